Source: an optimization exercise on an open RTL-to-GDS flow (aim: small area). Production flows keep margins and buffers that such runs may drop.
Where RTL was checked, it was by simulation tests only, not by an equivalence proof against the original.
The runs stand in the order in which they began. Some may have run side by side, so a run need not build on the results above it, and the first need not be the original design.
The series may have gaps, and a smaller design here may also do less where the tests do not look.
No functional check of the RTL was part of runs 2 to 5.
Power and IR drop assume default switching activity.

`design.v`:
```
`timescale 1ns / 1ps
module axis_extremum_finder #
(
    parameter integer                       AXIS_TDATA_WIDTH    = 32
)
(
    input  wire                             aclk,
    input  wire                             aresetn,
    input  wire [4:0]                       log_count,
    input  wire [2:0]                       shift,
    output wire [AXIS_TDATA_WIDTH/2-1:0]    lower_threshold,
    output wire [AXIS_TDATA_WIDTH/2-1:0]    upper_threshold,
    input  wire                             S_AXIS_tvalid,
    input  wire [AXIS_TDATA_WIDTH-1:0]      S_AXIS_tdata,
    output wire                             S_AXIS_tready
);
    localparam                              idle            = 1'b0, 
                                            measure         = 1'b1;
    logic  [AXIS_TDATA_WIDTH/2-1:0]         min,            min_next;
    logic  [AXIS_TDATA_WIDTH/2-1:0]         max,            max_next;
    logic  [AXIS_TDATA_WIDTH/2-1:0]         tmp_min,        tmp_min_next;
    logic  [AXIS_TDATA_WIDTH/2-1:0]         tmp_max,        tmp_max_next;
    logic  [31:0]                           count,          count_next;
    logic                                   state,          state_next;
    logic  [AXIS_TDATA_WIDTH/2-1:0]         tmp_center;
    logic  [AXIS_TDATA_WIDTH/2-1:0]         testreg;
    wire   [AXIS_TDATA_WIDTH/2-1:0]         signal_a;
    wire   [AXIS_TDATA_WIDTH/2-1:0]         signal_b; 
    wire   [31:0]                           max_count;
    assign S_AXIS_tready                    = aresetn;
    assign lower_threshold                  = min;
    assign upper_threshold                  = max;
    assign signal_a                         = S_AXIS_tdata[AXIS_TDATA_WIDTH/2-1:0];
    assign signal_b                         = S_AXIS_tdata[AXIS_TDATA_WIDTH-1:AXIS_TDATA_WIDTH/2];
    assign max_count                        = 1 << log_count;
    always_ff @(posedge aclk) begin
        if (~aresetn) begin
            min             <= {1'b0, {(AXIS_TDATA_WIDTH/2-1){1'b1}}};  
            max             <= {1'b1, {(AXIS_TDATA_WIDTH/2-1){1'b0}}};  
            tmp_min         <= {1'b0, {(AXIS_TDATA_WIDTH/2-1){1'b1}}};  
            tmp_max         <= {1'b1, {(AXIS_TDATA_WIDTH/2-1){1'b0}}};  
            count           <= 0;
            state           <= idle;
        end else begin
            min             <= min_next;
            max             <= max_next;
            tmp_min         <= tmp_min_next;
            tmp_max         <= tmp_max_next;
            count           <= count_next;
            state           <= state_next; 
        end
    end
    always_comb begin 
        min_next            = min;
        max_next            = max;
        tmp_min_next        = tmp_min;
        tmp_max_next        = tmp_max;
        count_next          = count;
        state_next          = state;
        tmp_center          = ($signed(tmp_max) + $signed(tmp_min)) >>> 1;
        case(state)
            idle: begin
                tmp_min_next        = {1'b0, {(AXIS_TDATA_WIDTH/2-1){1'b1}}};  
                tmp_max_next        = {1'b1, {(AXIS_TDATA_WIDTH/2-1){1'b0}}};  
                count_next          = 0;
                state_next          = measure;
            end
            measure: begin
                if ($signed(signal_a) < $signed(tmp_min))
                    tmp_min_next    = $signed(signal_a);
                if ($signed(signal_a) > $signed(tmp_max))
                    tmp_max_next    = $signed(signal_a);
                if (count >= max_count - 1) begin
                    min_next        = (($signed(tmp_min) - $signed(tmp_center)) >>> shift) + $signed(tmp_center);
                    max_next        = (($signed(tmp_max) - $signed(tmp_center)) >>> shift) + $signed(tmp_center);
                    state_next      = idle;
                end
                count_next = count + 1;
            end
        endcase
    end
endmodule
`timescale 1ns / 1ps
module axis_position_tracker #
(
    parameter integer                           S_AXIS_TDATA_WIDTH  = 32,
    parameter integer                           M_AXIS_TDATA_WIDTH  = 32
)
(
    input  wire                                 aclk,
    input  wire                                 aresetn,
    input  wire [(S_AXIS_TDATA_WIDTH/2)-1:0]    lower_threshold,
    input  wire [(S_AXIS_TDATA_WIDTH/2)-1:0]    upper_threshold,
    input  wire [4:0]                           log_scale,
    input  wire                                 S_AXIS_tvalid,
    input  wire [S_AXIS_TDATA_WIDTH-1:0]        S_AXIS_tdata,
    output wire                                 S_AXIS_tready,
    input  wire                                 M_AXIS_tready,
    output wire                                 M_AXIS_tvalid,
    output wire [M_AXIS_TDATA_WIDTH-1:0]        M_AXIS_tdata
);
    localparam                                  idle            = 2'b00, 
                                                low             = 2'b01, 
                                                high            = 2'b10;              
    logic  [M_AXIS_TDATA_WIDTH-1:0]             position,       position_next;
    logic  [1:0]                                state,          state_next;                
    logic  [S_AXIS_TDATA_WIDTH/2-1:0]           center;
    wire   [S_AXIS_TDATA_WIDTH/2-1:0]           signal_a;
    wire   [S_AXIS_TDATA_WIDTH/2-1:0]           signal_b;
    assign S_AXIS_tready                        = aresetn;
    assign M_AXIS_tvalid                        = aresetn;
    assign M_AXIS_tdata                         = position;
    assign signal_a                             = S_AXIS_tdata[(S_AXIS_TDATA_WIDTH/2)-1:0];
    assign signal_b                             = S_AXIS_tdata[S_AXIS_TDATA_WIDTH-1:S_AXIS_TDATA_WIDTH/2];
    always_ff @(posedge aclk) begin
        if (~aresetn) begin
            position        <= 0;
            state           <= idle;
        end else begin
            position        <= position_next;
            state           <= state_next;
        end
    end
    always_comb begin 
        position_next       = position;
        state_next          = state;
        center              = (($signed(upper_threshold) + $signed(lower_threshold)) >>> 1);
        case(state)
            idle: begin
                if ($signed(signal_a) < $signed(lower_threshold))
                    state_next = low;
            end
            low: begin
                if ($signed(signal_a) > $signed(upper_threshold))
                    state_next = high;
            end
            high: begin
                if ($signed(signal_a) < $signed(lower_threshold)) begin
                    if ($signed(signal_b) > $signed(center))
                        position_next = $signed(position) + $signed((1 << log_scale));
                    else
                        position_next = $signed(position) - $signed((1 << log_scale));
                    state_next = low;             
                end
            end
        endcase       
    end
endmodule
`timescale 1ns / 1ps
module axis_throttler #
(
    parameter integer                       AXIS_TDATA_WIDTH    = 32
)
(
    input  wire                             aclk,
    input  wire                             aresetn,
    input  wire [4:0]                       log_throttle,
    input  wire                             M_AXIS_tready,
    output wire                             M_AXIS_tvalid,
    output wire [AXIS_TDATA_WIDTH-1:0]      M_AXIS_tdata,
    output wire                             S_AXIS_tready,
    input  wire                             S_AXIS_tvalid,
    input  wire [AXIS_TDATA_WIDTH-1:0]      S_AXIS_tdata
);     
    logic [31:0]                            count,          count_next;
    logic                                   deny,           deny_next;
    wire  [31:0]                            max;
    assign      S_AXIS_tready               = M_AXIS_tready && ~deny;
    assign      M_AXIS_tvalid               = S_AXIS_tvalid && ~deny;
    assign      M_AXIS_tdata                = S_AXIS_tdata;
    assign      max                         = 1 << log_throttle;
    always_ff @(posedge aclk) begin
        if (~aresetn) begin
            count           <= 0;
            deny            <= 1'b0;
        end else begin
            count           <= count_next;
            deny            <= deny_next;
        end
    end
    always_comb begin 
        deny_next           = deny;
        count_next          = count;
        if (S_AXIS_tvalid) begin
            if (count >= max - 1) begin
                count_next      = 0;
                deny_next       = 1'b0;
            end else begin
                count_next      = count + 1;
                deny_next       = 1'b1;
            end
        end
    end
endmodule
`timescale 1ns / 1ps
module axis_differentiator #
(
    parameter integer                       AXIS_TDATA_WIDTH    = 32
)
(
    input  wire                             aclk,
    input  wire                             aresetn,
    input  wire                             enable,
    input  wire                             S_AXIS_tvalid,
    input  wire [AXIS_TDATA_WIDTH-1:0]      S_AXIS_tdata,
    output wire                             S_AXIS_tready,
    input  wire                             M_AXIS_tready,
    output wire                             M_AXIS_tvalid,
    output wire [AXIS_TDATA_WIDTH-1:0]      M_AXIS_tdata
);
    genvar                                  i;
    logic  signed [AXIS_TDATA_WIDTH-1:0]    shift1,                 shift1_next;
    logic  signed [AXIS_TDATA_WIDTH-1:0]    shift2,                 shift2_next;
    logic  signed [AXIS_TDATA_WIDTH-1:0]    shift3,                 shift3_next;
    logic  signed [AXIS_TDATA_WIDTH-1:0]    result,                 result_next;
    logic  signed [AXIS_TDATA_WIDTH-1:0]    shift_register[4:0],    shift_register_next[4:0];
    wire   signed [AXIS_TDATA_WIDTH:0]      sum1;                    
    wire   signed [AXIS_TDATA_WIDTH:0]      sum2;                    
    assign sum1             = shift_register[4] - shift_register[0];
    assign sum2             = shift_register[1] - shift_register[3];    
    assign M_AXIS_tdata     = enable ? result : S_AXIS_tdata;
    assign M_AXIS_tvalid    = S_AXIS_tvalid;
    assign S_AXIS_tready    = aresetn;
    for (i = 0; i < 5 ; i = i + 1) begin
        always_ff @(posedge aclk) begin
            if (~aresetn)
                shift_register[i] <= 0;
            else
                shift_register[i] <= shift_register_next[i];
        end       
    end
    always_ff @(posedge aclk) begin
        if (~aresetn) begin
            shift1    <= 0;
            shift2    <= 0;
            shift3    <= 0;
            result    <= 0;
        end else begin
            shift1 <= shift1_next;
            shift2 <= shift2_next;
            shift3 <= shift3_next;
            result <= result_next;
        end
    end     
    for (i = 1; i < 5 ; i = i + 1) begin
        always_comb begin  
            if (S_AXIS_tvalid)
                shift_register_next[i] = shift_register[i - 1];
            else
                shift_register_next[i] = shift_register[i];
        end
    end
    always_comb begin 
        shift1_next                 = shift1;
        shift2_next                 = shift2;
        shift3_next                 = shift3;
        result_next                 = result;
        shift_register_next[0]      = shift_register[0];
        if (S_AXIS_tvalid) begin
            shift_register_next[0]  = S_AXIS_tdata;
            shift1_next             = sum1 >>> 3;
            shift2_next             = sum1 >>> 4;
            shift3_next             = sum2 >>> 5;
            result_next             = shift1 + shift2 + sum2 - shift3;
        end
    end
endmodule
`timescale 1ns / 1ps
module vibrometer_tracker
(
    input  wire                             clk,
    input  wire                             aresetn,
    input  wire [4:0]                       log_count_extremum,
    input  wire [2:0]                       shift_extremum,
    input  wire [4:0]                       log_scale,
    input  wire                             filter_enable,
    input  wire [4:0]                       log_throttle,
    input  wire [31:0]                      raw_tdata,
    output wire [15:0]                      lower_threshold,
    output wire [15:0]                      upper_threshold,
    output wire [31:0]                      position_tdata,
    output wire                             filter_tvalid,
    output wire [31:0]                      filter_tdata
);
    wire                                    position_tvalid;
    wire                                    position_tready;
    wire                                    throttled_tvalid;
    wire   [31:0]                           throttled_tdata;
    wire                                    throttled_tready;
    wire                                    raw_tready_pt;
    wire                                    raw_tready_ef;
    axis_extremum_finder #(
        .AXIS_TDATA_WIDTH   (32)
    ) axis_extremum_finder (
        .aclk               (clk),
        .aresetn            (aresetn),
        .log_count          (log_count_extremum),
        .shift              (shift_extremum),
        .lower_threshold    (lower_threshold),
        .upper_threshold    (upper_threshold),
        .S_AXIS_tvalid      (1'b1),
        .S_AXIS_tdata       (raw_tdata),
        .S_AXIS_tready      (raw_tready_ef)
    );
    axis_position_tracker #(
        .S_AXIS_TDATA_WIDTH (32),
        .M_AXIS_TDATA_WIDTH (32)
    ) axis_position_tracker (
        .aclk               (clk),
        .aresetn            (aresetn),
        .lower_threshold    (lower_threshold),
        .upper_threshold    (upper_threshold),
        .log_scale          (log_scale),
        .S_AXIS_tvalid      (1'b1),
        .S_AXIS_tdata       (raw_tdata),
        .S_AXIS_tready      (raw_tready_pt),
        .M_AXIS_tready      (position_tready),
        .M_AXIS_tvalid      (position_tvalid),
        .M_AXIS_tdata       (position_tdata)
    );
    axis_throttler #(
        .AXIS_TDATA_WIDTH   (32)
    ) axis_throttler (
        .aclk               (clk),
        .aresetn            (aresetn),
        .log_throttle       (log_throttle),
        .M_AXIS_tready      (throttled_tready),
        .M_AXIS_tvalid      (throttled_tvalid),
        .M_AXIS_tdata       (throttled_tdata),
        .S_AXIS_tready      (position_tready),
        .S_AXIS_tvalid      (position_tvalid),
        .S_AXIS_tdata       (position_tdata)
    );
    axis_differentiator #(
        .AXIS_TDATA_WIDTH   (32)
    ) axis_differentiator (
        .aclk               (clk),
        .aresetn            (aresetn),
        .enable             (filter_enable),
        .S_AXIS_tvalid      (throttled_tvalid),
        .S_AXIS_tdata       (throttled_tdata),
        .S_AXIS_tready      (throttled_tready),
        .M_AXIS_tready      (1'b1),
        .M_AXIS_tvalid      (filter_tvalid),
        .M_AXIS_tdata       (filter_tdata)
    );
endmodule
```
`run.sh`:
```
#!/bin/bash
# synth_recipe.tcl (not shown) runs the flow's synth.tcl, then flattens the netlist and writes it again
# the make line also repeats each setting of config.mk as NAME=value (left out here)
make -C /OpenROAD-flow-scripts/flow DESIGN_CONFIG=/design/flow/config.mk WORK_HOME=/design/flow/orfs CLKGATE_MAP_FILE= SYNTH_SCRIPT=/design/flow/synth_recipe.tcl finish
```
`config.mk`:
```
export PLATFORM = sky130hd
export DESIGN_NAME = vibrometer_tracker
export DESIGN_NICKNAME = vibrometer_tracker
export VERILOG_FILES = /design/flow/design.v
export SDC_FILE = /design/flow/constraint.sdc
export NUM_CORES = 4
export LEC_CHECK = 0
export CAP_MARGIN = 20
export CORE_MARGIN = 2
export CORE_UTILIZATION = 40
export SLEW_MARGIN = 20
```
`constraint.sdc`:
```
create_clock -name core_clock -period 8.0 [get_ports {clk}]
set_input_delay 1.6000 -clock core_clock [delete_from_list [all_inputs] [get_ports {clk}]]
set_output_delay 1.6000 -clock core_clock [all_outputs]
set_load 0.01 [all_outputs]
```
==> results.cfg, run 1 <==
[logic_synthesis]
async_reset_ff_frac = 0
synth.cell_area_mm2 = 0.0328
synthFlopType = dfxtp_1
ys_warnings = 6
number_of_standard_cells_after_synthesis = 3946
synth_seq_cells = 414
synth_cell_type_count = 105
yosysSeqAreaShare = 0.253
synth_edf_count = 0
postSynthAreaPerCell_um2 = 8.31

[power]
comb_power_share = 0.428
internal_power_mw = 5.02
switchingPower_mw = 3.00
p_leak_nw = 16.5
ir_worst_vdd_mv = 0.180
power.density_cell_area_mw_per_mm2 = 216
p_sw_frac = 0.374
power_frac_seq = 0.275
design_power_total_mw = 8.02
share_clk_of_total_power = 0.297

[clock_network]
clock_tree.buffer_depth = 3
cts.sinks = 414
worst_setup_hold_path_clk_slew_ns = 0.07
clk_latency_ns = 0.63
cts_made_buffers = 50
clock-root-buffer = clkbuf_16
clock_tree_from_tritoncts = yes
htree_levels = 2

[timing]
post_route_fraction_of_the_period_consumed_by_the_critical_path = 0.935
setup_total_negative_slack_ns = 0
period_minus_slack_ns = 7.48
worst_slack_ns = 0.522
maxSlewHeadroom = 0.287
finalClockSkew_ns = 0.0289
worst_pin_slew_ns = 1.07
setup_violations = 0
fmax_mhz = 134
slew_violations = 0
report.final.hold_viol_count = 0

[global_routing]
grt_pass1_wl_mm = 148
first_global_vias = 26600
grt_antenna_before_repair = 4
grt.total_usage = 0.214
grt-ovfl-total = 0
largest_net_degree_at_the_start_of_global_routing = 179

[detailed_routing]
detail_route.first_pass.iterations = 5
number_of_vias_per_cell_after_detailed_routing = 5.45
drt_drc_violations_left = 0
dr.first_iter.drc_count = 1822
antenna_left = 0
route.detailed.wl_per_inst_um = 17.9
dr_total_vias = 28000
drt-total-wl_mm = 91.7

[place]
port-buffer-count = 149
finalWeightedCongestion = 0.898
placement.setup.worst_slack_ns = 0.282
place.detailed.instances = 5030
dp.final_hpwl_mm = 69.1

[flow_run]
max_cap_violations = 0

[floorplan]
chipHeight_um = 290
die-area_mm2 = 0.0843
die_w_um = 290
std_cell_rows = 104
initial_core_util = 0.406
core_area_mm2 = 0.0808
io_pins = 150

[setup_path]
timing.critical_path.slowest_stage_cell = fa_1
worst-path-max-fanout = 22
timing.critical_path.from_type = register
worst_ep_required_time_ns = 8.53
endpoint_class_of_the_critical_path = register
critical_path_class = register to register
worst-endpoint-arrival_ns = 8.01
crit_path_max_incr_delay_ns = 0.41

[cells_and_area]
layout.core_utilization = 0.459
syn_to_final_growth_pct = 13.2
ff_latch_area_mm2 = 0.00829
fillers = 7974
diodes = 0
final_net_count = 4507
multi_input_area_mm2 = 0.0229
layoutNonFillerInstCount = 5124
drive_gt1_frac = 0.0600

[run_status]
run_status = finished clean

[hold_path]
holdCritPathClass = register to register
[final timing paths]
path | start | end | slack (ns) | depth (start not counted)
worst max register to register | axis_extremum_finder.min[0]$_SDFFE_PN1P_ | axis_position_tracker.position[31]$_SDFFE_PN0P_ | 0.52 | 35
worst min-delay path | axis_differentiator.shift3[5]$_SDFFE_PN0P_ | axis_differentiator.shift3[5]$_SDFFE_PN0P_ | 0.45 | 2
worst max-delay path | axis_extremum_finder.min[0]$_SDFFE_PN1P_ | axis_position_tracker.position[31]$_SDFFE_PN0P_ | 0.52 | 35
worst min register to register | axis_differentiator.shift3[5]$_SDFFE_PN0P_ | axis_differentiator.shift3[5]$_SDFFE_PN0P_ | 0.45 | 2
[cells in the final DEF (no fill, tap or decap), drive strengths merged, types with 93 or more instances in the layout]
master         netlist  final
xnor2              148    148
nor2               475    475
dfxtp              414    414
o21ai              201    201
a21oi              301    301
inv                268    268
clkdlybuf4s50        0    147
nand3              102    102
a21o                98     98
xor2                93     93
nand2              237    237
ha                 362    362
mux2i              245    245
[sequential cells by signal, summed over array words and instances, names as in the netlist]
signal                              count
axis_differentiator.result             32
axis_differentiator.shift1             30
axis_differentiator.shift3             28
axis_differentiator.shift_register    160
axis_extremum_finder.count             32
axis_extremum_finder.max               16
axis_extremum_finder.min               16
axis_extremum_finder.state              1
axis_extremum_finder.tmp_max           16
axis_extremum_finder.tmp_min           16
axis_position_tracker.position         32
axis_position_tracker.state             2
axis_throttler.count                   32
axis_throttler.deny                     1
[through the flow]
step,cell area [µm²],hold WS [ns]
6_report,37100,0.452
3_3_place_gp,35300,0.439
4_1_cts,37100,0.454
5_1_grt,37100,0.470
3_5_place_dp,35300,0.445
2_1_floorplan,32800,0.426
[cells in the mapped netlist (all sizes together), types with 21 or more instances]
cell	count	area, µm²
mux2	48	541
dfxtp	414	8290
ha	362	4530
fa	68	1360
o21a	57	428
xnor2	148	1340
nor2b	50	320
o211ai	33	248
nor3	65	325
mux2i	245	2450
buf	37	156
and2	30	188
and3	34	213
nand4	32	200
o21ai	201	1020
nand2b	42	263
inv	268	1010
o311ai	26	235
xor2	93	815
a31oi	26	163
nand3	102	510
nor2	475	1790
or3	26	163
a211oi	41	330
o31ai	21	163
nand2	237	890
a21oi	301	1530
a21o	98	737
clkbuf	133	499
[layout make-up]
type | count | share of cell area
clock buffers | 74 | 0.0394
multi-input cells | 3094 | 0.617
clock inverters | 18 | 0.00684
inverters | 269 | 0.0274
well taps | 1060 | 0.0357
flip-flops and latches | 414 | 0.223
repair buffers | 195 | 0.0499
[cell families (layout without fill, tap and decap cells)]
family,Yosys count,count (layout),share of synthesized area
other cells,1,2,0.000114
mux,294,294,0.0920
simple gates,1157,1157,0.163
compound gates,969,969,0.195
flops,414,414,0.253
fa+ha+maj,430,430,0.180
buf+inv,439,556,0.0508
xor+xnor,242,242,0.0663
[power by group through the flow]
stage	Clock [mW]	Combinational, mW	Sequential (mW)
2_1_floorplan	0	2.59	2.21
3_3_place_gp	0	3.36	2.25
3_5_place_dp	0	3.36	2.25
4_1_cts	2.44	3.39	2.21
5_1_grt	2.51	3.80	2.21
6_report	2.38	3.44	2.20
[repair_timing]
| item | 4_1_cts | 5_1_grt |
|---|---|---|
| setup endpoints to repair | 0 | 7 |
| gates resized for setup | 0 | 6 |
| hold buffers | 0 | 0 |
| buffers inserted | 0 | 2 |
[metal layers]
layer,up-vias,GRT usage,wire [µm]
li1,14200,-,-
met1,13100,0.305,45100
met2,546,0.340,39900
met3,120,0.0243,4120
met4,2,0.0606,2630
met5,-,0,15
[worst max-delay path: cells and delay by family (launching register included)]
kind                       cells  cell delay, ns
muxes                          1            0.29
and+or+nand+nor                6            0.94
AOI/OAI and AO/OA             20            3.90
adders and majority gates      3            1.01
buffers and inverters          3            0.58
DFF                            1            0.36
xor gates and xnor gates       2            0.30
==> inputs of run 2 (changes only) <==
==> design.v (replaced) <==
`timescale 1ns / 1ps
module axis_extremum_finder
(
    input  wire                             aclk,
    input  wire                             aresetn,
    input  wire [4:0]                       log_count,
    input  wire [2:0]                       shift,
    output logic [15:0]                     lower_threshold,
    output logic [15:0]                     upper_threshold,
    input  wire [15:0]                      signal_a
);
    logic                                   measure;
    logic  [15:0]                           tmp_min, tmp_max;
    logic  [30:0]                           count;
    wire   [31:0]                           inc;
    wire                                    last;
    wire   [15:0]                           sum, center, d_min, d_max, new_min, new_max;
    wire   [15:0]                           sh_min, sh_max;
    vt_add #(.W(32)) u_inc (.a({1'b0, count}), .b(32'd0), .cin(1'b1), .s(inc));
    assign last = |(inc & (32'hFFFFFFFF << log_count));
    vt_add #(.W(16)) u_sum  (.a(tmp_max), .b(tmp_min),  .cin(1'b0), .s(sum));
    assign center = {sum[15], sum[15:1]};
    vt_add #(.W(16)) u_dmin (.a(tmp_min), .b(~center), .cin(1'b1), .s(d_min));
    vt_add #(.W(16)) u_dmax (.a(tmp_max), .b(~center), .cin(1'b1), .s(d_max));
    assign sh_min = $signed(d_min) >>> shift;
    assign sh_max = $signed(d_max) >>> shift;
    vt_add #(.W(16)) u_nmin (.a(sh_min),  .b(center),  .cin(1'b0), .s(new_min));
    vt_add #(.W(16)) u_nmax (.a(sh_max),  .b(center),  .cin(1'b0), .s(new_max));
    always_ff @(posedge aclk) begin
        if (~aresetn) begin
            lower_threshold <= 16'h7FFF;
            upper_threshold <= 16'h8000;
            measure         <= 1'b0;
        end else begin
            if (measure && last) begin
                lower_threshold <= new_min;
                upper_threshold <= new_max;
            end
            measure         <= ~(measure & last);
        end
    end
    always_ff @(posedge aclk) begin
        if (~measure) begin
            tmp_min         <= 16'h7FFF;
            tmp_max         <= 16'h8000;
            count           <= 31'd0;
        end else begin
            if ($signed(signal_a) < $signed(tmp_min))
                tmp_min     <= signal_a;
            if ($signed(signal_a) > $signed(tmp_max))
                tmp_max     <= signal_a;
            count           <= inc[30:0];
        end
    end
endmodule
`timescale 1ns / 1ps
module axis_position_tracker
(
    input  wire                             aclk,
    input  wire                             aresetn,
    input  wire [15:0]                      lower_threshold,
    input  wire [15:0]                      upper_threshold,
    input  wire [4:0]                       log_scale,
    input  wire [15:0]                      signal_a,
    input  wire [15:0]                      signal_b,
    output logic [31:0]                     position
);
    localparam                              idle            = 2'b00,
                                            low             = 2'b01,
                                            high            = 2'b10;
    logic  [1:0]                            state;
    wire   [15:0]                           sum, center;
    wire                                    below, above, forward, step;
    wire   [31:0]                           y, run, flip, from_l;
    vt_add #(.W(16)) u_sum (.a(upper_threshold), .b(lower_threshold), .cin(1'b0), .s(sum));
    assign center  = {sum[15], sum[15:1]};
    assign below   = $signed(signal_a) < $signed(lower_threshold);
    assign above   = $signed(signal_a) > $signed(upper_threshold);
    assign forward = $signed(signal_b) > $signed(center);
    assign step    = (state == high) & below;
    assign from_l  = 32'hFFFFFFFF << log_scale;
    assign y       = (position ^ {32{~forward}}) | ~from_l;
    vt_prefix_and #(.W(32)) u_run (.x(y), .y(run));
    assign flip    = {32{step}} & from_l & run;
    always_ff @(posedge aclk) begin
        if (~aresetn) begin
            position        <= 32'd0;
            state           <= idle;
        end else begin
            position        <= position ^ flip;
            case (state)
                idle:    if (below) state <= low;
                low:     if (above) state <= high;
                high:    if (below) state <= low;
                default: ;
            endcase
        end
    end
endmodule
`timescale 1ns / 1ps
module axis_throttler
(
    input  wire                             aclk,
    input  wire                             aresetn,
    input  wire [4:0]                       log_throttle,
    output logic                            deny
);
    logic [30:0]                            count;
    wire  [31:0]                            inc;
    wire                                    last;
    vt_add #(.W(32)) u_inc (.a({1'b0, count}), .b(32'd0), .cin(1'b1), .s(inc));
    assign last = |(inc & (32'hFFFFFFFF << log_throttle));
    always_ff @(posedge aclk) begin
        count <= (aresetn & ~last) ? inc[30:0] : 31'd0;
        deny  <= aresetn & ~last;
    end
endmodule
`timescale 1ns / 1ps
module axis_differentiator
(
    input  wire                             aclk,
    input  wire                             aresetn,
    input  wire                             enable,
    input  wire                             load,        
    input  wire                             hold,        
    input  wire [31:0]                      din,
    output wire [31:0]                      dout
);
    logic  [31:0]                           x0, x1, x2, x3, x4, part, result;
    wire   [32:0]                           sum1, sum2;
    wire   [31:0]                           a, b, c, cs_s, cs_c, part_next, result_next;
    vt_add #(.W(33)) u_sum1 (.a({x4[31], x4}), .b(~{x0[31], x0}), .cin(1'b1), .s(sum1));
    vt_add #(.W(33)) u_sum2 (.a({x1[31], x1}), .b(~{x3[31], x3}), .cin(1'b1), .s(sum2));
    assign a      = {{2{sum1[32]}}, sum1[32:3]};
    assign b      = {{3{sum1[32]}}, sum1[32:4]};
    assign c      = ~{{4{sum2[32]}}, sum2[32:5]};
    assign cs_s   = a ^ b ^ c;
    assign cs_c   = (a & b) | (a & c) | (b & c);
    vt_add #(.W(32)) u_part (.a(cs_s), .b({cs_c[30:0], 1'b1}), .cin(1'b0), .s(part_next));
    vt_add #(.W(32)) u_res  (.a(part), .b(sum2[31:0]), .cin(1'b0), .s(result_next));
    assign dout = enable ? result : din;
    always_ff @(posedge aclk) begin
        x0     <= ({32{load}} & din)         | ({32{hold}} & x0);
        x1     <= ({32{load}} & x0)          | ({32{hold}} & x1);
        x2     <= ({32{load}} & x1)          | ({32{hold}} & x2);
        x3     <= ({32{load}} & x2)          | ({32{hold}} & x3);
        x4     <= ({32{load}} & x3)          | ({32{hold}} & x4);
        part   <= ({32{load}} & part_next)   | ({32{hold}} & part);
        result <= ({32{load}} & result_next) | ({32{hold}} & result);
    end
endmodule
`timescale 1ns / 1ps
module vibrometer_tracker
(
    input  wire                             clk,
    input  wire                             aresetn,
    input  wire [4:0]                       log_count_extremum,
    input  wire [2:0]                       shift_extremum,
    input  wire [4:0]                       log_scale,
    input  wire                             filter_enable,
    input  wire [4:0]                       log_throttle,
    input  wire [31:0]                      raw_tdata,
    output wire [15:0]                      lower_threshold,
    output wire [15:0]                      upper_threshold,
    output wire [31:0]                      position_tdata,
    output wire                             filter_tvalid,
    output wire [31:0]                      filter_tdata
);
    wire                                    deny;
    axis_extremum_finder axis_extremum_finder (
        .aclk               (clk),
        .aresetn            (aresetn),
        .log_count          (log_count_extremum),
        .shift              (shift_extremum),
        .lower_threshold    (lower_threshold),
        .upper_threshold    (upper_threshold),
        .signal_a           (raw_tdata[15:0])
    );
    axis_position_tracker axis_position_tracker (
        .aclk               (clk),
        .aresetn            (aresetn),
        .lower_threshold    (lower_threshold),
        .upper_threshold    (upper_threshold),
        .log_scale          (log_scale),
        .signal_a           (raw_tdata[15:0]),
        .signal_b           (raw_tdata[31:16]),
        .position           (position_tdata)
    );
    axis_throttler axis_throttler (
        .aclk               (clk),
        .aresetn            (aresetn),
        .log_throttle       (log_throttle),
        .deny               (deny)
    );
    assign filter_tvalid = aresetn & ~deny;
    axis_differentiator axis_differentiator (
        .aclk               (clk),
        .aresetn            (aresetn),
        .enable             (filter_enable),
        .load               (filter_tvalid),
        .hold               (aresetn & deny),
        .din                (position_tdata),
        .dout               (filter_tdata)
    );
endmodule
module vt_add #
(
    parameter integer                       W = 32
)
(
    input  wire [W-1:0]                     a,
    input  wire [W-1:0]                     b,
    input  wire                             cin,
    output wire [W-1:0]                     s
);
    localparam integer                      LG = $clog2(W);
    wire   [W-1:0]                          p, g, gin;
    assign p   = a ^ b;
    assign g   = a & b;
    assign gin = {g[W-1:1], g[0] | (p[0] & cin)};
    genvar k, i;
    for (k = 0; k < 2 * LG; k = k + 1) begin : level
        localparam integer D = (k < LG) ? (1 << k) : (1 << (2 * LG - 1 - k));
        wire [W-1:0] gi, pi, go, po;
        if (k == 0) begin : first
            assign gi = gin;
            assign pi = p;
        end else begin : next
            assign gi = level[k-1].go;
            assign pi = level[k-1].po;
        end
        for (i = 0; i < W; i = i + 1) begin : bit_
            if ((k <  LG && i >= 2 * D - 1 && (i - (2 * D - 1)) % (2 * D) == 0) ||
                (k >= LG && i >= 3 * D - 1 && (i - (3 * D - 1)) % (2 * D) == 0)) begin : op
                assign go[i] = gi[i] | (pi[i] & gi[i - D]);
                assign po[i] = pi[i] & pi[i - D];
            end else begin : pass
                assign go[i] = gi[i];
                assign po[i] = pi[i];
            end
        end
    end
    assign s = p ^ {level[2*LG-1].go[W-2:0], cin};
endmodule
module vt_prefix_and #
(
    parameter integer                       W = 32
)
(
    input  wire [W-1:0]                     x,
    output wire [W-1:0]                     y
);
    localparam integer                      LG = $clog2(W);
    genvar k, i;
    for (k = 0; k < 2 * LG; k = k + 1) begin : level
        localparam integer D = (k < LG) ? (1 << k) : (1 << (2 * LG - 1 - k));
        wire [W-1:0] qi, qo;
        if (k == 0) begin : first
            assign qi = x;
        end else begin : next
            assign qi = level[k-1].qo;
        end
        for (i = 0; i < W; i = i + 1) begin : bit_
            if ((k <  LG && i >= 2 * D - 1 && (i - (2 * D - 1)) % (2 * D) == 0) ||
                (k >= LG && i >= 3 * D - 1 && (i - (3 * D - 1)) % (2 * D) == 0)) begin : op
                assign qo[i] = qi[i] & qi[i - D];
            end else begin : pass
                assign qo[i] = qi[i];
            end
        end
    end
    assign y = {level[2*LG-1].qo[W-2:0], 1'b1};
endmodule
==> run 2 against run 1 <==
Net effect:
- register-to-register slack got worse by 0.08 ns
- clock skew increased by 0.0010 ns
- setup slack got worse by 0.077 ns
==> results.cfg, run 2 <==
[detailed_routing]
drt_drc_violations_left = 0
antenna_left = 0
dr_total_vias = 22300
route.detailed.wl_per_inst_um = 16.6
detail_route.first_pass.iterations = 5
dr.first_iter.drc_count = 1138
drt-total-wl_mm = 71.8
number_of_vias_per_cell_after_detailed_routing = 5.16

[setup_path]
worst-path-max-fanout = 3
critical_path_class = register to register
timing.critical_path.slowest_stage_cell = fa_1
timing.critical_path.from_type = register
path_common_cell = a21o_1
critical_path.reg2reg.endpoint = axis_extremum_finder.upper_threshold[15]$_SDFFE_PN1P_
setup.worst_path.end = axis_extremum_finder.upper_threshold[15]$_SDFFE_PN1P_
worst-endpoint-arrival_ns = 7.99
regToRegStartpoint = axis_extremum_finder.tmp_max[1]$_SDFFE_PN0N_
worstSetupStartpoint = axis_extremum_finder.tmp_max[1]$_SDFFE_PN0N_
crit_path_max_incr_delay_ns = 0.49
worst-r2r-setup-slack_ns = 0.45
r2r.worst_path.cells = 34
endpoint_class_of_the_critical_path = register
worst_ep_required_time_ns = 8.43

[logic_synthesis]
synthMuxAreaShare = 0.109
synthTopCellsByArea = dfxtp_1, ha_1, fa_1, mux2i_1, nor2_1
synthFlopType = dfxtp_1
number_of_standard_cells_after_synthesis = 3251
yosysSeqAreaShare = 0.271
synth_edf_count = 0
post-synth-top-area-cell = dfxtp_1
async_reset_ff_frac = 0
synth_top_family_by_area = adder cells
post-synth-top-count-cell = nor2_1
synth-compound-area-share = 0.129
ys_warnings = 4
top_area_cell_type_share_of_the_netlist_area = 0.271
area_share_of_fa_ha_maj_cells_after_synthesis = 0.229
synth.cell_area_mm2 = 0.0285
postSynthAreaPerCell_um2 = 8.78
netlist_top_cells_count = nor2_1, dfxtp_1, ha_1, inv_1, mux2i_1
synth-xor-area-share = 0.0528
synth_seq_cells = 386
synth_cell_type_count = 72
synth_simple_gate_area_frac = 0.152

[floorplan]
die-area_mm2 = 0.0735
chipHeight_um = 271
initial_core_util = 0.406
die_w_um = 271
core_area_mm2 = 0.0703
std_cell_rows = 97
io_pins = 150

[place]
dp.final_hpwl_mm = 54.8
place.detailed.instances = 4238
finalWeightedCongestion = 0.849
port-buffer-count = 149

[cells_and_area]
syn_to_final_growth_pct = 14.7
multi_input_area_mm2 = 0.0193
top_library_cells_by_usage_in_the_layout_fill_and_taps_aside = nor2_1, dfxtp_1, inv_1, ha_1, mux2i_1
ff_latch_area_mm2 = 0.00773
final_net_count = 3839
layout_commonest_cell = nor2_1
fillers = 6823
layoutNonFillerInstCount = 4327
drive_gt1_frac = 0.0614

[power]
design_power_total_mw = 10.2
share_clk_of_total_power = 0.221
power_frac_seq = 0.210
p_leak_nw = 14.7
switchingPower_mw = 4.29
internal_power_mw = 5.95
comb_power_share = 0.570
p_sw_frac = 0.419
power.density_cell_area_mw_per_mm2 = 313
ir_worst_vdd_mv = 0.207

[clock_network]
htree_levels = 2
worst_setup_hold_path_clk_slew_ns = 0.06
cts.sinks = 386
clock-root-buffer = clkbuf_16
clk_latency_ns = 0.61
clock_tree_from_tritoncts = yes
cts_made_buffers = 47
clock_tree.buffer_depth = 3
holdBufCountCts = 0

[timing]
report.final.hold_viol_count = 0
setup_violations = 0
maxSlewHeadroom = 0.290
period_minus_slack_ns = 7.55
worst_pin_slew_ns = 1.06
finalClockSkew_ns = 0.0299
slew_violations = 0
fmax_mhz = 132
post_route_fraction_of_the_period_consumed_by_the_critical_path = 0.944

[flow_run]
max_cap_violations = 0

[run_status]
run_status = finished clean

[global_routing]
first_global_vias = 21700
grt.total_usage = 0.193
grt_pass1_wl_mm = 115
grt_antenna_before_repair = 2
largest_net_degree_at_the_start_of_global_routing = 169
grt-ovfl-total = 0

[hold_path]
holdCritPathClass = register to register
hold_start = axis_throttler.count[0]$_SDFF_PN0_
## run 2: repair_timing
action,in CTS,in global routing
gates resized for setup,0,27
setup endpoints to repair,0,7
setup buffers,0,1
## run 2: per-stage QoR
stage	util	instance area [µm²]	hold WS, ns	setup slack [ns]	setup TNS [ns]
floorplan	-	28500	0.421	0.514	0
finish	0.466	32700	0.450	0.445	0
global placement	0.440	30900	0.443	0.232	0
detailed placement	0.440	30900	0.445	0.168	0
global route	0.466	32700	0.473	-0.0213	-0.0213
CTS	0.464	32600	0.453	0.134	0
## run 2: logic make-up after synthesis
| logic type | Yosys count |
|---|---|
| compound gates | 578 |
| xor+xnor | 172 |
| fa+ha+maj | 444 |
| buf+inv | 441 |
| flops | 386 |
| mux | 302 |
| simple gates | 928 |
## run 2: cell type report
| cell class | count | area share |
|---|---|---|
| Clock inverter | 27 | 0.0104 |
| Timing Repair Buffer | 181 | 0.0528 |
| Inverter | 308 | 0.0356 |
| Antenna cell | 2 | 0.000153 |
| Tap cell | 940 | 0.0359 |
| Multi-Input combinational cell | 2424 | 0.589 |
| Clock buffer | 59 | 0.0401 |
| Sequential cell | 386 | 0.236 |
## run 2: worst min path at each step
stage                                               endpoint  cells past startpoint  slack (ns)
after floorplan           axis_throttler.count[0]$_SDFF_PN0_                      1        0.42
after global placement    axis_throttler.count[0]$_SDFF_PN0_                      1        0.44
after detailed placement  axis_throttler.count[0]$_SDFF_PN0_                      1        0.44
after CTS                 axis_throttler.count[0]$_SDFF_PN0_                      1        0.45
after global routing      axis_throttler.count[0]$_SDFF_PN0_                      1        0.47
final                     axis_throttler.count[0]$_SDFF_PN0_                      1        0.45
## run 2: power by group through the flow
stage | Sequential, mW | Clock (mW) | Combinational, mW
floorplan | 2.15 | 0 | 4.15
global placement | 2.19 | 0 | 5.62
detailed placement | 2.19 | 0 | 5.65
CTS | 2.15 | 2.32 | 5.70
global route | 2.16 | 2.40 | 6.51
finish | 2.15 | 2.26 | 5.84
## run 2: worst max-delay path, delay by kind of cell, from the launching register on
kind,cells,cell delay [ns]
buffers and inverters,1,0.08
DFF,1,0.35
AOI/OAI and AO/OA,17,2.74
xor gates and xnor gates,3,0.50
and+or+nand+nor,5,0.48
adders and majority gates,8,3.23
## run 2: routing by layer
layer | global-route usage | share of wire
met2 | 0.314 | 0.45
met5 | 0 | 0.000098
met1 | 0.263 | 0.48
met4 | 0.0486 | 0.022
met3 | 0.0347 | 0.047
==> inputs of run 3 (changes only) <==
--- a/design.v
+++ b/design.v
@@ -16,8 +16,10 @@
     wire                                    last;
     wire   [15:0]                           sum, center, d_min, d_max, new_min, new_max;
     wire   [15:0]                           sh_min, sh_max;
-    vt_add #(.W(32)) u_inc (.a({1'b0, count}), .b(32'd0), .cin(1'b1), .s(inc));
-    assign last = |(inc & (32'hFFFFFFFF << log_count));
+    wire   [30:0]                           upper;
+    assign upper = 31'h7FFFFFFF << log_count;
+    assign last  = (|(count & upper)) | (&(count | upper));
+    assign inc   = count + 32'd1;
     vt_add #(.W(16)) u_sum  (.a(tmp_max), .b(tmp_min),  .cin(1'b0), .s(sum));
     assign center = {sum[15], sum[15:1]};
     vt_add #(.W(16)) u_dmin (.a(tmp_min), .b(~center), .cin(1'b1), .s(d_min));
@@ -103,16 +105,20 @@
     input  wire                             aclk,
     input  wire                             aresetn,
     input  wire [4:0]                       log_throttle,
-    output logic                            deny
+    output logic                            deny,
+    output logic                            pass_        
 );
     logic [30:0]                            count;
     wire  [31:0]                            inc;
     wire                                    last;
-    vt_add #(.W(32)) u_inc (.a({1'b0, count}), .b(32'd0), .cin(1'b1), .s(inc));
-    assign last = |(inc & (32'hFFFFFFFF << log_throttle));
+    wire  [30:0]                            upper;
+    assign upper = 31'h7FFFFFFF << log_throttle;
+    assign last  = (|(count & upper)) | (&(count | upper));
+    assign inc   = count + 32'd1;
     always_ff @(posedge aclk) begin
         count <= (aresetn & ~last) ? inc[30:0] : 31'd0;
         deny  <= aresetn & ~last;
+        pass_ <= ~aresetn | last;
     end
 endmodule
 `timescale 1ns / 1ps
@@ -166,7 +172,7 @@
     output wire                             filter_tvalid,
     output wire [31:0]                      filter_tdata
 );
-    wire                                    deny;
+    wire                                    deny, pass_;
     axis_extremum_finder axis_extremum_finder (
         .aclk               (clk),
         .aresetn            (aresetn),
@@ -190,14 +196,15 @@
         .aclk               (clk),
         .aresetn            (aresetn),
         .log_throttle       (log_throttle),
-        .deny               (deny)
+        .deny               (deny),
+        .pass_              (pass_)
     );
     assign filter_tvalid = aresetn & ~deny;
     axis_differentiator axis_differentiator (
         .aclk               (clk),
         .aresetn            (aresetn),
         .enable             (filter_enable),
-        .load               (filter_tvalid),
+        .load               (aresetn & pass_),
         .hold               (aresetn & deny),
         .din                (position_tdata),
         .dout               (filter_tdata)
--- a/config.mk
+++ b/config.mk
@@ -8,4 +8,6 @@
 export CAP_MARGIN = 20
 export CORE_MARGIN = 2
 export CORE_UTILIZATION = 40
+export CTS_BUF_LIST = sky130_fd_sc_hd__clkbuf_4 sky130_fd_sc_hd__clkbuf_8
+export CTS_CLUSTER_SIZE = 24
 export SLEW_MARGIN = 20
==> run 3 against run 2 <==
Net effect:
- area after synthesis fell by 2.7%
- clock-buffer cell count rose by 59
- wire length up 5.9%
- sequential share of layout area up 0.74 points
- still clean
- clock skew grew 0.011 ns
==> results.cfg, run 3 <==
[clock_network]
cts.sinks = 387
htree_levels = 3
clock_tree.buffer_depth = 3
worst_setup_hold_path_clk_slew_ns = 0.06
cts_made_buffers = 77
clock-root-buffer = clkbuf_8
clk_latency_ns = 0.69
clock_tree_from_tritoncts = yes

[global_routing]
first_global_vias = 21900
grt.total_usage = 0.212
grt_antenna_before_repair = 7
grt_pass1_wl_mm = 120
grt-ovfl-total = 0
largest_net_degree_at_the_start_of_global_routing = 203

[logic_synthesis]
async_reset_ff_frac = 0
synth-compound-area-share = 0.196
synth_cell_type_count = 76
synth_edf_count = 0
synthFlopType = dfxtp_1
synthMuxAreaShare = 0.0378
synth_simple_gate_area_frac = 0.138
synth_seq_cells = 387
synth.cell_area_mm2 = 0.0278
post-synth-top-area-cell = dfxtp_1
top_area_cell_type_share_of_the_netlist_area = 0.279
synthTopCellsByArea = dfxtp_1, ha_1, fa_1, o21ai_0, nand2_1
netlist_top_cells_count = dfxtp_1, nand2_1, inv_1, o21ai_0, ha_1
synth_top_family_by_area = adder cells
number_of_standard_cells_after_synthesis = 3222
yosysSeqAreaShare = 0.279
postSynthAreaPerCell_um2 = 8.62
ys_warnings = 4
area_share_of_fa_ha_maj_cells_after_synthesis = 0.221
post-synth-top-count-cell = dfxtp_1
synth-xor-area-share = 0.0644

[floorplan]
core_area_mm2 = 0.0687
die_w_um = 267
die-area_mm2 = 0.0715
initial_core_util = 0.404
io_pins = 150
chipHeight_um = 267
std_cell_rows = 96

[cells_and_area]
top_library_cells_by_usage_in_the_layout_fill_and_taps_aside = dfxtp_1, nand2_1, inv_1, o21ai_0, ha_1
syn_to_final_growth_pct = 14.6
final_net_count = 3789
drive_gt1_frac = 0.0761
layout_commonest_cell = dfxtp_1
post-route-cell-area_mm2 = 0.0318
fillers = 6905
layoutNonFillerInstCount = 4323

[detailed_routing]
drt_drc_violations_left = 0
drt-total-wl_mm = 76.0
dr_total_vias = 22900
detail_route.first_pass.iterations = 7
met2_wirelength_mm = 33.2
highest-signal-layer = met5
detail_route.wirelength.met1_mm = 35.8
number_of_vias_per_cell_after_detailed_routing = 5.31
route.detailed.wl_per_inst_um = 17.6
dr.first_iter.drc_count = 1408
antenna_left = 0
route.met3.wl_mm = 4.96

[hold_path]
hold-path-endpoint = axis_differentiator.x3[22]$_DFF_P_
holdCritPathClass = register to register
hold_start = axis_differentiator.x2[22]$_DFF_P_
worstHoldPathCells = 1

[setup_path]
worst-path-max-fanout = 3
worst_ep_required_time_ns = 8.51
critical_path.reg2reg.endpoint = axis_extremum_finder.lower_threshold[15]$_SDFFE_PN0P_
timing.critical_path.slowest_stage_cell = fa_1
timing.critical_path.from_type = register
worst-endpoint-arrival_ns = 8.09
crit_path_max_incr_delay_ns = 0.59
r2r.worst_path.cells = 35
critical_path_class = register to register
regToRegStartpoint = axis_extremum_finder.tmp_max[1]$_SDFFE_PN0N_
worst-r2r-setup-slack_ns = 0.42
endpoint_class_of_the_critical_path = register

[place]
finalWeightedCongestion = 0.915
dpl-instance-area_mm2 = 0.0300
dp.final_hpwl_mm = 56.9
placement.setup.worst_slack_ns = 0.191
port-buffer-count = 149
place.detailed.instances = 4178

[timing]
report.final.hold_viol_count = 0
maxSlewHeadroom = 0.323
post_route_fraction_of_the_period_consumed_by_the_critical_path = 0.948
worst_pin_slew_ns = 1.01
worst_slack_ns = 0.419
fmax_mhz = 132
period_minus_slack_ns = 7.58
slew_violations = 0
finalClockSkew_ns = 0.0406
rsz0062_at_grt = yes
setup_total_negative_slack_ns = 0
setup_violations = 0

[power]
p_leak_nw = 13.5
ir_worst_vdd_mv = 0.303
power.density_cell_area_mw_per_mm2 = 422

[flow_run]
max_cap_violations = 0

[run_status]
run_status = finished clean
==> run 3: cell count changes after synthesis, sizes merged, moves of 30 or more <==
cell	previous run	this run
a22o	0	100
ha	307	277
mux2i	260	65
nand2	175	325
nand3	31	74
nor2	407	157
nor2b	67	28
o21ai	117	282
==> run 3: cell type report <==
class	count	area (µm²)	share of cell area
Tap cell	931	1160	0.0366
Sequential cell	387	7750	0.244
Clock inverter	22	215	0.00677
Antenna cell	3	7.51	0.000236
Inverter	305	1140	0.0360
Multi-Input combinational cell	2381	18400	0.577
Clock buffer	118	1470	0.0462
Timing Repair Buffer	176	1690	0.0532
==> run 3: worst max-delay path by stage <==
stage	from	endpoint	slack, ns	cells past startpoint
floorplan	axis_extremum_finder.tmp_max[1]$_SDFFE_PN0N_	axis_extremum_finder.lower_threshold[15]$_SDFFE_PN0P_	0.88	35
global placement	axis_extremum_finder.tmp_max[1]$_SDFFE_PN0N_	axis_extremum_finder.lower_threshold[15]$_SDFFE_PN0P_	0.29	35
detailed placement	axis_extremum_finder.tmp_max[2]$_SDFFE_PN0N_	axis_extremum_finder.lower_threshold[15]$_SDFFE_PN0P_	0.19	36
CTS	axis_extremum_finder.tmp_max[2]$_SDFFE_PN0N_	axis_extremum_finder.lower_threshold[15]$_SDFFE_PN0P_	0.15	36
global route	axis_extremum_finder.tmp_max[1]$_SDFFE_PN0N_	axis_extremum_finder.lower_threshold[15]$_SDFFE_PN0P_	-0.03	35
finish	axis_extremum_finder.tmp_max[1]$_SDFFE_PN0N_	axis_extremum_finder.lower_threshold[15]$_SDFFE_PN0P_	0.42	35
==> run 3: kinds of logic (layout without fill, tap and decap cells) <==
family          after synthesis  count (layout)
compound gates              848             848
xor+xnor                    204             204
fa+ha+maj                   413             413
buf+inv                     454             621
flops                       387             387
mux                         100             100
other cells                   0               3
simple gates                816             816
==> run 3: report_power, final <==
group	leakage [nW]	switching, mW	internal (mW)	total, mW
Combinational	9.43	5.05	3.92	8.97
Sequential	3.14	0.150	2.09	2.24
Clock	0.896	0.941	1.28	2.22
Total	13.5	6.15	7.28	13.4
==> run 3: worst max-delay path: cells and delay by family (launching register included) <==
| kind | cells | cell delay (ns) |
|---|---|---|
| and+or+nand+nor | 8 | 0.82 |
| xor gates and xnor gates | 3 | 0.47 |
| adders and majority gates | 8 | 3.18 |
| muxes | 2 | 0.37 |
| buffers and inverters | 1 | 0.09 |
| DFF | 1 | 0.37 |
| AOI/OAI and AO/OA | 13 | 2.10 |
==> run 3: what timing repair did <==
action | 4_1_cts | 5_1_grt
hold buffers | 0 | 0
resized for setup | 0 | 17
endpoints found under the setup margin | 0 | 9
buffers inserted | 0 | 2
==> run 3: metrics by stage <==
| step | util | hold WS, ns | power, mW |
|---|---|---|---|
| after floorplan | - | 0.420 | 8.94 |
| after global placement | 0.437 | 0.431 | 11.0 |
| after detailed placement | 0.437 | 0.439 | 11.1 |
| after CTS | 0.462 | 0.430 | 13.4 |
| after global routing | 0.463 | 0.448 | 14.8 |
| final | 0.463 | 0.446 | 13.4 |
==> run 3: per-layer routing <==
| layer | global-route usage | up-vias |
|---|---|---|
| met3 | 0.0534 | 133 |
| met2 | 0.327 | 526 |
| met1 | 0.290 | 10800 |
| met5 | 0 | - |
| li1 | - | 11400 |
| met4 | 0.0642 | 8 |
==> inputs of run 4 (changes only) <==
--- a/config.mk
+++ b/config.mk
@@ -8,6 +8,4 @@
 export CAP_MARGIN = 20
 export CORE_MARGIN = 2
 export CORE_UTILIZATION = 40
-export CTS_BUF_LIST = sky130_fd_sc_hd__clkbuf_4 sky130_fd_sc_hd__clkbuf_8
-export CTS_CLUSTER_SIZE = 24
 export SLEW_MARGIN = 20
==> run 4 against run 3 <==
Net effect:
- still clean
- sequential share of layout area hardly changed
- register-to-register slack better by 0.04 ns
- clock skew shrank 0.011 ns
- setup slack better by 0.037 ns
- combinational power barely moved
- area after synthesis is the same
- global-route usage shrank 0.24 points
- die area unchanged
- design area fell by 0.12%
- utilization is 0.055 points lower
- critical endpoint unchanged
- largest cell class unchanged
==> results.cfg, run 4 <==
[detailed_routing]
detail_route.first_pass.iterations = 6
number_of_vias_per_cell_after_detailed_routing = 5.33
dr_total_vias = 22700
route.detailed.wl_per_inst_um = 17.7
antenna_left = 0
drt_drc_violations_left = 0
dr.first_iter.drc_count = 1460
drt-total-wl_mm = 75.5

[timing]
worst_slack_ns = 0.457
period_minus_slack_ns = 7.54
rsz0062_at_grt = yes
post_route_fraction_of_the_period_consumed_by_the_critical_path = 0.943
finalClockSkew_ns = 0.0296
worst_pin_slew_ns = 1.02
fmax_mhz = 133
maxSlewHeadroom = 0.320
setup_violations = 0
slew_violations = 0
report.final.hold_viol_count = 0

[floorplan]
initial_core_util = 0.404
die-area_mm2 = 0.0715
chipHeight_um = 267
std_cell_rows = 96
core_area_mm2 = 0.0687
die_w_um = 267
io_pins = 150

[global_routing]
grt.total_usage = 0.209
grt_antenna_before_repair = 6
first_global_vias = 21700
grt_pass1_wl_mm = 119
largest_net_degree_at_the_start_of_global_routing = 203
grt-ovfl-total = 0

[logic_synthesis]
synth_seq_cells = 387
async_reset_ff_frac = 0
netlist_top_cells_count = dfxtp_1, nand2_1, inv_1, o21ai_0, ha_1
top_area_cell_type_share_of_the_netlist_area = 0.279
yosysSeqAreaShare = 0.279
synth.cell_area_mm2 = 0.0278
post-synth-top-area-cell = dfxtp_1
number_of_standard_cells_after_synthesis = 3222
ys_warnings = 4
postSynthAreaPerCell_um2 = 8.62
synth_edf_count = 0
synth_cell_type_count = 76
synthFlopType = dfxtp_1
synthTopCellsByArea = dfxtp_1, ha_1, fa_1, o21ai_0, nand2_1
post-synth-top-count-cell = dfxtp_1

[clock_network]
htree_levels = 2
worst_setup_hold_path_clk_slew_ns = 0.06
clock_tree_from_tritoncts = yes
cts.sinks = 387
holdBufCountCts = 0
cts_made_buffers = 48
clock-root-buffer = clkbuf_16
clock_tree.buffer_depth = 3
clk_latency_ns = 0.61

[cells_and_area]
final_net_count = 3760
layoutNonFillerInstCount = 4268
layout.core_utilization = 0.462
fillers = 6886
drive_gt1_frac = 0.0588
layout_commonest_cell = dfxtp_1
top_library_cells_by_usage_in_the_layout_fill_and_taps_aside = dfxtp_1, nand2_1, inv_1, o21ai_0, ha_1
syn_to_final_growth_pct = 14.4

[place]
placement.setup.worst_slack_ns = 0.191
finalWeightedCongestion = 0.915
port-buffer-count = 149
place.detailed.instances = 4178
dp.final_hpwl_mm = 56.9

[power]
power.density_cell_area_mw_per_mm2 = 425
ir_worst_vdd_mv = 0.303
p_leak_nw = 13.4

[setup_path]
endpoint_class_of_the_critical_path = register
worst-endpoint-arrival_ns = 8.00
worst-path-max-fanout = 3
critical_path_class = register to register
worst_ep_required_time_ns = 8.45
timing.critical_path.slowest_stage_cell = fa_1
crit_path_max_incr_delay_ns = 0.59
timing.critical_path.from_type = register

[flow_run]
max_cap_violations = 0

[hold_path]
holdCritPathClass = register to register

[run_status]
run_status = finished clean
## run 4: cell counts after synthesis
Identical to the previous run, type by type.
## run 4: cell families after synthesis
group / Yosys count / share of synthesized area
and+or+nand+nor: 816 / 0.138
DFF: 387 / 0.279
muxes: 100 / 0.0378
adders and majority gates: 413 / 0.221
buffers and inverters: 454 / 0.0629
xor gates and xnor gates: 204 / 0.0644
AOI/OAI and AO/OA: 848 / 0.196
## run 4: path summary, 6_finish.rpt
kind / to / depth (start not counted) / slack (ns) / from
worst max-delay path: axis_extremum_finder.lower_threshold[15]$_SDFFE_PN0P_ / 35 / 0.46 / axis_extremum_finder.tmp_max[1]$_SDFFE_PN0N_
worst min-delay path: axis_differentiator.x3[26]$_DFF_P_ / 1 / 0.44 / axis_differentiator.x2[26]$_DFF_P_
worst max register to register: axis_extremum_finder.lower_threshold[15]$_SDFFE_PN0P_ / 35 / 0.46 / axis_extremum_finder.tmp_max[1]$_SDFFE_PN0N_
worst min register to register: axis_differentiator.x3[26]$_DFF_P_ / 1 / 0.44 / axis_differentiator.x2[26]$_DFF_P_
## run 4: metal layers
metal | GRT usage | vias up | part of all wire
met2 | 0.326 | 495 | 0.44
li1 | - | 11400 | -
met3 | 0.0483 | 120 | 0.063
met4 | 0.0565 | 8 | 0.024
met5 | 0 | - | 0.00061
met1 | 0.290 | 10800 | 0.48
## run 4: report_power, final
part / switching, mW / total [mW] / internal, mW
registers: 0.150 / 2.24 / 2.09
clock network: 0.913 / 2.30 / 1.39
logic: 5.04 / 8.96 / 3.92
## run 4: final cells by class
type	instances	area (µm²)	area share
Sequential cell	387	7750	0.244
Antenna cell	2	5.00	0.000158
Timing Repair Buffer	176	1690	0.0533
Tap cell	931	1160	0.0367
Clock inverter	24	334	0.0105
Clock buffer	62	1310	0.0414
Inverter	305	1140	0.0360
Multi-Input combinational cell	2381	18400	0.578
## run 4: what timing repair did
action / CTS / global route
setup endpoints to repair: 0 / 9
buffers inserted: 0 / 2
gates resized for setup: 0 / 17
## run 4: through the flow
step	TNS, ns	hold WS, ns	power (mW)	area [µm²]
3_3_place_gp	0	0.431	11.0	30000
4_1_cts	0	0.446	13.4	31700
5_1_grt	-0.0117	0.471	14.8	31800
2_1_floorplan	0	0.420	8.94	27800
6_report	0	0.440	13.5	31800
3_5_place_dp	0	0.439	11.1	30000
## run 4: critical path, delay by kind of cell (launching register included)
| kind | cells | cell delay (ns) |
|---|---|---|
| muxes | 2 | 0.37 |
| xor gates and xnor gates | 3 | 0.47 |
| AOI/OAI and AO/OA | 13 | 2.08 |
| buffers and inverters | 1 | 0.10 |
| DFF | 1 | 0.37 |
| adders and majority gates | 8 | 3.18 |
| and+or+nand+nor | 8 | 0.82 |
==> inputs of run 5 (changes only) <==
==> flow/run.sh (new file) <==
#!/bin/bash
# Standard layout (standard.sh: standard synthesis, floorplan, power grid, placement,
# CTS, routing) with two knobs changed:
#  - port buffers use the smallest plain buffer instead of the default pick
#  - clock tree synthesis inserts no dummy loads
set -euo pipefail
export BUFFER_PORTS_ARGS="-buffer_cell sky130_fd_sc_hd__buf_1"
export CTS_ARGS="-sink_clustering_enable -repair_clock_nets -dont_use_dummy_load"
bash standard.sh finish > standard_flow.log 2>&1
==> standard.sh (new file) <==
#!/bin/bash
# synth_recipe.tcl (not shown) runs the flow's synth.tcl, then flattens the netlist and writes it again
# the make line also repeats each setting of config.mk as NAME=value (left out here)
make -C /OpenROAD-flow-scripts/flow DESIGN_CONFIG=/design/flow/config.mk WORK_HOME=/design/flow/orfs CLKGATE_MAP_FILE= SYNTH_SCRIPT=/design/flow/synth_recipe.tcl "${@:-finish}"
removed: run.sh
==> run 5 against run 4 <==
Net effect:
- design area is 3.9% lower
- utilization fell by 1.8 points
- global-route usage fell by 0.16 points
- worst hold slack lost 0.024 ns
- flip-flop and latch count stayed put
- first-iteration DRC count is 16% higher
- setup slack better by 0.082 ns
- final cell count decreased by 0.59%
- area after synthesis unchanged
- wire length fell by 1.2%
- fmax up 1.1%
- highest routed layer unchanged
==> results.cfg, run 5 <==
[run_status]
run_status = finished clean

[power]
power_frac_seq = 0.171
p_leak_nw = 12.9
ir_worst_vdd_mv = 0.345
comb_power_share = 0.690
switchingPower_mw = 6.03
p_sw_frac = 0.459
share_clk_of_total_power = 0.140
power.density_cell_area_mw_per_mm2 = 430
design_power_total_mw = 13.1
internal_power_mw = 7.10

[global_routing]
grt.total_usage = 0.208
largest_net_degree_at_the_start_of_global_routing = 199
grt-ovfl-total = 0
grt_antenna_before_repair = 8
first_global_vias = 21200
grt_pass1_wl_mm = 118

[logic_synthesis]
synthTopCellsByArea = dfxtp_1, ha_1, fa_1, o21ai_0, nand2_1
synth.cell_area_mm2 = 0.0278
post-synth-top-count-cell = dfxtp_1
synthFlopType = dfxtp_1
synth_cell_type_count = 76
synth_edf_count = 0
ys_warnings = 4
post-synth-top-area-cell = dfxtp_1
postSynthAreaPerCell_um2 = 8.62
top_area_cell_type_share_of_the_netlist_area = 0.279
yosysSeqAreaShare = 0.279
netlist_top_cells_count = dfxtp_1, nand2_1, inv_1, o21ai_0, ha_1
number_of_standard_cells_after_synthesis = 3222
async_reset_ff_frac = 0
synth_seq_cells = 387

[cells_and_area]
layout.core_utilization = 0.444
final_net_count = 3775
drive_gt1_frac = 0.0568
layout_commonest_cell = dfxtp_1
syn_to_final_growth_pct = 9.97
post-route-cell-area_mm2 = 0.0305
top_library_cells_by_usage_in_the_layout_fill_and_taps_aside = dfxtp_1, nand2_1, inv_1, o21ai_0, ha_1
fillers = 6904
diodes = 0

[flow_run]
max_cap_violations = 0

[clock_network]
htree_levels = 2
clock_tree_from_tritoncts = yes
cts_made_buffers = 48
holdBufCountCts = 0
clk_latency_ns = 0.62
worst_setup_hold_path_clk_slew_ns = 0.05
clock_tree.buffer_depth = 3
clock-root-buffer = clkbuf_16
cts.sinks = 387

[timing]
maxSlewHeadroom = 0.322
worst_pin_slew_ns = 1.02
finalClockSkew_ns = 0.0808
setup_violations = 0
post_route_fraction_of_the_period_consumed_by_the_critical_path = 0.933
rsz0062_at_grt = no
report.final.hold_viol_count = 0
setup_total_negative_slack_ns = 0
slew_violations = 0
period_minus_slack_ns = 7.46
fmax_mhz = 134

[detailed_routing]
drt_drc_violations_left = 0
route.detailed.wl_per_inst_um = 17.6
highest-signal-layer = met5
drt-total-wl_mm = 74.6
detail_route.first_pass.iterations = 8
met2_wirelength_mm = 32.3
detail_route.wirelength.met1_mm = 36.3
dr.first_iter.drc_count = 1688
number_of_vias_per_cell_after_detailed_routing = 5.31
route.met3.wl_mm = 4.15
dr_total_vias = 22600
antenna_left = 0

[floorplan]
io_pins = 150
std_cell_rows = 96
die_w_um = 267
die-area_mm2 = 0.0715
initial_core_util = 0.404
chipHeight_um = 267
core_area_mm2 = 0.0687

[setup_path]
worstSetupStartpoint = axis_extremum_finder.tmp_max[1]$_SDFFE_PN0N_
worst-endpoint-arrival_ns = 7.89
r2r.worst_path.cells = 34
worst-r2r-setup-slack_ns = 0.54
worst_ep_required_time_ns = 8.43
critical_path_class = register to register
crit_path_max_incr_delay_ns = 0.50
worst-path-max-fanout = 3
critical_path.reg2reg.endpoint = axis_extremum_finder.lower_threshold[15]$_SDFFE_PN0P_
regToRegStartpoint = axis_extremum_finder.tmp_max[1]$_SDFFE_PN0N_
endpoint_class_of_the_critical_path = register
timing.critical_path.from_type = register
timing.critical_path.slowest_stage_cell = fa_1

[place]
finalWeightedCongestion = 0.920
dpl-instance-area_mm2 = 0.0292
dp.final_hpwl_mm = 56.8
port-buffer-count = 149

[hold_path]
hold-path-endpoint = axis_differentiator.x3[29]$_DFF_P_
worstHoldPathCells = 1
holdCritPathClass = register to register
hold_start = axis_differentiator.x2[29]$_DFF_P_
[run 5: cell counts after synthesis]
Identical to the previous run, type by type.
[run 5: routing by layer]
metal,vias to the layer above,GRT usage
li1,11300,-
met1,10600,0.298
met2,502,0.319
met3,107,0.0357
met4,6,0.0566
met5,-,0
[run 5: worst max-delay path by stage]
stage	endpoint	slack [ns]
global route	axis_extremum_finder.upper_threshold[15]$_SDFFE_PN1P_	0.03
global placement	axis_extremum_finder.lower_threshold[15]$_SDFFE_PN0P_	0.30
detailed placement	axis_extremum_finder.lower_threshold[15]$_SDFFE_PN0P_	0.24
floorplan	axis_extremum_finder.lower_threshold[15]$_SDFFE_PN0P_	0.88
CTS	axis_extremum_finder.lower_threshold[15]$_SDFFE_PN0P_	0.18
finish	axis_extremum_finder.lower_threshold[15]$_SDFFE_PN0P_	0.54
[run 5: final cells by class]
type,count,area [µm²],area share
clock buffers,48,1200,0.0393
inverters,305,1140,0.0375
multi-input cells,2381,18400,0.602
flip-flops and latches,387,7750,0.254
well taps,931,1160,0.0382
repair buffers,191,893,0.0293
[run 5: what timing repair did]
action / 4_1_cts / 5_1_grt
endpoints found under the setup margin: 0 / 9
setup buffers: 0 / 2
gates resized for setup: 0 / 21
[run 5: per-stage QoR]
step                instances  hold slack (ns)  setup slack (ns)
finish                   4243            0.416             0.539
global route             4243            0.445            0.0287
CTS                      4241            0.421             0.183
detailed placement       4193            0.436             0.240
global placement         4192            0.432             0.305
floorplan                3222            0.420             0.881
[run 5: cells by family after synthesis]
family / Yosys count / share of synthesized area
multiplexers: 100 / 0.0378
adder cells (fa/ha/maj): 413 / 0.221
AO/OA/AOI/OAI: 848 / 0.196
AND/OR/NAND/NOR: 816 / 0.138
XOR/XNOR: 204 / 0.0644
flip-flops: 387 / 0.279
buffers and inverters: 454 / 0.0629
[run 5: power groups by stage]
stage | logic [mW] | clock network, mW | registers [mW]
2_1_floorplan | 6.71 | 0 | 2.23
3_3_place_gp | 8.81 | 0 | 2.28
3_5_place_dp | 8.84 | 0 | 2.28
4_1_cts | 8.91 | 1.89 | 2.24
5_1_grt | 10.3 | 1.96 | 2.26
6_report | 9.06 | 1.83 | 2.24
[run 5: worst max-delay path, delay by kind of cell (launching register included)]
family,cells,cell delay [ns]
muxes,2,0.31
AOI/OAI and AO/OA,13,2.12
and+or+nand+nor,8,0.85
buffers and inverters,1,0.08
DFF,1,0.36
xor gates and xnor gates,2,0.28
adders and majority gates,8,3.35
==> inputs of run 6 (changes only) <==
--- a/design.v
+++ b/design.v
@@ -220,7 +220,7 @@
     input  wire                             cin,
     output wire [W-1:0]                     s
 );
-    localparam integer                      LG = $clog2(W);
+    localparam integer                      LG = (W > 32) ? 6 : (W > 16) ? 5 : (W > 8) ? 4 : (W > 4) ? 3 : (W > 2) ? 2 : 1;
     wire   [W-1:0]                          p, g, gin;
     assign p   = a ^ b;
     assign g   = a & b;
@@ -257,7 +257,7 @@
     input  wire [W-1:0]                     x,
     output wire [W-1:0]                     y
 );
-    localparam integer                      LG = $clog2(W);
+    localparam integer                      LG = (W > 32) ? 6 : (W > 16) ? 5 : (W > 8) ? 4 : (W > 4) ? 3 : (W > 2) ? 2 : 1;
     genvar k, i;
     for (k = 0; k < 2 * LG; k = k + 1) begin : level
         localparam integer D = (k < LG) ? (1 << k) : (1 << (2 * LG - 1 - k));
==> run.sh (new file) <==
#!/bin/bash
# synth_recipe.tcl (not shown) runs the flow's synth.tcl, then flattens the netlist and writes it again
# the make line also repeats each setting of config.mk as NAME=value (left out here)
make -C /OpenROAD-flow-scripts/flow DESIGN_CONFIG=/design/flow/config.mk WORK_HOME=/design/flow/orfs CLKGATE_MAP_FILE= SYNTH_SCRIPT=/design/flow/synth_recipe.tcl finish
removed: flow/run.sh
removed: standard.sh
==> run 6 against run 5 <==
Net effect:
- still clean
- global-route usage rose by 0.16 points
- final cell count grew 0.59%
- die area stayed put
- non-clock buffer count fell by 15
- critical path depth is 1 higher
- design area is 4.1% higher
- clock-buffer cell count rose by 14
- first-iteration DRC count shrank 14%
- synthesized cell count unchanged
- power up 2.8%
- register-to-register slack got worse by 0.08 ns
- flip-flop and latch count is the same
- largest cell class unchanged
- largest power group unchanged
==> results.cfg, run 6 <==
[run_status]
run_status = finished clean

[cells_and_area]
final_net_count = 3760
fillers = 6886
top_library_cells_by_usage_in_the_layout_fill_and_taps_aside = dfxtp_1, nand2_1, inv_1, o21ai_0, ha_1
ff_latch_area_mm2 = 0.00775
post-route-cell-area_mm2 = 0.0318
multi_input_area_mm2 = 0.0184
syn_to_final_growth_pct = 14.4
layout_commonest_cell = dfxtp_1
drive_gt1_frac = 0.0588

[logic_synthesis]
netlist_top_cells_count = dfxtp_1, nand2_1, inv_1, o21ai_0, ha_1
postSynthAreaPerCell_um2 = 8.62
synthFlopType = dfxtp_1
yosysSeqAreaShare = 0.279
synth_edf_count = 0
synthTopCellsByArea = dfxtp_1, ha_1, fa_1, o21ai_0, nand2_1
post-synth-top-count-cell = dfxtp_1
ys_warnings = 4
synth_cell_type_count = 76
synth_seq_cells = 387
post-synth-top-area-cell = dfxtp_1
number_of_standard_cells_after_synthesis = 3222
top_area_cell_type_share_of_the_netlist_area = 0.279
synth.cell_area_mm2 = 0.0278
async_reset_ff_frac = 0

[setup_path]
timing.critical_path.slowest_stage_cell = fa_1
critical_path_class = register to register
setup.worst_path.end = axis_extremum_finder.lower_threshold[15]$_SDFFE_PN0P_
worstSetupStartpoint = axis_extremum_finder.tmp_max[1]$_SDFFE_PN0N_
critical_path.reg2reg.endpoint = axis_extremum_finder.lower_threshold[15]$_SDFFE_PN0P_
endpoint_class_of_the_critical_path = register
worst-path-max-fanout = 3
cp_top_family = adder cells
worst-path-buf-inv = 1
worst_ep_required_time_ns = 8.45
worst-endpoint-arrival_ns = 8.00
regToRegStartpoint = axis_extremum_finder.tmp_max[1]$_SDFFE_PN0N_
worst-r2r-setup-slack_ns = 0.46
timing.critical_path.from_type = register
crit_path_max_incr_delay_ns = 0.59
r2r.worst_path.cells = 35
timing.critical_path.depth = 35

[power]
design_power_total_mw = 13.5
p_leak_nw = 13.4
ir_worst_vdd_mv = 0.303
power.density_cell_area_mw_per_mm2 = 425

[timing]
setup_violations = 0
fmax_mhz = 133
slew_violations = 0
maxSlewHeadroom = 0.320
rsz0062_at_grt = yes
finalClockSkew_ns = 0.0296
worst_pin_slew_ns = 1.02
report.final.hold_viol_count = 0
post_route_fraction_of_the_period_consumed_by_the_critical_path = 0.943
period_minus_slack_ns = 7.54

[detailed_routing]
route.detailed.wl_per_inst_um = 17.7
dr_total_vias = 22700
drt-total-wl_mm = 75.5
antenna_left = 0
dr.first_iter.drc_count = 1460
detail_route.first_pass.iterations = 6
drt_drc_violations_left = 0
number_of_vias_per_cell_after_detailed_routing = 5.33

[place]
finalWeightedCongestion = 0.915
dpl-instance-area_mm2 = 0.0300
port-buffer-count = 149
dp.final_hpwl_mm = 56.9

[clock_network]
clk_latency_ns = 0.61
worst_setup_hold_path_clk_slew_ns = 0.06
clock_tree.buffer_depth = 3
holdBufCountCts = 0
clock_tree_from_tritoncts = yes
cts_made_buffers = 48
htree_levels = 2
clock-root-buffer = clkbuf_16
cts.sinks = 387

[hold_path]
holdCritPathClass = register to register
worstHoldPathCells = 1

[global_routing]
largest_net_degree_at_the_start_of_global_routing = 203
gr-usage-met2 = 0.326
met1_usage = 0.290
grt_antenna_before_repair = 6
first_global_vias = 21700
grt_most_used_layer = met2
grt-ovfl-total = 0
grt_pass1_wl_mm = 119
grt.met3_usage = 0.0483
grt.total_usage = 0.209

[floorplan]
core_area_mm2 = 0.0687
io_pins = 150
die_w_um = 267
chipHeight_um = 267
initial_core_util = 0.404
die-area_mm2 = 0.0715
std_cell_rows = 96

[flow_run]
max_cap_violations = 0
==> run 6: where the power goes <==
part           switching [mW]  total [mW]  internal (mW)
logic                    5.04        8.96           3.92
registers               0.150        2.24           2.09
clock network           0.913        2.30           1.39
total                    6.10        13.5           7.40
==> run 6: layer usage <==
| layer | routed length [µm] | share of wire |
|---|---|---|
| met3 | 4720 | 0.063 |
| met5 | 46 | 0.00061 |
| met1 | 36000 | 0.48 |
| met2 | 32900 | 0.44 |
| met4 | 1820 | 0.024 |
==> run 6: cells by family after synthesis <==
kind of cell	Yosys count	synth area share
fa+ha+maj	413	0.221
compound gates	848	0.196
flops	387	0.279
mux	100	0.0378
xor+xnor	204	0.0644
buf+inv	454	0.0629
simple gates	816	0.138
==> run 6: how the worst min path moves through the flow <==
stage	to	slack, ns	startpoint
finish	axis_differentiator.x3[26]$_DFF_P_	0.44	axis_differentiator.x2[26]$_DFF_P_
detailed placement	axis_differentiator.result[31]$_DFF_P_	0.44	axis_differentiator.result[31]$_DFF_P_
global placement	axis_differentiator.result[3]$_DFF_P_	0.43	axis_differentiator.result[3]$_DFF_P_
CTS	axis_differentiator.x3[26]$_DFF_P_	0.45	axis_differentiator.x2[26]$_DFF_P_
floorplan	axis_differentiator.result[13]$_DFF_P_	0.42	axis_differentiator.result[13]$_DFF_P_
global route	axis_differentiator.x3[26]$_DFF_P_	0.47	axis_differentiator.x2[26]$_DFF_P_
==> run 6: cell type report <==
class,count,share of cell area
Antenna cell,2,0.000158
Clock buffer,62,0.0414
Clock inverter,24,0.0105
Inverter,305,0.0360
Multi-Input combinational cell,2381,0.578
Sequential cell,387,0.244
Tap cell,931,0.0367
Timing Repair Buffer,176,0.0533
==> run 6: metrics by stage <==
step                hold WS, ns  TNS (ns)  utilization  setup WS (ns)  instances
detailed placement        0.439         0        0.437          0.191       4178
global route              0.471   -0.0117        0.462        -0.0117       4266
CTS                       0.446         0        0.461          0.168       4264
finish                    0.440         0        0.462          0.457       4268
floorplan                 0.420         0            -          0.881       3222
global placement          0.431         0        0.437          0.294       4178
==> run 6: what timing repair did <==
action / 4_1_cts / 5_1_grt
buffers inserted: 0 / 2
setup endpoints to repair: 0 / 9
resized for setup: 0 / 17
==> inputs of run 7 (changes only) <==
--- a/design.v
+++ b/design.v
@@ -11,23 +11,26 @@
 );
     logic                                   measure;
     logic  [15:0]                           tmp_min, tmp_max;
-    logic  [30:0]                           count;
-    wire   [31:0]                           inc;
+    logic  [31:0]                           count1;      
     wire                                    last;
     wire   [15:0]                           sum, center, d_min, d_max, new_min, new_max;
     wire   [15:0]                           sh_min, sh_max;
-    wire   [30:0]                           upper;
-    assign upper = 31'h7FFFFFFF << log_count;
-    assign last  = (|(count & upper)) | (&(count | upper));
-    assign inc   = count + 32'd1;
+    assign last = |(count1 & (32'hFFFFFFFF << log_count));
     vt_add #(.W(16)) u_sum  (.a(tmp_max), .b(tmp_min),  .cin(1'b0), .s(sum));
     assign center = {sum[15], sum[15:1]};
-    vt_add #(.W(16)) u_dmin (.a(tmp_min), .b(~center), .cin(1'b1), .s(d_min));
     vt_add #(.W(16)) u_dmax (.a(tmp_max), .b(~center), .cin(1'b1), .s(d_max));
-    assign sh_min = $signed(d_min) >>> shift;
     assign sh_max = $signed(d_max) >>> shift;
-    vt_add #(.W(16)) u_nmin (.a(sh_min),  .b(center),  .cin(1'b0), .s(new_min));
     vt_add #(.W(16)) u_nmax (.a(sh_max),  .b(center),  .cin(1'b0), .s(new_max));
+    wire   [15:0]                           top;
+    wire   [6:0]                            below;
+    wire                                    carry, wrap;
+    assign top    = ~(16'hFFFF >> shift);
+    assign below  = ~(7'h7F << shift);
+    assign carry  = sum[0] ? ((d_max[6:0] & below & 7'h7E) == 7'd0) : ((d_max[6:0] & below) == 7'd0);
+    assign wrap   = (d_max == 16'h8000) | (sum[0] & (d_max == 16'h8001));
+    assign sh_min = ~sh_max | ({16{wrap}} & top);
+    vt_add #(.W(16)) u_nmin (.a(sh_min),  .b(center),  .cin(carry), .s(d_min));
+    assign new_min = (shift == 3'd0) ? tmp_min : d_min;
     always_ff @(posedge aclk) begin
         if (~aresetn) begin
             lower_threshold <= 16'h7FFF;
@@ -45,13 +48,13 @@
         if (~measure) begin
             tmp_min         <= 16'h7FFF;
             tmp_max         <= 16'h8000;
-            count           <= 31'd0;
+            count1          <= 32'd1;
         end else begin
             if ($signed(signal_a) < $signed(tmp_min))
                 tmp_min     <= signal_a;
             if ($signed(signal_a) > $signed(tmp_max))
                 tmp_max     <= signal_a;
-            count           <= inc[30:0];
+            count1          <= count1 + 32'd1;
         end
     end
 endmodule
@@ -108,17 +111,13 @@
     output logic                            deny,
     output logic                            pass_        
 );
-    logic [30:0]                            count;
-    wire  [31:0]                            inc;
+    logic [31:0]                            count1;
     wire                                    last;
-    wire  [30:0]                            upper;
-    assign upper = 31'h7FFFFFFF << log_throttle;
-    assign last  = (|(count & upper)) | (&(count | upper));
-    assign inc   = count + 32'd1;
-    always_ff @(posedge aclk) begin
-        count <= (aresetn & ~last) ? inc[30:0] : 31'd0;
-        deny  <= aresetn & ~last;
-        pass_ <= ~aresetn | last;
+    assign last = |(count1 & (32'hFFFFFFFF << log_throttle));
+    always_ff @(posedge aclk) begin
+        count1 <= (aresetn & ~last) ? count1 + 32'd1 : 32'd1;
+        deny   <= aresetn & ~last;
+        pass_  <= ~aresetn | last;
     end
 endmodule
 `timescale 1ns / 1ps
==> flow/run.sh (new file) <==
#!/bin/bash
# Standard layout (standard.sh: standard synthesis, floorplan, power grid, placement,
# CTS, routing) with two knobs changed:
#  - port buffers use the smallest plain buffer instead of the default pick
#  - clock tree synthesis inserts no dummy loads
set -euo pipefail
export BUFFER_PORTS_ARGS="-buffer_cell sky130_fd_sc_hd__buf_1"
export CTS_ARGS="-sink_clustering_enable -repair_clock_nets -dont_use_dummy_load"
bash standard.sh finish > standard_flow.log 2>&1
==> standard.sh (new file) <==
#!/bin/bash
# synth_recipe.tcl (not shown) runs the flow's synth.tcl, then flattens the netlist and writes it again
# the make line also repeats each setting of config.mk as NAME=value (left out here)
make -C /OpenROAD-flow-scripts/flow DESIGN_CONFIG=/design/flow/config.mk WORK_HOME=/design/flow/orfs CLKGATE_MAP_FILE= SYNTH_SCRIPT=/design/flow/synth_recipe.tcl "${@:-finish}"
removed: run.sh
==> run 7 against run 6 <==
Net effect:
- still clean on timing, DRC and antenna
- setup slack lost 0.028 ns
- sequential share of layout area grew 2.1 points
- critical endpoint unchanged
- largest power group unchanged
- critical path depth is the same
==> results.cfg, run 7 <==
[setup_path]
crit_path_max_incr_delay_ns = 0.55
regToRegStartpoint = axis_extremum_finder.tmp_max[0]$_SDFFE_PN0N_
worst_ep_required_time_ns = 8.46
timing.critical_path.slowest_stage_cell = or4_4
worst-path-max-fanout = 2
critical_path_class = register to register
path_common_cell = fa_2
timing.critical_path.from_type = register
r2r.worst_path.cells = 35
worst-endpoint-arrival_ns = 8.03
endpoint_class_of_the_critical_path = register
worstSetupStartpoint = axis_extremum_finder.tmp_max[0]$_SDFFE_PN0N_

[timing]
post_route_fraction_of_the_period_consumed_by_the_critical_path = 0.946
report.final.hold_viol_count = 0
worst_pin_slew_ns = 1.18
fmax_mhz = 132
finalClockSkew_ns = 0.0424
period_minus_slack_ns = 7.57
setup_violations = 0
maxSlewHeadroom = 0.215
slew_violations = 0

[global_routing]
grt-ovfl-total = 0
grt.total_usage = 0.204
largest_net_degree_at_the_start_of_global_routing = 225
grt_antenna_before_repair = 1
first_global_vias = 20100
grt_pass1_wl_mm = 111

[floorplan]
core_area_mm2 = 0.0655
die-area_mm2 = 0.0679
std_cell_rows = 94
io_pins = 150
initial_core_util = 0.402
die_w_um = 261
chipHeight_um = 261

[logic_synthesis]
post-synth-top-count-cell = dfxtp_1
synthFlopType = dfxtp_1
number_of_standard_cells_after_synthesis = 2988
ys_warnings = 4
synth_cell_type_count = 81
synth.cell_area_mm2 = 0.0263
yosysSeqAreaShare = 0.296
top_area_cell_type_share_of_the_netlist_area = 0.296
post-synth-top-area-cell = dfxtp_1
netlist_top_cells_count = dfxtp_1, nand2_1, inv_1, ha_1, o21ai_0
async_reset_ff_frac = 0
postSynthAreaPerCell_um2 = 8.82
synthTopCellsByArea = dfxtp_1, ha_1, fa_1, o21ai_0, nand2_1
synth_edf_count = 0
synth_seq_cells = 389

[detailed_routing]
detail_route.first_pass.iterations = 5
dr.first_iter.drc_count = 1129
dr_total_vias = 21100
drt_drc_violations_left = 0
route.detailed.wl_per_inst_um = 17.4
drt-total-wl_mm = 69.5
number_of_vias_per_cell_after_detailed_routing = 5.29
antenna_left = 0

[clock_network]
holdBufCountCts = 0
cts_made_buffers = 47
htree_levels = 2
cts.sinks = 389
worst_setup_hold_path_clk_slew_ns = 0.06
clock_tree_from_tritoncts = yes
clock-root-buffer = clkbuf_16
clock_tree.buffer_depth = 3
clk_latency_ns = 0.59

[power]
ir_worst_vdd_mv = 0.281
p_leak_nw = 12.4
design_power_total_mw = 12.4
power.density_cell_area_mw_per_mm2 = 422

[hold_path]
holdCritPathClass = register to register
hold_start = axis_extremum_finder.count1[0]$_SDFF_PN1_
worstHoldPathCells = 1

[cells_and_area]
layoutNonFillerInstCount = 3987
final_net_count = 3569
fillers = 6469
drive_gt1_frac = 0.0695
layout_commonest_cell = dfxtp_1
top_library_cells_by_usage_in_the_layout_fill_and_taps_aside = dfxtp_1, nand2_1, inv_1, ha_1, o21ai_0
syn_to_final_growth_pct = 11.6

[place]
finalWeightedCongestion = 0.909
place.detailed.instances = 3936
port-buffer-count = 149
dp.final_hpwl_mm = 52.5

[run_status]
run_status = finished clean

[flow_run]
max_cap_violations = 0
[run 7: metal layers]
metal,wire length (µm),part of all wire,up-vias,track usage
met5,0,0,-,0
met4,1820,0.026,0,0.0616
met3,3370,0.049,106,0.0331
met2,31500,0.45,381,0.327
met1,32800,0.47,10000,0.281
li1,-,-,10600,-
[run 7: final timing paths]
kind | to | slack (ns)
worst max-delay path | axis_extremum_finder.lower_threshold[15]$_SDFFE_PN0P_ | 0.43
worst min-delay path | axis_extremum_finder.count1[0]$_SDFF_PN1_ | 0.45
worst max register to register | axis_extremum_finder.lower_threshold[15]$_SDFFE_PN0P_ | 0.43
worst min register to register | axis_extremum_finder.count1[0]$_SDFF_PN1_ | 0.45
[run 7: layout make-up]
cell class,count,area (µm²),share of cell area
timing repair buffer,214,1070,0.0363
antenna,1,2.50,0.0000851
sequential,389,7790,0.265
inverter,272,1020,0.0347
multi-input combinational,2200,17300,0.587
clock buffer,47,1180,0.0400
tap,864,1080,0.0368
[run 7: what timing repair did]
action                     CTS  global route
setup endpoints to repair    4             8
setup buffers                2             1
gates resized for setup     10            39
pin swaps                    6            30
[run 7: cells by family after synthesis]
family,after synthesis,synth area share
adders and majority gates,395,0.224
AOI/OAI and AO/OA,761,0.188
and+or+nand+nor,783,0.141
muxes,67,0.0286
DFF,389,0.296
xor gates and xnor gates,194,0.0648
buffers and inverters,399,0.0577
[run 7: stage by stage]
step / util / TNS [ns] / setup WS, ns / cell area [µm²] / hold WS, ns
6_report: 0.449 / 0 / 0.428 / 29400 / 0.449
3_3_place_gp: 0.428 / -0.171 / -0.0993 / 28000 / 0.426
3_5_place_dp: 0.428 / -0.438 / -0.233 / 28000 / 0.437
5_1_grt: 0.449 / -0.00956 / -0.00956 / 29400 / 0.463
4_1_cts: 0.446 / 0 / 0.0171 / 29200 / 0.451
2_1_floorplan: - / 0 / 0.00884 / 26400 / 0.396
[run 7: where the power goes]
group          internal (mW)  leakage, nW  switching [mW]
registers               2.11         3.15           0.158
logic                   3.81         8.66            4.51
clock network           1.02        0.579           0.795
total                   6.94         12.4            5.46
[run 7: critical path: cells and delay by family, from the launching register on]
family | cells | cell delay [ns]
buffers and inverters | 3 | 0.18
DFF | 1 | 0.32
xor gates and xnor gates | 3 | 0.50
AOI/OAI and AO/OA | 15 | 2.51
and+or+nand+nor | 6 | 1.41
adders and majority gates | 8 | 2.54
==> inputs of run 8 (changes only) <==
==> flow/run.sh (replaced) <==
#!/bin/bash
# Standard layout (standard.sh: standard synthesis, floorplan, power grid, placement,
# CTS, routing) with two knobs changed:
#  - port buffers use the smallest plain buffer instead of the default pick
#  - clock tree synthesis inserts no dummy loads and uses smaller clock buffers
set -euo pipefail
export BUFFER_PORTS_ARGS="-buffer_cell sky130_fd_sc_hd__buf_1"
export CTS_ARGS="-sink_clustering_enable -repair_clock_nets -dont_use_dummy_load -buf_list {sky130_fd_sc_hd__clkbuf_4 sky130_fd_sc_hd__clkbuf_8}"
bash standard.sh finish > standard_flow.log 2>&1
==> run 8 against run 7 <==
Net effect:
- still clean on timing, DRC and antenna
- first-iteration DRC count grew 1.6%
- sequential power is essentially flat
- via count grew 0.62%
- critical path type unchanged
- largest cell class unchanged
==> results.cfg, run 8 <==
[run_status]
run_status = finished clean

[cells_and_area]
multi_input_area_mm2 = 0.0172
syn_to_final_growth_pct = 11.0
layout_commonest_cell = dfxtp_1
final_net_count = 3598
ff_latch_area_mm2 = 0.00779
top_library_cells_by_usage_in_the_layout_fill_and_taps_aside = dfxtp_1, nand2_1, inv_1, ha_1, o21ai_0
layoutNonFillerInstCount = 4016
layout.core_utilization = 0.446
post-route-cell-area_mm2 = 0.0292
fillers = 6523
drive_gt1_frac = 0.0771

[place]
dp.final_hpwl_mm = 52.5
place.detailed.instances = 3936
placement.setup.worst_slack_ns = -0.233
dpl-instance-area_mm2 = 0.0280
port-buffer-count = 149
finalWeightedCongestion = 0.909

[power]
design_power_total_mw = 12.2
ir_worst_vdd_mv = 0.300
power.density_cell_area_mw_per_mm2 = 417
p_leak_nw = 12.4

[detailed_routing]
number_of_vias_per_cell_after_detailed_routing = 5.28
drt_drc_violations_left = 0
dr.first_iter.drc_count = 1147
dr_total_vias = 21200
detail_route.first_pass.iterations = 5
route.detailed.wl_per_inst_um = 17.4
antenna_left = 0
drt-total-wl_mm = 69.9

[floorplan]
std_cell_rows = 94
die-area_mm2 = 0.0679
initial_core_util = 0.402
io_pins = 150
chipHeight_um = 261
die_w_um = 261
core_area_mm2 = 0.0655

[logic_synthesis]
synth.cell_area_mm2 = 0.0263
number_of_standard_cells_after_synthesis = 2988
post-synth-top-count-cell = dfxtp_1
postSynthAreaPerCell_um2 = 8.82
netlist_top_cells_count = dfxtp_1, nand2_1, inv_1, ha_1, o21ai_0
synth_cell_type_count = 81
synthFlopType = dfxtp_1
top_area_cell_type_share_of_the_netlist_area = 0.296
ys_warnings = 4
synth_seq_cells = 389
yosysSeqAreaShare = 0.296
post-synth-top-area-cell = dfxtp_1
async_reset_ff_frac = 0
synth_edf_count = 0
synthTopCellsByArea = dfxtp_1, ha_1, fa_1, o21ai_0, nand2_1

[timing]
post_route_fraction_of_the_period_consumed_by_the_critical_path = 0.951
slew_violations = 0
worst_slack_ns = 0.390
rsz0062_at_grt = yes
setup_total_negative_slack_ns = 0
finalClockSkew_ns = 0.0603
period_minus_slack_ns = 7.61
fmax_mhz = 131
worst_pin_slew_ns = 1.17
maxSlewHeadroom = 0.222
setup_violations = 0
report.final.hold_viol_count = 0
fin_worst_hold_slack_ns = 0.449

[setup_path]
worst-endpoint-arrival_ns = 8.17
cp_top_family = adder cells
critical_path_class = register to register
crit_path_max_incr_delay_ns = 0.50
regToRegStartpoint = axis_extremum_finder.tmp_max[0]$_SDFFE_PN0N_
endpoint_class_of_the_critical_path = register
worst-path-buf-inv = 3
worst-path-max-fanout = 4
worstSetupStartpoint = axis_extremum_finder.tmp_max[0]$_SDFFE_PN0N_
timing.critical_path.slowest_stage_cell = mux4_2
timing.critical_path.from_type = register
worst_ep_required_time_ns = 8.56

[clock_network]
clock_tree_from_tritoncts = yes
cts_made_buffers = 76
clock_tree.buffer_depth = 3
cts.sinks = 389
clk_latency_ns = 0.65
htree_levels = 3
clock-root-buffer = clkbuf_8
worst_setup_hold_path_clk_slew_ns = 0.05

[hold_path]
holdCritPathClass = register to register
hold_start = axis_differentiator.result[4]$_DFF_P_

[global_routing]
first_global_vias = 20200
grt-ovfl-total = 0
largest_net_degree_at_the_start_of_global_routing = 225
grt_pass1_wl_mm = 111
grt.total_usage = 0.205
grt_antenna_before_repair = 1

[flow_run]
max_cap_violations = 0
## run 8: cell types whose count changed in the layout (fill, tap and decap cells not counted), sizes merged
cell,before,now
clkbuf,49,78
## run 8: kinds of logic (layout without fill, tap and decap cells)
logic type               after synthesis  count (layout)  share of synthesized area
AND/OR/NAND/NOR                      783             783                      0.141
AO/OA/AOI/OAI                        761             761                      0.188
buffers and inverters                399             562                     0.0577
adder cells (fa/ha/maj)              395             395                      0.224
flip-flops                           389             389                      0.296
XOR/XNOR                             194             194                     0.0648
multiplexers                          67              67                     0.0286
other                                  0               1                          0
## run 8: worst paths after layout
kind | slack, ns | end | cells after the start
max | 0.39 | axis_extremum_finder.lower_threshold[15]$_SDFFE_PN0P_ | 35
min | 0.45 | axis_differentiator.result[4]$_DFF_P_ | 2
max reg2reg | 0.39 | axis_extremum_finder.lower_threshold[15]$_SDFFE_PN0P_ | 35
min reg2reg | 0.45 | axis_differentiator.result[4]$_DFF_P_ | 2
## run 8: cell type report
cell class	instances	share of cell area
diodes	1	0.0000856
clock buffers	76	0.0358
inverters	272	0.0349
multi-input cells	2200	0.590
flip-flops and latches	389	0.266
well taps	864	0.0370
repair buffers	214	0.0363
## run 8: what timing repair did
| action | CTS | global route |
|---|---|---|
| pin swaps | 2 | 25 |
| hold buffers | 0 | 0 |
| gates resized for setup | 8 | 34 |
| endpoints found under the setup margin | 3 | 8 |
| setup buffers | 2 | 1 |
## run 8: routing by layer
layer | up-vias | global-route usage | wire, µm
met2 | 439 | 0.327 | 31800
met3 | 103 | 0.0387 | 3630
met5 | - | 0 | 0
li1 | 10600 | - | -
met1 | 10000 | 0.281 | 32900
met4 | 0 | 0.0638 | 1520
## run 8: power breakdown
| group | switching [mW] | internal [mW] |
|---|---|---|
| sequential | 0.159 | 2.11 |
| combinational | 4.50 | 3.79 |
| clock | 0.800 | 0.833 |
## run 8: worst reg2reg max path: cells and delay by family (launching register included)
kind / cells / cell delay (ns)
adders and majority gates: 8 / 2.57
buffers and inverters: 3 / 0.25
AOI/OAI and AO/OA: 12 / 2.25
and+or+nand+nor: 6 / 0.68
muxes: 2 / 0.80
xor gates and xnor gates: 4 / 0.67
DFF: 1 / 0.32
==> inputs of run 9 (changes only) <==
==> flow/run.sh (replaced) <==
#!/bin/bash
# Standard layout (standard.sh) with these changes:
#  - synthesis maps the logic with the area-oriented ABC script flow/abc_map.script
#    (same Yosys script otherwise, so registers, their names and cells are unchanged)
#  - port buffers use the smallest plain buffer instead of the default pick
#  - clock tree synthesis inserts no dummy loads and uses smaller clock buffers
set -euo pipefail
W=$PWD
rm -rf "$W/scripts_abc"
cp -r "$FLOW_HOME/scripts" "$W/scripts_abc"
cp "$W/flow/abc_map.script" "$W/scripts_abc/abc_speed.script"
export BUFFER_PORTS_ARGS="-buffer_cell sky130_fd_sc_hd__buf_1"
export CTS_ARGS="-sink_clustering_enable -repair_clock_nets -dont_use_dummy_load -buf_list {sky130_fd_sc_hd__clkbuf_4 sky130_fd_sc_hd__clkbuf_8}"
bash standard.sh SCRIPTS_DIR="$W/scripts_abc" synth > synth_flow.log 2>&1
bash standard.sh finish > standard_flow.log 2>&1
==> flow/abc_map.script (new file) <==
strash
dch
map -a
mfs2
strash
dch
map -a
topo
stime -c
==> run 9 against run 8 <==
Net effect:
- non-clock buffer count fell by 28
- area after synthesis fell by 6.4%
- fmax increased by 1.6%
- via count grew 0.91%
- first-iteration DRC count increased by 6.0%
- largest power group unchanged
- die area down 6.3%
- largest cell class unchanged
- worst hold slack worse by 0.027 ns
- still clean on timing, DRC and antenna
- clock skew is 0.0085 ns higher
==> results.cfg, run 9 <==
[run_status]
run_status = finished clean

[clock_network]
cts.sinks = 389
clock_tree.buffer_depth = 3
clk_latency_ns = 0.66
cts_made_buffers = 77
holdBufCountCts = 0
clock-root-buffer = clkbuf_8
worst_setup_hold_path_clk_slew_ns = 0.06
htree_levels = 3
clock_tree_from_tritoncts = yes

[setup_path]
timing.critical_path.from_type = register
critical_path_class = register to register
timing.critical_path.slowest_stage_cell = fa_1
r2r.worst_path.cells = 40
endpoint_class_of_the_critical_path = register
crit_path_max_incr_delay_ns = 0.56
worst-path-max-fanout = 3
worst_ep_required_time_ns = 8.47
worst-endpoint-arrival_ns = 7.96
path_common_cell = clkinv_1

[logic_synthesis]
synthTopCellsByArea = dfxtp_1, ha_1, fa_1, clkinv_1, o21ai_0
synth_seq_cells = 389
synthFlopType = dfxtp_1
post-synth-top-area-cell = dfxtp_1
async_reset_ff_frac = 0
postSynthAreaPerCell_um2 = 8.17
synth.cell_area_mm2 = 0.0247
top_area_cell_type_share_of_the_netlist_area = 0.316
synth_cell_type_count = 46
synth_edf_count = 0
post-synth-top-count-cell = clkinv_1
number_of_standard_cells_after_synthesis = 3019
yosysSeqAreaShare = 0.316
ys_warnings = 4
netlist_top_cells_count = clkinv_1, dfxtp_1, nand2_1, o21ai_0, ha_1

[place]
place.detailed.instances = 3988
dpl-instance-area_mm2 = 0.0265
port-buffer-count = 149
placement.setup.worst_slack_ns = 0.0593
finalWeightedCongestion = 0.926
dp.final_hpwl_mm = 51.3

[cells_and_area]
ff_latch_area_mm2 = 0.00779
layout_commonest_cell = clkinv_1
diodes = 0
post-route-cell-area_mm2 = 0.0278
syn_to_final_growth_pct = 12.6
drive_gt1_frac = 0.0600
layoutNonFillerInstCount = 4072
final_net_count = 3729
fillers = 6263
top_library_cells_by_usage_in_the_layout_fill_and_taps_aside = clkinv_1, dfxtp_1, nand2_1, o21ai_0, ha_1
multi_input_area_mm2 = 0.0152

[power]
internal_power_mw = 5.72
switchingPower_mw = 5.12
ir_worst_vdd_mv = 0.274
p_leak_nw = 10.3
share_clk_of_total_power = 0.151
power_frac_seq = 0.206
p_sw_frac = 0.472
comb_power_share = 0.643
power.density_cell_area_mw_per_mm2 = 390
design_power_total_mw = 10.8

[global_routing]
grt-ovfl-total = 0
largest_net_degree_at_the_start_of_global_routing = 95
grt_pass1_wl_mm = 109
grt.total_usage = 0.212
first_global_vias = 20300
grt_antenna_before_repair = 1

[timing]
fin_worst_hold_slack_ns = 0.422
worst_pin_slew_ns = 1.06
period_minus_slack_ns = 7.49
finalClockSkew_ns = 0.0688
slew_violations = 0
maxSlewHeadroom = 0.293
fmax_mhz = 134
setup_violations = 0
worst_slack_ns = 0.510
report.final.hold_viol_count = 0
post_route_fraction_of_the_period_consumed_by_the_critical_path = 0.936

[detailed_routing]
dr_total_vias = 21400
route.detailed.wl_per_inst_um = 16.6
dr.first_iter.drc_count = 1216
drt_drc_violations_left = 0
number_of_vias_per_cell_after_detailed_routing = 5.26
antenna_left = 0
detail_route.first_pass.iterations = 6
drt-total-wl_mm = 67.7

[hold_path]
holdCritPathClass = register to register
worstHoldPathCells = 2

[floorplan]
io_pins = 150
std_cell_rows = 91
core_area_mm2 = 0.0614
initial_core_util = 0.402
die_w_um = 252
chipHeight_um = 252
die-area_mm2 = 0.0637

[flow_run]
max_cap_violations = 0
-- run 9: cell count changes after synthesis, moves of 45 or more --
cell      before  now
inv_1        268    0
a22o_1       106    0
clkinv_1       1  515
xnor2_1       93   43
a21o_1        76    0
xor2_1       100   55
o22ai_1       14  136
clkbuf_1     107    0
a21oi_1      130  258
nand3_1       70  146
nor3_1        22   71
-- run 9: area by class of cell --
type / instances / area share
Timing Repair Buffer: 186 / 0.0303
Clock buffer: 77 / 0.0381
Multi-Input combinational cell: 2115 / 0.546
Sequential cell: 389 / 0.280
Tap cell: 790 / 0.0356
Inverter: 515 / 0.0696
-- run 9: layer usage --
| metal | vias up | GRT usage | wire length, µm |
|---|---|---|---|
| met5 | - | 0 | 13 |
| met4 | 2 | 0.0693 | 1930 |
| met3 | 114 | 0.0369 | 3250 |
| met2 | 438 | 0.342 | 30600 |
| met1 | 9921 | 0.289 | 31900 |
| li1 | 10900 | - | - |
-- run 9: power groups by stage --
stage	clock network (mW)	logic, mW	registers, mW
after global routing	1.77	7.93	2.25
after floorplan	0	4.78	2.25
final	1.63	6.97	2.24
after detailed placement	0	6.62	2.27
after global placement	0	6.60	2.27
after CTS	1.69	6.67	2.24
-- run 9: kinds of logic after synthesis --
logic type      Yosys count  share of synthesized area
compound gates          824                      0.191
simple gates            800                      0.141
buf+inv                 515                     0.0784
fa+ha+maj               392                      0.238
flops                   389                      0.316
xor+xnor                 98                     0.0348
mux                       1                   0.000406
-- run 9: path summary, 6_finish.rpt --
path	from	slack, ns	end
worst min register to register	axis_differentiator.x2[23]$_DFF_P_	0.42	axis_differentiator.x3[23]$_DFF_P_
worst min-delay path	axis_differentiator.x2[23]$_DFF_P_	0.42	axis_differentiator.x3[23]$_DFF_P_
worst max register to register	axis_extremum_finder.tmp_max[0]$_SDFFE_PN0N_	0.51	axis_extremum_finder.upper_threshold[15]$_SDFFE_PN1P_
worst max-delay path	axis_extremum_finder.tmp_max[0]$_SDFFE_PN0N_	0.51	axis_extremum_finder.upper_threshold[15]$_SDFFE_PN1P_
-- run 9: worst max-delay path: cells and delay by family (launching register included) --
kind | cells | cell delay (ns)
buf+inv | 7 | 0.62
fa+ha+maj | 7 | 2.49
flops | 1 | 0.33
simple gates | 6 | 0.73
xor+xnor | 2 | 0.35
compound gates | 18 | 2.83
-- run 9: through the flow --
step	utilization	TNS, ns
detailed placement	0.431	0
floorplan	-	0
finish	0.453	0
CTS	0.449	0
global route	0.453	-0.109
global placement	0.431	0
-- run 9: repair_timing --
item | 4_1_cts | 5_1_grt
gates resized for setup | 0 | 62
endpoints found under the setup margin | 0 | 31
hold endpoints to repair | 0 | 0
buffers inserted | 0 | 7
==> inputs of run 10 (changes only) <==
--- a/design.v
+++ b/design.v
@@ -15,6 +15,11 @@
     wire                                    last;
     wire   [15:0]                           sum, center, d_min, d_max, new_min, new_max;
     wire   [15:0]                           sh_min, sh_max;
+    wire   [31:0]                           inc;
+    wire                                    a_lt_min, a_gt_max;
+    vt_inc #(.W(32)) u_inc (.a(count1), .s(inc));
+    vt_lt  #(.W(16)) u_ltmin (.a(signal_a), .b(tmp_min), .lt(a_lt_min));
+    vt_lt  #(.W(16)) u_gtmax (.a(tmp_max), .b(signal_a), .lt(a_gt_max));
     assign last = |(count1 & (32'hFFFFFFFF << log_count));
     vt_add #(.W(16)) u_sum  (.a(tmp_max), .b(tmp_min),  .cin(1'b0), .s(sum));
     assign center = {sum[15], sum[15:1]};
@@ -50,11 +55,11 @@
             tmp_max         <= 16'h8000;
             count1          <= 32'd1;
         end else begin
-            if ($signed(signal_a) < $signed(tmp_min))
+            if (a_lt_min)
                 tmp_min     <= signal_a;
-            if ($signed(signal_a) > $signed(tmp_max))
+            if (a_gt_max)
                 tmp_max     <= signal_a;
-            count1          <= count1 + 32'd1;
+            count1          <= inc;
         end
     end
 endmodule
@@ -113,9 +118,11 @@
 );
     logic [31:0]                            count1;
     wire                                    last;
+    wire  [31:0]                            inc;
+    vt_inc #(.W(32)) u_inc (.a(count1), .s(inc));
     assign last = |(count1 & (32'hFFFFFFFF << log_throttle));
     always_ff @(posedge aclk) begin
-        count1 <= (aresetn & ~last) ? count1 + 32'd1 : 32'd1;
+        count1 <= (aresetn & ~last) ? inc : 32'd1;
         deny   <= aresetn & ~last;
         pass_  <= ~aresetn | last;
     end
@@ -277,3 +284,39 @@
     end
     assign y = {level[2*LG-1].qo[W-2:0], 1'b1};
 endmodule
+module vt_inc #
+(
+    parameter integer                       W = 32
+)
+(
+    input  wire [W-1:0]                     a,
+    output wire [W-1:0]                     s
+);
+    wire   [W-1:0]                          c;
+    assign c[0] = 1'b1;
+    genvar i;
+    for (i = 1; i < W; i = i + 1) begin : carry
+        assign c[i] = c[i-1] & a[i-1];
+    end
+    assign s = a ^ c;
+endmodule
+module vt_lt #
+(
+    parameter integer                       W = 16
+)
+(
+    input  wire [W-1:0]                     a,
+    input  wire [W-1:0]                     b,
+    output wire                             lt
+);
+    wire   [W:0]                            c;       
+    wire   [W-1:0]                          aa, bb;
+    assign aa = {~a[W-1], a[W-2:0]};
+    assign bb = {~b[W-1], b[W-2:0]};
+    assign c[0] = 1'b0;
+    genvar i;
+    for (i = 0; i < W; i = i + 1) begin : borrow
+        assign c[i+1] = (~aa[i] & bb[i]) | (~(aa[i] ^ bb[i]) & c[i]);
+    end
+    assign lt = c[W];
+endmodule
==> flow/run.sh (replaced) <==
#!/bin/bash
# Standard layout (standard.sh) with these changes:
#  - synthesis maps the logic with the area-oriented ABC script flow/abc_map.script and
#    leaves adders to ABC instead of extracting full/half adder cells (ADDER_MAP_FILE
#    empty); the Yosys script is otherwise the standard one, so the registers, their
#    names and their cells are unchanged
#  - port buffers use the smallest plain buffer instead of the default pick
#  - clock tree synthesis inserts no dummy loads and clusters up to 16 sinks per buffer
set -euo pipefail
W=$PWD
rm -rf "$W/scripts_abc"
cp -r "$FLOW_HOME/scripts" "$W/scripts_abc"
cp "$W/flow/abc_map.script" "$W/scripts_abc/abc_speed.script"
export BUFFER_PORTS_ARGS="-buffer_cell sky130_fd_sc_hd__buf_1"
export CTS_ARGS="-sink_clustering_enable -repair_clock_nets -dont_use_dummy_load -sink_clustering_size 16 -sink_clustering_max_diameter 80 -buf_list {sky130_fd_sc_hd__clkbuf_8}"
bash standard.sh SCRIPTS_DIR="$W/scripts_abc" ADDER_MAP_FILE= synth > synth_flow.log 2>&1
bash standard.sh finish > standard_flow.log 2>&1
==> flow/abc_map.script (replaced) <==
strash
dch
map -a
mfs2 -a
strash
dch
map -a
mfs2 -a
strash
dch
map -a
topo
stime -c
==> run 10 against run 9 <==
Net effect:
- synthesized cell count up 16%
- final cell count up 22%
- via count rose by 17%
- largest cell class unchanged
- largest power group unchanged
- highest routed layer unchanged
==> results.cfg, run 10 <==
[run_status]
run_status = finished clean

[floorplan]
io_pins = 150
std_cell_rows = 87
die_w_um = 242
die-area_mm2 = 0.0584
core_area_mm2 = 0.0562
chipHeight_um = 242
initial_core_util = 0.402

[flow_run]
max_cap_violations = 0

[timing]
worst_pin_slew_ns = 1.10
finalClockSkew_ns = 0.0356
setup_violations = 0
rsz0062_at_grt = yes
period_minus_slack_ns = 7.79
slew_violations = 0
post_route_fraction_of_the_period_consumed_by_the_critical_path = 0.974
report.final.hold_viol_count = 0
fmax_mhz = 128
worst_slack_ns = 0.207
maxSlewHeadroom = 0.269

[global_routing]
largest_net_degree_at_the_start_of_global_routing = 98
grt_pass1_wl_mm = 113
grt-ovfl-total = 0
first_global_vias = 22300
grt.total_usage = 0.232
grt_antenna_before_repair = 5

[cells_and_area]
drive_gt1_frac = 0.231
layoutNonFillerInstCount = 4956
multi_input_area_mm2 = 0.0140
ff_latch_area_mm2 = 0.00780
syn_to_final_growth_pct = 32.7
layout_commonest_cell = clkinv_1
fillers = 5673
top_library_cells_by_usage_in_the_layout_fill_and_taps_aside = clkinv_1, nor2_1, nand2_1, buf_4, dfxtp_1
final_net_count = 4253

[logic_synthesis]
netlist_top_cells_count = clkinv_1, nor2_1, nand2_1, dfxtp_1, o21ai_0
synth_cell_type_count = 44
synth.cell_area_mm2 = 0.0226
number_of_standard_cells_after_synthesis = 3510
synthTopCellsByArea = dfxtp_1, clkinv_1, nor2_1, nand2_1, o21ai_0
postSynthAreaPerCell_um2 = 6.44
post-synth-top-count-cell = clkinv_1
top_area_cell_type_share_of_the_netlist_area = 0.345
post-synth-top-area-cell = dfxtp_1
synth_seq_cells = 389
async_reset_ff_frac = 0
yosysSeqAreaShare = 0.345
synth_edf_count = 0
synthFlopType = dfxtp_1
ys_warnings = 4

[detailed_routing]
dr.first_iter.drc_count = 1310
route.detailed.wl_per_inst_um = 14.6
drt_drc_violations_left = 0
drt-total-wl_mm = 72.1
antenna_left = 0
dr_total_vias = 25000
number_of_vias_per_cell_after_detailed_routing = 5.04
detail_route.first_pass.iterations = 5

[setup_path]
endpoint_class_of_the_critical_path = register
timing.critical_path.slowest_stage_cell = dfxtp_2
path_common_cell = o21ai_2
worst-path-max-fanout = 4
worst_ep_required_time_ns = 8.54
worst-endpoint-arrival_ns = 8.34
crit_path_max_incr_delay_ns = 0.38
worst-r2r-setup-slack_ns = 0.21
critical_path_class = register to register
timing.critical_path.from_type = register

[clock_network]
htree_levels = 1
cts.sinks = 389
worst_setup_hold_path_clk_slew_ns = 0.11
clk_latency_ns = 0.68
clock_tree_from_tritoncts = yes
clock-root-buffer = clkbuf_8
cts_made_buffers = 30
clock_tree.buffer_depth = 3

[place]
dp.final_hpwl_mm = 52.0
place.detailed.instances = 4806
placement.setup.worst_slack_ns = -0.857
finalWeightedCongestion = 0.920
port-buffer-count = 149

[power]
power.density_cell_area_mw_per_mm2 = 258
p_leak_nw = 12.0
ir_worst_vdd_mv = 0.182

[hold_path]
holdCritPathClass = register to register
-- run 10: report_power, final --
| group | switching [mW] | internal, mW | total, mW |
|---|---|---|---|
| clock | 0.664 | 0.333 | 0.997 |
| combinational | 2.34 | 2.24 | 4.57 |
| sequential | 0.0951 | 2.06 | 2.16 |
-- run 10: metrics by stage --
stage	instance area (µm²)	setup TNS (ns)	hold WS (ns)	utilization	total power, mW
finish	30000	0	0.433	0.534	7.73
global route	30000	-2.25	0.460	0.534	8.30
CTS	28300	-0.274	0.441	0.503	7.08
detailed placement	27100	-6.63	0.415	0.482	5.62
global placement	27100	-4.56	0.412	0.482	5.61
floorplan	22600	0	0.381	-	4.17
-- run 10: what timing repair did --
item                                    CTS  global route
hold buffers                              0             0
gates cloned                              0             0
buffers inserted                         67            57
pin swaps                                52           167
endpoints found under the setup margin   18            42
resized for setup                       117           404
-- run 10: final cells by class --
| cell class | instances | area share |
|---|---|---|
| Multi-Input combinational cell | 2506 | 0.468 |
| Antenna cell | 2 | 0.000167 |
| Tap cell | 756 | 0.0316 |
| Timing Repair Buffer | 658 | 0.149 |
| Sequential cell | 389 | 0.260 |
| Clock buffer | 30 | 0.0138 |
| Inverter | 615 | 0.0778 |
-- run 10: cells by family after synthesis --
group	share of synthesized area
XOR/XNOR	0.0612
AND/OR/NAND/NOR	0.254
flip-flops	0.345
buffers and inverters	0.102
AO/OA/AOI/OAI	0.236
adder cells (fa/ha/maj)	0.00266
-- run 10: critical path: cells and delay by family (launching register included) --
kind / cells / cell delay (ns)
and+or+nand+nor: 35 / 3.73
xor gates and xnor gates: 2 / 0.42
buffers and inverters: 10 / 0.74
DFF: 1 / 0.38
adders and majority gates: 1 / 0.33
AOI/OAI and AO/OA: 22 / 2.06
-- run 10: routing by layer --
| layer | wire length [µm] | up-vias | global-route usage | share of wire |
|---|---|---|---|---|
| li1 | - | 13000 | - | - |
| met1 | 33200 | 11300 | 0.314 | 0.46 |
| met2 | 33300 | 485 | 0.387 | 0.46 |
| met3 | 3600 | 104 | 0.0325 | 0.050 |
| met4 | 1930 | 6 | 0.0579 | 0.027 |
| met5 | 46 | - | 0 | 0.00064 |
-- run 10: worst paths after layout --
kind / startpoint / end / cells past startpoint
setup reg to reg: axis_differentiator.x1[1]$_DFF_P_ / axis_differentiator.part[30]$_DFF_P_ / 70
hold reg to reg: axis_extremum_finder.count1[0]$_SDFF_PN1_ / axis_extremum_finder.count1[0]$_SDFF_PN1_ / 1
setup / recovery: axis_differentiator.x1[1]$_DFF_P_ / axis_differentiator.part[30]$_DFF_P_ / 70
hold / removal: axis_extremum_finder.count1[0]$_SDFF_PN1_ / axis_extremum_finder.count1[0]$_SDFF_PN1_ / 1
==> inputs of run 11 (changes only) <==
==> flow/run.sh (replaced) <==
#!/bin/bash
# Standard layout (standard.sh) with these changes:
#  - synthesis maps the logic with the area-oriented ABC script flow/abc_map.script and
#    leaves adders to ABC instead of extracting full/half adder cells (ADDER_MAP_FILE
#    empty); the Yosys script is otherwise the standard one, so the registers, their
#    names and their cells are unchanged
#  - port buffers use the smallest plain buffer instead of the default pick
#  - clock tree synthesis inserts no dummy loads and uses smaller clock buffers
set -euo pipefail
W=$PWD
rm -rf "$W/scripts_abc"
cp -r "$FLOW_HOME/scripts" "$W/scripts_abc"
cp "$W/flow/abc_map.script" "$W/scripts_abc/abc_speed.script"
export BUFFER_PORTS_ARGS="-buffer_cell sky130_fd_sc_hd__buf_1"
export CTS_ARGS="-sink_clustering_enable -repair_clock_nets -dont_use_dummy_load -buf_list {sky130_fd_sc_hd__clkbuf_4 sky130_fd_sc_hd__clkbuf_8}"
bash standard.sh SCRIPTS_DIR="$W/scripts_abc" ADDER_MAP_FILE= synth > synth_flow.log 2>&1
bash standard.sh finish > standard_flow.log 2>&1
==> run 11 against run 10 <==
Net effect:
- still clean
- utilization is 1.1 points higher
- non-clock buffer count is 6 higher
- first-iteration DRC count is 0.84% higher
- sequential power hardly changed
- worst hold slack worse by 0.012 ns
- clock-buffer cell count is 45 higher
- largest cell class unchanged
- highest routed layer unchanged
==> results.cfg, run 11 <==
[power]
p_leak_nw = 12.3
share_clk_of_total_power = 0.192
comb_power_share = 0.549
power.density_cell_area_mw_per_mm2 = 273
ir_worst_vdd_mv = 0.158
power_frac_seq = 0.259
switchingPower_mw = 3.22
internal_power_mw = 5.12
p_sw_frac = 0.386
design_power_total_mw = 8.35

[floorplan]
core_area_mm2 = 0.0562
die_w_um = 242
std_cell_rows = 87
initial_core_util = 0.402
die-area_mm2 = 0.0584
io_pins = 150
chipHeight_um = 242

[global_routing]
grt.total_usage = 0.238
first_global_vias = 23000
grt_antenna_before_repair = 5
largest_net_degree_at_the_start_of_global_routing = 98
grt_pass1_wl_mm = 115
grt-ovfl-total = 0

[timing]
fmax_mhz = 130
period_minus_slack_ns = 7.69
finalClockSkew_ns = 0.0467
worst_pin_slew_ns = 1.10
report.final.hold_viol_count = 0
setup_total_negative_slack_ns = 0
setup_violations = 0
rsz0062_at_grt = yes
post_route_fraction_of_the_period_consumed_by_the_critical_path = 0.961
maxSlewHeadroom = 0.264
slew_violations = 0

[logic_synthesis]
synth_simple_gate_area_frac = 0.254
synth_seq_cells = 389
async_reset_ff_frac = 0
post-synth-top-count-cell = clkinv_1
netlist_top_cells_count = clkinv_1, nor2_1, nand2_1, dfxtp_1, o21ai_0
synthTopCellsByArea = dfxtp_1, clkinv_1, nor2_1, nand2_1, o21ai_0
synth_edf_count = 0
number_of_standard_cells_after_synthesis = 3510
yosysSeqAreaShare = 0.345
synthMuxAreaShare = 0
synth_top_family_by_area = simple AND/OR/NAND/NOR gates
ys_warnings = 4
area_share_of_fa_ha_maj_cells_after_synthesis = 0.00266
post-synth-top-area-cell = dfxtp_1
synthFlopType = dfxtp_1
top_area_cell_type_share_of_the_netlist_area = 0.345
postSynthAreaPerCell_um2 = 6.44
synth.cell_area_mm2 = 0.0226
synth-xor-area-share = 0.0612
synth-compound-area-share = 0.236
synth_cell_type_count = 44

[setup_path]
timing.critical_path.from_type = register
endpoint_class_of_the_critical_path = register
worst_ep_required_time_ns = 8.48
timing.critical_path.slowest_stage_cell = dfxtp_4
worst-path-max-fanout = 3
cp_top_family = simple AND/OR/NAND/NOR gates
crit_path_max_incr_delay_ns = 0.36
worst-path-buf-inv = 8
path_common_cell = nor2_4
worst-endpoint-arrival_ns = 8.17
critical_path_class = register to register

[detailed_routing]
number_of_vias_per_cell_after_detailed_routing = 5.05
dr.first_iter.drc_count = 1321
antenna_left = 0
drt_drc_violations_left = 0
dr_total_vias = 25300
route.detailed.wl_per_inst_um = 14.7
drt-total-wl_mm = 73.4
detail_route.first_pass.iterations = 6

[clock_network]
htree_levels = 3
cts_made_buffers = 75
holdBufCountCts = 0
clock_tree_from_tritoncts = yes
clk_latency_ns = 0.64
clock_tree.buffer_depth = 3
clock-root-buffer = clkbuf_8
worst_setup_hold_path_clk_slew_ns = 0.05
cts.sinks = 389

[cells_and_area]
top_library_cells_by_usage_in_the_layout_fill_and_taps_aside = clkinv_1, nand2_1, nor2_1, buf_4, dfxtp_1
layout_commonest_cell = clkinv_1
final_net_count = 4304
syn_to_final_growth_pct = 35.3
drive_gt1_frac = 0.238
fillers = 5608

[flow_run]
max_cap_violations = 0

[place]
port-buffer-count = 149
finalWeightedCongestion = 0.920
dp.final_hpwl_mm = 52.0

[hold_path]
holdCritPathClass = register to register

[run_status]
run_status = finished clean
## run 11: metrics by stage
step / cell area, µm² / setup slack (ns) / std cells / hold slack (ns) / utilization
3_3_place_gp: 27100 / -0.668 / 4806 / 0.412 / 0.482
3_5_place_dp: 27100 / -0.857 / 4806 / 0.415 / 0.482
4_1_cts: 29100 / -0.100 / 4960 / 0.429 / 0.517
2_1_floorplan: 22600 / 0.0341 / 3510 / 0.381 / -
5_1_grt: 30600 / -0.230 / 5006 / 0.444 / 0.544
6_report: 30600 / 0.308 / 5007 / 0.421 / 0.544
## run 11: worst paths after layout
path         depth (start not counted)                                      start                                         to  slack (ns)
max                                 67          axis_differentiator.x1[1]$_DFF_P_       axis_differentiator.part[30]$_DFF_P_        0.31
min                                  1  axis_extremum_finder.count1[0]$_SDFF_PN1_  axis_extremum_finder.count1[0]$_SDFF_PN1_        0.42
max reg2reg                         67          axis_differentiator.x1[1]$_DFF_P_       axis_differentiator.part[30]$_DFF_P_        0.31
min reg2reg                          1  axis_extremum_finder.count1[0]$_SDFF_PN1_  axis_extremum_finder.count1[0]$_SDFF_PN1_        0.42
## run 11: power groups by stage
stage                     Clock, mW  Combinational (mW)  Sequential, mW
after global placement            0                3.41            2.20
after detailed placement          0                3.43            2.20
after global routing           1.75                5.03            2.17
final                          1.61                4.58            2.16
after floorplan                   0                1.99            2.18
after CTS                      1.66                3.94            2.16
## run 11: logic make-up (layout without fill, tap and decap cells)
logic type,Yosys count,count (layout)
xor+xnor,158,158
buf+inv,615,1354
flops,389,389
other cells,0,2
fa+ha+maj,6,6
compound gates,926,926
simple gates,1416,1416
## run 11: repair_timing
item	CTS	global route
pin swaps	71	166
buffers inserted	80	52
resized for setup	137	367
endpoints found under the setup margin	15	44
## run 11: final cells by class
class,instances,area (µm²),area share
Multi-Input combinational cell,2506,14000,0.457
Sequential cell,389,7800,0.255
Timing Repair Buffer,664,4480,0.146
Inverter,615,2340,0.0766
Clock buffer,75,1030,0.0338
Tap cell,756,946,0.0309
Antenna cell,2,5.00,0.000164
## run 11: routing by layer
| metal | global-route usage | share of wire | vias up |
|---|---|---|---|
| met5 | 0 | 0.00060 | - |
| met4 | 0.0726 | 0.029 | 6 |
| met3 | 0.0474 | 0.058 | 161 |
| met2 | 0.392 | 0.46 | 576 |
| met1 | 0.314 | 0.45 | 11400 |
| li1 | - | - | 13100 |
==> inputs of run 12 (changes only) <==
==> flow/run.sh (replaced) <==
#!/bin/bash
# Standard layout (standard.sh) with these changes:
#  - synthesis maps the logic with the ABC script flow/abc_map.script (area-oriented) and
#    leaves adders to ABC instead of extracting full/half adder cells (ADDER_MAP_FILE
#    empty); the Yosys script is otherwise the standard one, so the registers, their
#    names and their cells are unchanged
#  - port buffers use the smallest plain buffer instead of the default pick
#  - clock tree synthesis inserts no dummy loads and clusters up to 16 sinks per buffer
set -euo pipefail
W=$PWD
rm -rf "$W/scripts_abc"
cp -r "$FLOW_HOME/scripts" "$W/scripts_abc"
cp "$W/flow/abc_map.script" "$W/scripts_abc/abc_speed.script"
export BUFFER_PORTS_ARGS="-buffer_cell sky130_fd_sc_hd__buf_1"
export CTS_ARGS="-sink_clustering_enable -repair_clock_nets -dont_use_dummy_load -sink_clustering_size 16 -sink_clustering_max_diameter 80 -buf_list {sky130_fd_sc_hd__clkbuf_8}"
bash standard.sh SCRIPTS_DIR="$W/scripts_abc" ADDER_MAP_FILE= synth > synth_flow.log 2>&1
bash standard.sh finish > standard_flow.log 2>&1
==> flow/abc_map.script (replaced) <==
strash
dc2
dch
map -a
mfs2 -a
strash
dch
map -a
topo
stime -c
buffer -c
upsize -c
dnsize -c
==> run 12 against run 11 <==
Net effect:
- now fails the layout checks on negative setup slack
- register-to-register slack worse by 0.53 ns
- non-clock buffer count is 174 lower
- sequential share of layout area is 1.9 points higher
- sequential power hardly changed
- synthesized cell count is 3.0% higher
- flip-flop and latch count stayed put
- area after synthesis is 3.3% higher
==> results.cfg, run 12 <==
[setup_path]
critical_path.reg2reg.endpoint = axis_differentiator.part[11]$_DFF_P_
worst-endpoint-arrival_ns = 8.78
endpoint_class_of_the_critical_path = register
worst-path-max-fanout = 3
path_common_cell = buf_4
worst-path-buf-inv = 35
r2r.worst_path.cells = 71
critical_path_class = register to register
worst-r2r-setup-slack_ns = -0.22
setup.worst_path.end = axis_differentiator.part[11]$_DFF_P_
timing.critical_path.from_type = register
worstSetupStartpoint = axis_differentiator.x1[1]$_DFF_P_
regToRegStartpoint = axis_differentiator.x1[1]$_DFF_P_
crit_path_max_incr_delay_ns = 0.36
timing.critical_path.slowest_stage_cell = dfxtp_2
worst_ep_required_time_ns = 8.56
cp_top_family = buffers and inverters
timing.critical_path.depth = 71

[global_routing]
first_global_vias = 21800
grt_antenna_before_repair = 2
grt_most_used_layer = met2
met1_usage = 0.311
largest_net_degree_at_the_start_of_global_routing = 79
grt.met3_usage = 0.0285
grt-ovfl-total = 0
gr-usage-met2 = 0.366
grt_pass1_wl_mm = 111
grt.total_usage = 0.225

[timing]
setup_violations = 4
fmax_mhz = 122
maxSlewHeadroom = 0.318
period_minus_slack_ns = 8.22
slew_violations = 0
worst_pin_slew_ns = 1.02
report.final.hold_viol_count = 0
post_route_fraction_of_the_period_consumed_by_the_critical_path = 1.03
rsz0062_at_grt = yes
worst_slack_ns = -0.221
finalClockSkew_ns = 0.0501

[place]
port-buffer-count = 149
dp.final_hpwl_mm = 51.3
dpl-instance-area_mm2 = 0.0264
finalWeightedCongestion = 0.904
placement.setup.worst_slack_ns = -0.211

[logic_synthesis]
top_area_cell_type_share_of_the_netlist_area = 0.334
number_of_standard_cells_after_synthesis = 3614
postSynthAreaPerCell_um2 = 6.46
netlist_top_cells_count = nand2_1, nor2_1, inv_1, dfxtp_1, o21ai_0
synth.cell_area_mm2 = 0.0233
synthFlopType = dfxtp_1
post-synth-top-count-cell = nand2_1
yosysSeqAreaShare = 0.334
synth_edf_count = 0
async_reset_ff_frac = 0
synthTopCellsByArea = dfxtp_1, nand2_1, nor2_1, inv_1, o21ai_0
synth_seq_cells = 389
ys_warnings = 4
synth_cell_type_count = 68
post-synth-top-area-cell = dfxtp_1

[hold_path]
holdCritPathClass = register to register
worstHoldPathCells = 1

[power]
comb_power_share = 0.545
power_frac_seq = 0.311
internal_power_mw = 4.22
share_clk_of_total_power = 0.144
p_sw_frac = 0.398
power.density_cell_area_mw_per_mm2 = 247
switchingPower_mw = 2.80
p_leak_nw = 12.4
ir_worst_vdd_mv = 0.121

[run_status]
run_status = complete, but fails checks
so.violations = negative setup slack

[flow_run]
max_cap_violations = 0

[floorplan]
chipHeight_um = 246
die_w_um = 246
std_cell_rows = 88
die-area_mm2 = 0.0603
initial_core_util = 0.404
core_area_mm2 = 0.0577
io_pins = 150

[clock_network]
worst_setup_hold_path_clk_slew_ns = 0.11
cts_made_buffers = 31
htree_levels = 1
holdBufCountCts = 0
clock-root-buffer = clkbuf_8
clk_latency_ns = 0.67
clock_tree.buffer_depth = 3
clock_tree_from_tritoncts = yes
cts.sinks = 389

[cells_and_area]
final_net_count = 4082
drive_gt1_frac = 0.178
syn_to_final_growth_pct = 21.9
layout_commonest_cell = nand2_1
top_library_cells_by_usage_in_the_layout_fill_and_taps_aside = nand2_1, inv_1, nor2_1, dfxtp_1, buf_4
post-route-cell-area_mm2 = 0.0285

[detailed_routing]
dr.first_iter.drc_count = 1440
antenna_left = 0
detail_route.first_pass.iterations = 5
number_of_vias_per_cell_after_detailed_routing = 5.02
dr_total_vias = 24100
route.detailed.wl_per_inst_um = 14.7
drt_drc_violations_left = 0
drt-total-wl_mm = 70.6
==> run 12: how the worst min path moves through the flow <==
stage	from	slack (ns)	to
finish	axis_extremum_finder.count1[0]$_SDFF_PN1_	0.44	axis_extremum_finder.count1[0]$_SDFF_PN1_
global route	axis_extremum_finder.count1[0]$_SDFF_PN1_	0.47	axis_extremum_finder.count1[0]$_SDFF_PN1_
CTS	axis_extremum_finder.count1[0]$_SDFF_PN1_	0.45	axis_extremum_finder.count1[0]$_SDFF_PN1_
detailed placement	axis_extremum_finder.count1[0]$_SDFF_PN1_	0.43	axis_extremum_finder.count1[0]$_SDFF_PN1_
global placement	axis_extremum_finder.count1[0]$_SDFF_PN1_	0.42	axis_extremum_finder.count1[0]$_SDFF_PN1_
floorplan	axis_extremum_finder.count1[0]$_SDFF_PN1_	0.38	axis_extremum_finder.count1[0]$_SDFF_PN1_
==> run 12: cell families (layout without fill, tap and decap cells) <==
kind of cell | count (synthesis) | after routing | synth area share
AOI/OAI and AO/OA | 904 | 904 | 0.231
adders and majority gates | 2 | 2 | 0.000911
DFF | 389 | 389 | 0.334
buffers and inverters | 708 | 1120 | 0.114
and+or+nand+nor | 1445 | 1446 | 0.256
xor gates and xnor gates | 166 | 166 | 0.0650
other | 0 | 4 | 0
==> run 12: cell type report <==
type                            instances  area, µm²
Multi-Input combinational cell       2518      13900
Antenna cell                            4       10.0
Inverter                              599       2250
Tap cell                              765        957
Clock buffer                           31        427
Sequential cell                       389       7800
Fill cell                            5921      29200
Timing Repair Buffer                  490       3130
==> run 12: power groups by stage <==
| stage | clock network [mW] | registers [mW] | logic [mW] |
|---|---|---|---|
| floorplan | 0 | 2.19 | 1.99 |
| global placement | 0 | 2.22 | 3.05 |
| detailed placement | 0 | 2.22 | 3.06 |
| CTS | 1.04 | 2.18 | 3.34 |
| global route | 1.11 | 2.20 | 4.22 |
| finish | 1.01 | 2.18 | 3.82 |
==> run 12: stage by stage <==
stage               hold slack (ns)   util  instances  power (mW)  setup TNS, ns
floorplan                     0.381      -       3614        4.18              0
finish                        0.438  0.493       4796        7.02         -0.575
CTS                           0.449  0.472       4740        6.56        -0.0477
global placement              0.418  0.457       4669        5.27         -0.172
detailed placement            0.426  0.457       4669        5.28         -0.835
global route                  0.468  0.493       4793        7.52          -6.48
==> run 12: what timing repair did <==
item / in CTS / in global routing
pin swaps: 12 / 103
gates cloned: 0 / 1
endpoints found under the setup margin: 8 / 36
buffers inserted: 40 / 53
resized for setup: 39 / 223
==> run 12: worst reg2reg max path, delay by kind of cell, from the launching register on <==
family	cells	cell delay [ns]
flip-flops	1	0.36
XOR/XNOR	2	0.35
buffers and inverters	35	4.07
AO/OA/AOI/OAI	11	1.31
AND/OR/NAND/NOR	23	2.07
==> run 12: metal layers <==
metal  wire [µm]  vias up  share of wire
met5          10        -        0.00014
met4        1860        2          0.026
met3        3980       95          0.056
met2       31100      502           0.44
met1       33600    10900           0.48
li1            -    12600              -
==> inputs of run 13 (changes only) <==
--- a/flow/run.sh
+++ b/flow/run.sh
@@ -6,12 +6,14 @@
 #    names and their cells are unchanged
 #  - port buffers use the smallest plain buffer instead of the default pick
 #  - clock tree synthesis inserts no dummy loads and clusters up to 16 sinks per buffer
+#  - after global routing, repair_timing -recover_power downsizes cells off the critical paths
 set -euo pipefail
 W=$PWD
 rm -rf "$W/scripts_abc"
 cp -r "$FLOW_HOME/scripts" "$W/scripts_abc"
 cp "$W/flow/abc_map.script" "$W/scripts_abc/abc_speed.script"
 export BUFFER_PORTS_ARGS="-buffer_cell sky130_fd_sc_hd__buf_1"
+export RECOVER_POWER=100
 export CTS_ARGS="-sink_clustering_enable -repair_clock_nets -dont_use_dummy_load -sink_clustering_size 16 -sink_clustering_max_diameter 80 -buf_list {sky130_fd_sc_hd__clkbuf_8}"
 bash standard.sh SCRIPTS_DIR="$W/scripts_abc" ADDER_MAP_FILE= synth > synth_flow.log 2>&1
 bash standard.sh finish > standard_flow.log 2>&1
==> flow/abc_map.script (replaced) <==
strash
dc2
dch
map -a
mfs2 -a
strash
dch
map -D 5000
topo
stime -c
buffer -c
upsize -c
dnsize -c
==> run 13 against run 12 <==
Net effect:
- synthesized cell count up 5.1%
- critical path depth down 30
- sequential power about the same
- fails the layout checks on max-capacitance violations, max-slew violations
- combinational power down 29%
- fmax up 17%
- via count up 0.17%
- clock power about the same
- highest routed layer unchanged
- design area down 7.0%
- register-to-register slack better by 1.2 ns
==> results.cfg, run 13 <==
[timing]
maxSlewHeadroom = -0.818
rsz0062_at_grt = no
finalClockSkew_ns = 0.0789
setup_violations = 0
post_route_fraction_of_the_period_consumed_by_the_critical_path = 0.875
report.final.hold_viol_count = 0
setup_total_negative_slack_ns = 0
period_minus_slack_ns = 7.00
slew_violations = 209
fmax_mhz = 143
worst_pin_slew_ns = 2.73
worst_slack_ns = 0.999

[setup_path]
timing.critical_path.from_type = register
timing.critical_path.slowest_stage_cell = dfxtp_1
worst-endpoint-arrival_ns = 7.51
worst-path-max-fanout = 6
critical_path_class = register to register
endpoint_class_of_the_critical_path = register
path_common_cell = nand2_1
r2r.worst_path.cells = 41
crit_path_max_incr_delay_ns = 0.46
worst_ep_required_time_ns = 8.51

[cells_and_area]
drive_gt1_frac = 0.0702
layout_commonest_cell = nand2_1
top_library_cells_by_usage_in_the_layout_fill_and_taps_aside = nand2_1, inv_1, nor2_1, dfxtp_1, o21ai_0
final_net_count = 3945
syn_to_final_growth_pct = 6.43
fillers = 6682

[floorplan]
die_w_um = 253
core_area_mm2 = 0.0616
initial_core_util = 0.404
std_cell_rows = 91
io_pins = 150
chipHeight_um = 253
die-area_mm2 = 0.0642

[clock_network]
clk_latency_ns = 0.71
worst_setup_hold_path_clk_slew_ns = 0.10
clock-root-buffer = clkbuf_8
cts.sinks = 389
clock_tree_from_tritoncts = yes
cts_made_buffers = 31
cts_resized = 0
htree_levels = 1
holdBufCountCts = 0
setup_bufs_post_cts = 0
clock_tree.buffer_depth = 3

[global_routing]
first_global_vias = 21900
grt.total_usage = 0.216
grt_antenna_before_repair = 9
largest_net_degree_at_the_start_of_global_routing = 78
grt-ovfl-total = 0
grt_pass1_wl_mm = 112

[flow_run]
max_cap_violations = 4

[logic_synthesis]
top_area_cell_type_share_of_the_netlist_area = 0.313
synth_seq_cells = 389
yosysSeqAreaShare = 0.313
synthTopCellsByArea = dfxtp_1, nand2_1, inv_1, nor2_1, o21ai_0
async_reset_ff_frac = 0
synth.cell_area_mm2 = 0.0249
ys_warnings = 4
post-synth-top-count-cell = nand2_1
netlist_top_cells_count = nand2_1, inv_1, nor2_1, dfxtp_1, o21ai_0
synth_edf_count = 0
postSynthAreaPerCell_um2 = 6.55
post-synth-top-area-cell = dfxtp_1
number_of_standard_cells_after_synthesis = 3797
synthFlopType = dfxtp_1
synth_cell_type_count = 88

[place]
dp.final_hpwl_mm = 55.0
placement.setup.worst_slack_ns = 1.31
port-buffer-count = 149
finalWeightedCongestion = 0.926

[detailed_routing]
dr_total_vias = 24100
route.detailed.wl_per_inst_um = 14.9
dr.first_iter.drc_count = 1334
drt-total-wl_mm = 70.7
antenna_left = 0
drt_drc_violations_left = 0
detail_route.first_pass.iterations = 5
number_of_vias_per_cell_after_detailed_routing = 5.10

[run_status]
so.violations = max-capacitance violations, max-slew violations
run_status = complete, but fails checks

[hold_path]
holdCritPathClass = register to register
worstHoldPathCells = 1

[power]
power.density_cell_area_mw_per_mm2 = 222
p_leak_nw = 11.1
ir_worst_vdd_mv = 0.161
-- run 13: cell types whose count changed in the layout (fill, tap and decap cells not counted), sizes merged, moves of 27 or more --
cell   previous run  this run
buf             488       143
nand2           600       748
nand3           109       161
nor2            602       528
o22ai           181       215
xnor2            53        26
xor2            113        72
-- run 13: path summary, 6_finish.rpt --
| check | startpoint | to | slack [ns] |
|---|---|---|---|
| setup / recovery | axis_extremum_finder.tmp_max[0]$_SDFFE_PN0P_ | axis_extremum_finder.lower_threshold[13]$_SDFFE_PN1P_ | 1.0 |
| hold / removal | axis_extremum_finder.count1[0]$_SDFF_PN1_ | axis_extremum_finder.count1[0]$_SDFF_PN1_ | 0.42 |
| setup reg to reg | axis_extremum_finder.tmp_max[0]$_SDFFE_PN0P_ | axis_extremum_finder.lower_threshold[13]$_SDFFE_PN1P_ | 1.0 |
| hold reg to reg | axis_extremum_finder.count1[0]$_SDFF_PN1_ | axis_extremum_finder.count1[0]$_SDFF_PN1_ | 0.42 |
-- run 13: stage by stage --
stage / hold WS [ns] / total power [mW] / area [µm²] / util / std cells
floorplan: 0.381 / 4.42 / 24900 / - / 3797
global placement: 0.400 / 4.90 / 26100 / 0.424 / 4696
detailed placement: 0.406 / 4.91 / 26100 / 0.424 / 4696
CTS: 0.427 / 5.94 / 26600 / 0.431 / 4727
global route: 0.445 / 6.36 / 26500 / 0.430 / 4728
finish: 0.424 / 5.87 / 26500 / 0.430 / 4730
-- run 13: final cells by class --
| class | count | area, µm² | share of cell area |
|---|---|---|---|
| antenna | 3 | 7.51 | 0.000284 |
| clock buffer | 31 | 427 | 0.0161 |
| inverter | 605 | 2270 | 0.0858 |
| multi-input combinational | 2701 | 14300 | 0.540 |
| sequential | 389 | 7790 | 0.294 |
| tap | 837 | 1050 | 0.0396 |
| timing repair buffer | 164 | 641 | 0.0242 |
-- run 13: kinds of logic (layout without fill, tap and decap cells) --
kind of cell / Yosys count / in the layout / share of synthesized area
other cells: 0 / 3 / 0
flops: 389 / 389 / 0.313
buf+inv: 707 / 800 / 0.110
xor+xnor: 98 / 98 / 0.0363
simple gates: 1600 / 1600 / 0.280
mux: 1 / 1 / 0.000402
compound gates: 1002 / 1002 / 0.259
-- run 13: worst max-delay path: cells and delay by family, from the launching register on --
kind                   cells  cell delay [ns]
AO/OA/AOI/OAI             21             3.50
XOR/XNOR                   4             0.96
buffers and inverters      2             0.20
flip-flops                 1             0.46
AND/OR/NAND/NOR           14             1.68
-- run 13: routing by layer --
layer / vias to the layer above / GRT usage / wire length [µm]
li1: 12800 / - / -
met1: 10800 / 0.294 / 33900
met2: 413 / 0.342 / 30300
met3: 95 / 0.0485 / 4520
met4: 10 / 0.0558 / 1900
met5: - / 0 / 65
-- run 13: power by group --
group	internal, mW	total (mW)	switching, mW	leakage (nW)
Combinational	0.945	2.70	1.75	7.71
Clock	0.343	1.01	0.670	0.223
Sequential	2.07	2.16	0.0971	3.16
Total	3.36	5.87	2.52	11.1
==> inputs of run 14 (changes only) <==
==> flow/abc_map.script (replaced) <==
strash
dc2
dch
map -a
mfs2 -a
strash
dch
map -D 6000
topo
stime -c
buffer -c
upsize -c
dnsize -c
==> run 14 against run 13 <==
Net effect:
- the layout still fails its checks (max-capacitance violations, max-slew violations)
- combinational power about the same
- critical path depth increased by 11
- global-route usage decreased by 0.50 points
- utilization increased by 0.40 points
- wire length decreased by 5.9%
- worst hold slack improved by 0.0050 ns
- register-to-register slack got worse by 0.23 ns
- power increased by 0.88%
- fmax decreased by 3.2%
- synthesized cell count decreased by 5.3%
==> results.cfg, run 14 <==
[global_routing]
met1_usage = 0.285
grt_most_used_layer = met2
grt.total_usage = 0.211
grt_antenna_before_repair = 2
gr-usage-met2 = 0.337
grt.met3_usage = 0.0429
first_global_vias = 20900
grt-ovfl-total = 0
largest_net_degree_at_the_start_of_global_routing = 80
grt_pass1_wl_mm = 108

[detailed_routing]
detail_route.first_pass.iterations = 5
route.detailed.wl_per_inst_um = 14.9
antenna_left = 0
drt_drc_violations_left = 0
number_of_vias_per_cell_after_detailed_routing = 5.08
drt-total-wl_mm = 66.5
dr.first_iter.drc_count = 1280
dr_total_vias = 22700

[run_status]
so.violations = max-capacitance violations, max-slew violations
run_status = complete, but fails checks

[setup_path]
worst-endpoint-arrival_ns = 7.71
critical_path_class = register to register
worst-path-max-fanout = 4
worstSetupStartpoint = axis_differentiator.x1[0]$_DFF_P_
crit_path_max_incr_delay_ns = 0.36
timing.critical_path.from_type = register
endpoint_class_of_the_critical_path = register
regToRegStartpoint = axis_differentiator.x1[0]$_DFF_P_
timing.critical_path.slowest_stage_cell = xnor2_2
worst_ep_required_time_ns = 8.48

[logic_synthesis]
synth_simple_gate_area_frac = 0.255
ys_warnings = 4
synth_edf_count = 0
synthTopCellsByArea = dfxtp_1, nand2_1, inv_1, nor2_1, o21ai_0
top_area_cell_type_share_of_the_netlist_area = 0.324
synth_cell_type_count = 82
synth-compound-area-share = 0.246
area_share_of_fa_ha_maj_cells_after_synthesis = 0
synth_seq_cells = 389
number_of_standard_cells_after_synthesis = 3596
yosysSeqAreaShare = 0.324
post-synth-top-count-cell = nand2_1
netlist_top_cells_count = nand2_1, inv_1, nor2_1, dfxtp_1, o21ai_0
synth_top_family_by_area = simple AND/OR/NAND/NOR gates
postSynthAreaPerCell_um2 = 6.69
post-synth-top-area-cell = dfxtp_1
async_reset_ff_frac = 0
synthMuxAreaShare = 0.000416
synth-xor-area-share = 0.0646
synth.cell_area_mm2 = 0.0240
synthFlopType = dfxtp_1

[floorplan]
die_w_um = 249
die-area_mm2 = 0.0621
std_cell_rows = 89
io_pins = 150
initial_core_util = 0.406
chipHeight_um = 249
core_area_mm2 = 0.0592

[cells_and_area]
fillers = 6340
drive_gt1_frac = 0.0844
multi_input_area_mm2 = 0.0136
layout_commonest_cell = nand2_1
final_net_count = 3752
top_library_cells_by_usage_in_the_layout_fill_and_taps_aside = nand2_1, inv_1, nor2_1, dfxtp_1, o21ai_0
syn_to_final_growth_pct = 6.90
ff_latch_area_mm2 = 0.00779

[clock_network]
clock-root-buffer = clkbuf_8
clock_tree_from_tritoncts = yes
htree_levels = 2
cts.sinks = 389
holdBufCountCts = 0
cts_made_buffers = 34
clock_tree.buffer_depth = 3
clk_latency_ns = 0.64
worst_setup_hold_path_clk_slew_ns = 0.10

[place]
port-buffer-count = 149
dp.final_hpwl_mm = 50.0
finalWeightedCongestion = 0.913

[power]
ir_worst_vdd_mv = 0.123
power.density_cell_area_mw_per_mm2 = 231
p_leak_nw = 10.6
design_power_total_mw = 5.93

[timing]
post_route_fraction_of_the_period_consumed_by_the_critical_path = 0.904
finalClockSkew_ns = 0.0826
setup_total_negative_slack_ns = 0
maxSlewHeadroom = -0.869
slew_violations = 281
rsz0062_at_grt = no
setup_violations = 0
worst_pin_slew_ns = 2.80
fmax_mhz = 138
period_minus_slack_ns = 7.23
report.final.hold_viol_count = 0

[flow_run]
max_cap_violations = 5

[hold_path]
holdCritPathClass = register to register
hold_start = axis_extremum_finder.count1[0]$_SDFF_PN1_
[run 14: cell count changes in the layout (fill, tap and decap cells not counted), sizes merged, moves of 11 or more]
cell   delta
nand3    -88
xor2     +47
nand2    -39
inv      -32
a21oi    -28
xnor2    +23
o22ai    -22
o21ai    -14
o21a     +13
nor2     -11
or2      +11
[run 14: final timing paths]
kind | end | slack [ns] | cells after the start
hold / removal | axis_extremum_finder.count1[0]$_SDFF_PN1_ | 0.43 | 1
setup / recovery | axis_differentiator.part[30]$_DFF_P_ | 0.77 | 52
hold reg to reg | axis_extremum_finder.count1[0]$_SDFF_PN1_ | 0.43 | 1
setup reg to reg | axis_differentiator.part[30]$_DFF_P_ | 0.77 | 52
[run 14: stage by stage]
stage,hold slack (ns),std cells,setup slack (ns),utilization,area (µm²)
4_1_cts,0.430,4468,0.675,0.434,25700
3_3_place_gp,0.404,4434,0.567,0.426,25200
3_5_place_dp,0.409,4434,0.500,0.426,25200
6_report,0.429,4471,0.766,0.434,25700
5_1_grt,0.456,4471,0.00274,0.434,25700
2_1_floorplan,0.381,3596,1.65,-,24000
[run 14: area by class of cell]
type / count / area share
timing repair buffer: 168 / 0.0264
sequential: 389 / 0.303
inverter: 576 / 0.0842
multi-input combinational: 2530 / 0.530
clock buffer: 34 / 0.0182
tap: 773 / 0.0376
antenna: 1 / 0.0000974
[run 14: power breakdown]
part / switching, mW / internal, mW / total [mW]
combinational: 1.74 / 0.953 / 2.70
sequential: 0.0973 / 2.07 / 2.17
clock: 0.682 / 0.383 / 1.07
[run 14: logic make-up after synthesis]
family,count (synthesis)
buffers and inverters,677
xor gates and xnor gates,168
muxes,1
and+or+nand+nor,1434
AOI/OAI and AO/OA,927
DFF,389
[run 14: critical path, delay by kind of cell (launching register included)]
family,cells,cell delay [ns]
xor gates and xnor gates,3,0.80
buffers and inverters,1,0.08
DFF,1,0.32
and+or+nand+nor,20,2.09
AOI/OAI and AO/OA,28,3.78
[run 14: repair_timing]
action | CTS | global route
gates resized for setup | 0 | 10
setup endpoints to repair | 0 | 8
setup buffers | 0 | 2
[run 14: layer usage]
layer,wire length [µm],up-vias
met5,16,-
met4,1630,2
met3,4050,83
met2,29100,477
met1,31700,10200
li1,-,11900
==> inputs of run 15 (changes only) <==
--- a/flow/run.sh
+++ b/flow/run.sh
@@ -6,14 +6,12 @@
 #    names and their cells are unchanged
 #  - port buffers use the smallest plain buffer instead of the default pick
 #  - clock tree synthesis inserts no dummy loads and clusters up to 16 sinks per buffer
-#  - after global routing, repair_timing -recover_power downsizes cells off the critical paths
 set -euo pipefail
 W=$PWD
 rm -rf "$W/scripts_abc"
 cp -r "$FLOW_HOME/scripts" "$W/scripts_abc"
 cp "$W/flow/abc_map.script" "$W/scripts_abc/abc_speed.script"
 export BUFFER_PORTS_ARGS="-buffer_cell sky130_fd_sc_hd__buf_1"
-export RECOVER_POWER=100
 export CTS_ARGS="-sink_clustering_enable -repair_clock_nets -dont_use_dummy_load -sink_clustering_size 16 -sink_clustering_max_diameter 80 -buf_list {sky130_fd_sc_hd__clkbuf_8}"
 bash standard.sh SCRIPTS_DIR="$W/scripts_abc" ADDER_MAP_FILE= synth > synth_flow.log 2>&1
 bash standard.sh finish > standard_flow.log 2>&1
==> flow/abc_map.script (replaced) <==
strash
dc2
dch
map -a
mfs2 -a
strash
dch
map
topo
stime -c
buffer -c
upsize -c
dnsize -c
==> run 15 against run 14 <==
Net effect:
- the run now finishes clean
- utilization is 0.37 points lower
- combinational power hardly changed
- die area is 5.5% higher
- final cell count is 8.4% higher
- clock power hardly changed
- via count is 11% higher
- global-route usage is 1.2 points higher
- design area is 5.4% higher
- area after synthesis is 5.6% higher
- register-to-register slack better by 0.39 ns
- critical path depth is 9 lower
- critical path type unchanged
- critical endpoint is now axis_position_tracker.position[31]$_SDFF_PN0_
- largest cell class unchanged
==> results.cfg, run 15 <==
[floorplan]
core_area_mm2 = 0.0630
die_w_um = 256
chipHeight_um = 256
io_pins = 150
die-area_mm2 = 0.0655
initial_core_util = 0.403
std_cell_rows = 92

[flow_run]
max_cap_violations = 0

[logic_synthesis]
yosysSeqAreaShare = 0.307
postSynthAreaPerCell_um2 = 6.51
synthMuxAreaShare = 0
async_reset_ff_frac = 0
post-synth-top-count-cell = nand2_1
number_of_standard_cells_after_synthesis = 3900
synth.cell_area_mm2 = 0.0254
synth-xor-area-share = 0.0282
synth_top_family_by_area = simple AND/OR/NAND/NOR gates
post-synth-top-area-cell = dfxtp_1
synth_seq_cells = 389
synthFlopType = dfxtp_1
synth-compound-area-share = 0.260
synth_simple_gate_area_frac = 0.288
ys_warnings = 4
synth_edf_count = 0
synth_cell_type_count = 94
synthTopCellsByArea = dfxtp_1, nand2_1, inv_1, nor2_1, o22ai_1
area_share_of_fa_ha_maj_cells_after_synthesis = 0
netlist_top_cells_count = nand2_1, inv_1, nor2_1, dfxtp_1, o21ai_0
top_area_cell_type_share_of_the_netlist_area = 0.307

[place]
finalWeightedCongestion = 0.937
port-buffer-count = 149
dp.final_hpwl_mm = 58.2
placement.setup.worst_slack_ns = 1.18

[setup_path]
cp_top_family = simple AND/OR/NAND/NOR gates
timing.critical_path.from_type = register
worst-path-max-fanout = 33
crit_path_max_incr_delay_ns = 0.44
endpoint_class_of_the_critical_path = register
critical_path_class = register to register
worst-endpoint-arrival_ns = 7.33
timing.critical_path.slowest_stage_cell = nor4_2
worst-path-buf-inv = 2
worst_ep_required_time_ns = 8.49
path_common_cell = nor2_2

[global_routing]
first_global_vias = 23500
grt.total_usage = 0.223
grt_antenna_before_repair = 7
grt-ovfl-total = 0
grt_pass1_wl_mm = 120
largest_net_degree_at_the_start_of_global_routing = 86

[timing]
fmax_mhz = 146
setup_violations = 0
period_minus_slack_ns = 6.84
report.final.hold_viol_count = 0
setup_total_negative_slack_ns = 0
finalClockSkew_ns = 0.0429
maxSlewHeadroom = 0.374
rsz0062_at_grt = no
post_route_fraction_of_the_period_consumed_by_the_critical_path = 0.855
slew_violations = 0
worst_pin_slew_ns = 0.938
worst_slack_ns = 1.16

[detailed_routing]
antenna_left = 0
dr.first_iter.drc_count = 1669
number_of_vias_per_cell_after_detailed_routing = 5.22
drt-total-wl_mm = 74.9
drt_drc_violations_left = 0
dr_total_vias = 25300
detail_route.first_pass.iterations = 7
route.detailed.wl_per_inst_um = 15.4

[power]
p_leak_nw = 11.5
design_power_total_mw = 5.92
power.density_cell_area_mw_per_mm2 = 218
ir_worst_vdd_mv = 0.129

[cells_and_area]
syn_to_final_growth_pct = 6.67
layout_commonest_cell = nand2_1
final_net_count = 4054
top_library_cells_by_usage_in_the_layout_fill_and_taps_aside = nand2_1, inv_1, nor2_1, dfxtp_1, o21ai_0
drive_gt1_frac = 0.0670

[run_status]
run_status = finished clean

[clock_network]
holdBufCountCts = 0
clock_tree.buffer_depth = 3
cts_resized = 0
setup_bufs_post_cts = 0
clk_latency_ns = 0.63
worst_setup_hold_path_clk_slew_ns = 0.11
clock-root-buffer = clkbuf_8
htree_levels = 2
cts_made_buffers = 34
clock_tree_from_tritoncts = yes
cts.sinks = 389

[hold_path]
holdCritPathClass = register to register
run 15: cell types whose count changed after synthesis, sizes merged, moves of 21 or more:
cell,delta
a21oi,+48
nand3,+150
xnor2,-26
o22ai,+31
nand2,+59
xor2,-61
nand4,+21
nor2,-23
inv,+60
run 15: worst paths after layout:
check                                                       startpoint                                       endpoint  slack, ns  cells after the start
setup / recovery  axis_extremum_finder.upper_threshold[0]$_SDFFE_PN0P_  axis_position_tracker.position[31]$_SDFF_PN0_       1.16                     43
hold reg to reg              axis_extremum_finder.count1[0]$_SDFF_PN1_      axis_extremum_finder.count1[0]$_SDFF_PN1_       0.43                      1
hold / removal               axis_extremum_finder.count1[0]$_SDFF_PN1_      axis_extremum_finder.count1[0]$_SDFF_PN1_       0.43                      1
setup reg to reg  axis_extremum_finder.upper_threshold[0]$_SDFFE_PN0P_  axis_position_tracker.position[31]$_SDFF_PN0_       1.16                     43
run 15: metrics by stage:
| stage | cells | cell area (µm²) | hold WS [ns] | util |
|---|---|---|---|---|
| 2_1_floorplan | 3900 | 25400 | 0.381 | - |
| 3_3_place_gp | 4811 | 26600 | 0.405 | 0.423 |
| 3_5_place_dp | 4811 | 26600 | 0.407 | 0.423 |
| 4_1_cts | 4845 | 27100 | 0.432 | 0.430 |
| 5_1_grt | 4847 | 27100 | 0.439 | 0.430 |
| 6_report | 4847 | 27100 | 0.429 | 0.430 |
run 15: final cells by class:
| cell class | instances | area (µm²) |
|---|---|---|
| inverter | 636 | 2400 |
| sequential | 389 | 7790 |
| fill | 6782 | 35900 |
| multi-input combinational | 2774 | 14700 |
| antenna | 2 | 5.00 |
| timing repair buffer | 166 | 689 |
| tap | 846 | 1060 |
| clock buffer | 34 | 468 |
run 15: power by group:
part | switching (mW) | internal, mW
Sequential | 0.0896 | 2.06
Clock | 0.695 | 0.383
Combinational | 1.76 | 0.930
run 15: kinds of logic (layout without fill, tap and decap cells):
logic type / count (synthesis) / after routing
AND/OR/NAND/NOR: 1657 / 1657
AO/OA/AOI/OAI: 1036 / 1036
buffers and inverters: 737 / 836
flip-flops: 389 / 389
XOR/XNOR: 81 / 81
other: 0 / 2
run 15: worst reg2reg max path: cells and delay by family, from the launching register on:
kind	cells	cell delay (ns)
and+or+nand+nor	23	3.28
DFF	1	0.38
xor gates and xnor gates	1	0.20
AOI/OAI and AO/OA	17	2.49
buffers and inverters	2	0.38
run 15: per-layer routing:
layer | up-vias | share of wire | GRT usage
met5 | - | 0.00095 | 0
met4 | 10 | 0.027 | 0.0692
met3 | 122 | 0.059 | 0.0432
met2 | 509 | 0.46 | 0.377
met1 | 11500 | 0.46 | 0.286
li1 | 13200 | - | -
==> inputs of run 16 (changes only) <==
==> flow/abc_map.script (replaced) <==
strash
dc2
dch
map -a
mfs2 -a
strash
dch
map -D 7000
topo
stime -c
buffer -c
upsize -c
dnsize -c
==> run 16 against run 15 <==
Net effect:
- the layout now fails its checks (negative setup slack)
- power rose by 10%
- fmax fell by 15%
- area after synthesis fell by 8.5%
- register-to-register slack got worse by 1.3 ns
==> results.cfg, run 16 <==
[run_status]
so.violations = negative setup slack
run_status = complete, but fails checks

[logic_synthesis]
postSynthAreaPerCell_um2 = 6.46
synth_edf_count = 0
post-synth-top-count-cell = nand2_1
synthFlopType = dfxtp_1
ys_warnings = 4
synth_seq_cells = 389
synthTopCellsByArea = dfxtp_1, nand2_1, inv_1, nor2_1, o21ai_0
yosysSeqAreaShare = 0.335
netlist_top_cells_count = nand2_1, inv_1, nor2_1, dfxtp_1, o21ai_0
synth_cell_type_count = 70
async_reset_ff_frac = 0
synth.cell_area_mm2 = 0.0232
post-synth-top-area-cell = dfxtp_1
number_of_standard_cells_after_synthesis = 3595
top_area_cell_type_share_of_the_netlist_area = 0.335

[detailed_routing]
drt-total-wl_mm = 70.0
drt_drc_violations_left = 0
detail_route.first_pass.iterations = 7
route.detailed.wl_per_inst_um = 14.9
number_of_vias_per_cell_after_detailed_routing = 5.07
antenna_left = 0
dr.first_iter.drc_count = 1439
dr_total_vias = 23700

[floorplan]
chipHeight_um = 245
die-area_mm2 = 0.0600
io_pins = 150
core_area_mm2 = 0.0576
die_w_um = 245
std_cell_rows = 88
initial_core_util = 0.404

[setup_path]
worst-endpoint-arrival_ns = 8.62
critical_path_class = register to register
worst-path-max-fanout = 4
regToRegStartpoint = axis_differentiator.x1[1]$_DFF_P_
timing.critical_path.from_type = register
timing.critical_path.slowest_stage_cell = dfxtp_2
endpoint_class_of_the_critical_path = register
worst_ep_required_time_ns = 8.52
worst-r2r-setup-slack_ns = -0.1
path_common_cell = nand2_2
r2r.worst_path.cells = 61
critical_path.reg2reg.endpoint = axis_differentiator.part[31]$_DFF_P_
crit_path_max_incr_delay_ns = 0.34

[cells_and_area]
layout_commonest_cell = inv_1
fillers = 5992
syn_to_final_growth_pct = 19.4
top_library_cells_by_usage_in_the_layout_fill_and_taps_aside = inv_1, nand2_1, nor2_1, dfxtp_1, o21ai_0
ff_latch_area_mm2 = 0.00780
post-route-cell-area_mm2 = 0.0278
layout.core_utilization = 0.482
final_net_count = 3974
drive_gt1_frac = 0.160
multi_input_area_mm2 = 0.0139
layoutNonFillerInstCount = 4686

[timing]
setup_total_negative_slack_ns = -0.202
fmax_mhz = 124
post_route_fraction_of_the_period_consumed_by_the_critical_path = 1.01
period_minus_slack_ns = 8.10
setup_violations = 3
report.final.hold_viol_count = 0
worst_slack_ns = -0.0950
rsz0062_at_grt = yes
finalClockSkew_ns = 0.0612
maxSlewHeadroom = 0.254
slew_violations = 0
worst_pin_slew_ns = 1.11

[hold_path]
hold_start = axis_differentiator.x2[1]$_DFF_P_
worstHoldPathCells = 2
holdCritPathClass = register to register
hold-path-endpoint = axis_differentiator.x3[1]$_DFF_P_

[power]
p_leak_nw = 11.8
power.density_cell_area_mw_per_mm2 = 236
design_power_total_mw = 6.54
ir_worst_vdd_mv = 0.156

[global_routing]
grt-ovfl-total = 0
largest_net_degree_at_the_start_of_global_routing = 95
first_global_vias = 20900
grt_pass1_wl_mm = 108
grt_antenna_before_repair = 5
grt.total_usage = 0.221

[clock_network]
clock_tree_from_tritoncts = yes
worst_setup_hold_path_clk_slew_ns = 0.11
clk_latency_ns = 0.69
clock-root-buffer = clkbuf_8
holdBufCountCts = 0
cts.sinks = 389
clock_tree.buffer_depth = 3
cts_made_buffers = 30
htree_levels = 1

[place]
finalWeightedCongestion = 0.921
place.detailed.instances = 4571
dpl-instance-area_mm2 = 0.0256
port-buffer-count = 149
dp.final_hpwl_mm = 51.1

[flow_run]
max_cap_violations = 0
==> run 16: cell families after synthesis <==
family,count (synthesis),share of synthesized area
buf+inv,713,0.115
xor+xnor,163,0.0634
flops,389,0.335
compound gates,912,0.237
simple gates,1416,0.248
fa+ha+maj,2,0.000915
==> run 16: per-stage QoR <==
step,setup WS [ns],hold slack [ns]
final,-0.0950,0.430
after global routing,-0.574,0.464
after CTS,0.00382,0.427
after detailed placement,-0.227,0.406
after global placement,-0.132,0.400
after floorplan,0.665,0.381
==> run 16: critical path: cells and delay by family, from the launching register on <==
kind / cells / cell delay (ns)
flip-flops: 1 / 0.34
buffers and inverters: 2 / 0.18
XOR/XNOR: 2 / 0.42
AO/OA/AOI/OAI: 29 / 3.65
AND/OR/NAND/NOR: 28 / 3.33
==> run 16: final cells by class <==
cell class              count  area share
multi-input cells        2493       0.499
flip-flops and latches    389       0.281
repair buffers            395      0.0871
inverters                 612      0.0830
well taps                 765      0.0345
clock buffers              30      0.0149
diodes                      2    0.000180
==> run 16: routing by layer <==
layer,vias to the layer above,track usage,wire (µm)
li1,12300,-,-
met1,10800,0.306,33200
met2,498,0.358,31200
met3,87,0.0333,3880
met4,6,0.0513,1590
met5,-,0.00817,92
==> run 16: where the power goes <==
part	internal (mW)	switching, mW	leakage [nW]
clock network	0.334	0.661	0.216
logic	1.49	1.88	8.46
registers	2.07	0.103	3.16
total	3.89	2.65	11.8
==> run 16: repair_timing <==
item                       in CTS  in global routing
gates resized for setup        35                275
pin swaps                      14                128
cloned                          0                  0
setup endpoints to repair       5                 32
buffers inserted               18                 65
==> run 16: how the worst max path moves through the flow <==
stage,cells after the start,endpoint,slack [ns],startpoint
floorplan,61,axis_differentiator.part[30]$_DFF_P_,0.67,axis_differentiator.x1[1]$_DFF_P_
global placement,65,axis_differentiator.part[31]$_DFF_P_,-0.13,axis_differentiator.x0[2]$_DFF_P_
detailed placement,65,axis_differentiator.part[31]$_DFF_P_,-0.23,axis_differentiator.x0[2]$_DFF_P_
CTS,63,axis_differentiator.part[31]$_DFF_P_,0.004,axis_differentiator.x1[1]$_DFF_P_
global route,63,axis_differentiator.part[31]$_DFF_P_,-0.57,axis_differentiator.x1[1]$_DFF_P_
finish,61,axis_differentiator.part[31]$_DFF_P_,-0.1,axis_differentiator.x1[1]$_DFF_P_
==> inputs of run 17 (changes only) <==
==> flow/abc_map.script (replaced) <==
strash
dc2
dch
map -a
mfs2 -a
strash
dch
map -D 6000
topo
stime -c
buffer -c
upsize -c
dnsize -c
==> run 17 against run 16 <==
Net effect:
- the run now finishes clean
- utilization shrank 4.8 points
- non-clock buffer count shrank 227
- fmax grew 12%
- sequential share of layout area grew 2.1 points
- largest cell class unchanged
- worst hold slack lost 0.0016 ns
- design area shrank 7.3%
- via count shrank 4.7%
==> results.cfg, run 17 <==
[setup_path]
worst-r2r-setup-slack_ns = 0.77
timing.critical_path.from_type = register
timing.critical_path.slowest_stage_cell = xnor2_1
worst_ep_required_time_ns = 8.48
critical_path_class = register to register
path_common_cell = o21a_4
regToRegStartpoint = axis_differentiator.x3[2]$_DFF_P_
critical_path.reg2reg.endpoint = axis_differentiator.part[30]$_DFF_P_
r2r.worst_path.cells = 52
worst-endpoint-arrival_ns = 7.71
setup.worst_path.end = axis_differentiator.part[30]$_DFF_P_
endpoint_class_of_the_critical_path = register
worstSetupStartpoint = axis_differentiator.x3[2]$_DFF_P_
worst-path-max-fanout = 4
crit_path_max_incr_delay_ns = 0.43

[global_routing]
largest_net_degree_at_the_start_of_global_routing = 80
first_global_vias = 20900
grt_antenna_before_repair = 2
grt.total_usage = 0.211
grt-ovfl-total = 0
grt_pass1_wl_mm = 108

[floorplan]
die-area_mm2 = 0.0621
chipHeight_um = 249
std_cell_rows = 89
die_w_um = 249
initial_core_util = 0.406
core_area_mm2 = 0.0592
io_pins = 150

[timing]
slew_violations = 0
maxSlewHeadroom = 0.335
report.final.hold_viol_count = 0
rsz0062_at_grt = no
post_route_fraction_of_the_period_consumed_by_the_critical_path = 0.904
worst_pin_slew_ns = 0.994
finalClockSkew_ns = 0.0821
setup_total_negative_slack_ns = 0
fmax_mhz = 138
period_minus_slack_ns = 7.23
setup_violations = 0

[logic_synthesis]
synthFlopType = dfxtp_1
post-synth-top-count-cell = nand2_1
ys_warnings = 4
synth_cell_type_count = 82
synth.cell_area_mm2 = 0.0240
number_of_standard_cells_after_synthesis = 3596
top_area_cell_type_share_of_the_netlist_area = 0.324
synth_seq_cells = 389
async_reset_ff_frac = 0
postSynthAreaPerCell_um2 = 6.69
post-synth-top-area-cell = dfxtp_1
netlist_top_cells_count = nand2_1, inv_1, nor2_1, dfxtp_1, o21ai_0
yosysSeqAreaShare = 0.324
synth_edf_count = 0
synthTopCellsByArea = dfxtp_1, nand2_1, inv_1, nor2_1, o21ai_0

[cells_and_area]
drive_gt1_frac = 0.0871
layoutNonFillerInstCount = 4471
layout_commonest_cell = nand2_1
multi_input_area_mm2 = 0.0136
final_net_count = 3752
post-route-cell-area_mm2 = 0.0257
layout.core_utilization = 0.434
top_library_cells_by_usage_in_the_layout_fill_and_taps_aside = nand2_1, inv_1, nor2_1, dfxtp_1, o21ai_0
syn_to_final_growth_pct = 7.06
fillers = 6331
ff_latch_area_mm2 = 0.00779

[detailed_routing]
antenna_left = 0
route.detailed.wl_per_inst_um = 14.9
dr.first_iter.drc_count = 1312
dr_total_vias = 22600
drt_drc_violations_left = 0
detail_route.first_pass.iterations = 5
drt-total-wl_mm = 66.5
number_of_vias_per_cell_after_detailed_routing = 5.06

[place]
place.detailed.instances = 4434
port-buffer-count = 149
dp.final_hpwl_mm = 50.0
dpl-instance-area_mm2 = 0.0252
finalWeightedCongestion = 0.913

[clock_network]
clk_latency_ns = 0.64
holdBufCountCts = 0
clock_tree.buffer_depth = 3
htree_levels = 2
cts_made_buffers = 34
cts.sinks = 389
clock_tree_from_tritoncts = yes
clock-root-buffer = clkbuf_8
worst_setup_hold_path_clk_slew_ns = 0.11

[power]
power.density_cell_area_mw_per_mm2 = 230
ir_worst_vdd_mv = 0.123
p_leak_nw = 10.7
switchingPower_mw = 2.52
power_frac_seq = 0.365
internal_power_mw = 3.41
comb_power_share = 0.456
design_power_total_mw = 5.93
share_clk_of_total_power = 0.179
p_sw_frac = 0.425

[hold_path]
hold_start = axis_extremum_finder.count1[0]$_SDFF_PN1_
holdCritPathClass = register to register

[run_status]
run_status = finished clean

[flow_run]
max_cap_violations = 0
## run 17: what timing repair did
action / 4_1_cts / 5_1_grt
resized for setup: 0 / 10
buffers inserted: 0 / 2
setup endpoints to repair: 0 / 8
hold endpoints to repair: 0 / 0
## run 17: worst min path at each step
| stage | cells past startpoint | endpoint | slack [ns] |
|---|---|---|---|
| after floorplan | 1 | axis_extremum_finder.count1[0]$_SDFF_PN1_ | 0.38 |
| after global placement | 1 | axis_extremum_finder.count1[0]$_SDFF_PN1_ | 0.40 |
| after detailed placement | 1 | axis_extremum_finder.count1[0]$_SDFF_PN1_ | 0.41 |
| after CTS | 1 | axis_extremum_finder.count1[0]$_SDFF_PN1_ | 0.43 |
| after global routing | 2 | axis_differentiator.x3[27]$_DFF_P_ | 0.46 |
| final | 1 | axis_extremum_finder.count1[0]$_SDFF_PN1_ | 0.43 |
## run 17: area by class of cell
type,count,share of cell area
diodes,1,0.0000972
clock buffers,34,0.0182
inverters,576,0.0841
multi-input cells,2530,0.530
flip-flops and latches,389,0.303
well taps,773,0.0376
repair buffers,168,0.0275
## run 17: power by group through the flow
stage,combinational [mW],sequential (mW),clock (mW)
after global routing,3.07,2.18,1.18
after floorplan,2.16,2.18,0
final,2.70,2.17,1.06
after CTS,2.68,2.16,1.12
after global placement,2.65,2.21,0
after detailed placement,2.66,2.21,0
## run 17: critical path: cells and delay by family (launching register included)
family,cells,cell delay [ns]
buffers and inverters,2,0.13
XOR/XNOR,2,0.62
flip-flops,1,0.35
AO/OA/AOI/OAI,24,3.75
AND/OR/NAND/NOR,24,2.19
## run 17: logic make-up (layout without fill, tap and decap cells)
family	Yosys count	count (layout)	synth area share
AO/OA/AOI/OAI	927	927	0.246
flip-flops	389	389	0.324
buffers and inverters	677	778	0.111
XOR/XNOR	168	168	0.0646
multiplexers	1	1	0.000416
AND/OR/NAND/NOR	1434	1434	0.255
other	0	1	0
## run 17: routing by layer
metal | GRT usage | wire length, µm
met4 | 0.0620 | 1570
met2 | 0.337 | 29100
met1 | 0.285 | 31900
met5 | 0 | 16
met3 | 0.0429 | 3850
## run 17: per-stage QoR
stage	setup slack, ns	hold WS [ns]
after floorplan	1.65	0.381
after detailed placement	0.500	0.409
final	0.770	0.429
after global placement	0.567	0.404
after CTS	0.675	0.430
after global routing	0.00274	0.456
==> inputs of run 18 (changes only) <==
--- a/flow/abc_map.script
+++ b/flow/abc_map.script
@@ -1,3 +1,8 @@
+strash
+dc2
+dch
+map -a
+mfs2 -a
 strash
 dc2
 dch
==> run 18 against run 17 <==
Net effect:
- die area down 2.7%
- utilization up 0.58 points
- critical endpoint unchanged
- largest cell class unchanged
- clock power down 5%
- fmax down 0.63%
- global-route usage up 0.41 points
- largest power group unchanged
- clock skew down 0.021 ns
- via count down 0.74%
- worst hold slack better by 0.0046 ns
- non-clock buffer count up 5
==> results.cfg, run 18 <==
[logic_synthesis]
postSynthAreaPerCell_um2 = 6.59
synth_cell_type_count = 78
synth_seq_cells = 389
post-synth-top-count-cell = nand2_1
synth-compound-area-share = 0.241
synthMuxAreaShare = 0.000428
post-synth-top-area-cell = dfxtp_1
yosysSeqAreaShare = 0.333
ys_warnings = 4
synth_simple_gate_area_frac = 0.246
top_area_cell_type_share_of_the_netlist_area = 0.333
synth_edf_count = 0
synth-xor-area-share = 0.0652
number_of_standard_cells_after_synthesis = 3550
synth_top_family_by_area = simple AND/OR/NAND/NOR gates
netlist_top_cells_count = nand2_1, inv_1, nor2_1, dfxtp_1, o21ai_0
synthFlopType = dfxtp_1
synthTopCellsByArea = dfxtp_1, nand2_1, inv_1, nor2_1, o21ai_0
async_reset_ff_frac = 0
synth.cell_area_mm2 = 0.0234
area_share_of_fa_ha_maj_cells_after_synthesis = 0.00230

[detailed_routing]
route.detailed.wl_per_inst_um = 15.0
drt-total-wl_mm = 66.5
met2_wirelength_mm = 29.8
route.met3.wl_mm = 3.52
detail_route.wirelength.met1_mm = 31.5
highest-signal-layer = met5
dr.first_iter.drc_count = 1374
number_of_vias_per_cell_after_detailed_routing = 5.08
detail_route.first_pass.iterations = 5
drt_drc_violations_left = 0
antenna_left = 0
dr_total_vias = 22500

[timing]
rsz0062_at_grt = yes
worst_slack_ns = 0.724
slew_violations = 0
fmax_mhz = 137
fin_worst_hold_slack_ns = 0.433
report.final.hold_viol_count = 0
post_route_fraction_of_the_period_consumed_by_the_critical_path = 0.910
worst_pin_slew_ns = 1.02
maxSlewHeadroom = 0.322
period_minus_slack_ns = 7.28
setup_violations = 0
setup_total_negative_slack_ns = 0
finalClockSkew_ns = 0.0615

[global_routing]
grt_antenna_before_repair = 6
largest_net_degree_at_the_start_of_global_routing = 90
grt.total_usage = 0.215
grt-ovfl-total = 0
grt_pass1_wl_mm = 105
first_global_vias = 20200

[cells_and_area]
top_library_cells_by_usage_in_the_layout_fill_and_taps_aside = nand2_1, inv_1, nor2_1, dfxtp_1, o21ai_0
multi_input_area_mm2 = 0.0133
layoutNonFillerInstCount = 4421
fillers = 6153
drive_gt1_frac = 0.0766
post-route-cell-area_mm2 = 0.0254
ff_latch_area_mm2 = 0.00779
layout_commonest_cell = nand2_1
layout.core_utilization = 0.440
syn_to_final_growth_pct = 8.66
final_net_count = 3709

[setup_path]
worst-path-max-fanout = 4
path_common_cell = nand2_1
regToRegStartpoint = axis_differentiator.x1[0]$_DFF_P_
endpoint_class_of_the_critical_path = register
worst-endpoint-arrival_ns = 7.80
timing.critical_path.slowest_stage_cell = dfxtp_1
worst-r2r-setup-slack_ns = 0.72
critical_path_class = register to register
critical_path.reg2reg.endpoint = axis_differentiator.part[30]$_DFF_P_
worst_ep_required_time_ns = 8.52
timing.critical_path.from_type = register
crit_path_max_incr_delay_ns = 0.32
r2r.worst_path.cells = 52

[floorplan]
std_cell_rows = 88
die_w_um = 246
die-area_mm2 = 0.0604
initial_core_util = 0.405
chipHeight_um = 246
core_area_mm2 = 0.0577
io_pins = 150

[hold_path]
hold-path-endpoint = axis_throttler.count1[0]$_SDFF_PN1_
worstHoldPathCells = 1
hold_start = axis_throttler.count1[0]$_SDFF_PN1_
holdCritPathClass = register to register

[clock_network]
cts.sinks = 389
clock_tree.buffer_depth = 3
clock_tree_from_tritoncts = yes
htree_levels = 1
clk_latency_ns = 0.69
cts_made_buffers = 31
clock-root-buffer = clkbuf_8
worst_setup_hold_path_clk_slew_ns = 0.11

[power]
comb_power_share = 0.493
p_sw_frac = 0.437
power_frac_seq = 0.344
p_leak_nw = 10.6
share_clk_of_total_power = 0.163
internal_power_mw = 3.51
switchingPower_mw = 2.73
design_power_total_mw = 6.24
ir_worst_vdd_mv = 0.154
power.density_cell_area_mw_per_mm2 = 246

[place]
port-buffer-count = 149
place.detailed.instances = 4383
dpl-instance-area_mm2 = 0.0246
dp.final_hpwl_mm = 50.4
placement.setup.worst_slack_ns = 0.310
finalWeightedCongestion = 0.897

[run_status]
run_status = finished clean

[flow_run]
max_cap_violations = 0
[run 18: changes by cell type after synthesis, sizes merged, moves of 9 or more]
cell,change
nor2,-50
nand2,+13
o21a,-13
a31oi,+10
o21bai,-10
xnor2,+9
[run 18: layout make-up]
class,count,share of cell area
Sequential cell,389,0.307
Inverter,573,0.0849
Multi-Input combinational cell,2488,0.525
Tap cell,765,0.0377
Antenna cell,2,0.000197
Clock buffer,31,0.0168
Timing Repair Buffer,173,0.0292
[run 18: cells by family after synthesis]
kind of cell,after synthesis
mux,1
simple gates,1391
compound gates,922
fa+ha+maj,5
buf+inv,673
flops,389
xor+xnor,169
[run 18: worst max path at each step]
stage / endpoint / start / depth (start not counted)
2_1_floorplan: axis_position_tracker.position[30]$_SDFF_PN0_ / raw_tdata[16] / 49
3_3_place_gp: axis_position_tracker.position[31]$_SDFF_PN0_ / raw_tdata[16] / 48
3_5_place_dp: axis_position_tracker.position[31]$_SDFF_PN0_ / raw_tdata[16] / 48
4_1_cts: axis_differentiator.part[30]$_DFF_P_ / axis_differentiator.x1[0]$_DFF_P_ / 55
5_1_grt: axis_extremum_finder.lower_threshold[15]$_SDFFE_PN0P_ / axis_extremum_finder.tmp_min[0]$_SDFFE_PN1P_ / 56
6_report: axis_differentiator.part[30]$_DFF_P_ / axis_differentiator.x1[0]$_DFF_P_ / 52
[run 18: layer usage]
metal	up-vias	GRT usage
met3	98	0.0392
met4	4	0.0540
li1	11800	-
met5	-	0
met2	411	0.352
met1	10100	0.289
[run 18: critical path: cells and delay by family, from the launching register on]
family | cells | cell delay, ns
xor+xnor | 2 | 0.51
flops | 1 | 0.32
compound gates | 25 | 3.31
simple gates | 24 | 2.84
buf+inv | 1 | 0.08
[run 18: timing repair]
item / CTS / global route
buffers inserted: 0 / 5
gates resized for setup: 0 / 73
endpoints found under the setup margin: 0 / 17
hold buffers: 0 / 0
[run 18: power by group through the flow]
| stage | registers [mW] | logic, mW | clock network, mW |
|---|---|---|---|
| floorplan | 2.17 | 2.40 | 0 |
| global placement | 2.19 | 2.91 | 0 |
| detailed placement | 2.19 | 2.93 | 0 |
| CTS | 2.15 | 2.95 | 1.06 |
| global route | 2.16 | 3.48 | 1.12 |
| finish | 2.15 | 3.08 | 1.01 |
==> inputs of run 19 (changes only) <==
==> flow/abc_map.script (replaced) <==
strash
dc2
dch -f
map -a
mfs2 -a
strash
dc2
dch -f
map -a
mfs2 -a
strash
dch
map -D 6000
topo
stime -c
buffer -c
upsize -c
dnsize -c
==> run 19 against run 18 <==
Net effect:
- first-iteration DRC count fell by 6.8%
- critical path depth up 4
- register-to-register slack barely moved
- die area rose by 1.6%
- design area up 1.6%
- final cell count grew 0.70%
- still clean on timing, DRC and antenna
- synthesized cell count up 0.39%
- fmax hardly changed
- clock power about the same
- critical path type unchanged
- power fell by 3.5%
- flip-flop and latch count stayed put
- clock skew shrank 0.010 ns
==> results.cfg, run 19 <==
[logic_synthesis]
netlist_top_cells_count = nand2_1, inv_1, nor2_1, dfxtp_1, o21ai_0
top_area_cell_type_share_of_the_netlist_area = 0.328
post-synth-top-count-cell = nand2_1
synth.cell_area_mm2 = 0.0238
ys_warnings = 4
yosysSeqAreaShare = 0.328
postSynthAreaPerCell_um2 = 6.67
async_reset_ff_frac = 0
synth_seq_cells = 389
number_of_standard_cells_after_synthesis = 3564
post-synth-top-area-cell = dfxtp_1
synth_cell_type_count = 85
synthTopCellsByArea = dfxtp_1, nand2_1, inv_1, nor2_1, o22ai_1
synthFlopType = dfxtp_1
synth_edf_count = 0

[cells_and_area]
top_library_cells_by_usage_in_the_layout_fill_and_taps_aside = nand2_1, inv_1, nor2_1, dfxtp_1, o21ai_0
final_net_count = 3731
drive_gt1_frac = 0.0887
layout_commonest_cell = nand2_1
fillers = 6309
layoutNonFillerInstCount = 4452
syn_to_final_growth_pct = 8.59
post-route-cell-area_mm2 = 0.0258

[timing]
finalClockSkew_ns = 0.0512
fmax_mhz = 137
rsz0062_at_grt = yes
post_route_fraction_of_the_period_consumed_by_the_critical_path = 0.909
setup_violations = 0
worst_slack_ns = 0.726
slew_violations = 0
report.final.hold_viol_count = 0
period_minus_slack_ns = 7.27
worst_pin_slew_ns = 0.942
maxSlewHeadroom = 0.371

[clock_network]
clk_latency_ns = 0.69
cts_made_buffers = 31
worst_setup_hold_path_clk_slew_ns = 0.12
htree_levels = 1
clock_tree_from_tritoncts = yes
clock-root-buffer = clkbuf_8
cts.sinks = 389
clock_tree.buffer_depth = 3

[detailed_routing]
drt-total-wl_mm = 66.9
drt_drc_violations_left = 0
number_of_vias_per_cell_after_detailed_routing = 5.14
route.detailed.wl_per_inst_um = 15.0
dr.first_iter.drc_count = 1280
antenna_left = 0
dr_total_vias = 22900
detail_route.first_pass.iterations = 5

[global_routing]
first_global_vias = 20400
grt-ovfl-total = 0
largest_net_degree_at_the_start_of_global_routing = 81
grt.total_usage = 0.213
grt_pass1_wl_mm = 106
grt_antenna_before_repair = 2

[floorplan]
die-area_mm2 = 0.0614
core_area_mm2 = 0.0589
initial_core_util = 0.403
io_pins = 150
chipHeight_um = 248
die_w_um = 248
std_cell_rows = 89

[power]
power_frac_seq = 0.357
ir_worst_vdd_mv = 0.149
p_leak_nw = 10.7
internal_power_mw = 3.41
p_sw_frac = 0.435
design_power_total_mw = 6.02
share_clk_of_total_power = 0.169
comb_power_share = 0.474
power.density_cell_area_mw_per_mm2 = 233
switchingPower_mw = 2.62

[place]
place.detailed.instances = 4410
port-buffer-count = 149
finalWeightedCongestion = 0.918
dp.final_hpwl_mm = 50.9
dpl-instance-area_mm2 = 0.0250
placement.setup.worst_slack_ns = 0.425

[setup_path]
r2r.worst_path.cells = 56
path_common_cell = nor2_2
worst-path-max-fanout = 5
critical_path_class = register to register
worst_ep_required_time_ns = 8.52
crit_path_max_incr_delay_ns = 0.40
timing.critical_path.slowest_stage_cell = dfxtp_2
worst-endpoint-arrival_ns = 7.79
worst-r2r-setup-slack_ns = 0.73
endpoint_class_of_the_critical_path = register
timing.critical_path.from_type = register

[run_status]
run_status = finished clean

[hold_path]
worstHoldPathCells = 2
holdCritPathClass = register to register

[flow_run]
max_cap_violations = 0
## run 19: changes by cell type in the layout (fill, tap and decap cells not counted), sizes merged, moves of 5 or more
cell,previous run,this run
xnor2,58,52
a21o,4,11
a22oi,25,20
nand2,722,705
or2,35,30
o22ai,201,221
buf,171,178
o211ai,11,16
xor2,111,103
inv,572,559
nor2,467,530
o21ai,345,293
o21bai,3,18
## run 19: per-stage QoR
stage               setup TNS (ns)   util  hold slack, ns
CTS                              0  0.431           0.410
global placement                 0  0.424           0.393
floorplan                        0      -           0.379
finish                           0  0.438           0.407
detailed placement               0  0.424           0.394
global route                -0.413  0.438           0.429
## run 19: layout make-up
cell class,instances,area (µm²),area share
antenna,3,7.51,0.000291
clock buffer,31,427,0.0165
inverter,562,2110,0.0818
multi-input combinational,2514,13700,0.531
sequential,389,7790,0.302
tap,773,967,0.0375
timing repair buffer,180,795,0.0308
## run 19: cells by family after synthesis
family | Yosys count | synth area share
adder cells (fa/ha/maj) | 1 | 0.000421
flip-flops | 389 | 0.328
buffers and inverters | 661 | 0.110
XOR/XNOR | 155 | 0.0597
AND/OR/NAND/NOR | 1440 | 0.254
AO/OA/AOI/OAI | 916 | 0.247
multiplexers | 2 | 0.000843
## run 19: worst max-delay path, delay by kind of cell, from the launching register on
kind	cells	cell delay (ns)
buffers and inverters	3	0.23
muxes	1	0.22
xor gates and xnor gates	3	0.76
DFF	1	0.40
and+or+nand+nor	36	3.98
AOI/OAI and AO/OA	13	1.50
## run 19: final timing paths
path                                           startpoint                                                     to
min                     axis_differentiator.x2[6]$_DFF_P_                      axis_differentiator.x3[6]$_DFF_P_
min reg2reg             axis_differentiator.x2[6]$_DFF_P_                      axis_differentiator.x3[6]$_DFF_P_
max          axis_extremum_finder.tmp_max[1]$_SDFFE_PN0P_  axis_extremum_finder.lower_threshold[15]$_SDFFE_PN0P_
max reg2reg  axis_extremum_finder.tmp_max[1]$_SDFFE_PN0P_  axis_extremum_finder.lower_threshold[15]$_SDFFE_PN0P_
## run 19: power groups by stage
stage | combinational (mW) | sequential (mW) | clock, mW
3_3_place_gp | 2.72 | 2.19 | 0
3_5_place_dp | 2.72 | 2.19 | 0
2_1_floorplan | 2.23 | 2.17 | 0
6_report | 2.85 | 2.15 | 1.02
4_1_cts | 2.73 | 2.15 | 1.07
5_1_grt | 3.22 | 2.16 | 1.12
## run 19: timing repair
item	CTS	global route
setup buffers	0	8
endpoints found under the setup margin	0	13
gates resized for setup	0	60
hold buffers	0	0
## run 19: layer usage
layer  share of wire  GRT usage  up-vias
li1                -          -    11900
met3           0.062     0.0310      111
met5               0          0        -
met2            0.43      0.336      530
met1            0.48      0.301    10400
met4           0.028     0.0611        0
==> inputs of run 20 (changes only) <==
--- a/config.mk
+++ b/config.mk
@@ -7,5 +7,5 @@
 export LEC_CHECK = 0
 export CAP_MARGIN = 20
 export CORE_MARGIN = 2
-export CORE_UTILIZATION = 40
+export CORE_UTILIZATION = 60
 export SLEW_MARGIN = 20
==> run 20 against run 19 <==
Net effect:
- utilization up 21 points
- clock power down 5%
- register-to-register slack worse by 0.07 ns
- final cell count down 5.8%
- synthesized cell count unchanged
- sequential share of layout area up 0.62 points
- critical path type unchanged
- critical endpoint is now axis_differentiator.part[29]$_DFF_P_
==> results.cfg, run 20 <==
[place]
port-buffer-count = 149
finalWeightedCongestion = 0.919
dp.final_hpwl_mm = 48.7
dpl-instance-area_mm2 = 0.0246
placement.setup.worst_slack_ns = 0.234

[clock_network]
clk_latency_ns = 0.67
clock_tree_from_tritoncts = yes
htree_levels = 1
holdBufCountCts = 0
cts_made_buffers = 29
clock_tree.buffer_depth = 3
cts.sinks = 389
worst_setup_hold_path_clk_slew_ns = 0.11
clock-root-buffer = clkbuf_8

[floorplan]
chipHeight_um = 203
io_pins = 150
die_w_um = 203
die-area_mm2 = 0.0412
std_cell_rows = 72
core_area_mm2 = 0.0388
initial_core_util = 0.612

[logic_synthesis]
synth_seq_cells = 389
post-synth-top-count-cell = nand2_1
ys_warnings = 4
synth_edf_count = 0
post-synth-top-area-cell = dfxtp_1
number_of_standard_cells_after_synthesis = 3564
top_area_cell_type_share_of_the_netlist_area = 0.328
synth_cell_type_count = 85
yosysSeqAreaShare = 0.328
synthTopCellsByArea = dfxtp_1, nand2_1, inv_1, nor2_1, o22ai_1
postSynthAreaPerCell_um2 = 6.67
netlist_top_cells_count = nand2_1, inv_1, nor2_1, dfxtp_1, o21ai_0
async_reset_ff_frac = 0
synth.cell_area_mm2 = 0.0238
synthFlopType = dfxtp_1

[setup_path]
critical_path_class = register to register
path_common_cell = a21oi_4
timing.critical_path.slowest_stage_cell = xor2_1
endpoint_class_of_the_critical_path = register
worst-path-buf-inv = 1
crit_path_max_incr_delay_ns = 0.39
cp_top_family = compound AO/OA/AOI/OAI gates
worst-path-max-fanout = 4
worst_ep_required_time_ns = 8.60
worst-endpoint-arrival_ns = 7.94
timing.critical_path.from_type = register

[detailed_routing]
drt_drc_violations_left = 0
route.detailed.wl_per_inst_um = 15.4
detail_route.first_pass.iterations = 6
drt-total-wl_mm = 64.5
antenna_left = 0
dr_total_vias = 23400
dr.first_iter.drc_count = 1697
number_of_vias_per_cell_after_detailed_routing = 5.59

[global_routing]
largest_net_degree_at_the_start_of_global_routing = 66
grt-ovfl-total = 0
grt_antenna_before_repair = 3
grt.total_usage = 0.306
grt_pass1_wl_mm = 105
first_global_vias = 22000

[power]
power.density_cell_area_mw_per_mm2 = 235
ir_worst_vdd_mv = 0.171
p_leak_nw = 10.7

[timing]
slew_violations = 0
fmax_mhz = 136
period_minus_slack_ns = 7.34
finalClockSkew_ns = 0.0603
worst_pin_slew_ns = 0.923
worst_slack_ns = 0.661
post_route_fraction_of_the_period_consumed_by_the_critical_path = 0.917
setup_violations = 0
report.final.hold_viol_count = 0
maxSlewHeadroom = 0.384
rsz0062_at_grt = yes

[cells_and_area]
layout_commonest_cell = nand2_1
fillers = 3624
drive_gt1_frac = 0.0827
top_library_cells_by_usage_in_the_layout_fill_and_taps_aside = nand2_1, inv_1, nor2_1, dfxtp_1, o21ai_0
layout.core_utilization = 0.652
syn_to_final_growth_pct = 6.47
post-route-cell-area_mm2 = 0.0253
final_net_count = 3733
diodes = 0

[run_status]
run_status = finished clean

[flow_run]
max_cap_violations = 0

[hold_path]
holdCritPathClass = register to register
==> run 20: cell count changes in the layout (fill, tap and decap cells not counted), moves of 4 or more <==
cell,before,now
xnor2_1,43,48
nor2_1,475,481
xor2_1,82,94
xnor2_2,9,4
xor2_2,21,9
buf_4,31,35
nor2_2,48,42
==> run 20: where the power goes <==
part	total, mW	switching (mW)	internal, mW	leakage (nW)
clock network	0.965	0.643	0.323	0.209
registers	2.15	0.0943	2.06	3.16
logic	2.83	1.84	0.995	7.31
total	5.95	2.57	3.37	10.7
==> run 20: area by class of cell <==
class                      count  area [µm²]  area share
inverter                     562        2110      0.0834
clock buffer                  29         399      0.0158
sequential                   389        7790       0.308
timing repair buffer         184         825      0.0326
multi-input combinational   2514       13500       0.535
tap                          518         648      0.0256
==> run 20: logic make-up after synthesis <==
kind of cell / after synthesis / synth area share
xor+xnor: 155 / 0.0597
simple gates: 1440 / 0.254
buf+inv: 661 / 0.110
compound gates: 916 / 0.247
flops: 389 / 0.328
mux: 2 / 0.000843
fa+ha+maj: 1 / 0.000421
==> run 20: path summary, 6_finish.rpt <==
check / startpoint / endpoint / slack [ns] / depth (start not counted)
min: axis_extremum_finder.count1[0]$_SDFF_PN1_ / axis_extremum_finder.count1[0]$_SDFF_PN1_ / 0.42 / 1
min reg2reg: axis_extremum_finder.count1[0]$_SDFF_PN1_ / axis_extremum_finder.count1[0]$_SDFF_PN1_ / 0.42 / 1
max: axis_differentiator.x3[0]$_DFF_P_ / axis_differentiator.part[29]$_DFF_P_ / 0.66 / 49
max reg2reg: axis_differentiator.x3[0]$_DFF_P_ / axis_differentiator.part[29]$_DFF_P_ / 0.66 / 49
==> run 20: what timing repair did <==
item / CTS / global route
buffers inserted: 0 / 15
endpoints found under the hold margin: 0 / 0
gates resized for setup: 0 / 32
endpoints found under the setup margin: 0 / 16
==> run 20: layer usage <==
layer | share of wire | vias up | global-route usage
met2 | 0.47 | 688 | 0.534
met5 | 0.00053 | - | 0
met4 | 0.037 | 6 | 0.112
li1 | - | 11900 | -
met3 | 0.070 | 135 | 0.0469
met1 | 0.43 | 10700 | 0.382
==> run 20: metrics by stage <==
step	hold WS (ns)	power, mW	cells	setup TNS, ns
6_report	0.425	5.95	4196	0
3_5_place_dp	0.402	4.90	4152	0
4_1_cts	0.426	5.87	4181	0
5_1_grt	0.443	6.40	4196	-0.164
3_3_place_gp	0.390	4.84	4152	0
2_1_floorplan	0.379	4.40	3564	0
==> inputs of run 21 (changes only) <==
==> flow/abc_map.script (replaced) <==
strash
dc2
dch
map -a
mfs2 -a
strash
dc2
dch
map -a
mfs2 -a
strash
dch
map -D 6000
mfs2
strash
dch
map -D 6000
topo
stime -c
buffer -c
upsize -c
dnsize -c
--- a/config.mk
+++ b/config.mk
@@ -7,5 +7,5 @@
 export LEC_CHECK = 0
 export CAP_MARGIN = 20
 export CORE_MARGIN = 2
-export CORE_UTILIZATION = 60
+export CORE_UTILIZATION = 40
 export SLEW_MARGIN = 20
==> run 21 against run 20 <==
Net effect:
- still clean
- setup slack worse by 0.28 ns
- utilization down 19 points
- power up 8.5%
- worst hold slack better by 0.0051 ns
- sequential power about the same
- largest cell class unchanged
==> results.cfg, run 21 <==
[run_status]
run_status = finished clean

[timing]
setup_total_negative_slack_ns = 0
fin_worst_hold_slack_ns = 0.430
fmax_mhz = 131
rsz0062_at_grt = yes
post_route_fraction_of_the_period_consumed_by_the_critical_path = 0.952
period_minus_slack_ns = 7.62
worst_pin_slew_ns = 0.851
slew_violations = 0
setup_violations = 0
report.final.hold_viol_count = 0
finalClockSkew_ns = 0.0693
maxSlewHeadroom = 0.431

[logic_synthesis]
netlist_top_cells_count = nand2_1, inv_1, nor2_1, dfxtp_1, o21ai_0
number_of_standard_cells_after_synthesis = 3528
synth_edf_count = 0
synthFlopType = dfxtp_1
synth_top_family_by_area = simple AND/OR/NAND/NOR gates
async_reset_ff_frac = 0
ys_warnings = 4
area_share_of_fa_ha_maj_cells_after_synthesis = 0.00379
postSynthAreaPerCell_um2 = 6.54
post-synth-top-count-cell = nand2_1
synth.cell_area_mm2 = 0.0231
synth_seq_cells = 389
synthMuxAreaShare = 0.000867
post-synth-top-area-cell = dfxtp_1
synth-compound-area-share = 0.235
synth_cell_type_count = 73
synth-xor-area-share = 0.0660
top_area_cell_type_share_of_the_netlist_area = 0.337
yosysSeqAreaShare = 0.337
synthTopCellsByArea = dfxtp_1, nand2_1, inv_1, nor2_1, o21ai_0
synth_simple_gate_area_frac = 0.250

[setup_path]
timing.critical_path.from_type = register
worstSetupStartpoint = axis_differentiator.x3[0]$_DFF_P_
worst-path-max-fanout = 3
worst_ep_required_time_ns = 8.53
critical_path_class = register to register
timing.critical_path.slowest_stage_cell = dfxtp_2
endpoint_class_of_the_critical_path = register
worst-endpoint-arrival_ns = 8.15
regToRegStartpoint = axis_differentiator.x3[0]$_DFF_P_
crit_path_max_incr_delay_ns = 0.34

[floorplan]
die-area_mm2 = 0.0597
chipHeight_um = 244
io_pins = 150
die_w_um = 244
core_area_mm2 = 0.0574
std_cell_rows = 88
initial_core_util = 0.402

[power]
p_sw_frac = 0.430
comb_power_share = 0.510
internal_power_mw = 3.68
p_leak_nw = 10.9
power_frac_seq = 0.335
power.density_cell_area_mw_per_mm2 = 245
ir_worst_vdd_mv = 0.128
switchingPower_mw = 2.77
design_power_total_mw = 6.45
share_clk_of_total_power = 0.155

[clock_network]
holdBufCountCts = 0
clock_tree.buffer_depth = 3
clock-root-buffer = clkbuf_8
worst_setup_hold_path_clk_slew_ns = 0.09
htree_levels = 1
clk_latency_ns = 0.71
clock_tree_from_tritoncts = yes
cts.sinks = 389
cts_made_buffers = 30

[global_routing]
grt-ovfl-total = 0
first_global_vias = 20800
largest_net_degree_at_the_start_of_global_routing = 73
grt_pass1_wl_mm = 105
grt.total_usage = 0.213
grt_antenna_before_repair = 3

[cells_and_area]
layout_commonest_cell = nand2_1
syn_to_final_growth_pct = 14.1
top_library_cells_by_usage_in_the_layout_fill_and_taps_aside = nand2_1, inv_1, nor2_1, dfxtp_1, o21ai_0
drive_gt1_frac = 0.112
final_net_count = 3761

[hold_path]
holdCritPathClass = register to register
hold_start = axis_extremum_finder.count1[0]$_SDFF_PN1_

[detailed_routing]
dr.first_iter.drc_count = 1423
drt-total-wl_mm = 65.9
route.detailed.wl_per_inst_um = 14.7
detail_route.first_pass.iterations = 7
drt_drc_violations_left = 0
antenna_left = 0
number_of_vias_per_cell_after_detailed_routing = 5.11
dr_total_vias = 22900

[place]
port-buffer-count = 149
dp.final_hpwl_mm = 49.0
finalWeightedCongestion = 0.890

[flow_run]
max_cap_violations = 0
[run 21: power by group through the flow]
stage | Sequential [mW] | Combinational, mW | Clock [mW]
after floorplan | 2.18 | 2.23 | 0
after global placement | 2.20 | 2.76 | 0
after detailed placement | 2.20 | 2.78 | 0
after CTS | 2.16 | 2.80 | 1.04
after global routing | 2.18 | 3.70 | 1.10
final | 2.16 | 3.29 | 1.00
[run 21: what timing repair did]
action	4_1_cts	5_1_grt
endpoints found under the setup margin	0	18
resized for setup	0	212
buffers inserted	0	67
[run 21: logic make-up (layout without fill, tap and decap cells)]
logic type	count (synthesis)	in the layout
AO/OA/AOI/OAI	904	904
XOR/XNOR	173	173
adder cells (fa/ha/maj)	8	8
buffers and inverters	648	826
flip-flops	389	389
multiplexers	2	2
other	0	2
AND/OR/NAND/NOR	1404	1404
[run 21: area by class of cell]
class	instances	area, µm²
well taps	765	957
multi-input cells	2491	13800
clock buffers	30	413
diodes	2	5.00
repair buffers	245	1310
inverters	551	2070
fillers	6032	31000
flip-flops and latches	389	7800
[run 21: worst paths after layout]
path,to,slack [ns],depth (start not counted)
min reg2reg,axis_extremum_finder.count1[0]$_SDFF_PN1_,0.43,1
min,axis_extremum_finder.count1[0]$_SDFF_PN1_,0.43,1
max reg2reg,axis_differentiator.part[30]$_DFF_P_,0.38,57
max,axis_differentiator.part[30]$_DFF_P_,0.38,57
[run 21: stage by stage]
| step | util | instance area (µm²) | worst slack (ns) | cells |
|---|---|---|---|---|
| 2_1_floorplan | - | 23100 | 0.934 | 3528 |
| 3_3_place_gp | 0.426 | 24400 | 0.150 | 4374 |
| 3_5_place_dp | 0.426 | 24400 | 0.128 | 4374 |
| 4_1_cts | 0.433 | 24800 | 0.234 | 4404 |
| 5_1_grt | 0.459 | 26300 | -0.216 | 4473 |
| 6_report | 0.459 | 26300 | 0.382 | 4473 |
[run 21: worst max-delay path: cells and delay by family (launching register included)]
family	cells	cell delay, ns
AO/OA/AOI/OAI	24	3.39
XOR/XNOR	2	0.35
flip-flops	1	0.34
buffers and inverters	2	0.18
AND/OR/NAND/NOR	29	3.20
[run 21: metal layers]
layer / wire [µm] / part of all wire / track usage
met5: 13 / 0.00020 / 0
met4: 1940 / 0.029 / 0.0599
met3: 3460 / 0.052 / 0.0349
met2: 30200 / 0.46 / 0.357
met1: 30300 / 0.46 / 0.281
==> inputs of run 22 (changes only) <==
==> flow/abc_map.script (replaced) <==
strash
dc2
dch
map -a
mfs2 -a
strash
dc2
dch
map -a
mfs2 -a
strash
dch
map -D 6000
topo
stime -c
buffer -c
upsize -c
dnsize -c
--- a/config.mk
+++ b/config.mk
@@ -7,5 +7,5 @@
 export LEC_CHECK = 0
 export CAP_MARGIN = 20
 export CORE_MARGIN = 2
-export CORE_UTILIZATION = 40
+export CORE_UTILIZATION = 65
 export SLEW_MARGIN = 20
==> run 22 against run 21 <==
Net effect:
- still clean
- worst hold slack worse by 0.0018 ns
- via count increased by 3.6%
- combinational power decreased by 5%
- register-to-register slack gained 0.098 ns
- design area fell by 5.0%
- global-route usage rose by 12 points
- power down 3.2%
==> results.cfg, run 22 <==
[clock_network]
cts.sinks = 389
clock-root-buffer = clkbuf_8
clk_latency_ns = 0.67
htree_levels = 1
worst_setup_hold_path_clk_slew_ns = 0.10
clock_tree.buffer_depth = 3
clock_tree_from_tritoncts = yes
cts_made_buffers = 30

[timing]
setup_total_negative_slack_ns = 0
period_minus_slack_ns = 7.52
worst_pin_slew_ns = 1.01
worst_slack_ns = 0.480
rsz0062_at_grt = yes
setup_violations = 0
slew_violations = 0
maxSlewHeadroom = 0.325
report.final.hold_viol_count = 0
fmax_mhz = 133
post_route_fraction_of_the_period_consumed_by_the_critical_path = 0.940
fin_worst_hold_slack_ns = 0.428
finalClockSkew_ns = 0.0807

[floorplan]
die_w_um = 194
die-area_mm2 = 0.0375
core_area_mm2 = 0.0355
std_cell_rows = 69
io_pins = 150
initial_core_util = 0.659
chipHeight_um = 194

[logic_synthesis]
ys_warnings = 4
post-synth-top-area-cell = dfxtp_1
synthFlopType = dfxtp_1
top_area_cell_type_share_of_the_netlist_area = 0.333
netlist_top_cells_count = nand2_1, inv_1, nor2_1, dfxtp_1, o21ai_0
synth_cell_type_count = 78
synthTopCellsByArea = dfxtp_1, nand2_1, inv_1, nor2_1, o21ai_0
postSynthAreaPerCell_um2 = 6.59
synth.cell_area_mm2 = 0.0234
post-synth-top-count-cell = nand2_1
synth_edf_count = 0
async_reset_ff_frac = 0
number_of_standard_cells_after_synthesis = 3550
yosysSeqAreaShare = 0.333
synth_seq_cells = 389

[hold_path]
worstHoldPathCells = 1
holdCritPathClass = register to register
hold_start = axis_extremum_finder.count1[0]$_SDFF_PN1_
hold-path-endpoint = axis_extremum_finder.count1[0]$_SDFF_PN1_

[global_routing]
grt_antenna_before_repair = 2
grt_pass1_wl_mm = 104
first_global_vias = 21900
largest_net_degree_at_the_start_of_global_routing = 94
grt.total_usage = 0.329
grt-ovfl-total = 0

[setup_path]
critical_path.reg2reg.endpoint = axis_differentiator.part[30]$_DFF_P_
worst-r2r-setup-slack_ns = 0.48
endpoint_class_of_the_critical_path = register
worst_ep_required_time_ns = 8.52
regToRegStartpoint = axis_differentiator.x1[1]$_DFF_P_
timing.critical_path.from_type = register
critical_path_class = register to register
worst-endpoint-arrival_ns = 8.04
timing.critical_path.slowest_stage_cell = dfxtp_1
path_common_cell = nand2_1
worst-path-max-fanout = 5
r2r.worst_path.cells = 53
worstSetupStartpoint = axis_differentiator.x1[1]$_DFF_P_
crit_path_max_incr_delay_ns = 0.34

[detailed_routing]
drt_drc_violations_left = 0
number_of_vias_per_cell_after_detailed_routing = 5.75
antenna_left = 0
dr.first_iter.drc_count = 1510
drt-total-wl_mm = 65.0
detail_route.first_pass.iterations = 8
route.detailed.wl_per_inst_um = 15.8
dr_total_vias = 23700

[power]
p_leak_nw = 10.6
p_sw_frac = 0.441
internal_power_mw = 3.49
ir_worst_vdd_mv = 0.218
power.density_cell_area_mw_per_mm2 = 250
power_frac_seq = 0.345
comb_power_share = 0.498
share_clk_of_total_power = 0.157
design_power_total_mw = 6.25
switchingPower_mw = 2.76

[cells_and_area]
layout.core_utilization = 0.705
drive_gt1_frac = 0.0739
diodes = 0
post-route-cell-area_mm2 = 0.0250
layoutNonFillerInstCount = 4115
layout_commonest_cell = nand2_1
top_library_cells_by_usage_in_the_layout_fill_and_taps_aside = nand2_1, inv_1, nor2_1, dfxtp_1, o21ai_0
syn_to_final_growth_pct = 6.98
fillers = 3071
final_net_count = 3709

[place]
port-buffer-count = 149
place.detailed.instances = 4075
placement.setup.worst_slack_ns = 0.228
dpl-instance-area_mm2 = 0.0242
dp.final_hpwl_mm = 48.5
finalWeightedCongestion = 0.951

[run_status]
run_status = finished clean

[flow_run]
max_cap_violations = 0
run 22: what timing repair did:
action / in CTS / in global routing
buffers inserted: 0 / 10
setup endpoints to repair: 0 / 15
hold buffers: 0 / 0
gates resized for setup: 0 / 66
run 22: per-layer routing:
metal,wire (µm),up-vias,track usage
met5,13,-,0
met4,2570,2,0.125
met3,4360,179,0.0536
met2,31300,795,0.577
met1,26800,10900,0.404
li1,-,11800,-
run 22: worst max-delay path, delay by kind of cell, from the launching register on:
kind / cells / cell delay [ns]
xor+xnor: 1 / 0.19
simple gates: 30 / 3.93
flops: 1 / 0.34
buf+inv: 1 / 0.10
compound gates: 21 / 2.80
run 22: kinds of logic (layout without fill, tap and decap cells):
| logic type | count (synthesis) | in the layout | synth area share |
|---|---|---|---|
| and+or+nand+nor | 1391 | 1391 | 0.246 |
| xor gates and xnor gates | 169 | 169 | 0.0652 |
| muxes | 1 | 1 | 0.000428 |
| buffers and inverters | 673 | 777 | 0.111 |
| AOI/OAI and AO/OA | 922 | 922 | 0.241 |
| DFF | 389 | 389 | 0.333 |
| adders and majority gates | 5 | 5 | 0.00230 |
run 22: cell type report:
cell class | count | area, µm² | share of cell area
Clock buffer | 30 | 413 | 0.0165
Inverter | 573 | 2160 | 0.0862
Multi-Input combinational cell | 2488 | 13300 | 0.533
Sequential cell | 389 | 7790 | 0.312
Tap cell | 461 | 577 | 0.0231
Timing Repair Buffer | 174 | 749 | 0.0300
run 22: worst max-delay path by stage:
stage	end	slack [ns]	depth (start not counted)
final	axis_differentiator.part[30]$_DFF_P_	0.48	53
after global routing	axis_differentiator.part[30]$_DFF_P_	-0.20	57
after CTS	axis_differentiator.part[30]$_DFF_P_	0.43	56
after detailed placement	axis_position_tracker.position[31]$_SDFF_PN0_	0.23	48
after global placement	axis_position_tracker.position[31]$_SDFF_PN0_	0.42	48
after floorplan	axis_position_tracker.position[30]$_SDFF_PN0_	1.16	49
run 22: power by group through the flow:
stage               registers [mW]  logic [mW]  clock network (mW)
finish                        2.15        3.11               0.980
global route                  2.17        3.47                1.05
CTS                           2.15        2.95               0.994
detailed placement            2.19        2.93                   0
global placement              2.19        2.85                   0
floorplan                     2.17        2.40                   0
==> inputs of run 23 (changes only) <==
==> flow/abc_map.script (replaced) <==
strash
dc2
dch
map -a
mfs2 -a
strash
dc2
dch
map -a
mfs2 -a
strash
dch
map -D 5500
topo
stime -c
buffer -c
upsize -c
dnsize -c
==> run 23 against run 22 <==
Net effect:
- first-iteration DRC count grew 30%
- utilization shrank 0.87 points
- still clean on timing, DRC and antenna
- critical path depth is the same
- synthesized cell count grew 0.39%
- die area grew 0.18%
- largest power group unchanged
- combinational power shrank 3%
- global-route usage is essentially flat
- highest routed layer unchanged
==> results.cfg, run 23 <==
[run_status]
run_status = finished clean

[timing]
report.final.hold_viol_count = 0
fmax_mhz = 140
setup_violations = 0
period_minus_slack_ns = 7.16
maxSlewHeadroom = 0.293
finalClockSkew_ns = 0.0788
post_route_fraction_of_the_period_consumed_by_the_critical_path = 0.895
slew_violations = 0
worst_pin_slew_ns = 1.06
setup_total_negative_slack_ns = 0
rsz0062_at_grt = no

[cells_and_area]
layout_commonest_cell = nand2_1
syn_to_final_growth_pct = 5.72
final_net_count = 3714
post-route-cell-area_mm2 = 0.0248
diodes = 0
drive_gt1_frac = 0.0525
top_library_cells_by_usage_in_the_layout_fill_and_taps_aside = nand2_1, inv_1, nor2_1, dfxtp_1, o21ai_0

[floorplan]
die-area_mm2 = 0.0376
die_w_um = 194
initial_core_util = 0.658
std_cell_rows = 69
io_pins = 150
chipHeight_um = 194
core_area_mm2 = 0.0356

[place]
dpl-instance-area_mm2 = 0.0243
port-buffer-count = 149
finalWeightedCongestion = 0.947
dp.final_hpwl_mm = 48.1

[setup_path]
path_common_cell = nand2_1
cp_top_family = simple AND/OR/NAND/NOR gates
timing.critical_path.slowest_stage_cell = dfxtp_1
worst-r2r-setup-slack_ns = 0.84
worst-path-buf-inv = 2
timing.critical_path.from_type = register
worst_ep_required_time_ns = 8.51
worst-endpoint-arrival_ns = 7.67
crit_path_max_incr_delay_ns = 0.42
endpoint_class_of_the_critical_path = register
critical_path_class = register to register
worst-path-max-fanout = 4

[logic_synthesis]
post-synth-top-count-cell = nand2_1
synth_edf_count = 0
synth.cell_area_mm2 = 0.0234
number_of_standard_cells_after_synthesis = 3564
synthFlopType = dfxtp_1
synth_cell_type_count = 79
ys_warnings = 4
synthTopCellsByArea = dfxtp_1, nand2_1, inv_1, nor2_1, o21ai_0
post-synth-top-area-cell = dfxtp_1
yosysSeqAreaShare = 0.332
postSynthAreaPerCell_um2 = 6.57
synth_seq_cells = 389
async_reset_ff_frac = 0
top_area_cell_type_share_of_the_netlist_area = 0.332
netlist_top_cells_count = nand2_1, inv_1, nor2_1, dfxtp_1, o21ai_0

[clock_network]
clock-root-buffer = clkbuf_8
clock_tree.buffer_depth = 3
worst_setup_hold_path_clk_slew_ns = 0.10
htree_levels = 1
clk_latency_ns = 0.68
cts_made_buffers = 30
clock_tree_from_tritoncts = yes
cts.sinks = 389

[power]
switchingPower_mw = 2.70
ir_worst_vdd_mv = 0.194
internal_power_mw = 3.44
p_leak_nw = 10.5
comb_power_share = 0.490
power.density_cell_area_mw_per_mm2 = 248
p_sw_frac = 0.439
power_frac_seq = 0.351
share_clk_of_total_power = 0.159

[flow_run]
max_cap_violations = 0

[global_routing]
first_global_vias = 22100
grt.total_usage = 0.329
largest_net_degree_at_the_start_of_global_routing = 107
grt_pass1_wl_mm = 105
grt-ovfl-total = 0
grt_antenna_before_repair = 1

[hold_path]
holdCritPathClass = register to register

[detailed_routing]
dr.first_iter.drc_count = 1956
drt-total-wl_mm = 64.1
detail_route.first_pass.iterations = 8
route.detailed.wl_per_inst_um = 15.6
number_of_vias_per_cell_after_detailed_routing = 5.80
antenna_left = 0
drt_drc_violations_left = 0
dr_total_vias = 23900
## run 23: path summary, 6_finish.rpt
| path | to | cells after the start | start |
|---|---|---|---|
| max | axis_extremum_finder.lower_threshold[15]$_SDFFE_PN0P_ | 53 | axis_extremum_finder.tmp_max[0]$_SDFFE_PN0P_ |
| min | axis_extremum_finder.count1[0]$_SDFF_PN1_ | 1 | axis_extremum_finder.count1[0]$_SDFF_PN1_ |
| max reg2reg | axis_extremum_finder.lower_threshold[15]$_SDFFE_PN0P_ | 53 | axis_extremum_finder.tmp_max[0]$_SDFFE_PN0P_ |
| min reg2reg | axis_extremum_finder.count1[0]$_SDFF_PN1_ | 1 | axis_extremum_finder.count1[0]$_SDFF_PN1_ |
## run 23: final cells by class
type / instances / area [µm²]
Tap cell: 461 / 577
Fill cell: 3241 / 10800
Sequential cell: 389 / 7790
Inverter: 565 / 2120
Clock buffer: 30 / 413
Timing Repair Buffer: 166 / 693
Multi-Input combinational cell: 2509 / 13200
## run 23: power by group through the flow
stage,registers (mW),logic [mW],clock network [mW]
after detailed placement,2.19,2.93,0
after global placement,2.19,2.85,0
final,2.15,3.01,0.975
after floorplan,2.17,2.38,0
after global routing,2.17,3.37,1.05
after CTS,2.15,2.95,0.991
## run 23: cell families after synthesis
group                      after synthesis  synth area share
buffers and inverters                  666             0.107
adders and majority gates                2          0.000855
muxes                                    2          0.000855
and+or+nand+nor                       1404             0.249
xor gates and xnor gates               165            0.0633
AOI/OAI and AO/OA                      936             0.246
DFF                                    389             0.332
## run 23: through the flow
| step | setup slack [ns] | total power, mW | cells | utilization | hold WS [ns] |
|---|---|---|---|---|---|
| floorplan | 1.66 | 4.55 | 3564 | - | 0.381 |
| global placement | 0.888 | 5.04 | 4089 | 0.684 | 0.396 |
| detailed placement | 0.724 | 5.12 | 4089 | 0.684 | 0.400 |
| CTS | 0.821 | 6.09 | 4119 | 0.695 | 0.425 |
| global route | 0.0387 | 6.59 | 4120 | 0.696 | 0.454 |
| finish | 0.840 | 6.14 | 4120 | 0.696 | 0.424 |
## run 23: metal layers
layer  track usage  vias up  part of all wire
met5             0        -           0.00025
met4         0.118        2             0.039
met3        0.0431      175             0.073
met2         0.569      834              0.46
met1         0.420    11000              0.42
li1              -    11900                 -
## run 23: what timing repair did
action	in CTS	in global routing
hold buffers	0	0
setup buffers	0	1
endpoints found under the hold margin	0	0
gates resized for setup	0	7
setup endpoints to repair	0	7
## run 23: worst register-to-register path: cells and delay by family (launching register included)
| family | cells | cell delay (ns) |
|---|---|---|
| and+or+nand+nor | 32 | 3.09 |
| AOI/OAI and AO/OA | 16 | 2.65 |
| xor gates and xnor gates | 3 | 0.70 |
| DFF | 1 | 0.42 |
| buffers and inverters | 2 | 0.21 |
==> inputs of run 24 (changes only) <==
==> flow/abc_map.script (replaced) <==
strash
dc2
dch
map -a
mfs2 -a
strash
dc2
dch
map -a
mfs2 -a
strash
dch
map -D 6000
topo
stime -c
upsize -c
dnsize -c
--- a/config.mk
+++ b/config.mk
@@ -7,5 +7,5 @@
 export LEC_CHECK = 0
 export CAP_MARGIN = 20
 export CORE_MARGIN = 2
-export CORE_UTILIZATION = 65
+export CORE_UTILIZATION = 40
 export SLEW_MARGIN = 20
==> run 24 against run 23 <==
Net effect:
- clock skew decreased by 0.036 ns
- die area up 59%
- critical path depth grew 4
- still clean
- register-to-register slack worse by 0.15 ns
==> results.cfg, run 24 <==
[cells_and_area]
fillers = 6093
layout.core_utilization = 0.446
final_net_count = 3713
drive_gt1_frac = 0.0875
layout_commonest_cell = nand2_1
ff_latch_area_mm2 = 0.00779
top_library_cells_by_usage_in_the_layout_fill_and_taps_aside = nand2_1, clkinv_1, nor2_1, dfxtp_1, o21ai_0
syn_to_final_growth_pct = 10.6
multi_input_area_mm2 = 0.0134
post-route-cell-area_mm2 = 0.0256

[power]
p_leak_nw = 9.48
ir_worst_vdd_mv = 0.138
power.density_cell_area_mw_per_mm2 = 243

[clock_network]
clk_latency_ns = 0.68
worst_setup_hold_path_clk_slew_ns = 0.10
clock_tree_from_tritoncts = yes
cts_made_buffers = 31
cts.sinks = 389
htree_levels = 1
clock_tree.buffer_depth = 3
clock-root-buffer = clkbuf_8

[floorplan]
die_w_um = 244
core_area_mm2 = 0.0574
chipHeight_um = 244
io_pins = 150
initial_core_util = 0.403
die-area_mm2 = 0.0597
std_cell_rows = 88

[logic_synthesis]
ys_warnings = 4
synthFlopType = dfxtp_1
synth_cell_type_count = 80
top_area_cell_type_share_of_the_netlist_area = 0.337
number_of_standard_cells_after_synthesis = 3450
synth.cell_area_mm2 = 0.0231
synthTopCellsByArea = dfxtp_1, nand2_1, clkinv_1, nor2_1, o21ai_0
synth_seq_cells = 389
netlist_top_cells_count = nand2_1, clkinv_1, nor2_1, dfxtp_1, o21ai_0
async_reset_ff_frac = 0
post-synth-top-area-cell = dfxtp_1
post-synth-top-count-cell = nand2_1
postSynthAreaPerCell_um2 = 6.70
synth_edf_count = 0
yosysSeqAreaShare = 0.337

[run_status]
run_status = finished clean

[place]
dpl-instance-area_mm2 = 0.0248
port-buffer-count = 149
finalWeightedCongestion = 0.901
placement.setup.worst_slack_ns = 0.517
dp.final_hpwl_mm = 50.0

[detailed_routing]
dr_total_vias = 22600
number_of_vias_per_cell_after_detailed_routing = 5.12
route.detailed.wl_per_inst_um = 14.7
dr.first_iter.drc_count = 1233
drt_drc_violations_left = 0
antenna_left = 0
drt-total-wl_mm = 65.2
detail_route.first_pass.iterations = 5

[timing]
fmax_mhz = 137
finalClockSkew_ns = 0.0428
maxSlewHeadroom = 0.234
report.final.hold_viol_count = 0
setup_violations = 0
worst_slack_ns = 0.692
slew_violations = 0
worst_pin_slew_ns = 1.14
rsz0062_at_grt = no
setup_total_negative_slack_ns = 0
fin_worst_hold_slack_ns = 0.427
period_minus_slack_ns = 7.31
post_route_fraction_of_the_period_consumed_by_the_critical_path = 0.914

[setup_path]
critical_path_class = register to register
endpoint_class_of_the_critical_path = register
path_common_cell = nand2_1
worst_ep_required_time_ns = 8.57
timing.critical_path.from_type = register
timing.critical_path.slowest_stage_cell = dfxtp_1
worst-path-max-fanout = 4
worst-endpoint-arrival_ns = 7.88
crit_path_max_incr_delay_ns = 0.32

[hold_path]
holdCritPathClass = register to register

[global_routing]
largest_net_degree_at_the_start_of_global_routing = 125
first_global_vias = 20400
grt_pass1_wl_mm = 104
grt_antenna_before_repair = 2
grt-ovfl-total = 0
grt.total_usage = 0.213

[flow_run]
max_cap_violations = 0
run 24: per-layer routing:
layer  track usage  up-vias  part of all wire
li1              -    11900                 -
met1         0.289    10100              0.47
met2         0.346      454              0.44
met3        0.0378       92             0.058
met4        0.0570        2             0.028
met5             0        -           0.00015
run 24: cell families after synthesis:
kind of cell / after synthesis / share of synthesized area
and+or+nand+nor: 1391 / 0.253
AOI/OAI and AO/OA: 922 / 0.245
buffers and inverters: 573 / 0.0936
DFF: 389 / 0.337
xor gates and xnor gates: 169 / 0.0684
adders and majority gates: 5 / 0.00238
muxes: 1 / 0.000433
run 24: path summary, 6_finish.rpt:
path | from | end | slack (ns) | cells after the start
worst max-delay path | axis_differentiator.x1[0]$_DFF_P_ | axis_differentiator.result[31]$_DFF_P_ | 0.69 | 57
worst min-delay path | axis_extremum_finder.count1[0]$_SDFF_PN1_ | axis_extremum_finder.count1[0]$_SDFF_PN1_ | 0.43 | 1
worst max register to register | axis_differentiator.x1[0]$_DFF_P_ | axis_differentiator.result[31]$_DFF_P_ | 0.69 | 57
worst min register to register | axis_extremum_finder.count1[0]$_SDFF_PN1_ | axis_extremum_finder.count1[0]$_SDFF_PN1_ | 0.43 | 1
run 24: through the flow:
step	total power, mW	instances
floorplan	4.55	3450
global placement	5.15	4386
detailed placement	5.16	4386
CTS	6.18	4417
global route	6.75	4424
finish	6.22	4424
run 24: final cells by class:
cell class	instances	share of cell area
antenna	1	0.0000979
clock buffer	31	0.0167
inverter	573	0.0847
multi-input combinational	2488	0.526
sequential	389	0.305
tap	765	0.0374
timing repair buffer	177	0.0302
run 24: where the power goes:
| group | internal (mW) | total [mW] | switching, mW |
|---|---|---|---|
| Combinational | 1.10 | 3.06 | 1.96 |
| Sequential | 2.06 | 2.16 | 0.0943 |
| Clock | 0.344 | 0.999 | 0.656 |
| Total | 3.51 | 6.22 | 2.71 |
run 24: timing repair:
item | 4_1_cts | 5_1_grt
buffers inserted | 0 | 6
endpoints found under the setup margin | 0 | 11
resized for setup | 0 | 58
hold buffers | 0 | 0
run 24: critical path, delay by kind of cell (launching register included):
family | cells | cell delay, ns
AO/OA/AOI/OAI | 26 | 3.49
flip-flops | 1 | 0.32
AND/OR/NAND/NOR | 28 | 2.79
XOR/XNOR | 2 | 0.47
buffers and inverters | 1 | 0.08
==> inputs of run 25 (changes only) <==
==> flow/abc_map.script (replaced) <==
strash
dc2
dch
map -a
mfs2 -a
strash
dc2
dch
map -a
mfs2 -a
strash
dch
map -D 5500
topo
stime -c
upsize -c
dnsize -c
--- a/config.mk
+++ b/config.mk
@@ -7,5 +7,5 @@
 export LEC_CHECK = 0
 export CAP_MARGIN = 20
 export CORE_MARGIN = 2
-export CORE_UTILIZATION = 40
+export CORE_UTILIZATION = 65
 export SLEW_MARGIN = 20
==> run 25 against run 24 <==
Net effect:
- first-iteration DRC count increased by 12%
- design area is 2.1% lower
- synthesized cell count is 0.38% higher
- area after synthesis increased by 0.96%
- critical endpoint is now axis_extremum_finder.lower_threshold[15]$_SDFFE_PN0P_
- highest routed layer is now met4
==> results.cfg, run 25 <==
[clock_network]
htree_levels = 1
worst_setup_hold_path_clk_slew_ns = 0.10
clk_latency_ns = 0.67
cts.sinks = 389
clock_tree.buffer_depth = 3
cts_made_buffers = 30
clock-root-buffer = clkbuf_8
clock_tree_from_tritoncts = yes
setup_bufs_post_cts = 0

[cells_and_area]
ff_latch_area_mm2 = 0.00779
syn_to_final_growth_pct = 7.23
fillers = 3136
layoutNonFillerInstCount = 4118
drive_gt1_frac = 0.0670
final_net_count = 3710
layout.core_utilization = 0.705
layout_commonest_cell = nand2_1
top_library_cells_by_usage_in_the_layout_fill_and_taps_aside = nand2_1, clkinv_1, nor2_1, dfxtp_1, o21ai_0
post-route-cell-area_mm2 = 0.0250
multi_input_area_mm2 = 0.0134

[setup_path]
worst-r2r-setup-slack_ns = 0.87
regToRegStartpoint = axis_extremum_finder.tmp_max[0]$_SDFFE_PN0P_
r2r.worst_path.cells = 46
critical_path_class = register to register
worst_ep_required_time_ns = 8.50
worst-path-max-fanout = 7
timing.critical_path.from_type = register
path_common_cell = nand2_1
crit_path_max_incr_delay_ns = 0.47
worst-endpoint-arrival_ns = 7.63
timing.critical_path.slowest_stage_cell = xor2_1
endpoint_class_of_the_critical_path = register
critical_path.reg2reg.endpoint = axis_extremum_finder.lower_threshold[15]$_SDFFE_PN0P_

[place]
placement.setup.worst_slack_ns = 0.592
dpl-instance-area_mm2 = 0.0246
dp.final_hpwl_mm = 48.3
finalWeightedCongestion = 0.940
port-buffer-count = 149
place.detailed.instances = 4086

[hold_path]
hold-path-endpoint = axis_throttler.count1[0]$_SDFF_PN1_
holdCritPathClass = register to register
hold_start = axis_throttler.count1[0]$_SDFF_PN1_
worstHoldPathCells = 1

[timing]
setup_violations = 0
finalClockSkew_ns = 0.0552
worst_pin_slew_ns = 1.11
fin_worst_hold_slack_ns = 0.432
setup_total_negative_slack_ns = 0
post_route_fraction_of_the_period_consumed_by_the_critical_path = 0.891
period_minus_slack_ns = 7.13
worst_slack_ns = 0.870
rsz0062_at_grt = no
slew_violations = 0
report.final.hold_viol_count = 0
fmax_mhz = 140
maxSlewHeadroom = 0.254

[power]
internal_power_mw = 3.46
power_frac_seq = 0.349
share_clk_of_total_power = 0.157
design_power_total_mw = 6.19
p_leak_nw = 9.42
power.density_cell_area_mw_per_mm2 = 247
switchingPower_mw = 2.73
ir_worst_vdd_mv = 0.182
p_sw_frac = 0.441
comb_power_share = 0.494

[floorplan]
initial_core_util = 0.658
core_area_mm2 = 0.0355
chipHeight_um = 193
io_pins = 150
die-area_mm2 = 0.0374
std_cell_rows = 69
die_w_um = 193

[logic_synthesis]
synth-compound-area-share = 0.251
ys_warnings = 4
synth-xor-area-share = 0.0659
post-synth-top-area-cell = dfxtp_1
synth_seq_cells = 389
top_area_cell_type_share_of_the_netlist_area = 0.334
synthTopCellsByArea = dfxtp_1, nand2_1, clkinv_1, nor2_1, o21ai_0
synth_cell_type_count = 88
yosysSeqAreaShare = 0.334
number_of_standard_cells_after_synthesis = 3463
postSynthAreaPerCell_um2 = 6.74
synth.cell_area_mm2 = 0.0233
synthMuxAreaShare = 0.000858
area_share_of_fa_ha_maj_cells_after_synthesis = 0.000911
synth_top_family_by_area = simple AND/OR/NAND/NOR gates
synth_edf_count = 0
post-synth-top-count-cell = nand2_1
netlist_top_cells_count = nand2_1, clkinv_1, nor2_1, dfxtp_1, o21ai_0
async_reset_ff_frac = 0
synth_simple_gate_area_frac = 0.256
synthFlopType = dfxtp_1

[detailed_routing]
drt-total-wl_mm = 64.2
route.detailed.wl_per_inst_um = 15.6
antenna_left = 0
drt_drc_violations_left = 0
detail_route.first_pass.iterations = 5
dr_total_vias = 23700
number_of_vias_per_cell_after_detailed_routing = 5.77
dr.first_iter.drc_count = 1378

[flow_run]
max_cap_violations = 0

[global_routing]
grt-ovfl-total = 0
grt_antenna_before_repair = 0
largest_net_degree_at_the_start_of_global_routing = 97
first_global_vias = 22300
grt_pass1_wl_mm = 105
grt.total_usage = 0.333

[run_status]
run_status = finished clean
run 25: changes by cell type in the layout (fill, tap and decap cells not counted), sizes merged, moves of 13 or more:
cell	before	now
nor2	467	418
nand2	722	756
nand3	71	101
buf	175	160
inv	44	29
o21ai	345	332
run 25: logic make-up after synthesis:
logic type | after synthesis
xor gates and xnor gates | 165
and+or+nand+nor | 1404
DFF | 389
muxes | 2
adders and majority gates | 2
buffers and inverters | 565
AOI/OAI and AO/OA | 936
run 25: how the worst max path moves through the flow:
stage	start	cells after the start	end
finish	axis_extremum_finder.tmp_max[0]$_SDFFE_PN0P_	46	axis_extremum_finder.lower_threshold[15]$_SDFFE_PN0P_
global route	axis_differentiator.x4[2]$_DFF_P_	55	axis_differentiator.part[30]$_DFF_P_
CTS	axis_differentiator.x0[1]$_DFF_P_	54	axis_differentiator.part[30]$_DFF_P_
detailed placement	raw_tdata[16]	44	axis_position_tracker.position[30]$_SDFF_PN0_
global placement	raw_tdata[16]	44	axis_position_tracker.position[31]$_SDFF_PN0_
floorplan	aresetn	4	axis_differentiator.part[30]$_DFF_P_
run 25: final cells by class:
type	count	share of cell area
inverters	565	0.0857
flip-flops and latches	389	0.311
clock buffers	30	0.0165
multi-input cells	2509	0.537
diodes	2	0.000200
repair buffers	162	0.0263
well taps	461	0.0230
run 25: power by group through the flow:
stage | Clock [mW] | Sequential, mW | Combinational, mW
after floorplan | 0 | 2.18 | 2.41
after global placement | 0 | 2.19 | 2.91
after detailed placement | 0 | 2.20 | 2.99
after CTS | 0.992 | 2.15 | 3.01
after global routing | 1.05 | 2.17 | 3.43
final | 0.973 | 2.16 | 3.06
run 25: worst max-delay path: cells and delay by family (launching register included):
kind            cells  cell delay [ns]
compound gates     18             2.76
xor+xnor            3             0.93
flops               1             0.40
simple gates       23             2.54
buf+inv             2             0.34
run 25: what timing repair did:
item                       CTS  global route
gates resized for setup      0             2
setup endpoints to repair    0             2
hold buffers                 0             0
run 25: layer usage:
layer  up-vias  wire length [µm]  global-route usage
met3       173              4290              0.0370
met1     10800             27400               0.427
met2       781             29300               0.564
met5         -                 0                   0
met4         0              3200               0.156
li1      12000                 -                   -
==> inputs of run 26 (changes only) <==
==> flow/abc_map.script (replaced) <==
strash
dc2
dch
map -a
mfs2 -a
strash
dc2
dch
map -a
mfs2 -a
strash
dch
map -D 5500
topo
stime -c
buffer -c
upsize -c
dnsize -c
--- a/config.mk
+++ b/config.mk
@@ -7,5 +7,5 @@
 export LEC_CHECK = 0
 export CAP_MARGIN = 20
 export CORE_MARGIN = 2
-export CORE_UTILIZATION = 65
+export CORE_UTILIZATION = 50
 export SLEW_MARGIN = 20
==> run 26 against run 25 <==
Net effect:
- clock skew is 0.013 ns higher
- power is 0.93% higher
- utilization is 16 points lower
- area after synthesis is 0.36% higher
- via count is 2.4% lower
- first-iteration DRC count is 3.2% higher
- critical path type unchanged
- largest cell class unchanged
==> results.cfg, run 26 <==
[run_status]
run_status = finished clean

[global_routing]
grt.total_usage = 0.273
grt_pass1_wl_mm = 107
largest_net_degree_at_the_start_of_global_routing = 102
first_global_vias = 21200
grt-ovfl-total = 0
grt_antenna_before_repair = 0

[setup_path]
timing.critical_path.from_type = register
worst-r2r-setup-slack_ns = 0.74
worst_ep_required_time_ns = 8.54
timing.critical_path.slowest_stage_cell = dfxtp_1
worst-endpoint-arrival_ns = 7.80
endpoint_class_of_the_critical_path = register
timing.critical_path.depth = 50
cp_top_family = compound AO/OA/AOI/OAI gates
crit_path_max_incr_delay_ns = 0.45
worst-path-buf-inv = 4
r2r.worst_path.cells = 50
critical_path_class = register to register
worst-path-max-fanout = 11

[floorplan]
io_pins = 150
chipHeight_um = 220
initial_core_util = 0.505
die-area_mm2 = 0.0486
die_w_um = 220
core_area_mm2 = 0.0464
std_cell_rows = 79

[logic_synthesis]
ys_warnings = 4
netlist_top_cells_count = nand2_1, inv_1, nor2_1, dfxtp_1, o21ai_0
number_of_standard_cells_after_synthesis = 3564
synthFlopType = dfxtp_1
post-synth-top-count-cell = nand2_1
synth-xor-area-share = 0.0633
area_share_of_fa_ha_maj_cells_after_synthesis = 0.000855
synth_simple_gate_area_frac = 0.249
synth_edf_count = 0
synthTopCellsByArea = dfxtp_1, nand2_1, inv_1, nor2_1, o21ai_0
synth_seq_cells = 389
synth_top_family_by_area = simple AND/OR/NAND/NOR gates
post-synth-top-area-cell = dfxtp_1
synth_cell_type_count = 79
postSynthAreaPerCell_um2 = 6.57
yosysSeqAreaShare = 0.332
synthMuxAreaShare = 0.000855
synth-compound-area-share = 0.246
top_area_cell_type_share_of_the_netlist_area = 0.332
async_reset_ff_frac = 0
synth.cell_area_mm2 = 0.0234

[power]
p_leak_nw = 10.6
power.density_cell_area_mw_per_mm2 = 249
ir_worst_vdd_mv = 0.160

[timing]
fmax_mhz = 138
report.final.hold_viol_count = 0
slew_violations = 0
worst_slack_ns = 0.741
post_route_fraction_of_the_period_consumed_by_the_critical_path = 0.907
period_minus_slack_ns = 7.26
setup_violations = 0
setup_total_negative_slack_ns = 0
worst_pin_slew_ns = 1.06
maxSlewHeadroom = 0.290
fin_worst_hold_slack_ns = 0.433
rsz0062_at_grt = no
finalClockSkew_ns = 0.0683

[cells_and_area]
layout.core_utilization = 0.540
drive_gt1_frac = 0.0551
syn_to_final_growth_pct = 6.94
layout_commonest_cell = nand2_1
layoutNonFillerInstCount = 4273
top_library_cells_by_usage_in_the_layout_fill_and_taps_aside = nand2_1, inv_1, nor2_1, dfxtp_1, o21ai_0
final_net_count = 3720
fillers = 4721

[detailed_routing]
drt_drc_violations_left = 0
antenna_left = 0
route.detailed.wl_per_inst_um = 15.7
number_of_vias_per_cell_after_detailed_routing = 5.42
dr_total_vias = 23200
dr.first_iter.drc_count = 1422
drt-total-wl_mm = 67.3
detail_route.first_pass.iterations = 5

[clock_network]
cts.sinks = 389
clock_tree_from_tritoncts = yes
holdBufCountCts = 0
clock-root-buffer = clkbuf_8
clk_latency_ns = 0.64
worst_setup_hold_path_clk_slew_ns = 0.10
clock_tree.buffer_depth = 3
htree_levels = 2
cts_made_buffers = 35

[place]
placement.setup.worst_slack_ns = 0.535
dp.final_hpwl_mm = 50.8
port-buffer-count = 149
place.detailed.instances = 4236
finalWeightedCongestion = 0.937

[hold_path]
holdCritPathClass = register to register
worstHoldPathCells = 1

[flow_run]
max_cap_violations = 0
run 26: worst reg2reg max path, delay by kind of cell (launching register included):
kind / cells / cell delay [ns]
buffers and inverters: 4 / 0.26
XOR/XNOR: 1 / 0.18
flip-flops: 1 / 0.45
AND/OR/NAND/NOR: 22 / 2.89
AO/OA/AOI/OAI: 23 / 3.42
run 26: per-layer routing:
layer | track usage | wire length, µm
met5 | 0 | 0
met2 | 0.464 | 31100
met4 | 0.0716 | 1550
met3 | 0.0487 | 3920
met1 | 0.357 | 30700
run 26: cells by family after synthesis:
logic type                 count (synthesis)
adders and majority gates                  2
DFF                                      389
xor gates and xnor gates                 165
buffers and inverters                    666
muxes                                      2
and+or+nand+nor                         1404
AOI/OAI and AO/OA                        936
run 26: report_power, final:
part	total [mW]	internal (mW)	switching [mW]
clock network	1.07	0.394	0.674
logic	3.03	1.05	1.97
registers	2.15	2.06	0.0885
total	6.24	3.51	2.74
run 26: final cells by class:
type,count,area (µm²),share of cell area
Multi-Input combinational cell,2509,13200,0.527
Sequential cell,389,7790,0.311
Inverter,565,2120,0.0847
Clock buffer,35,482,0.0192
Timing Repair Buffer,167,697,0.0278
Antenna cell,1,2.50,0.0000999
Tap cell,607,759,0.0303
run 26: final timing paths:
| kind | from | to |
|---|---|---|
| max | axis_extremum_finder.upper_threshold[1]$_SDFFE_PN0P_ | axis_position_tracker.position[31]$_SDFF_PN0_ |
| min | axis_extremum_finder.count1[0]$_SDFF_PN1_ | axis_extremum_finder.count1[0]$_SDFF_PN1_ |
| max reg2reg | axis_extremum_finder.upper_threshold[1]$_SDFFE_PN0P_ | axis_position_tracker.position[31]$_SDFF_PN0_ |
| min reg2reg | axis_extremum_finder.count1[0]$_SDFF_PN1_ | axis_extremum_finder.count1[0]$_SDFF_PN1_ |
run 26: per-stage QoR:
stage	power (mW)	cell area [µm²]
2_1_floorplan	4.55	23400
3_3_place_gp	5.11	24500
3_5_place_dp	5.17	24500
4_1_cts	6.26	25000
5_1_grt	6.76	25000
6_report	6.24	25000
run 26: timing repair:
| item | in CTS | in global routing |
|---|---|---|
| setup buffers | 0 | 1 |
| resized for setup | 0 | 11 |
| endpoints found under the setup margin | 0 | 8 |
==> inputs of run 27 (changes only) <==
--- a/config.mk
+++ b/config.mk
@@ -7,5 +7,5 @@
 export LEC_CHECK = 0
 export CAP_MARGIN = 20
 export CORE_MARGIN = 2
-export CORE_UTILIZATION = 50
+export CORE_UTILIZATION = 75
 export SLEW_MARGIN = 20
==> run 27 against run 26 <==
Net effect:
- setup slack worse by 0.14 ns
- first-iteration DRC count increased by 64%
- final cell count shrank 5.1%
- die area down 33%
- combinational power hardly changed
- critical endpoint unchanged
- largest power group unchanged
- sequential power hardly changed
- still clean on timing, DRC and antenna
- highest routed layer is now met5
- wire length fell by 3.2%
- largest cell class unchanged
==> results.cfg, run 27 <==
[timing]
worst_pin_slew_ns = 1.01
post_route_fraction_of_the_period_consumed_by_the_critical_path = 0.924
period_minus_slack_ns = 7.39
rsz0062_at_grt = no
finalClockSkew_ns = 0.0673
maxSlewHeadroom = 0.330
report.final.hold_viol_count = 0
setup_total_negative_slack_ns = 0
slew_violations = 0
setup_violations = 0
fmax_mhz = 135

[clock_network]
clock_tree.buffer_depth = 3
cts.sinks = 389
cts_made_buffers = 29
htree_levels = 1
clock_tree_from_tritoncts = yes
holdBufCountCts = 0
worst_setup_hold_path_clk_slew_ns = 0.10
clock-root-buffer = clkbuf_8
clk_latency_ns = 0.63

[floorplan]
die_w_um = 181
core_area_mm2 = 0.0307
initial_core_util = 0.764
io_pins = 150
std_cell_rows = 64
chipHeight_um = 181
die-area_mm2 = 0.0327

[global_routing]
grt_pass1_wl_mm = 106
first_global_vias = 23300
largest_net_degree_at_the_start_of_global_routing = 98
grt.total_usage = 0.383
grt_antenna_before_repair = 4
grt-ovfl-total = 0

[detailed_routing]
number_of_vias_per_cell_after_detailed_routing = 6.03
drt_drc_violations_left = 0
dr.first_iter.drc_count = 2329
dr_total_vias = 24400
drt-total-wl_mm = 65.1
antenna_left = 0
route.detailed.wl_per_inst_um = 16.1
detail_route.first_pass.iterations = 8

[power]
p_sw_frac = 0.443
ir_worst_vdd_mv = 0.278
share_clk_of_total_power = 0.155
power_frac_seq = 0.350
power.density_cell_area_mw_per_mm2 = 249
internal_power_mw = 3.43
p_leak_nw = 10.5
comb_power_share = 0.495
switchingPower_mw = 2.73

[run_status]
run_status = finished clean

[cells_and_area]
top_library_cells_by_usage_in_the_layout_fill_and_taps_aside = nand2_1, inv_1, nor2_1, dfxtp_1, o21ai_0
syn_to_final_growth_pct = 5.35
layout_commonest_cell = nand2_1
final_net_count = 3711
drive_gt1_frac = 0.0522
post-route-cell-area_mm2 = 0.0247

[place]
dpl-instance-area_mm2 = 0.0242
port-buffer-count = 149
dp.final_hpwl_mm = 48.7
finalWeightedCongestion = 1.00

[logic_synthesis]
post-synth-top-area-cell = dfxtp_1
synthTopCellsByArea = dfxtp_1, nand2_1, inv_1, nor2_1, o21ai_0
synthFlopType = dfxtp_1
top_area_cell_type_share_of_the_netlist_area = 0.332
ys_warnings = 4
synth_edf_count = 0
async_reset_ff_frac = 0
synth_seq_cells = 389
number_of_standard_cells_after_synthesis = 3564
synth.cell_area_mm2 = 0.0234
yosysSeqAreaShare = 0.332
post-synth-top-count-cell = nand2_1
postSynthAreaPerCell_um2 = 6.57
synth_cell_type_count = 79
netlist_top_cells_count = nand2_1, inv_1, nor2_1, dfxtp_1, o21ai_0

[setup_path]
timing.critical_path.from_type = register
worst-endpoint-arrival_ns = 7.91
path_common_cell = a21oi_1
critical_path_class = register to register
endpoint_class_of_the_critical_path = register
timing.critical_path.slowest_stage_cell = maj3_1
worst_ep_required_time_ns = 8.51
crit_path_max_incr_delay_ns = 0.38
worst-path-max-fanout = 20

[flow_run]
max_cap_violations = 0

[hold_path]
holdCritPathClass = register to register
## run 27: worst max-delay path, delay by kind of cell (launching register included)
family / cells / cell delay, ns
AO/OA/AOI/OAI: 24 / 3.69
buffers and inverters: 2 / 0.12
flip-flops: 1 / 0.37
XOR/XNOR: 1 / 0.18
adder cells (fa/ha/maj): 2 / 0.55
AND/OR/NAND/NOR: 18 / 2.35
## run 27: through the flow
| step | worst slack (ns) | utilization | hold WS, ns | cells | total power [mW] |
|---|---|---|---|---|---|
| 2_1_floorplan | 1.66 | - | 0.381 | 3564 | 4.55 |
| 3_3_place_gp | 0.904 | 0.790 | 0.393 | 4023 | 5.00 |
| 3_5_place_dp | 0.636 | 0.790 | 0.405 | 4023 | 5.13 |
| 4_1_cts | 0.713 | 0.803 | 0.428 | 4052 | 6.06 |
| 5_1_grt | 0.00701 | 0.805 | 0.462 | 4054 | 6.58 |
| 6_report | 0.606 | 0.805 | 0.423 | 4054 | 6.16 |
## run 27: worst paths after layout
path,start,end,slack (ns),cells after the start
worst min register to register,axis_extremum_finder.count1[0]$_SDFF_PN1_,axis_extremum_finder.count1[0]$_SDFF_PN1_,0.42,1
worst max-delay path,axis_extremum_finder.upper_threshold[0]$_SDFFE_PN0P_,axis_position_tracker.position[31]$_SDFF_PN0_,0.61,47
worst max register to register,axis_extremum_finder.upper_threshold[0]$_SDFFE_PN0P_,axis_position_tracker.position[31]$_SDFF_PN0_,0.61,47
worst min-delay path,axis_extremum_finder.count1[0]$_SDFF_PN1_,axis_extremum_finder.count1[0]$_SDFF_PN1_,0.42,1
## run 27: power by group through the flow
stage / Sequential (mW) / Combinational [mW] / Clock, mW
after floorplan: 2.17 / 2.38 / 0
after global placement: 2.19 / 2.82 / 0
after detailed placement: 2.19 / 2.94 / 0
after CTS: 2.15 / 2.96 / 0.959
after global routing: 2.17 / 3.40 / 1.02
final: 2.15 / 3.05 / 0.952
## run 27: per-layer routing
metal | wire (µm) | track usage
met2 | 30200 | 0.651
met3 | 6010 | 0.0681
met1 | 25200 | 0.459
met5 | 23 | 0
met4 | 3660 | 0.214
## run 27: what timing repair did
action	4_1_cts	5_1_grt
gates resized for setup	0	11
setup buffers	0	0
endpoints found under the setup margin	0	9
## run 27: cell type report
class | count | area (µm²)
diodes | 2 | 5.00
clock buffers | 29 | 399
fillers | 2272 | 6000
inverters | 565 | 2120
multi-input cells | 2509 | 13200
flip-flops and latches | 389 | 7790
well taps | 396 | 495
repair buffers | 164 | 674
## run 27: kinds of logic after synthesis
kind of cell             share of synthesized area
adder cells (fa/ha/maj)                   0.000855
AND/OR/NAND/NOR                              0.249
multiplexers                              0.000855
AO/OA/AOI/OAI                                0.246
XOR/XNOR                                    0.0633
buffers and inverters                        0.107
flip-flops                                   0.332

what the ideal ports hide:
How much do the figures lean on ideal ports? The routed layouts below were timed once more, with nothing changed but the port constraints. Step 1 assumes that a clkbuf_16 drives the clock port and a buf_2 every other input. Step 2 moves the port delays by t, midway between the first and last clock arrival at a register: inputs arrive t later, outputs are due t later. That takes back most of the time a late clock gives input paths. Three values: ideal, step 1, step 2; two values: the first two.
run | shift t [ns] | setup slack, ns | worst setup path after step 2 | clock arrival spread, ns | slew at the worst register clock pin (ns)
run 1 | 0.674 | 0.522 / 0.522 / 0.522 | register to register | 0.031 / 0.031 | 0.07 / 0.07
run 2 | 0.659 | 0.445 / 0.445 / 0.445 | register to register | 0.030 / 0.030 | 0.06 / 0.06
run 3 | 0.726 | 0.419 / 0.419 / 0.419 | register to register | 0.041 / 0.041 | 0.07 / 0.07
run 4 | 0.655 | 0.457 / 0.457 / 0.457 | register to register | 0.029 / 0.029 | 0.06 / 0.06
run 5 | 0.645 | 0.539 / 0.539 / 0.539 | register to register | 0.081 / 0.081 | 0.06 / 0.06
run 6 | 0.655 | 0.457 / 0.457 / 0.457 | register to register | 0.029 / 0.029 | 0.06 / 0.06
run 7 | 0.629 | 0.428 / 0.428 / 0.428 | register to register | 0.045 / 0.045 | 0.06 / 0.06
run 8 | 0.682 | 0.390 / 0.390 / 0.390 | register to register | 0.068 / 0.068 | 0.06 / 0.06
run 9 | 0.673 | 0.510 / 0.510 / 0.510 | register to register | 0.080 / 0.081 | 0.06 / 0.06
run 10 | 0.712 | 0.207 / 0.207 / 0.207 | register to register | 0.038 / 0.038 | 0.11 / 0.11
run 11 | 0.675 | 0.308 / 0.308 / 0.308 | register to register | 0.047 / 0.047 | 0.06 / 0.06
run 12 | 0.708 | -0.221 / -0.221 / -0.221 | register to register | 0.063 / 0.063 | 0.12 / 0.12
run 13 | 0.730 | 0.999 / 0.999 / 0.553 | input to register | 0.078 / 0.079 | 0.12 / 0.12
run 14 | 0.647 | 0.766 / 0.766 / 0.463 | input to register | 0.082 / 0.083 | 0.11 / 0.11
run 15 | 0.670 | 1.159 / 1.159 / 1.159 | register to register | 0.053 / 0.054 | 0.11 / 0.11
run 16 | 0.710 | -0.095 / -0.095 / -0.095 | register to register | 0.065 / 0.065 | 0.11 / 0.11
run 17 | 0.646 | 0.770 / 0.770 / 0.459 | input to register | 0.082 / 0.082 | 0.11 / 0.11
run 18 | 0.720 | 0.724 / 0.724 / 0.448 | input to register | 0.062 / 0.063 | 0.11 / 0.11
run 19 | 0.720 | 0.726 / 0.726 / 0.550 | input to register | 0.052 / 0.052 | 0.12 / 0.12
run 20 | 0.691 | 0.661 / 0.661 / 0.354 | input to register | 0.061 / 0.061 | 0.11 / 0.11
run 21 | 0.730 | 0.382 / 0.382 / 0.112 | input to register | 0.069 / 0.069 | 0.11 / 0.11
run 22 | 0.685 | 0.480 / 0.480 / 0.382 | input to register | 0.086 / 0.085 | 0.11 / 0.11
run 23 | 0.697 | 0.840 / 0.840 / 0.717 | input to register | 0.079 / 0.079 | 0.11 / 0.11
run 24 | 0.710 | 0.692 / 0.692 / 0.469 | input to register | 0.043 / 0.043 | 0.11 / 0.11
run 25 | 0.698 | 0.870 / 0.870 / 0.483 | input to register | 0.056 / 0.055 | 0.11 / 0.11
run 26 | 0.664 | 0.741 / 0.741 / 0.442 | input to register | 0.068 / 0.069 | 0.11 / 0.11
run 27 | 0.649 | 0.606 / 0.606 / 0.538 | input to register | 0.068 / 0.067 | 0.11 / 0.11
For run 13, which loses most, drivers alone change the setup slack by 0.000 ns; drivers and shift together by -0.446 ns.
